This design comes from an exercise in tuning for small area on the open sky130 flow, not from production work.
Where RTL was checked, it was by simulation tests only, not by an equivalence proof against the original.
The runs stand in the order in which they began. Some may have run side by side, so a run need not build on the results above it, and the first need not be the original design.
Not every run is shown, and edits may drop behaviour that the tests do not exercise.
The RTL of runs 2, 4 and 13 was laid out without a check of its function.
No driver is modelled on the clock port, so clock power and skew are understated where the tree is cut down; a real chip needs a root buffer or a tree.
No activity file was given, so power comes from the tool's default toggle rates.

==> design/flow/design.v <==
`timescale 1ns / 1ps
module dflopie #(
    parameter W = 1
) (
    input               clk_i, 
    input               rst_n_i,
    input               en_i,
    input       [W-1:0] data_in, 
    output      [W-1:0] data_out 
);
reg [W-1:0] data_out_reg;
always @(posedge clk_i or negedge rst_n_i) begin
    if(!rst_n_i) begin 
        data_out_reg <= 0;
    end
    else if(en_i) begin 
        data_out_reg <= data_in;
    end
end
assign data_out = data_out_reg;
endmodule
`timescale 1ns / 1ps
module fir_filter #(
    parameter  INPUT_SIGNAL = 8, 
    parameter  CO_EFF_WIDTH = 8,
    parameter  OUTPUT_SIGNAL = 16,
    parameter  TAPS          = 7
) (
    input clk_i,
    input rst_n_i,
    input en_i,
    input signed [INPUT_SIGNAL-1:0] noisy_sig_i,
    output reg signed [OUTPUT_SIGNAL-1:0] filtered_res_o
);
wire signed [CO_EFF_WIDTH-1:0] co_eff [0:TAPS-1];
wire signed [OUTPUT_SIGNAL-1:0] pdt [0:TAPS-1];
wire signed [OUTPUT_SIGNAL-1:0] delay [1:TAPS-1];
wire signed [OUTPUT_SIGNAL-1:0] sum [1:TAPS-1];
assign co_eff[0] = -1;
assign co_eff[1] = 23;
assign co_eff[2] = 33;
assign co_eff[3] = 38;
assign co_eff[4] = 33;
assign co_eff[5] = 23;
assign co_eff[6] = -1;
genvar jj;
generate
    for (jj=0 ; jj<TAPS; jj++) begin 
        assign pdt[jj] = co_eff[jj] * noisy_sig_i;
    end
endgenerate
genvar kk;
generate
    for (kk = 1; kk < TAPS ; kk++) begin 
        assign sum[kk] = delay[kk] + pdt[TAPS-(kk+1)];
    end
endgenerate
genvar ll;
generate
    for (ll = 1; ll < TAPS-1 ; ll++) begin 
        dflopie #(.W(OUTPUT_SIGNAL)) delay_ll 
        (
            .data_in(sum[ll]),
            .data_out(delay[ll+1]),
            .clk_i(clk_i),
            .rst_n_i(rst_n_i),
            .en_i(en_i)
        );
    end
endgenerate
dflopie #(.W(OUTPUT_SIGNAL)) delay_ll_d 
(
    .data_in(pdt[TAPS-1]),
    .data_out(delay[1]),
    .clk_i(clk_i),
    .rst_n_i(rst_n_i),
    .en_i(en_i)        
);
always @ (posedge clk_i or negedge rst_n_i) begin 
    if(!rst_n_i) 
        filtered_res_o <= 'b0;
    else
        filtered_res_o <= sum[6]; 
end
endmodule
==> design/flow/run.sh <==
#!/bin/bash
# synth_recipe.tcl (not shown) runs the flow's synth.tcl, then flattens the netlist and writes it again
# the make line also repeats each setting of config.mk as NAME=value (left out here)
make -C /OpenROAD-flow-scripts/flow DESIGN_CONFIG=/design/flow/config.mk WORK_HOME=/design/flow/orfs CLKGATE_MAP_FILE= SYNTH_SCRIPT=/design/flow/synth_recipe.tcl finish
==> design/flow/config.mk <==
export PLATFORM = sky130hd
export DESIGN_NAME = fir_filter
export DESIGN_NICKNAME = fir_filter
export VERILOG_FILES = /design/flow/design.v
export SDC_FILE = /design/flow/constraint.sdc
export NUM_CORES = 4
export LEC_CHECK = 0
export CAP_MARGIN = 20
export CORE_MARGIN = 2
export CORE_UTILIZATION = 40
export SLEW_MARGIN = 20
==> design/flow/constraint.sdc <==
create_clock -name core_clock -period 7.0 [get_ports {clk_i}]
set_input_delay 1.4000 -clock core_clock [delete_from_list [all_inputs] [get_ports {clk_i}]]
set_output_delay 1.4000 -clock core_clock [all_outputs]
set_load 0.01 [all_outputs]
==> flow_summary.toml, run 1 <==
[logic_synthesis]
synth_edf_count = 0
ys_ff_latch = 112
ys_async_sr_fraction_pct = 100
syn_avg_cell_area_um2 = 9.24
ys.warnings.count = 2
syn_inst = 1142
syn_area_mm2 = 0.0105
synthFlopType = "dfrtp_1"
yosysSeqAreaShare_pct = 26.6
syn-num-nets = 1328
synth.distinct_cells = 80

[global_route]
grt_pass1_vias = 8294
grt_max_degree = 59
grt_pass1_wl_um = 43300
grt-ovfl-total = 0
antenna_found_initial = 0
grtUsageTotal_pct = 19.4

[worst_hold_path]
hold_path_startpoint = "genblk3[2].delay_ll.data_out_reg[4]$_DFFE_PN0P_"
hold_path_end = "genblk3[2].delay_ll.data_out_reg[4]$_DFFE_PN0P_"
min_path_type = "reg2reg"
hold_depth = 1

[setup_path]
critPathLaunchType = "input port"
crit_type = "in2reg"
path_max_fanout = 6
crit_required_ns = 7.27
timing.rr.end = "genblk3[1].delay_ll.data_out_reg[10]$_DFFE_PN0P_"
reg2reg_from = "delay_ll_d.data_out_reg[0]$_DFFE_PN0P_"
cp.arrival_ns = 6.70
slowest_stage = "clkdlybuf4s50_1"
cp-end-kind = "flip-flop"
path_common_cell = "ha_1"
reg2reg_slack_ns = 4.33
reg2reg_depth = 8
max_stage_delay_ns = 0.63
worstPathCellList = "clkdlybuf4s50_1, inv_1, fa_1, inv_1, ha_1, fa_1, ha_1, a21oi_1, o21bai_1, a2111o_1, nand2_1, xnor2_1, ha_1, a211oi_1, o21ai_0, a21oi_1, o311ai_4, and4bb_1, a211o_1"

[clocking]
cts_tree = "yes"
cts.htree.levels = 3
clk_latency_ns = 0.38
clock_sinks = 112
ctsResizeCount = 0
hold_buffers = 0
numCtsBuffers = 9
cts_setup_buffers = 0
cts_root_buf = "clkbuf_16"
clkTransAtPathRegs_ns = 0.09
clock_path_buffers = 2

[routing]
wl_um = 26200
ant_nets = 0
drt_pre_antenna_iters = 5
wl_per_cell_um = 17.5
viasPerCell = 5.61
drt_iter0_drc = 502
vias = 8422
drc = 0

[die]
pin_count = 27
initial_utilization_pct = 40.6
dieArea_mm2 = 0.0277
die_h_um = 166
die-width_um = 166
row_count = 59
core-area_mm2 = 0.0260

[layout]
finalNetCount = 1347
final_common_cell = "ha_1"
area_delta_synth_final_pct = 9.22
fin_util_pct = 44.3
diodes = 0
largest_register_ffs = 80
instances_no_fill = 1501
layout_common_cells = "ha_1 (151), dfrtp_1 (112), inv_1 (98)"
drive_gt1_share_pct = 7.12

[run]
cap_violations = 0

[status]
status = "finished clean"

[sta]
fmax_mhz = 155
fin_crit_ns = 6.43
finalHoldViolations = 0
setup_viol = 0
finalWorstSetupSlack_ns = 0.568
tns_ns = 0
tightest_slew_ns = 0.831
fin_hold_ws_ns = 0.500
maxSlewHeadroom_pct = 44.5
finClkSkew_ns = 0.0190
post-route-period-util_pct = 91.9
rsz0062_at_grt = "no"
drv_slew = 0

[power]
vdd_drop_max_v = 0.000251
power.leakage_nw = 5.32
p_per_area_mw_per_mm2 = 468

[place]
port_buffers = 26
hpwl_um = 20400
dpl.cell_count = 1485
dp_slack_ns = 0.186
gp_congestion = 0.913
[through the flow]
step	area, um^2	power (W)
2_1_floorplan	10500	0.00393
3_3_place_gp	11200	0.00475
3_5_place_dp	11200	0.00480
4_1_cts	11500	0.00539
5_1_grt	11500	0.00592
6_report	11500	0.00539
[cell type report]
type,count,area [um^2]
inverters,100,375
well taps,335,419
clock buffers,9,225
fillers,2527,14500
multi-input cells,900,7250
flip-flops and latches,112,2800
repair buffers,38,345
clock inverters,7,98.8
[cell families after synthesis]
family / after synthesis / synth area share [%]
AOI/OAI and AO/OA: 367 / 24.2
xor gates and xnor gates: 73 / 6.19
adders and majority gates: 175 / 22.5
buffers and inverters: 130 / 4.66
DFF: 112 / 26.6
muxes: 42 / 4.46
and+or+nand+nor: 243 / 11.5
[worst max-delay path: cells and delay by family]
family	cells	cell delay [ns]
adders and majority gates	5	2.01
buffers and inverters	3	0.90
and+or+nand+nor	2	0.30
xor gates and xnor gates	1	0.15
AOI/OAI and AO/OA	8	1.93
[power breakdown]
| group | total, W | internal (W) | leakage (nW) | switching (W) |
|---|---|---|---|---|
| combinational | 0.00369 | 0.00164 | 3.84 | 0.00205 |
| clock | 0.000562 | 0.000261 | 0.154 | 0.000302 |
| sequential | 0.00114 | 0.000950 | 1.32 | 0.000193 |
| total | 0.00539 | 0.00285 | 5.32 | 0.00254 |
[synthesized netlist by cell type, drive strengths merged (3+ instances only)]
master / number / area [um^2]
inv: 99 / 372
o311ai: 11 / 121
nor4: 3 / 18.8
a31o: 5 / 43.8
a21boi: 5 / 37.5
and2: 5 / 31.3
o21a: 31 / 233
a21oi: 87 / 435
buf: 3 / 15.0
a211o: 8 / 70.1
dfrtp: 112 / 2800
o31a: 4 / 35.0
xor2: 19 / 166
nand4: 7 / 43.8
nand3b: 7 / 52.6
o31ai: 19 / 143
nor3b: 7 / 52.6
mux2: 40 / 450
xnor2: 53 / 464
nand3: 14 / 70.1
fa: 24 / 480
nor3: 23 / 115
a211oi: 17 / 143
ha: 151 / 1890
a21o: 38 / 285
o211ai: 14 / 110
a31oi: 10 / 62.6
or3: 6 / 42.5
nor2: 52 / 195
nand2b: 9 / 56.3
clkbuf: 27 / 101
nor2b: 14 / 87.6
nand2: 71 / 267
o21bai: 16 / 120
a311oi: 6 / 52.6
a2111o: 6 / 67.6
o2111ai: 4 / 35.0
o21ai: 56 / 280
and3: 18 / 113
a221o: 5 / 50.1
[metal layers]
metal	GRT usage [%]	share of wire, %	wire length [um]
met5	0	0	0
met4	5.88	2.6	669
met3	2.10	2.8	744
met2	31.1	44	11600
met1	27.6	50	13200
[worst max path at each step]
stage	endpoint	cells past startpoint	start	slack, ns
after global routing	genblk3[5].delay_ll.data_out_reg[15]$_DFFE_PN0P_	19	noisy_sig_i[5]	0.29
after floorplan	genblk3[5].delay_ll.data_out_reg[15]$_DFFE_PN0P_	18	noisy_sig_i[4]	1.26
after CTS	genblk3[5].delay_ll.data_out_reg[15]$_DFFE_PN0P_	19	noisy_sig_i[5]	0.59
after detailed placement	genblk3[5].delay_ll.data_out_reg[15]$_DFFE_PN0P_	19	noisy_sig_i[5]	0.19
after global placement	genblk3[5].delay_ll.data_out_reg[15]$_DFFE_PN0P_	19	noisy_sig_i[5]	0.31
final	genblk3[5].delay_ll.data_out_reg[15]$_DFFE_PN0P_	19	noisy_sig_i[5]	0.57
==> run 2, diff against run 1 <==
==> design/flow/design.v (replaced) <==
`timescale 1ns / 1ps
module dflopie #(
    parameter W = 1
) (
    input               clk_i, 
    input               rst_n_i,
    input               en_i,
    input       [W-1:0] data_in, 
    output      [W-1:0] data_out 
);
reg [W-1:0] data_out_reg;
always @(posedge clk_i or negedge rst_n_i) begin
    if(!rst_n_i) begin 
        data_out_reg <= 0;
    end
    else if(en_i) begin 
        data_out_reg <= data_in;
    end
end
assign data_out = data_out_reg;
endmodule
`timescale 1ns / 1ps
module fir_filter #(
    parameter  INPUT_SIGNAL = 8,
    parameter  CO_EFF_WIDTH = 8,
    parameter  OUTPUT_SIGNAL = 16,
    parameter  TAPS          = 7
) (
    input clk_i,
    input rst_n_i,
    input en_i,
    input signed [INPUT_SIGNAL-1:0] noisy_sig_i,
    output reg signed [OUTPUT_SIGNAL-1:0] filtered_res_o
);
reg [7:0] h1, h2, h3, h4, h5, h6;
always @(posedge clk_i or negedge rst_n_i) begin
    if (!rst_n_i) begin
        h1 <= 8'd0; h2 <= 8'd0; h3 <= 8'd0; h4 <= 8'd0; h5 <= 8'd0; h6 <= 8'd0;
    end else if (en_i) begin
        h1 <= noisy_sig_i; h2 <= h1; h3 <= h2; h4 <= h3; h5 <= h4; h6 <= h5;
    end
end
wire s1 = h1[0] ^ h5[0];
wire c2 = h1[0] & h5[0];
wire s3, c4;
fir_fa u_s3 (.a(h1[1]), .b(h5[1]), .ci(c2), .s(s3), .co(c4));
wire s5, c6;
fir_fa u_s5 (.a(h1[2]), .b(h5[2]), .ci(c4), .s(s5), .co(c6));
wire s7, c8;
fir_fa u_s7 (.a(h1[3]), .b(h5[3]), .ci(c6), .s(s7), .co(c8));
wire s9, c10;
fir_fa u_s9 (.a(h1[4]), .b(h5[4]), .ci(c8), .s(s9), .co(c10));
wire s11, c12;
fir_fa u_s11 (.a(h1[5]), .b(h5[5]), .ci(c10), .s(s11), .co(c12));
wire s13, c14;
fir_fa u_s13 (.a(h1[6]), .b(h5[6]), .ci(c12), .s(s13), .co(c14));
wire iv15 = ~c14;
wire s16, c17;
fir_fa u_s16 (.a(h1[7]), .b(h5[7]), .ci(iv15), .s(s16), .co(c17));
wire s18 = h2[0] ^ h4[0];
wire c19 = h2[0] & h4[0];
wire s20, c21;
fir_fa u_s20 (.a(h2[1]), .b(h4[1]), .ci(c19), .s(s20), .co(c21));
wire s22, c23;
fir_fa u_s22 (.a(h2[2]), .b(h4[2]), .ci(c21), .s(s22), .co(c23));
wire s24, c25;
fir_fa u_s24 (.a(h2[3]), .b(h4[3]), .ci(c23), .s(s24), .co(c25));
wire s26, c27;
fir_fa u_s26 (.a(h2[4]), .b(h4[4]), .ci(c25), .s(s26), .co(c27));
wire s28, c29;
fir_fa u_s28 (.a(h2[5]), .b(h4[5]), .ci(c27), .s(s28), .co(c29));
wire s30, c31;
fir_fa u_s30 (.a(h2[6]), .b(h4[6]), .ci(c29), .s(s30), .co(c31));
wire iv32 = ~c31;
wire s33, c34;
fir_fa u_s33 (.a(h2[7]), .b(h4[7]), .ci(iv32), .s(s33), .co(c34));
wire s35 = h6[0] ^ s1;
wire c36 = ~h6[0] | ~s1;
wire iv37 = ~s18;
wire s38, c39;
fir_fa u_s38 (.a(iv37), .b(s35), .ci(noisy_sig_i[0]), .s(s38), .co(c39));
wire iv40 = ~h6[1];
wire s41, c42;
fir_fa u_s41 (.a(h3[0]), .b(iv40), .ci(c36), .s(s41), .co(c42));
wire iv43 = ~s20;
wire s44, c45;
fir_fa u_s44 (.a(s3), .b(iv43), .ci(noisy_sig_i[1]), .s(s44), .co(c45));
wire iv46 = ~s41;
wire s47, c48;
fir_fa u_s47 (.a(iv46), .b(c39), .ci(s44), .s(s47), .co(c48));
wire iv49 = ~h6[2];
wire s50, c51;
fir_fa u_s50 (.a(h3[0]), .b(h3[1]), .ci(iv49), .s(s50), .co(c51));
wire iv52 = ~noisy_sig_i[2];
wire s53, c54;
fir_fa u_s53 (.a(s50), .b(iv52), .ci(c42), .s(s53), .co(c54));
wire iv55 = ~s22;
wire s56, c57;
fir_fa u_s56 (.a(s5), .b(iv55), .ci(c45), .s(s56), .co(c57));
wire iv58 = ~s53;
wire s59, c60;
fir_fa u_s59 (.a(iv58), .b(c48), .ci(s56), .s(s59), .co(c60));
wire s61 = s47 ^ s59;
wire c62 = s47 | s59;
wire iv63 = ~h6[3];
wire s64, c65;
fir_fa u_s64 (.a(h3[1]), .b(h3[2]), .ci(iv63), .s(s64), .co(c65));
wire s66, c67;
fir_fa u_s66 (.a(s1), .b(c51), .ci(s64), .s(s66), .co(c67));
wire iv68 = ~noisy_sig_i[3];
wire s69, c70;
fir_fa u_s69 (.a(iv68), .b(s66), .ci(c54), .s(s69), .co(c70));
wire iv71 = ~s24;
wire s72, c73;
fir_fa u_s72 (.a(s7), .b(iv71), .ci(c57), .s(s72), .co(c73));
wire iv74 = ~s69;
wire s75, c76;
fir_fa u_s75 (.a(iv74), .b(c60), .ci(s72), .s(s75), .co(c76));
wire s77 = c62 ^ s75;
wire c78 = c62 | s75;
wire iv79 = ~h6[4];
wire s80, c81;
fir_fa u_s80 (.a(h3[2]), .b(h3[3]), .ci(iv79), .s(s80), .co(c81));
wire s82, c83;
fir_fa u_s82 (.a(s1), .b(c65), .ci(s80), .s(s82), .co(c83));
wire iv84 = ~noisy_sig_i[4];
wire s85, c86;
fir_fa u_s85 (.a(s3), .b(iv84), .ci(c67), .s(s85), .co(c86));
wire s87, c88;
fir_fa u_s87 (.a(s82), .b(s85), .ci(c70), .s(s87), .co(c88));
wire iv89 = ~s26;
wire s90, c91;
fir_fa u_s90 (.a(s9), .b(iv89), .ci(c73), .s(s90), .co(c91));
wire iv92 = ~s87;
wire s93, c94;
fir_fa u_s93 (.a(iv92), .b(c76), .ci(s90), .s(s93), .co(c94));
wire s95 = c78 ^ s93;
wire c96 = c78 | s93;
wire s97, c98;
fir_fa u_s97 (.a(h3[0]), .b(h3[3]), .ci(h3[4]), .s(s97), .co(c98));
wire iv99 = ~h6[5];
wire s100, c101;
fir_fa u_s100 (.a(iv99), .b(s18), .ci(c81), .s(s100), .co(c101));
wire iv102 = ~noisy_sig_i[5];
wire s103, c104;
fir_fa u_s103 (.a(s97), .b(s3), .ci(iv102), .s(s103), .co(c104));
wire s105, c106;
fir_fa u_s105 (.a(c83), .b(s100), .ci(s5), .s(s105), .co(c106));
wire s107, c108;
fir_fa u_s107 (.a(c86), .b(s103), .ci(s105), .s(s107), .co(c108));
wire iv109 = ~s11;
wire s110, c111;
fir_fa u_s110 (.a(c88), .b(s107), .ci(iv109), .s(s110), .co(c111));
wire iv112 = ~c91;
wire s113, c114;
fir_fa u_s113 (.a(s28), .b(iv112), .ci(s110), .s(s113), .co(c114));
wire iv115 = ~s113;
wire s116, c117;
fir_fa u_s116 (.a(c94), .b(c96), .ci(iv115), .s(s116), .co(c117));
wire s118, c119;
fir_fa u_s118 (.a(h3[1]), .b(h3[4]), .ci(h3[5]), .s(s118), .co(c119));
wire iv120 = ~h6[6];
wire s121, c122;
fir_fa u_s121 (.a(iv120), .b(c98), .ci(s118), .s(s121), .co(c122));
wire iv123 = ~noisy_sig_i[6];
wire s124, c125;
fir_fa u_s124 (.a(s20), .b(c101), .ci(iv123), .s(s124), .co(c125));
wire s126, c127;
fir_fa u_s126 (.a(s121), .b(s5), .ci(c104), .s(s126), .co(c127));
wire s128, c129;
fir_fa u_s128 (.a(s124), .b(s7), .ci(c106), .s(s128), .co(c129));
wire s130, c131;
fir_fa u_s130 (.a(s126), .b(c108), .ci(s128), .s(s130), .co(c131));
wire iv132 = ~s13;
wire s133, c134;
fir_fa u_s133 (.a(s130), .b(iv132), .ci(s30), .s(s133), .co(c134));
wire s135, c136;
fir_fa u_s135 (.a(c111), .b(c114), .ci(s133), .s(s135), .co(c136));
wire s137 = s135 ^ c117;
wire c138 = s135 & ~c117;
wire s139, c140;
fir_fa u_s139 (.a(h3[2]), .b(h3[5]), .ci(h3[6]), .s(s139), .co(c140));
wire s141, c142;
fir_fa u_s141 (.a(h6[7]), .b(c119), .ci(s139), .s(s141), .co(c142));
wire s143, c144;
fir_fa u_s143 (.a(noisy_sig_i[7]), .b(c122), .ci(s141), .s(s143), .co(c144));
wire s145, c146;
fir_fa u_s145 (.a(s22), .b(c125), .ci(s7), .s(s145), .co(c146));
wire s147, c148;
fir_fa u_s147 (.a(s143), .b(c127), .ci(s9), .s(s147), .co(c148));
wire s149, c150;
fir_fa u_s149 (.a(c129), .b(s145), .ci(c131), .s(s149), .co(c150));
wire s151, c152;
fir_fa u_s151 (.a(s147), .b(s149), .ci(s16), .s(s151), .co(c152));
wire iv153 = ~s33;
wire s154, c155;
fir_fa u_s154 (.a(iv153), .b(c134), .ci(c136), .s(s154), .co(c155));
wire s156, c157;
fir_fa u_s156 (.a(s151), .b(c138), .ci(s154), .s(s156), .co(c157));
wire iv158 = ~h3[7];
wire s159, c160;
fir_fa u_s159 (.a(h3[3]), .b(h3[6]), .ci(iv158), .s(s159), .co(c160));
wire s161, c162;
fir_fa u_s161 (.a(c140), .b(s159), .ci(c142), .s(s161), .co(c162));
wire s163, c164;
fir_fa u_s163 (.a(c144), .b(s161), .ci(s24), .s(s163), .co(c164));
wire s165, c166;
fir_fa u_s165 (.a(s9), .b(c146), .ci(s163), .s(s165), .co(c166));
wire s167, c168;
fir_fa u_s167 (.a(s11), .b(c148), .ci(s165), .s(s167), .co(c168));
wire iv169 = ~c34;
wire s170, c171;
fir_fa u_s170 (.a(c150), .b(c17), .ci(iv169), .s(s170), .co(c171));
wire s172, c173;
fir_fa u_s172 (.a(s167), .b(c152), .ci(s170), .s(s172), .co(c173));
wire s174, c175;
fir_fa u_s174 (.a(c155), .b(s172), .ci(c157), .s(s174), .co(c175));
wire s176, c177;
fir_fa u_s176 (.a(h3[4]), .b(iv158), .ci(c160), .s(s176), .co(c177));
wire s178, c179;
fir_fa u_s178 (.a(s176), .b(c162), .ci(s26), .s(s178), .co(c179));
wire s180, c181;
fir_fa u_s180 (.a(c164), .b(s11), .ci(c166), .s(s180), .co(c181));
wire s182, c183;
fir_fa u_s182 (.a(s178), .b(s13), .ci(c168), .s(s182), .co(c183));
wire s184, c185;
fir_fa u_s184 (.a(s180), .b(c171), .ci(s182), .s(s184), .co(c185));
wire s186, c187;
fir_fa u_s186 (.a(c173), .b(s184), .ci(c175), .s(s186), .co(c187));
wire g188 = s186;
wire p189 = ~(s186);
wire s190, c191;
fir_fa u_s190 (.a(h3[5]), .b(c177), .ci(s28), .s(s190), .co(c191));
wire s192, c193;
fir_fa u_s192 (.a(c179), .b(s13), .ci(c181), .s(s192), .co(c193));
wire iv194 = ~s16;
wire s195, c196;
fir_fa u_s195 (.a(s190), .b(iv194), .ci(c183), .s(s195), .co(c196));
wire s197, c198;
fir_fa u_s197 (.a(s192), .b(c185), .ci(s195), .s(s197), .co(c198));
wire g199 = (c187 & s197);
wire p200 = (c187 ^ s197);
wire y201 = p200 ^ g188;
wire cc202 = g199 | (p200 & g188);
wire s203, c204;
fir_fa u_s203 (.a(h3[6]), .b(s30), .ci(c191), .s(s203), .co(c204));
wire iv205 = ~c193;
wire s206, c207;
fir_fa u_s206 (.a(c17), .b(s16), .ci(iv205), .s(s206), .co(c207));
wire iv208 = ~s206;
wire s209, c210;
fir_fa u_s209 (.a(s203), .b(c196), .ci(iv208), .s(s209), .co(c210));
wire g211 = (c198 & s209);
wire p212 = (c198 ^ s209);
wire y213 = p212 ^ cc202;
wire cc214 = g211 | (p212 & cc202);
wire iv215 = ~c204;
wire s216, c217;
fir_fa u_s216 (.a(h3[7]), .b(c17), .ci(iv215), .s(s216), .co(c217));
wire s218, c219;
fir_fa u_s218 (.a(s33), .b(c207), .ci(s216), .s(s218), .co(c219));
wire s220 = s218 ^ c210;
wire c221 = ~s218 | c210;
wire g222 = 1'b0;
wire p223 = s220;
wire y224 = p223 ^ cc214;
wire cc225 = g222 | (p223 & cc214);
wire s226, c227;
fir_fa u_s226 (.a(c34), .b(c217), .ci(c219), .s(s226), .co(c227));
wire s228 = c221 ^ s226;
wire c229 = c221 | ~s226;
wire g230 = 1'b0;
wire p231 = s228;
wire y232 = p231 ^ cc225;
wire cc233 = g230 | (p231 & cc225);
wire g234 = (~c227 & c229);
wire p235 = ~(c227 ^ c229);
wire y236 = p235 ^ cc233;
wire cc237 = g234 | (p235 & cc233);
wire y238 = cc237;
wire [15:0] y = {~y238, y236, y232, y224, y213, y201, p189, s174, s156, ~s137, ~s116, s95, s77, s61, s47, ~s38};
always @(posedge clk_i or negedge rst_n_i) begin
    if (!rst_n_i)
        filtered_res_o <= 16'sd0;
    else
        filtered_res_o <= y;
end
endmodule
module fir_fa (input a, input b, input ci, output s, output co);
assign s = a ^ b ^ ci;
assign co = (a & b) | (a & ci) | (b & ci);
endmodule
--- a/design/flow/config.mk
+++ b/design/flow/config.mk
@@ -5,7 +5,10 @@
 export SDC_FILE = /design/flow/constraint.sdc
 export NUM_CORES = 4
 export LEC_CHECK = 0
+export ABC_AREA = 1
 export CAP_MARGIN = 20
 export CORE_MARGIN = 2
 export CORE_UTILIZATION = 40
 export SLEW_MARGIN = 20
+export SYNTH_HIERARCHICAL = 1
+export SYNTH_MINIMUM_KEEP_SIZE = 0
==> run 2 against run 1 <==
Net effect:
- now fails the layout checks on negative setup slack
- highest routed layer unchanged
- final cell count decreased by 63%
- setup slack lost 0.69 ns
- flip-flop and latch count fell by 48
- via count is 70% lower
- utilization up 4.8 points
- fmax fell by 9.7%
- final area fell by 56%
- clock skew decreased by 0.0024 ns
- area after synthesis shrank 60%
- register-to-register slack worse by 4.4 ns
==> flow_summary.toml, run 2 <==
[sta]
drv_slew = 0
rsz0062_at_grt = "yes"
finalWorstSetupSlack_ns = -0.122
fin_hold_ws_ns = 0.481
fin_crit_ns = 7.12
maxSlewHeadroom_pct = 44.9
finalHoldViolations = 0
tns_ns = -0.122
fmax_mhz = 140
tightest_slew_ns = 0.826
setup_viol = 1
finClkSkew_ns = 0.0166
post-route-period-util_pct = 102

[setup_path]
path_max_fanout = 2
reg2reg_slack_ns = -0.08
cp.arrival_ns = 7.37
startpoint = "noisy_sig_i[5]"
timing.rr.end = "filtered_res_o[14]$_DFF_PN0_"
crit_required_ns = 7.25
critPathLaunchType = "input port"
crit_type = "in2reg"
reg2reg_from = "h5[0]$_DFFE_PN0P_"
reg2reg_depth = 23
cp-end-kind = "flip-flop"

[clocking]
clock_path_buffers = 2
numCtsBuffers = 9
cts_tree = "yes"
clock_sinks = 64
hold_buffers = 0
clkTransAtPathRegs_ns = 0.08
clk_latency_ns = 0.35
cts.htree.levels = 3
cts_root_buf = "clkbuf_8"

[logic_synthesis]
synth_area_leaders = "fa_1 (40%), dfrtp_1 (38%), nand2_1 (13%), inv_1 (4.6%), ha_1 (3.2%)"
ys_async_sr_fraction_pct = 100
syn_area_mm2 = 0.00424
syn-num-nets = 474
yosysSeqAreaShare_pct = 37.8
synth.largest_area_cell = "fa_1"
synthTopCellsByCount = "nand2_1 (144), fa_1 (85), dfrtp_1 (64), inv_1 (52), ha_1 (11)"
synth_top_area_share_pct = 40.1
ys.warnings.count = 7
yosysMostFrequentCell = "nand2_1"
syn_avg_cell_area_um2 = 11.6
synthFlopType = "dfrtp_1"
ys_ff_latch = 64
syn_inst = 367
synth_edf_count = 0
synth.distinct_cells = 8

[layout]
final_common_cell = "nand2_1"
fin_util_pct = 49.1
finalNetCount = 528
seq_area_mm2 = 0.00160
design_area_mm2 = 0.00507
fillers = 949
largest_register_ffs = 16
area_delta_synth_final_pct = 19.6
drive_gt1_share_pct = 18.3
multi_input_area_mm2 = 0.00247
diodes = 0
layout_common_cells = "nand2_1 (144), dfrtp_1 (64), fa_1 (60)"

[routing]
drt_iter0_drc = 105
vias = 2539
drc = 0
drt_pre_antenna_iters = 4
viasPerCell = 4.52
ant_nets = 0
wl_per_cell_um = 14.2
wl_um = 7970

[die]
row_count = 37
dieArea_mm2 = 0.0114
initial_utilization_pct = 41.1
core-area_mm2 = 0.0103
die_h_um = 107
pin_count = 27
die-width_um = 107

[place]
hpwl_um = 6020
placed_area_mm2 = 0.00483
gp_congestion = 0.809
port_buffers = 26

[global_route]
grtUsageTotal_pct = 16.0
grt_max_degree = 65
grt-ovfl-total = 0
antenna_found_initial = 0
grt_pass1_wl_um = 13700
grt_pass1_vias = 2800

[worst_hold_path]
hold_path_end = "h6[4]$_DFFE_PN0P_"
hold_path_startpoint = "h6[4]$_DFFE_PN0P_"
min_path_type = "reg2reg"
hold_depth = 2

[status]
status = "failed layout checks"
so_faults = "negative setup slack"

[run]
cap_violations = 0
## run 2: cell types whose count changed after synthesis, sizes merged, moves of 40 or more
cell	delta
nor2	-52
mux2	-40
o21ai	-56
dfrtp	-48
fa	+61
inv	-46
a21oi	-87
ha	-140
nand2	+73
xnor2	-53
## run 2: cells by family (layout without fill, tap and decap cells)
logic type	count (synthesis)	in the layout	share of synthesized area, %
AND/OR/NAND/NOR	144	144	12.7
adder cells (fa/ha/maj)	96	96	43.4
buffers and inverters	63	122	6.11
flip-flops	64	64	37.8
## run 2: worst max path at each step
| stage | to | slack, ns | depth (start not counted) |
|---|---|---|---|
| after floorplan | filtered_res_o[14]$_DFF_PN0_ | 0.01 | 23 |
| final | filtered_res_o[14]$_DFF_PN0_ | -0.12 | 20 |
| after detailed placement | filtered_res_o[14]$_DFF_PN0_ | -0.69 | 24 |
| after global routing | filtered_res_o[14]$_DFF_PN0_ | -0.25 | 23 |
| after CTS | filtered_res_o[14]$_DFF_PN0_ | -0.18 | 23 |
| after global placement | filtered_res_o[14]$_DFF_PN0_ | -0.59 | 24 |
## run 2: area by class of cell
cell class	instances	share of cell area, %
sequential	64	31.6
clock buffer	9	2.44
multi-input combinational	240	48.7
tap	136	3.36
timing repair buffer	53	9.06
inverter	53	3.92
clock inverter	7	0.938
## run 2: routing by layer
| metal | vias up | track usage, % | wire length [um] |
|---|---|---|---|
| li1 | 1169 | - | - |
| met1 | 1330 | 21.7 | 3570 |
| met2 | 38 | 25.4 | 4110 |
| met3 | 2 | 4.62 | 257 |
| met4 | 0 | 4.64 | 40 |
| met5 | - | 0 | 0 |
## run 2: what timing repair did
| item | CTS | global route |
|---|---|---|
| pin swaps | 6 | 2 |
| gates resized for setup | 13 | 14 |
| setup endpoints to repair | 2 | 2 |
| buffers inserted | 0 | 1 |
## run 2: Yosys stat by module, one instance, submodules excluded
module      times used  cell area (um^2)  cells  flip-flops and latches
fir_filter           1              2600    285                      64
fir_fa              82              20.0      1                       0
## run 2: worst max-delay path: stages
cell	delay, ns
clkdlybuf4s50_1	0.54
inv_1	0.07
fa_1	0.38
fa_1	0.48
fa_1	0.58
fa_1	0.44
fa_2	0.35
fa_1	0.46
fa_2	0.35
fa_2	0.34
fa_1	0.50
inv_2	0.05
fa_2	0.34
inv_2	0.06
fa_2	0.20
ha_4	0.14
ha_4	0.12
inv_2	0.03
fa_2	0.52
inv_2	0.03
## run 2: through the flow
stage / worst slack [ns] / cells
floorplan: 0.00984 / 367
global placement: -0.594 / 545
detailed placement: -0.686 / 545
CTS: -0.177 / 561
global route: -0.250 / 562
finish: -0.122 / 562
Power of run 2 is not shown: default switching activity piles up to over one toggle a cycle in this logic, so the estimate is an artifact.
==> run 3, diff against run 2 <==
--- a/design/flow/design.v
+++ b/design/flow/design.v
@@ -176,8 +176,8 @@
 fir_fa u_s133 (.a(s130), .b(iv132), .ci(s30), .s(s133), .co(c134));
 wire s135, c136;
 fir_fa u_s135 (.a(c111), .b(c114), .ci(s133), .s(s135), .co(c136));
-wire s137 = s135 ^ c117;
-wire c138 = s135 & ~c117;
+wire g137 = (~c117 & s135);
+wire p138 = ~(c117 ^ s135);
 wire s139, c140;
 fir_fa u_s139 (.a(h3[2]), .b(h3[5]), .ci(h3[6]), .s(s139), .co(c140));
 wire s141, c142;
@@ -195,90 +195,96 @@
 wire iv153 = ~s33;
 wire s154, c155;
 fir_fa u_s154 (.a(iv153), .b(c134), .ci(c136), .s(s154), .co(c155));
-wire s156, c157;
-fir_fa u_s156 (.a(s151), .b(c138), .ci(s154), .s(s156), .co(c157));
-wire iv158 = ~h3[7];
-wire s159, c160;
-fir_fa u_s159 (.a(h3[3]), .b(h3[6]), .ci(iv158), .s(s159), .co(c160));
+wire g156 = (s151 & s154);
+wire p157 = (s151 ^ s154);
+wire y158 = p157 ^ g137;
+wire cc159 = g156 | (p157 & g137);
+wire iv160 = ~h3[7];
 wire s161, c162;
-fir_fa u_s161 (.a(c140), .b(s159), .ci(c142), .s(s161), .co(c162));
+fir_fa u_s161 (.a(h3[3]), .b(h3[6]), .ci(iv160), .s(s161), .co(c162));
 wire s163, c164;
-fir_fa u_s163 (.a(c144), .b(s161), .ci(s24), .s(s163), .co(c164));
+fir_fa u_s163 (.a(c140), .b(s161), .ci(c142), .s(s163), .co(c164));
 wire s165, c166;
-fir_fa u_s165 (.a(s9), .b(c146), .ci(s163), .s(s165), .co(c166));
+fir_fa u_s165 (.a(c144), .b(s163), .ci(s24), .s(s165), .co(c166));
 wire s167, c168;
-fir_fa u_s167 (.a(s11), .b(c148), .ci(s165), .s(s167), .co(c168));
-wire iv169 = ~c34;
-wire s170, c171;
-fir_fa u_s170 (.a(c150), .b(c17), .ci(iv169), .s(s170), .co(c171));
+fir_fa u_s167 (.a(s9), .b(c146), .ci(s165), .s(s167), .co(c168));
+wire s169, c170;
+fir_fa u_s169 (.a(s11), .b(c148), .ci(s167), .s(s169), .co(c170));
+wire iv171 = ~c34;
 wire s172, c173;
-fir_fa u_s172 (.a(s167), .b(c152), .ci(s170), .s(s172), .co(c173));
+fir_fa u_s172 (.a(c150), .b(c17), .ci(iv171), .s(s172), .co(c173));
 wire s174, c175;
-fir_fa u_s174 (.a(c155), .b(s172), .ci(c157), .s(s174), .co(c175));
-wire s176, c177;
-fir_fa u_s176 (.a(h3[4]), .b(iv158), .ci(c160), .s(s176), .co(c177));
-wire s178, c179;
-fir_fa u_s178 (.a(s176), .b(c162), .ci(s26), .s(s178), .co(c179));
+fir_fa u_s174 (.a(s169), .b(c152), .ci(s172), .s(s174), .co(c175));
+wire g176 = (c155 & s174);
+wire p177 = (c155 ^ s174);
+wire y178 = p177 ^ cc159;
+wire cc179 = g176 | (p177 & cc159);
 wire s180, c181;
-fir_fa u_s180 (.a(c164), .b(s11), .ci(c166), .s(s180), .co(c181));
+fir_fa u_s180 (.a(h3[4]), .b(iv160), .ci(c162), .s(s180), .co(c181));
 wire s182, c183;
-fir_fa u_s182 (.a(s178), .b(s13), .ci(c168), .s(s182), .co(c183));
+fir_fa u_s182 (.a(s180), .b(c164), .ci(s26), .s(s182), .co(c183));
 wire s184, c185;
-fir_fa u_s184 (.a(s180), .b(c171), .ci(s182), .s(s184), .co(c185));
+fir_fa u_s184 (.a(c166), .b(s11), .ci(c168), .s(s184), .co(c185));
 wire s186, c187;
-fir_fa u_s186 (.a(c173), .b(s184), .ci(c175), .s(s186), .co(c187));
-wire g188 = s186;
-wire p189 = ~(s186);
-wire s190, c191;
-fir_fa u_s190 (.a(h3[5]), .b(c177), .ci(s28), .s(s190), .co(c191));
-wire s192, c193;
-fir_fa u_s192 (.a(c179), .b(s13), .ci(c181), .s(s192), .co(c193));
-wire iv194 = ~s16;
-wire s195, c196;
-fir_fa u_s195 (.a(s190), .b(iv194), .ci(c183), .s(s195), .co(c196));
-wire s197, c198;
-fir_fa u_s197 (.a(s192), .b(c185), .ci(s195), .s(s197), .co(c198));
-wire g199 = (c187 & s197);
-wire p200 = (c187 ^ s197);
-wire y201 = p200 ^ g188;
-wire cc202 = g199 | (p200 & g188);
+fir_fa u_s186 (.a(s182), .b(s13), .ci(c170), .s(s186), .co(c187));
+wire s188, c189;
+fir_fa u_s188 (.a(s184), .b(c173), .ci(s186), .s(s188), .co(c189));
+wire s190 = c175 ^ s188;
+wire c191 = c175 | s188;
+wire g192 = 1'b0;
+wire p193 = ~s190;
+wire y194 = p193 ^ cc179;
+wire cc195 = g192 | (p193 & cc179);
+wire s196, c197;
+fir_fa u_s196 (.a(h3[5]), .b(c181), .ci(s28), .s(s196), .co(c197));
+wire s198, c199;
+fir_fa u_s198 (.a(c183), .b(s13), .ci(c185), .s(s198), .co(c199));
+wire iv200 = ~s16;
+wire s201, c202;
+fir_fa u_s201 (.a(s196), .b(iv200), .ci(c187), .s(s201), .co(c202));
 wire s203, c204;
-fir_fa u_s203 (.a(h3[6]), .b(s30), .ci(c191), .s(s203), .co(c204));
-wire iv205 = ~c193;
-wire s206, c207;
-fir_fa u_s206 (.a(c17), .b(s16), .ci(iv205), .s(s206), .co(c207));
-wire iv208 = ~s206;
+fir_fa u_s203 (.a(s198), .b(c189), .ci(s201), .s(s203), .co(c204));
+wire g205 = (c191 & s203);
+wire p206 = (c191 ^ s203);
+wire y207 = p206 ^ cc195;
+wire cc208 = g205 | (p206 & cc195);
 wire s209, c210;
-fir_fa u_s209 (.a(s203), .b(c196), .ci(iv208), .s(s209), .co(c210));
-wire g211 = (c198 & s209);
-wire p212 = (c198 ^ s209);
-wire y213 = p212 ^ cc202;
-wire cc214 = g211 | (p212 & cc202);
-wire iv215 = ~c204;
-wire s216, c217;
-fir_fa u_s216 (.a(h3[7]), .b(c17), .ci(iv215), .s(s216), .co(c217));
-wire s218, c219;
-fir_fa u_s218 (.a(s33), .b(c207), .ci(s216), .s(s218), .co(c219));
-wire s220 = s218 ^ c210;
-wire c221 = ~s218 | c210;
-wire g222 = 1'b0;
-wire p223 = s220;
-wire y224 = p223 ^ cc214;
-wire cc225 = g222 | (p223 & cc214);
-wire s226, c227;
-fir_fa u_s226 (.a(c34), .b(c217), .ci(c219), .s(s226), .co(c227));
-wire s228 = c221 ^ s226;
-wire c229 = c221 | ~s226;
-wire g230 = 1'b0;
-wire p231 = s228;
-wire y232 = p231 ^ cc225;
-wire cc233 = g230 | (p231 & cc225);
-wire g234 = (~c227 & c229);
-wire p235 = ~(c227 ^ c229);
-wire y236 = p235 ^ cc233;
-wire cc237 = g234 | (p235 & cc233);
-wire y238 = cc237;
-wire [15:0] y = {~y238, y236, y232, y224, y213, y201, p189, s174, s156, ~s137, ~s116, s95, s77, s61, s47, ~s38};
+fir_fa u_s209 (.a(h3[6]), .b(s30), .ci(c197), .s(s209), .co(c210));
+wire iv211 = ~c199;
+wire s212, c213;
+fir_fa u_s212 (.a(c17), .b(s16), .ci(iv211), .s(s212), .co(c213));
+wire iv214 = ~s212;
+wire s215, c216;
+fir_fa u_s215 (.a(s209), .b(c202), .ci(iv214), .s(s215), .co(c216));
+wire g217 = (c204 & s215);
+wire p218 = (c204 ^ s215);
+wire y219 = p218 ^ cc208;
+wire cc220 = g217 | (p218 & cc208);
+wire iv221 = ~c210;
+wire s222, c223;
+fir_fa u_s222 (.a(h3[7]), .b(c17), .ci(iv221), .s(s222), .co(c223));
+wire s224, c225;
+fir_fa u_s224 (.a(s33), .b(c213), .ci(s222), .s(s224), .co(c225));
+wire s226 = s224 ^ c216;
+wire c227 = ~s224 | c216;
+wire g228 = 1'b0;
+wire p229 = s226;
+wire y230 = p229 ^ cc220;
+wire cc231 = g228 | (p229 & cc220);
+wire s232, c233;
+fir_fa u_s232 (.a(c34), .b(c223), .ci(c225), .s(s232), .co(c233));
+wire s234 = c227 ^ s232;
+wire c235 = c227 | ~s232;
+wire g236 = 1'b0;
+wire p237 = s234;
+wire y238 = p237 ^ cc231;
+wire cc239 = g236 | (p237 & cc231);
+wire g240 = (~c233 & c235);
+wire p241 = ~(c233 ^ c235);
+wire y242 = p241 ^ cc239;
+wire cc243 = g240 | (p241 & cc239);
+wire y244 = cc243;
+wire [15:0] y = {~y244, y242, y238, y230, y219, y207, y194, y178, y158, p138, ~s116, s95, s77, s61, s47, ~s38};
 always @(posedge clk_i or negedge rst_n_i) begin
     if (!rst_n_i)
         filtered_res_o <= 16'sd0;
==> run 3 against run 2 <==
Net effect:
- the run now finishes clean
- synthesized cell count is 2.2% higher
- fmax rose by 4.3%
- global-route usage decreased by 0.81 points
- flip-flop and latch count unchanged
- register-to-register slack improved by 0.32 ns
- final cell count shrank 2.0%
- final area shrank 2.7%
- area after synthesis increased by 0.74%
- routed wire length fell by 4.1%
- critical path depth rose by 2
- worst hold slack worse by 0.0092 ns
==> flow_summary.toml, run 3 <==
[status]
status = "finished clean"

[global_route]
grt_max_degree = 65
grt-ovfl-total = 0
antenna_found_initial = 0
grt_pass1_vias = 2630
grtUsageTotal_pct = 15.2
grt_pass1_wl_um = 13100

[layout]
final_common_cell = "nand2_1"
largest_register_ffs = 16
diodes = 0
instances_no_fill = 551
finalNetCount = 518
layout_common_cells = "nand2_1 (144), fa_1 (65), dfrtp_1 (64)"
drive_gt1_share_pct = 10.8
area_delta_synth_final_pct = 15.5

[die]
core-area_mm2 = 0.0104
dieArea_mm2 = 0.0115
initial_utilization_pct = 41.2
pin_count = 27
die_h_um = 107
row_count = 37
die-width_um = 107

[sta]
finalHoldViolations = 0
fmax_mhz = 146
post-route-period-util_pct = 97.6
maxSlewHeadroom_pct = 45.6
finClkSkew_ns = 0.00593
rsz0062_at_grt = "no"
finalWorstSetupSlack_ns = 0.171
drv_slew = 0
tightest_slew_ns = 0.816
fin_crit_ns = 6.83
setup_viol = 0

[clocking]
cts_tree = "yes"
clock_path_buffers = 2
cts.htree.levels = 3
clock_sinks = 64
hold_buffers = 0
clk_latency_ns = 0.35
numCtsBuffers = 9
cts_root_buf = "clkbuf_8"
clkTransAtPathRegs_ns = 0.07

[logic_synthesis]
synth_compound_area_share_pct = 0
yosys.area_share.simple_pct = 12.7
synth_top_area_share_pct = 39.4
synth.distinct_cells = 8
ys_ff_latch = 64
syn_inst = 375
synth.mux.area_fraction_pct = 0
ys_async_sr_fraction_pct = 100
synth.largest_area_cell = "fa_1"
syn-num-nets = 483
synthAdderAreaFrac_pct = 43.2
ys.warnings.count = 7
synth_top_family_by_area = "adder cells"
synthFlopType = "dfrtp_1"
syn_avg_cell_area_um2 = 11.4
synth_area_leaders = "fa_1 (39%), dfrtp_1 (37%), nand2_1 (13%), inv_1 (5.2%), ha_1 (3.8%)"
synthTopCellsByCount = "nand2_1 (144), fa_1 (84), dfrtp_1 (64), inv_1 (59), ha_1 (13)"
synth_xor_xnor_area_share_pct = 0
synth_edf_count = 0
yosysSeqAreaShare_pct = 37.5
syn_area_mm2 = 0.00427
yosysMostFrequentCell = "nand2_1"

[place]
dp_slack_ns = -0.385
port_buffers = 26
hpwl_um = 5880
dpl.cell_count = 534
gp_congestion = 0.802

[routing]
vias = 2493
drt_pre_antenna_iters = 4
drt_iter0_drc = 100
viasPerCell = 4.52
wl_per_cell_um = 13.9
wl_um = 7650
drc = 0
ant_nets = 0

[setup_path]
crit_required_ns = 7.24
cp-end-kind = "flip-flop"
path_max_fanout = 2
crit_type = "in2reg"
critPathLaunchType = "input port"
cp.arrival_ns = 7.07

[run]
cap_violations = 0

[worst_hold_path]
min_path_type = "reg2reg"
-- run 3: cell count changes after synthesis --
| cell | change |
|---|---|
| fa_1 | -1 |
| ha_1 | +2 |
| inv_1 | +7 |
-- run 3: cell type report --
class                           count  area (um^2)
Fill cell                         993         5440
Timing Repair Buffer               34          315
Multi-Input combinational cell    241         2430
Sequential cell                    64         1600
Clock inverter                      6         60.1
Tap cell                          136          170
Inverter                           60          225
Clock buffer                       10          128
-- run 3: Yosys stat by module, one instance, submodules excluded --
module / area, um^2 / times used / cells inside / flip-flops and latches
fir_filter: 2690 / 1 / 296 / 64
fir_fa: 20.0 / 79 / 1 / 0
-- run 3: timing repair --
action	CTS	global route
pin swaps	1	7
buffers inserted	0	1
setup endpoints to repair	1	2
resized for setup	4	16
-- run 3: logic make-up (layout without fill, tap and decap cells) --
| family | count (synthesis) | count (layout) |
|---|---|---|
| adder cells (fa/ha/maj) | 97 | 97 |
| buffers and inverters | 70 | 110 |
| flip-flops | 64 | 64 |
| AND/OR/NAND/NOR | 144 | 144 |
-- run 3: routing by layer --
metal | vias up | track usage [%] | wire length (um)
met5 | - | 0 | 0
met4 | 0 | 4.95 | 99
met3 | 8 | 3.39 | 232
met2 | 39 | 24.2 | 3870
met1 | 1297 | 21.0 | 3450
li1 | 1149 | - | -
-- run 3: worst paths after layout --
kind                       slack [ns]               from  cells past startpoint                            to
setup reg to reg                 0.24  h2[0]$_DFFE_PN0P_                     24  filtered_res_o[14]$_DFF_PN0_
hold / removal                   0.47  h6[3]$_DFFE_PN0P_                      2             h6[3]$_DFFE_PN0P_
min in group asynchronous        1.21            rst_n_i                      2   filtered_res_o[7]$_DFF_PN0_
max in group asynchronous        5.23            rst_n_i                      2  filtered_res_o[15]$_DFF_PN0_
setup / recovery                 0.17     noisy_sig_i[6]                     22  filtered_res_o[14]$_DFF_PN0_
hold reg to reg                  0.47  h6[3]$_DFFE_PN0P_                      2             h6[3]$_DFFE_PN0P_
-- run 3: worst max-delay path, stage by stage --
cell,delay [ns]
clkdlybuf4s50_1,0.47
inv_1,0.08
fa_1,0.48
fa_1,0.57
fa_1,0.44
fa_1,0.51
fa_2,0.35
fa_1,0.48
inv_1,0.05
fa_1,0.38
inv_1,0.08
fa_2,0.18
ha_1,0.13
inv_1,0.04
fa_1,0.35
inv_1,0.07
fa_1,0.16
ha_1,0.15
ha_1,0.13
inv_1,0.04
fa_1,0.47
inv_1,0.04
-- run 3: metrics by stage --
stage                     util [%]  area [um^2]  hold slack, ns  setup TNS [ns]
after global routing          47.6         4930           0.515               0
after global placement        45.2         4690           0.457          -0.520
final                         47.6         4930           0.472               0
after detailed placement      45.2         4690           0.461          -0.638
after floorplan                  -         4270           0.442               0
after CTS                     47.1         4890           0.480               0
Power of run 3 is left out for the same reason.
==> run 4, diff against run 3 <==
==> design/flow/design.v (replaced) <==
`timescale 1ns / 1ps
module dflopie #(
    parameter W = 1
) (
    input               clk_i, 
    input               rst_n_i,
    input               en_i,
    input       [W-1:0] data_in, 
    output      [W-1:0] data_out 
);
reg [W-1:0] data_out_reg;
always @(posedge clk_i or negedge rst_n_i) begin
    if(!rst_n_i) begin 
        data_out_reg <= 0;
    end
    else if(en_i) begin 
        data_out_reg <= data_in;
    end
end
assign data_out = data_out_reg;
endmodule
`timescale 1ns / 1ps
module fir_filter #(
    parameter  INPUT_SIGNAL = 8,
    parameter  CO_EFF_WIDTH = 8,
    parameter  OUTPUT_SIGNAL = 16,
    parameter  TAPS          = 7
) (
    input clk_i,
    input rst_n_i,
    input en_i,
    input signed [INPUT_SIGNAL-1:0] noisy_sig_i,
    output reg signed [OUTPUT_SIGNAL-1:0] filtered_res_o
);
reg [7:0] h1, h2, h3, h4, h5, h6;
wire en_n;
fir_inv u_en_n (.a(en_i), .y(en_n));
wire [7:0] h1_d, h2_d, h3_d, h4_d, h5_d, h6_d;
wire [7:0] h1_k, h2_k, h3_k, h4_k, h5_k, h6_k;
fir_nand u_k1[7:0] (.a(en_n), .b(h1), .y(h1_k));
fir_oai u_d1[7:0] (.g(h1_k), .p(en_n), .c(noisy_sig_i), .y(h1_d));
fir_nand u_k2[7:0] (.a(en_n), .b(h2), .y(h2_k));
fir_oai u_d2[7:0] (.g(h2_k), .p(en_n), .c(h1), .y(h2_d));
fir_nand u_k3[7:0] (.a(en_n), .b(h3), .y(h3_k));
fir_oai u_d3[7:0] (.g(h3_k), .p(en_n), .c(h2), .y(h3_d));
fir_nand u_k4[7:0] (.a(en_n), .b(h4), .y(h4_k));
fir_oai u_d4[7:0] (.g(h4_k), .p(en_n), .c(h3), .y(h4_d));
fir_nand u_k5[7:0] (.a(en_n), .b(h5), .y(h5_k));
fir_oai u_d5[7:0] (.g(h5_k), .p(en_n), .c(h4), .y(h5_d));
fir_nand u_k6[7:0] (.a(en_n), .b(h6), .y(h6_k));
fir_oai u_d6[7:0] (.g(h6_k), .p(en_n), .c(h5), .y(h6_d));
always @(posedge clk_i or negedge rst_n_i) begin
    if (!rst_n_i) begin
        h1 <= 8'hff; h2 <= 8'd0; h3 <= 8'hff; h4 <= 8'd0; h5 <= 8'hff; h6 <= 8'd0;
    end else begin
        h1 <= h1_d; h2 <= h2_d; h3 <= h3_d; h4 <= h4_d; h5 <= h5_d; h6 <= h6_d;
    end
end
wire x1;
fir_xor u_x1 (.a(h1[0]), .b(h5[0]), .y(x1));
wire g2;
fir_nor u_g2 (.a(h1[0]), .b(h5[0]), .y(g2));
wire iv3;
fir_inv u_iv3 (.a(g2), .y(iv3));
wire s4, c5;
fir_fa u_s4 (.a(h1[1]), .b(h5[1]), .c(iv3), .s(s4), .co(c5));
wire s6, c7;
fir_fa u_s6 (.a(h1[2]), .b(h5[2]), .c(c5), .s(s6), .co(c7));
wire s8, c9;
fir_fa u_s8 (.a(h1[3]), .b(h5[3]), .c(c7), .s(s8), .co(c9));
wire s10, c11;
fir_fa u_s10 (.a(h1[4]), .b(h5[4]), .c(c9), .s(s10), .co(c11));
wire s12, c13;
fir_fa u_s12 (.a(h1[5]), .b(h5[5]), .c(c11), .s(s12), .co(c13));
wire s14, c15;
fir_fa u_s14 (.a(h1[6]), .b(h5[6]), .c(c13), .s(s14), .co(c15));
wire iv16;
fir_inv u_iv16 (.a(c15), .y(iv16));
wire s17, c18;
fir_fa u_s17 (.a(h1[7]), .b(h5[7]), .c(iv16), .s(s17), .co(c18));
wire x19;
fir_xor u_x19 (.a(h2[0]), .b(h4[0]), .y(x19));
wire g20;
fir_nand u_g20 (.a(h2[0]), .b(h4[0]), .y(g20));
wire iv21;
fir_inv u_iv21 (.a(g20), .y(iv21));
wire s22, c23;
fir_fa u_s22 (.a(h2[1]), .b(h4[1]), .c(iv21), .s(s22), .co(c23));
wire s24, c25;
fir_fa u_s24 (.a(h2[2]), .b(h4[2]), .c(c23), .s(s24), .co(c25));
wire s26, c27;
fir_fa u_s26 (.a(h2[3]), .b(h4[3]), .c(c25), .s(s26), .co(c27));
wire s28, c29;
fir_fa u_s28 (.a(h2[4]), .b(h4[4]), .c(c27), .s(s28), .co(c29));
wire s30, c31;
fir_fa u_s30 (.a(h2[5]), .b(h4[5]), .c(c29), .s(s30), .co(c31));
wire s32, c33;
fir_fa u_s32 (.a(h2[6]), .b(h4[6]), .c(c31), .s(s32), .co(c33));
wire iv34;
fir_inv u_iv34 (.a(c33), .y(iv34));
wire s35, c36;
fir_fa u_s35 (.a(h2[7]), .b(h4[7]), .c(iv34), .s(s35), .co(c36));
wire x37;
fir_xor u_x37 (.a(h6[0]), .b(x1), .y(x37));
wire g38;
fir_nand u_g38 (.a(h6[0]), .b(x1), .y(g38));
wire iv39;
fir_inv u_iv39 (.a(x19), .y(iv39));
wire s40, c41;
fir_fa u_s40 (.a(iv39), .b(x37), .c(noisy_sig_i[0]), .s(s40), .co(c41));
wire iv42;
fir_inv u_iv42 (.a(s40), .y(iv42));
wire iv43;
fir_inv u_iv43 (.a(g38), .y(iv43));
wire s44, c45;
fir_fa u_s44 (.a(h3[0]), .b(h6[1]), .c(iv43), .s(s44), .co(c45));
wire iv46;
fir_inv u_iv46 (.a(noisy_sig_i[1]), .y(iv46));
wire s47, c48;
fir_fa u_s47 (.a(s4), .b(s22), .c(iv46), .s(s47), .co(c48));
wire iv49;
fir_inv u_iv49 (.a(s47), .y(iv49));
wire s50, c51;
fir_fa u_s50 (.a(s44), .b(c41), .c(iv49), .s(s50), .co(c51));
wire s52, c53;
fir_fa u_s52 (.a(h3[0]), .b(h3[1]), .c(h6[2]), .s(s52), .co(c53));
wire s54, c55;
fir_fa u_s54 (.a(s52), .b(c45), .c(noisy_sig_i[2]), .s(s54), .co(c55));
wire s56, c57;
fir_fa u_s56 (.a(s6), .b(s24), .c(c48), .s(s56), .co(c57));
wire s58, c59;
fir_fa u_s58 (.a(s54), .b(c51), .c(s50), .s(s58), .co(c59));
wire x60;
fir_xnor u_x60 (.a(s56), .b(s58), .y(x60));
wire g61;
wire iv62;
fir_inv u_iv62 (.a(s56), .y(iv62));
fir_nor u_g61 (.a(iv62), .b(s58), .y(g61));
wire s63, c64;
fir_fa u_s63 (.a(h3[1]), .b(h3[2]), .c(h6[3]), .s(s63), .co(c64));
wire iv65;
fir_inv u_iv65 (.a(x1), .y(iv65));
wire s66, c67;
fir_fa u_s66 (.a(iv65), .b(c53), .c(s63), .s(s66), .co(c67));
wire s68, c69;
fir_fa u_s68 (.a(noisy_sig_i[3]), .b(s66), .c(c55), .s(s68), .co(c69));
wire s70, c71;
fir_fa u_s70 (.a(s8), .b(s26), .c(c57), .s(s70), .co(c71));
wire iv72;
fir_inv u_iv72 (.a(s70), .y(iv72));
wire s73, c74;
fir_fa u_s73 (.a(s68), .b(iv72), .c(c59), .s(s73), .co(c74));
wire x75;
fir_xnor u_x75 (.a(g61), .b(s73), .y(x75));
wire g76;
wire iv77;
fir_inv u_iv77 (.a(g61), .y(iv77));
fir_nor u_g76 (.a(iv77), .b(s73), .y(g76));
wire s78, c79;
fir_fa u_s78 (.a(h3[2]), .b(h3[3]), .c(h6[4]), .s(s78), .co(c79));
wire s80, c81;
fir_fa u_s80 (.a(c64), .b(s78), .c(s4), .s(s80), .co(c81));
wire s82, c83;
fir_fa u_s82 (.a(iv65), .b(noisy_sig_i[4]), .c(c67), .s(s82), .co(c83));
wire s84, c85;
fir_fa u_s84 (.a(s80), .b(s82), .c(c69), .s(s84), .co(c85));
wire s86, c87;
fir_fa u_s86 (.a(s10), .b(s28), .c(c71), .s(s86), .co(c87));
wire iv88;
fir_inv u_iv88 (.a(s86), .y(iv88));
wire s89, c90;
fir_fa u_s89 (.a(s84), .b(iv88), .c(c74), .s(s89), .co(c90));
wire x91;
fir_xnor u_x91 (.a(g76), .b(s89), .y(x91));
wire g92;
wire iv93;
fir_inv u_iv93 (.a(g76), .y(iv93));
fir_nor u_g92 (.a(iv93), .b(s89), .y(g92));
wire s94, c95;
fir_fa u_s94 (.a(h3[0]), .b(h3[3]), .c(h3[4]), .s(s94), .co(c95));
wire s96, c97;
fir_fa u_s96 (.a(h6[5]), .b(c79), .c(s94), .s(s96), .co(c97));
wire s98, c99;
fir_fa u_s98 (.a(s4), .b(noisy_sig_i[5]), .c(s96), .s(s98), .co(c99));
wire s100, c101;
fir_fa u_s100 (.a(s6), .b(c81), .c(c83), .s(s100), .co(c101));
wire s102, c103;
fir_fa u_s102 (.a(s98), .b(s100), .c(c85), .s(s102), .co(c103));
wire s104, c105;
fir_fa u_s104 (.a(x19), .b(s12), .c(s30), .s(s104), .co(c105));
wire iv106;
fir_inv u_iv106 (.a(s102), .y(iv106));
wire s107, c108;
fir_fa u_s107 (.a(c87), .b(iv106), .c(s104), .s(s107), .co(c108));
wire iv109;
fir_inv u_iv109 (.a(c90), .y(iv109));
wire s110, c111;
fir_fa u_s110 (.a(iv109), .b(s107), .c(g92), .s(s110), .co(c111));
wire s112, c113;
fir_fa u_s112 (.a(h3[1]), .b(h3[4]), .c(h3[5]), .s(s112), .co(c113));
wire s114, c115;
fir_fa u_s114 (.a(h6[6]), .b(c95), .c(s112), .s(s114), .co(c115));
wire s116, c117;
fir_fa u_s116 (.a(noisy_sig_i[6]), .b(c97), .c(s114), .s(s116), .co(c117));
wire s118, c119;
fir_fa u_s118 (.a(s6), .b(c99), .c(s8), .s(s118), .co(c119));
wire iv120;
fir_inv u_iv120 (.a(s22), .y(iv120));
wire s121, c122;
fir_fa u_s121 (.a(iv120), .b(s116), .c(c101), .s(s121), .co(c122));
wire s123, c124;
fir_fa u_s123 (.a(s118), .b(s121), .c(c103), .s(s123), .co(c124));
wire s125, c126;
fir_fa u_s125 (.a(s14), .b(s32), .c(c105), .s(s125), .co(c126));
wire iv127;
fir_inv u_iv127 (.a(s123), .y(iv127));
wire s128, c129;
fir_fa u_s128 (.a(iv127), .b(c108), .c(s125), .s(s128), .co(c129));
wire x130;
fir_xor u_x130 (.a(s128), .b(c111), .y(x130));
wire g131;
fir_nand u_g131 (.a(s128), .b(c111), .y(g131));
wire s132, c133;
fir_fa u_s132 (.a(h3[2]), .b(h3[5]), .c(h3[6]), .s(s132), .co(c133));
wire iv134;
fir_inv u_iv134 (.a(h6[7]), .y(iv134));
wire s135, c136;
fir_fa u_s135 (.a(iv134), .b(c113), .c(s132), .s(s135), .co(c136));
wire iv137;
fir_inv u_iv137 (.a(noisy_sig_i[7]), .y(iv137));
wire s138, c139;
fir_fa u_s138 (.a(iv137), .b(c115), .c(s135), .s(s138), .co(c139));
wire s140, c141;
fir_fa u_s140 (.a(c117), .b(s8), .c(s138), .s(s140), .co(c141));
wire s142, c143;
fir_fa u_s142 (.a(s10), .b(c119), .c(c122), .s(s142), .co(c143));
wire s144, c145;
fir_fa u_s144 (.a(s140), .b(s142), .c(c124), .s(s144), .co(c145));
wire s146, c147;
fir_fa u_s146 (.a(s17), .b(s35), .c(s144), .s(s146), .co(c147));
wire s148, c149;
fir_fa u_s148 (.a(s24), .b(c126), .c(c129), .s(s148), .co(c149));
wire iv150;
fir_inv u_iv150 (.a(s148), .y(iv150));
wire s151, c152;
fir_fa u_s151 (.a(s146), .b(g131), .c(iv150), .s(s151), .co(c152));
wire iv153;
fir_inv u_iv153 (.a(s151), .y(iv153));
wire iv154;
fir_inv u_iv154 (.a(h3[7]), .y(iv154));
wire s155, c156;
fir_fa u_s155 (.a(h3[3]), .b(h3[6]), .c(iv154), .s(s155), .co(c156));
wire s157, c158;
fir_fa u_s157 (.a(c133), .b(s155), .c(c136), .s(s157), .co(c158));
wire iv159;
fir_inv u_iv159 (.a(s26), .y(iv159));
wire s160, c161;
fir_fa u_s160 (.a(c139), .b(s157), .c(iv159), .s(s160), .co(c161));
wire s162, c163;
fir_fa u_s162 (.a(s10), .b(c141), .c(s160), .s(s162), .co(c163));
wire s164, c165;
fir_fa u_s164 (.a(s12), .b(c143), .c(s162), .s(s164), .co(c165));
wire s166, c167;
fir_fa u_s166 (.a(c18), .b(c36), .c(s164), .s(s166), .co(c167));
wire s168, c169;
fir_fa u_s168 (.a(c145), .b(s166), .c(c147), .s(s168), .co(c169));
wire iv170;
fir_inv u_iv170 (.a(c149), .y(iv170));
wire s171, c172;
fir_fa u_s171 (.a(iv170), .b(s168), .c(c152), .s(s171), .co(c172));
wire iv173;
fir_inv u_iv173 (.a(s171), .y(iv173));
wire s174, c175;
fir_fa u_s174 (.a(h3[4]), .b(iv154), .c(c156), .s(s174), .co(c175));
wire s176, c177;
fir_fa u_s176 (.a(s174), .b(c158), .c(c161), .s(s176), .co(c177));
wire s178, c179;
fir_fa u_s178 (.a(s12), .b(c163), .c(s176), .s(s178), .co(c179));
wire s180, c181;
fir_fa u_s180 (.a(s14), .b(c165), .c(s178), .s(s180), .co(c181));
wire iv182;
fir_inv u_iv182 (.a(s28), .y(iv182));
wire s183, c184;
fir_fa u_s183 (.a(iv182), .b(c167), .c(s180), .s(s183), .co(c184));
wire s185, c186;
fir_fa u_s185 (.a(s183), .b(c169), .c(c172), .s(s185), .co(c186));
wire s187, c188;
fir_fa u_s187 (.a(h3[5]), .b(c175), .c(c177), .s(s187), .co(c188));
wire s189, c190;
fir_fa u_s189 (.a(s14), .b(c179), .c(s187), .s(s189), .co(c190));
wire iv191;
fir_inv u_iv191 (.a(c181), .y(iv191));
wire s192, c193;
fir_fa u_s192 (.a(s30), .b(s17), .c(iv191), .s(s192), .co(c193));
wire iv194;
fir_inv u_iv194 (.a(s192), .y(iv194));
wire s195, c196;
fir_fa u_s195 (.a(s189), .b(c184), .c(iv194), .s(s195), .co(c196));
wire g197;
fir_or u_g197 (.a(s195), .b(c186), .y(g197));
wire x198;
fir_xnor u_x198 (.a(s195), .b(c186), .y(x198));
wire x199;
fir_xor u_x199 (.a(x198), .b(s185), .y(x199));
wire cy200;
fir_oai u_cy200 (.g(g197), .p(x198), .c(s185), .y(cy200));
wire iv201;
fir_inv u_iv201 (.a(s32), .y(iv201));
wire s202, c203;
fir_fa u_s202 (.a(h3[6]), .b(iv201), .c(c188), .s(s202), .co(c203));
wire iv204;
fir_inv u_iv204 (.a(c190), .y(iv204));
wire s205, c206;
fir_fa u_s205 (.a(c18), .b(s17), .c(iv204), .s(s205), .co(c206));
wire iv207;
fir_inv u_iv207 (.a(s202), .y(iv207));
wire s208, c209;
fir_fa u_s208 (.a(iv207), .b(c193), .c(s205), .s(s208), .co(c209));
wire g210;
wire iv211;
fir_inv u_iv211 (.a(s208), .y(iv211));
fir_nor u_g210 (.a(iv211), .b(c196), .y(g210));
wire x212;
fir_xnor u_x212 (.a(s208), .b(c196), .y(x212));
wire x213;
fir_xor u_x213 (.a(x212), .b(cy200), .y(x213));
wire cy214;
fir_aoi u_cy214 (.g(g210), .p(x212), .c(cy200), .y(cy214));
wire iv215;
fir_inv u_iv215 (.a(s35), .y(iv215));
wire s216, c217;
fir_fa u_s216 (.a(h3[7]), .b(c18), .c(iv215), .s(s216), .co(c217));
wire iv218;
fir_inv u_iv218 (.a(c203), .y(iv218));
wire s219, c220;
fir_fa u_s219 (.a(iv218), .b(c206), .c(s216), .s(s219), .co(c220));
wire x221;
fir_xor u_x221 (.a(s219), .b(c209), .y(x221));
wire g222;
fir_nor u_g222 (.a(s219), .b(c209), .y(g222));
wire x223;
fir_xor u_x223 (.a(x221), .b(cy214), .y(x223));
wire g224;
fir_nor u_g224 (.a(x221), .b(cy214), .y(g224));
wire iv225;
fir_inv u_iv225 (.a(c36), .y(iv225));
wire s226, c227;
fir_fa u_s226 (.a(iv225), .b(c217), .c(c220), .s(s226), .co(c227));
wire x228;
fir_xor u_x228 (.a(g222), .b(s226), .y(x228));
wire g229;
wire iv230;
fir_inv u_iv230 (.a(g222), .y(iv230));
fir_nor u_g229 (.a(iv230), .b(s226), .y(g229));
wire x231;
fir_xor u_x231 (.a(x228), .b(g224), .y(x231));
wire g232;
fir_nand u_g232 (.a(x228), .b(g224), .y(g232));
wire g233;
wire iv234;
fir_inv u_iv234 (.a(g229), .y(iv234));
fir_nand u_g233 (.a(c227), .b(iv234), .y(g233));
wire x235;
fir_xor u_x235 (.a(c227), .b(g229), .y(x235));
wire x236;
fir_xor u_x236 (.a(x235), .b(g232), .y(x236));
wire cy237;
fir_oai u_cy237 (.g(g233), .p(x235), .c(g232), .y(cy237));
wire iv238;
fir_inv u_iv238 (.a(cy237), .y(iv238));
wire [15:0] y = {iv238, x236, x231, x223, x213, x199, s185, iv173, iv153, x130, s110, x91, x75, x60, s50, iv42};
always @(posedge clk_i or negedge rst_n_i) begin
    if (!rst_n_i)
        filtered_res_o <= 16'sd0;
    else
        filtered_res_o <= y;
end
endmodule
module fir_aoi (input g, input p, input c, output y);
assign y = ~(g | (p & c));
endmodule
module fir_fa (input a, input b, input c, output s, output co);
assign s = a ^ b ^ c;
assign co = (a & b) | (a & c) | (b & c);
endmodule
module fir_inv (input a, output y);
assign y = ~a;
endmodule
module fir_nand (input a, input b, output y);
assign y = ~(a & b);
endmodule
module fir_nor (input a, input b, output y);
assign y = ~(a | b);
endmodule
module fir_oai (input g, input p, input c, output y);
assign y = ~(g & (p | c));
endmodule
module fir_or (input a, input b, output y);
assign y = a | b;
endmodule
module fir_xnor (input a, input b, output y);
assign y = ~(a ^ b);
endmodule
module fir_xor (input a, input b, output y);
assign y = a ^ b;
endmodule
--- a/design/flow/config.mk
+++ b/design/flow/config.mk
@@ -5,7 +5,7 @@
 export SDC_FILE = /design/flow/constraint.sdc
 export NUM_CORES = 4
 export LEC_CHECK = 0
-export ABC_AREA = 1
+export ABC_AREA = 0
 export CAP_MARGIN = 20
 export CORE_MARGIN = 2
 export CORE_UTILIZATION = 40
==> run 4 against run 3 <==
Net effect:
- still clean
- register-to-register slack better by 0.12 ns
- die area is 4.5% lower
- final cell count fell by 9.1%
- via count fell by 9.6%
- non-clock buffer count grew 2
==> flow_summary.toml, run 4 <==
[logic_synthesis]
synthFlopType = "dfrtp_1"
synth_area_leaders = "fa_1 (40%), dfrtp_1 (25%), dfstp_2 (15%), o21ai_1 (6.1%), nand2_1 (4.9%)"
syn_avg_cell_area_um2 = 12.8
syn_area_mm2 = 0.00407
synth_top_area_share_pct = 40.3
synthTopCellsByCount = "fa_1 (82), nand2_1 (53), o21ai_1 (50), inv_1 (41), dfrtp_1 (40)"
yosysSeqAreaShare_pct = 40.1
ys_ff_latch = 64
syn_inst = 317
ys_async_sr_fraction_pct = 100
synth.largest_area_cell = "fa_1"
synth_edf_count = 0
yosysMostFrequentCell = "fa_1"
ys.warnings.count = 7
syn-num-nets = 410
synth.distinct_cells = 11

[layout]
area_delta_synth_final_pct = 17.6
layout_common_cells = "fa_1 (77), nand2_1 (53), o21ai_1 (49)"
design_area_mm2 = 0.00478
drive_gt1_share_pct = 16.0
final_common_cell = "fa_1"
fillers = 911
finalNetCount = 457
largest_register_ffs = 16
instances_no_fill = 501
seq_area_mm2 = 0.00163
diodes = 0
multi_input_area_mm2 = 0.00230

[die]
core-area_mm2 = 0.00982
pin_count = 27
row_count = 36
die_h_um = 105
dieArea_mm2 = 0.0110
initial_utilization_pct = 41.5
die-width_um = 105

[setup_path]
reg2reg_slack_ns = 0.36
cp-end-kind = "flip-flop"
reg2reg_depth = 21
crit_required_ns = 7.21
path_common_cell = "fa_1"
reg2reg_from = "h5[0]$_DFF_PN1_"
cp.arrival_ns = 6.92
worstPathCellList = "clkdlybuf4s50_1, fa_1, fa_1, fa_1, fa_1, fa_1, inv_1, fa_1, fa_1, inv_1, fa_1, fa_1, fa_1, xnor2_1, o21ai_2, a21oi_2, nor2_2, nand2_1, xor2_1"
max_stage_delay_ns = 0.48
path_max_fanout = 2
slowest_stage = "fa_1"
crit_type = "in2reg"
critPathLaunchType = "input port"
timing.rr.end = "filtered_res_o[14]$_DFF_PN0_"

[global_route]
grt_pass1_wl_um = 11700
grtUsageTotal_pct = 13.8
grt_pass1_vias = 2376
grt-ovfl-total = 0
grt_max_degree = 97
antenna_found_initial = 0

[clocking]
clock_path_buffers = 2
cts_root_buf = "clkbuf_8"
clkTransAtPathRegs_ns = 0.07
clk_latency_ns = 0.34
cts.htree.levels = 3
clock_sinks = 64
cts_tree = "yes"
numCtsBuffers = 9

[routing]
wl_per_cell_um = 13.2
viasPerCell = 4.50
ant_nets = 0
vias = 2254
drt_iter0_drc = 68
wl_um = 6610
drc = 0
drt_pre_antenna_iters = 4

[status]
status = "finished clean"

[sta]
finClkSkew_ns = 0.00987
post-route-period-util_pct = 95.9
finalHoldViolations = 0
fmax_mhz = 149
fin_hold_ws_ns = 0.470
setup_viol = 0
maxSlewHeadroom_pct = 42.1
drv_slew = 0
fin_crit_ns = 6.71
rsz0062_at_grt = "no"
tightest_slew_ns = 0.869
tns_ns = 0

[place]
dpl.cell_count = 483
port_buffers = 26
hpwl_um = 5280
gp_congestion = 0.832
placed_area_mm2 = 0.00454

[worst_hold_path]
hold_depth = 1
min_path_type = "reg2reg"
hold_path_end = "h5[1]$_DFF_PN1_"
hold_path_startpoint = "h4[1]$_DFF_PN0_"

[run]
cap_violations = 0
-- run 4: cell count changes after synthesis, sizes merged, moves of 10 or more --
cell,before,now
ha,13,0
inv,60,41
dfstp,0,24
nand2,144,53
o21ai,0,50
dfrtp,64,40
xor2,0,12
buf,10,0
-- run 4: cells by family (layout without fill, tap and decap cells) --
family,Yosys count,after routing,share of synthesized area (%)
adders and majority gates,82,82,40.3
DFF,64,64,40.1
and+or+nand+nor,62,62,5.78
AOI/OAI and AO/OA,51,51,6.36
buffers and inverters,41,92,3.78
xor gates and xnor gates,17,17,3.66
-- run 4: worst max path at each step --
| stage | from | end | slack, ns | cells after the start |
|---|---|---|---|---|
| 3_5_place_dp | noisy_sig_i[2] | filtered_res_o[15]$_DFF_PN0_ | -0.15 | 20 |
| 3_3_place_gp | noisy_sig_i[1] | filtered_res_o[15]$_DFF_PN0_ | -0.10 | 20 |
| 5_1_grt | h5[0]$_DFF_PN1_ | filtered_res_o[15]$_DFF_PN0_ | 0.002 | 22 |
| 2_1_floorplan | h5[0]$_DFF_PN1_ | filtered_res_o[14]$_DFF_PN0_ | 0.48 | 21 |
| 4_1_cts | h5[0]$_DFF_PN1_ | filtered_res_o[14]$_DFF_PN0_ | 0.13 | 21 |
| 6_report | noisy_sig_i[2] | filtered_res_o[14]$_DFF_PN0_ | 0.29 | 19 |
-- run 4: through the flow --
stage / utilization (%) / worst slack, ns
final: 48.7 / 0.288
after CTS: 48.3 / 0.132
after floorplan: - / 0.484
after global routing: 48.7 / 0.00216
after detailed placement: 46.3 / -0.148
after global placement: 46.3 / -0.102
-- run 4: layout make-up --
cell class	count	share of cell area, %
Clock buffer	12	3.24
Tap cell	133	3.48
Inverter	41	3.22
Clock inverter	3	0.889
Timing Repair Buffer	36	6.90
Sequential cell	64	34.1
Multi-Input combinational cell	212	48.1
-- run 4: worst max-delay path, delay by kind of cell --
family | cells | cell delay [ns]
XOR/XNOR | 2 | 0.34
buffers and inverters | 3 | 0.55
AND/OR/NAND/NOR | 2 | 0.23
AO/OA/AOI/OAI | 2 | 0.26
adder cells (fa/ha/maj) | 10 | 4.14
-- run 4: metal layers --
layer | up-vias | share of wire, % | track usage (%)
li1 | 1076 | - | -
met3 | 6 | 3.3 | 3.24
met4 | 0 | 1.2 | 4.86
met2 | 34 | 47 | 20.5
met1 | 1138 | 48 | 20.0
met5 | - | 0 | 0
-- run 4: per-module statistics from Yosys (local to each module, per instance), a selection --
module	area (um^2)	cells
fir_xor	8.76	1
fir_inv	3.75	1
fir_nand	3.75	1
fir_xnor	8.76	1
fir_nor	3.75	1
fir_oai	5.00	1
fir_filter	1630	64
-- run 4: timing repair --
item	4_1_cts	5_1_grt
setup endpoints to repair	0	2
hold buffers	0	0
gates resized for setup	0	8
setup buffers	0	3
Power of run 4 is left out for the same reason.
==> run 5, diff against run 4 <==
--- a/design/flow/design.v
+++ b/design/flow/design.v
@@ -216,10 +216,10 @@
 fir_inv u_iv127 (.a(s123), .y(iv127));
 wire s128, c129;
 fir_fa u_s128 (.a(iv127), .b(c108), .c(s125), .s(s128), .co(c129));
-wire x130;
-fir_xor u_x130 (.a(s128), .b(c111), .y(x130));
-wire g131;
-fir_nand u_g131 (.a(s128), .b(c111), .y(g131));
+wire g130;
+fir_nand u_g130 (.a(s128), .b(c111), .y(g130));
+wire x131;
+fir_xor u_x131 (.a(s128), .b(c111), .y(x131));
 wire s132, c133;
 fir_fa u_s132 (.a(h3[2]), .b(h3[5]), .c(h3[6]), .s(s132), .co(c133));
 wire iv134;
@@ -240,135 +240,153 @@
 fir_fa u_s146 (.a(s17), .b(s35), .c(s144), .s(s146), .co(c147));
 wire s148, c149;
 fir_fa u_s148 (.a(s24), .b(c126), .c(c129), .s(s148), .co(c149));
-wire iv150;
-fir_inv u_iv150 (.a(s148), .y(iv150));
-wire s151, c152;
-fir_fa u_s151 (.a(s146), .b(g131), .c(iv150), .s(s151), .co(c152));
-wire iv153;
-fir_inv u_iv153 (.a(s151), .y(iv153));
-wire iv154;
-fir_inv u_iv154 (.a(h3[7]), .y(iv154));
-wire s155, c156;
-fir_fa u_s155 (.a(h3[3]), .b(h3[6]), .c(iv154), .s(s155), .co(c156));
-wire s157, c158;
-fir_fa u_s157 (.a(c133), .b(s155), .c(c136), .s(s157), .co(c158));
-wire iv159;
-fir_inv u_iv159 (.a(s26), .y(iv159));
-wire s160, c161;
-fir_fa u_s160 (.a(c139), .b(s157), .c(iv159), .s(s160), .co(c161));
-wire s162, c163;
-fir_fa u_s162 (.a(s10), .b(c141), .c(s160), .s(s162), .co(c163));
-wire s164, c165;
-fir_fa u_s164 (.a(s12), .b(c143), .c(s162), .s(s164), .co(c165));
-wire s166, c167;
-fir_fa u_s166 (.a(c18), .b(c36), .c(s164), .s(s166), .co(c167));
-wire s168, c169;
-fir_fa u_s168 (.a(c145), .b(s166), .c(c147), .s(s168), .co(c169));
-wire iv170;
-fir_inv u_iv170 (.a(c149), .y(iv170));
-wire s171, c172;
-fir_fa u_s171 (.a(iv170), .b(s168), .c(c152), .s(s171), .co(c172));
-wire iv173;
-fir_inv u_iv173 (.a(s171), .y(iv173));
-wire s174, c175;
-fir_fa u_s174 (.a(h3[4]), .b(iv154), .c(c156), .s(s174), .co(c175));
+wire g150;
+wire iv151;
+fir_inv u_iv151 (.a(s146), .y(iv151));
+fir_nand u_g150 (.a(s148), .b(iv151), .y(g150));
+wire x152;
+fir_xor u_x152 (.a(s146), .b(s148), .y(x152));
+wire x153;
+fir_xor u_x153 (.a(x152), .b(g130), .y(x153));
+wire cy154;
+fir_oai u_cy154 (.g(g150), .p(x152), .c(g130), .y(cy154));
+wire iv155;
+fir_inv u_iv155 (.a(h3[7]), .y(iv155));
+wire s156, c157;
+fir_fa u_s156 (.a(h3[3]), .b(h3[6]), .c(iv155), .s(s156), .co(c157));
+wire s158, c159;
+fir_fa u_s158 (.a(c133), .b(s156), .c(c136), .s(s158), .co(c159));
+wire iv160;
+fir_inv u_iv160 (.a(s26), .y(iv160));
+wire s161, c162;
+fir_fa u_s161 (.a(c139), .b(s158), .c(iv160), .s(s161), .co(c162));
+wire s163, c164;
+fir_fa u_s163 (.a(s10), .b(c141), .c(s161), .s(s163), .co(c164));
+wire s165, c166;
+fir_fa u_s165 (.a(s12), .b(c143), .c(s163), .s(s165), .co(c166));
+wire s167, c168;
+fir_fa u_s167 (.a(c18), .b(c36), .c(s165), .s(s167), .co(c168));
+wire s169, c170;
+fir_fa u_s169 (.a(c145), .b(s167), .c(c147), .s(s169), .co(c170));
+wire g171;
+wire iv172;
+fir_inv u_iv172 (.a(c149), .y(iv172));
+fir_nor u_g171 (.a(iv172), .b(s169), .y(g171));
+wire x173;
+fir_xnor u_x173 (.a(c149), .b(s169), .y(x173));
+wire x174;
+fir_xor u_x174 (.a(x173), .b(cy154), .y(x174));
+wire cy175;
+fir_aoi u_cy175 (.g(g171), .p(x173), .c(cy154), .y(cy175));
 wire s176, c177;
-fir_fa u_s176 (.a(s174), .b(c158), .c(c161), .s(s176), .co(c177));
+fir_fa u_s176 (.a(h3[4]), .b(iv155), .c(c157), .s(s176), .co(c177));
 wire s178, c179;
-fir_fa u_s178 (.a(s12), .b(c163), .c(s176), .s(s178), .co(c179));
+fir_fa u_s178 (.a(s176), .b(c159), .c(c162), .s(s178), .co(c179));
 wire s180, c181;
-fir_fa u_s180 (.a(s14), .b(c165), .c(s178), .s(s180), .co(c181));
-wire iv182;
-fir_inv u_iv182 (.a(s28), .y(iv182));
-wire s183, c184;
-fir_fa u_s183 (.a(iv182), .b(c167), .c(s180), .s(s183), .co(c184));
+fir_fa u_s180 (.a(s12), .b(c164), .c(s178), .s(s180), .co(c181));
+wire s182, c183;
+fir_fa u_s182 (.a(s14), .b(c166), .c(s180), .s(s182), .co(c183));
+wire iv184;
+fir_inv u_iv184 (.a(s28), .y(iv184));
 wire s185, c186;
-fir_fa u_s185 (.a(s183), .b(c169), .c(c172), .s(s185), .co(c186));
-wire s187, c188;
-fir_fa u_s187 (.a(h3[5]), .b(c175), .c(c177), .s(s187), .co(c188));
-wire s189, c190;
-fir_fa u_s189 (.a(s14), .b(c179), .c(s187), .s(s189), .co(c190));
-wire iv191;
-fir_inv u_iv191 (.a(c181), .y(iv191));
-wire s192, c193;
-fir_fa u_s192 (.a(s30), .b(s17), .c(iv191), .s(s192), .co(c193));
-wire iv194;
-fir_inv u_iv194 (.a(s192), .y(iv194));
-wire s195, c196;
-fir_fa u_s195 (.a(s189), .b(c184), .c(iv194), .s(s195), .co(c196));
-wire g197;
-fir_or u_g197 (.a(s195), .b(c186), .y(g197));
-wire x198;
-fir_xnor u_x198 (.a(s195), .b(c186), .y(x198));
-wire x199;
-fir_xor u_x199 (.a(x198), .b(s185), .y(x199));
-wire cy200;
-fir_oai u_cy200 (.g(g197), .p(x198), .c(s185), .y(cy200));
-wire iv201;
-fir_inv u_iv201 (.a(s32), .y(iv201));
-wire s202, c203;
-fir_fa u_s202 (.a(h3[6]), .b(iv201), .c(c188), .s(s202), .co(c203));
-wire iv204;
-fir_inv u_iv204 (.a(c190), .y(iv204));
-wire s205, c206;
-fir_fa u_s205 (.a(c18), .b(s17), .c(iv204), .s(s205), .co(c206));
-wire iv207;
-fir_inv u_iv207 (.a(s202), .y(iv207));
-wire s208, c209;
-fir_fa u_s208 (.a(iv207), .b(c193), .c(s205), .s(s208), .co(c209));
-wire g210;
-wire iv211;
-fir_inv u_iv211 (.a(s208), .y(iv211));
-fir_nor u_g210 (.a(iv211), .b(c196), .y(g210));
-wire x212;
-fir_xnor u_x212 (.a(s208), .b(c196), .y(x212));
-wire x213;
-fir_xor u_x213 (.a(x212), .b(cy200), .y(x213));
-wire cy214;
-fir_aoi u_cy214 (.g(g210), .p(x212), .c(cy200), .y(cy214));
-wire iv215;
-fir_inv u_iv215 (.a(s35), .y(iv215));
-wire s216, c217;
-fir_fa u_s216 (.a(h3[7]), .b(c18), .c(iv215), .s(s216), .co(c217));
-wire iv218;
-fir_inv u_iv218 (.a(c203), .y(iv218));
-wire s219, c220;
-fir_fa u_s219 (.a(iv218), .b(c206), .c(s216), .s(s219), .co(c220));
-wire x221;
-fir_xor u_x221 (.a(s219), .b(c209), .y(x221));
-wire g222;
-fir_nor u_g222 (.a(s219), .b(c209), .y(g222));
-wire x223;
-fir_xor u_x223 (.a(x221), .b(cy214), .y(x223));
-wire g224;
-fir_nor u_g224 (.a(x221), .b(cy214), .y(g224));
-wire iv225;
-fir_inv u_iv225 (.a(c36), .y(iv225));
-wire s226, c227;
-fir_fa u_s226 (.a(iv225), .b(c217), .c(c220), .s(s226), .co(c227));
+fir_fa u_s185 (.a(iv184), .b(c168), .c(s182), .s(s185), .co(c186));
+wire x187;
+fir_xor u_x187 (.a(s185), .b(c170), .y(x187));
+wire g188;
+fir_nand u_g188 (.a(s185), .b(c170), .y(g188));
+wire x189;
+fir_xor u_x189 (.a(x187), .b(cy175), .y(x189));
+wire g190;
+fir_nor u_g190 (.a(x187), .b(cy175), .y(g190));
+wire s191, c192;
+fir_fa u_s191 (.a(h3[5]), .b(c177), .c(c179), .s(s191), .co(c192));
+wire s193, c194;
+fir_fa u_s193 (.a(s14), .b(c181), .c(s191), .s(s193), .co(c194));
+wire iv195;
+fir_inv u_iv195 (.a(c183), .y(iv195));
+wire s196, c197;
+fir_fa u_s196 (.a(s30), .b(s17), .c(iv195), .s(s196), .co(c197));
+wire iv198;
+fir_inv u_iv198 (.a(s196), .y(iv198));
+wire s199, c200;
+fir_fa u_s199 (.a(s193), .b(c186), .c(iv198), .s(s199), .co(c200));
+wire g201;
+wire iv202;
+fir_inv u_iv202 (.a(g188), .y(iv202));
+fir_nor u_g201 (.a(iv202), .b(s199), .y(g201));
+wire x203;
+fir_xnor u_x203 (.a(g188), .b(s199), .y(x203));
+wire x204;
+fir_xor u_x204 (.a(x203), .b(g190), .y(x204));
+wire cy205;
+fir_aoi u_cy205 (.g(g201), .p(x203), .c(g190), .y(cy205));
+wire iv206;
+fir_inv u_iv206 (.a(s32), .y(iv206));
+wire s207, c208;
+fir_fa u_s207 (.a(h3[6]), .b(iv206), .c(c192), .s(s207), .co(c208));
+wire iv209;
+fir_inv u_iv209 (.a(c194), .y(iv209));
+wire s210, c211;
+fir_fa u_s210 (.a(c18), .b(s17), .c(iv209), .s(s210), .co(c211));
+wire iv212;
+fir_inv u_iv212 (.a(s207), .y(iv212));
+wire s213, c214;
+fir_fa u_s213 (.a(iv212), .b(c197), .c(s210), .s(s213), .co(c214));
+wire g215;
+wire iv216;
+fir_inv u_iv216 (.a(c200), .y(iv216));
+fir_nand u_g215 (.a(s213), .b(iv216), .y(g215));
+wire x217;
+fir_xor u_x217 (.a(s213), .b(c200), .y(x217));
+wire x218;
+fir_xor u_x218 (.a(x217), .b(cy205), .y(x218));
+wire cy219;
+fir_oai u_cy219 (.g(g215), .p(x217), .c(cy205), .y(cy219));
+wire iv220;
+fir_inv u_iv220 (.a(s35), .y(iv220));
+wire s221, c222;
+fir_fa u_s221 (.a(h3[7]), .b(c18), .c(iv220), .s(s221), .co(c222));
+wire iv223;
+fir_inv u_iv223 (.a(c208), .y(iv223));
+wire s224, c225;
+fir_fa u_s224 (.a(iv223), .b(c211), .c(s221), .s(s224), .co(c225));
+wire x226;
+fir_xor u_x226 (.a(s224), .b(c214), .y(x226));
+wire g227;
+fir_nor u_g227 (.a(s224), .b(c214), .y(g227));
 wire x228;
-fir_xor u_x228 (.a(g222), .b(s226), .y(x228));
+fir_xnor u_x228 (.a(x226), .b(cy219), .y(x228));
 wire g229;
 wire iv230;
-fir_inv u_iv230 (.a(g222), .y(iv230));
-fir_nor u_g229 (.a(iv230), .b(s226), .y(g229));
-wire x231;
-fir_xor u_x231 (.a(x228), .b(g224), .y(x231));
-wire g232;
-fir_nand u_g232 (.a(x228), .b(g224), .y(g232));
-wire g233;
-wire iv234;
-fir_inv u_iv234 (.a(g229), .y(iv234));
-fir_nand u_g233 (.a(c227), .b(iv234), .y(g233));
-wire x235;
-fir_xor u_x235 (.a(c227), .b(g229), .y(x235));
-wire x236;
-fir_xor u_x236 (.a(x235), .b(g232), .y(x236));
-wire cy237;
-fir_oai u_cy237 (.g(g233), .p(x235), .c(g232), .y(cy237));
-wire iv238;
-fir_inv u_iv238 (.a(cy237), .y(iv238));
-wire [15:0] y = {iv238, x236, x231, x223, x213, x199, s185, iv173, iv153, x130, s110, x91, x75, x60, s50, iv42};
+fir_inv u_iv230 (.a(cy219), .y(iv230));
+fir_nor u_g229 (.a(iv230), .b(x226), .y(g229));
+wire iv231;
+fir_inv u_iv231 (.a(c36), .y(iv231));
+wire s232, c233;
+fir_fa u_s232 (.a(iv231), .b(c222), .c(c225), .s(s232), .co(c233));
+wire x234;
+fir_xor u_x234 (.a(g227), .b(s232), .y(x234));
+wire g235;
+wire iv236;
+fir_inv u_iv236 (.a(g227), .y(iv236));
+fir_nor u_g235 (.a(iv236), .b(s232), .y(g235));
+wire x237;
+fir_xor u_x237 (.a(x234), .b(g229), .y(x237));
+wire g238;
+fir_nand u_g238 (.a(x234), .b(g229), .y(g238));
+wire g239;
+wire iv240;
+fir_inv u_iv240 (.a(g235), .y(iv240));
+fir_nand u_g239 (.a(c233), .b(iv240), .y(g239));
+wire x241;
+fir_xor u_x241 (.a(c233), .b(g235), .y(x241));
+wire x242;
+fir_xor u_x242 (.a(x241), .b(g238), .y(x242));
+wire cy243;
+fir_oai u_cy243 (.g(g239), .p(x241), .c(g238), .y(cy243));
+wire iv244;
+fir_inv u_iv244 (.a(cy243), .y(iv244));
+wire [15:0] y = {iv244, x242, x237, x228, x218, x204, x189, x174, x153, x131, s110, x91, x75, x60, s50, iv42};
 always @(posedge clk_i or negedge rst_n_i) begin
     if (!rst_n_i)
         filtered_res_o <= 16'sd0;
@@ -395,9 +413,6 @@
 module fir_oai (input g, input p, input c, output y);
 assign y = ~(g & (p | c));
 endmodule
-module fir_or (input a, input b, output y);
-assign y = a | b;
-endmodule
 module fir_xnor (input a, input b, output y);
 assign y = ~(a ^ b);
 endmodule
==> run 5 against run 4 <==
Net effect:
- still clean
- die area is 0.44% higher
- worst hold slack got worse by 0.0014 ns
- sequential share of layout area up 0.26 points
- utilization is 0.63 points lower
- flip-flop and latch count unchanged
- non-clock buffer count decreased by 8
- setup slack improved by 0.40 ns
- via count fell by 0.80%
- final area fell by 0.84%
- final cell count up 0.40%
- fmax rose by 6.3%
==> flow_summary.toml, run 5 <==
[clocking]
clock_sinks = 64
clkTransAtPathRegs_ns = 0.07
hold_buffers = 0
cts.htree.levels = 3
cts_setup_buffers = 0
ctsResizeCount = 0
clock_path_buffers = 2
cts_root_buf = "clkbuf_8"
clk_latency_ns = 0.36
cts_tree = "yes"
numCtsBuffers = 9

[logic_synthesis]
ys_async_sr_fraction_pct = 100
synth.distinct_cells = 10
synth.mux.area_fraction_pct = 0
syn-num-nets = 416
synth.largest_area_cell = "fa_1"
syn_avg_cell_area_um2 = 12.5
syn_inst = 326
synth_xor_xnor_area_share_pct = 4.93
yosys.area_share.simple_pct = 6.06
synthFlopType = "dfrtp_1"
synth_top_family_by_area = "adder cells"
synth_area_leaders = "fa_1 (39%), dfrtp_1 (24%), dfstp_2 (15%), o21ai_1 (6.2%), nand2_1 (5.1%)"
synthAdderAreaFrac_pct = 38.7
synthTopCellsByCount = "fa_1 (79), nand2_1 (56), o21ai_1 (51), inv_1 (41), dfrtp_1 (40)"
ys.warnings.count = 7
synth_edf_count = 0
yosysSeqAreaShare_pct = 39.9
synth_compound_area_share_pct = 6.67
syn_area_mm2 = 0.00409
yosysMostFrequentCell = "fa_1"
ys_ff_latch = 64
synth_top_area_share_pct = 38.7

[layout]
layout_common_cells = "fa_1 (79), nand2_1 (56), o21ai_1 (51)"
diodes = 0
finalNetCount = 455
area_delta_synth_final_pct = 16.0
final_common_cell = "fa_1"
drive_gt1_share_pct = 12.4
fillers = 897
largest_register_ffs = 16

[setup_path]
cp-end-kind = "flip-flop"
worstPathCellList = "clkdlybuf4s50_1, fa_1, fa_1, fa_1, fa_1, fa_1, fa_1, fa_1, fa_1, xnor2_1, a21oi_2, nor2_1, a21oi_2, o21ai_1, inv_1, nor2_1, nand2_1, o21ai_1, inv_1"
reg2reg_depth = 22
path_max_fanout = 2
reg2reg_from = "h5[0]$_DFF_PN1_"
path_common_cell = "fa_1"
crit_type = "in2reg"
critPathLaunchType = "input port"
cp.arrival_ns = 6.57
reg2reg_slack_ns = 0.81
slowest_stage = "fa_1"
timing.rr.end = "filtered_res_o[15]$_DFF_PN0_"
crit_required_ns = 7.25
max_stage_delay_ns = 0.48

[die]
dieArea_mm2 = 0.0110
row_count = 36
initial_utilization_pct = 41.5
pin_count = 27
die_h_um = 105
core-area_mm2 = 0.00986
die-width_um = 105

[place]
hpwl_um = 5250
gp_congestion = 0.787
dp_slack_ns = 0.301
port_buffers = 26

[sta]
maxSlewHeadroom_pct = 42.5
tightest_slew_ns = 0.863
fin_crit_ns = 6.32
rsz0062_at_grt = "no"
drv_slew = 0
fin_hold_ws_ns = 0.468
post-route-period-util_pct = 90.2
finalWorstSetupSlack_ns = 0.683
tns_ns = 0
finClkSkew_ns = 0.00944
fmax_mhz = 158
setup_viol = 0
finalHoldViolations = 0

[global_route]
grtUsageTotal_pct = 14.3
grt_pass1_wl_um = 12000
grt_pass1_vias = 2453
grt_max_degree = 97
grt-ovfl-total = 0
antenna_found_initial = 0

[routing]
drt_iter0_drc = 83
ant_nets = 0
drc = 0
drt_pre_antenna_iters = 4
vias = 2236
wl_per_cell_um = 13.1
viasPerCell = 4.45
wl_um = 6570

[run]
cap_violations = 0

[worst_hold_path]
hold_depth = 1
hold_path_startpoint = "h4[3]$_DFF_PN0_"
min_path_type = "reg2reg"
hold_path_end = "h5[3]$_DFF_PN1_"

[status]
status = "finished clean"
[run 5: cell types whose count changed after synthesis]
| cell | delta |
|---|---|
| xor2_1 | +5 |
| or2_1 | -1 |
| nor2_1 | +2 |
| xnor2_1 | +1 |
| a21oi_2 | +1 |
| nand2_1 | +3 |
| fa_1 | -3 |
| o21ai_1 | +1 |
[run 5: stage by stage]
step                      instances  cell area, um^2  util, %
after floorplan                 326             4090        -
after detailed placement        487             4530     45.9
after CTS                       503             4740     48.1
after global routing            503             4740     48.1
final                           503             4740     48.1
after global placement          487             4530     45.9
[run 5: worst max path at each step]
stage	startpoint	to	slack, ns	depth (start not counted)
CTS	noisy_sig_i[2]	filtered_res_o[15]$_DFF_PN0_	0.68	19
global route	noisy_sig_i[2]	filtered_res_o[15]$_DFF_PN0_	0.37	19
finish	noisy_sig_i[2]	filtered_res_o[15]$_DFF_PN0_	0.68	19
floorplan	noisy_sig_i[2]	filtered_res_o[14]$_DFF_PN0_	1.03	17
global placement	noisy_sig_i[2]	filtered_res_o[15]$_DFF_PN0_	0.35	19
detailed placement	noisy_sig_i[2]	filtered_res_o[15]$_DFF_PN0_	0.30	19
[run 5: layout make-up]
cell class	count	area, um^2	share of cell area, %
clock inverters	7	95.1	2.00
clock buffers	9	124	2.61
repair buffers	28	270	5.70
multi-input cells	221	2300	48.5
inverters	41	154	3.24
well taps	133	166	3.51
flip-flops and latches	64	1630	34.4
[run 5: routing by layer]
| layer | track usage, % | vias to the layer above | wire length, um |
|---|---|---|---|
| met2 | 21.8 | 34 | 3080 |
| met3 | 2.99 | 7 | 250 |
| met1 | 19.8 | 1097 | 3140 |
| met5 | 0 | - | 0 |
| li1 | - | 1098 | - |
| met4 | 6.57 | 0 | 94 |
[run 5: modules after synthesis (local to each module, per instance)]
module / cells inside / area, um^2 / flip-flops and latches / copies in the design
fir_fa: 1 / 20.0 / 0 / 79
fir_inv: 1 / 3.75 / 0 / 41
fir_nand: 1 / 3.75 / 0 / 56
fir_xor: 1 / 8.76 / 0 / 17
fir_filter: 64 / 1630 / 64 / 1
fir_nor: 1 / 3.75 / 0 / 10
fir_oai: 1 / 5.00 / 0 / 51
fir_aoi: 1 / 8.76 / 0 / 2
fir_xnor: 1 / 8.76 / 0 / 6
[run 5: worst max-delay path: cells and delay by family]
kind	cells	cell delay [ns]
adder cells (fa/ha/maj)	8	3.32
XOR/XNOR	1	0.28
AO/OA/AOI/OAI	4	0.54
buffers and inverters	3	0.58
AND/OR/NAND/NOR	3	0.44
[run 5: cells by family after synthesis]
family	Yosys count
fa+ha+maj	79
simple gates	66
compound gates	53
xor+xnor	23
buf+inv	41
flops	64
Power of run 5 is left out for the same reason.
==> run 6, diff against run 5 <==
==> design/flow/flow/run.sh (new file) <==
#!/bin/bash
# Standard layout, with the port buffers made of the smallest buffer cell.
set -euo pipefail
export BUFFER_PORTS_ARGS="-buffer_cell sky130_fd_sc_hd__buf_1"
bash standard.sh > standard.log 2>&1
==> design/flow/standard.sh (new file) <==
#!/bin/bash
# synth_recipe.tcl (not shown) runs the flow's synth.tcl, then flattens the netlist and writes it again
# the make line also repeats each setting of config.mk as NAME=value (left out here)
make -C /OpenROAD-flow-scripts/flow DESIGN_CONFIG=/design/flow/config.mk WORK_HOME=/design/flow/orfs CLKGATE_MAP_FILE= SYNTH_SCRIPT=/design/flow/synth_recipe.tcl "${@:-finish}"
--- a/design/flow/config.mk
+++ b/design/flow/config.mk
@@ -8,7 +8,9 @@
 export ABC_AREA = 0
 export CAP_MARGIN = 20
 export CORE_MARGIN = 2
-export CORE_UTILIZATION = 40
+export CORE_UTILIZATION = 60
+export CTS_BUF_LIST = sky130_fd_sc_hd__clkbuf_4
+export CTS_CLUSTER_SIZE = 32
 export SLEW_MARGIN = 20
 export SYNTH_HIERARCHICAL = 1
 export SYNTH_MINIMUM_KEEP_SIZE = 0
removed: design/flow/run.sh
==> run 6 against run 5 <==
Net effect:
- critical path depth up 2
- fmax up 2.5%
- area after synthesis unchanged
- still clean
- global-route usage up 6.1 points
- critical endpoint is now filtered_res_o[14]$_DFF_PN0_
- final area down 6.4%
- worst hold slack better by 0.016 ns
- clock skew up 0.015 ns
- routed wire length down 2.8%
==> flow_summary.toml, run 6 <==
[sta]
setup_viol = 0
fin_crit_ns = 6.16
fmax_mhz = 162
post-route-period-util_pct = 88.0
tightest_slew_ns = 0.861
finClkSkew_ns = 0.0242
maxSlewHeadroom_pct = 42.6
rsz0062_at_grt = "no"
drv_slew = 0
tns_ns = 0
finalHoldViolations = 0

[layout]
largest_register_ffs = 16
layout_common_cells = "fa_1 (79), nand2_1 (56), o21ai_1 (51)"
design_area_mm2 = 0.00444
finalNetCount = 455
diodes = 0
fillers = 534
final_common_cell = "fa_1"
drive_gt1_share_pct = 12.2
fin_util_pct = 66.4
area_delta_synth_final_pct = 8.57

[setup_path]
cp-end-kind = "flip-flop"
worstPathCellList = "nor2_1, inv_1, fa_1, fa_1, fa_1, fa_1, fa_1, fa_1, fa_1, fa_1, fa_1, xor2_1, o21ai_1, a21oi_2, nor2_1, a21oi_2, o21ai_1, inv_1, nor2_1, nand2_1, xor2_1"
path_common_cell = "fa_1"
slowest_stage = "fa_1"
critPathLaunchType = "flip-flop"
cp.arrival_ns = 6.45
reg2reg_depth = 21
path_max_fanout = 4
crit_type = "reg2reg"
max_stage_delay_ns = 0.66
crit_required_ns = 7.29

[routing]
wl_um = 6380
ant_nets = 0
wl_per_cell_um = 14.2
drt_pre_antenna_iters = 4
drt_iter0_drc = 61
drc = 0
viasPerCell = 5.00
vias = 2248

[clocking]
clk_latency_ns = 0.41
clock_path_buffers = 2
cts_root_buf = "clkbuf_4"
clock_sinks = 64
cts_setup_buffers = 0
cts_tree = "yes"
clkTransAtPathRegs_ns = 0.10
cts.htree.levels = 3
hold_buffers = 0
numCtsBuffers = 9
ctsResizeCount = 0

[logic_synthesis]
synth.distinct_cells = 10
synth_top_area_share_pct = 38.7
ys_ff_latch = 64
yosysMostFrequentCell = "fa_1"
synthFlopType = "dfrtp_1"
synth_edf_count = 0
synth.largest_area_cell = "fa_1"
ys.warnings.count = 7
yosysSeqAreaShare_pct = 39.9
synthTopCellsByCount = "fa_1 (79), nand2_1 (56), o21ai_1 (51), inv_1 (41), dfrtp_1 (40)"
syn_inst = 326
syn-num-nets = 416
ys_async_sr_fraction_pct = 100
synth_area_leaders = "fa_1 (39%), dfrtp_1 (24%), dfstp_2 (15%), o21ai_1 (6.2%), nand2_1 (5.1%)"
syn_avg_cell_area_um2 = 12.5
syn_area_mm2 = 0.00409

[global_route]
grt_pass1_vias = 2297
grt_max_degree = 97
grt_pass1_wl_um = 11200
antenna_found_initial = 0
grt-ovfl-total = 0
grtUsageTotal_pct = 20.4

[worst_hold_path]
min_path_type = "reg2reg"
hold_depth = 1

[die]
core-area_mm2 = 0.00668
die_h_um = 86.6
dieArea_mm2 = 0.00749
initial_utilization_pct = 61.2
row_count = 30
pin_count = 27
die-width_um = 86.6

[place]
placed_area_mm2 = 0.00430
hpwl_um = 5140
port_buffers = 26
gp_congestion = 0.808

[status]
status = "finished clean"

[run]
cap_violations = 0
==> run 6: cell count changes in the layout (fill, tap and decap cells not counted), sizes merged <==
cell           change
clkdlybuf4s50     -25
buf               +24
clkbuf             +4
bufinv             -1
clkinv             -1
inv                -1
==> run 6: path summary, 6_finish.rpt <==
kind,startpoint,slack [ns],endpoint
min in group asynchronous,rst_n_i,1.14,h2[1]$_DFF_PN0_
hold reg to reg,h4[4]$_DFF_PN0_,0.48,h5[4]$_DFF_PN1_
hold / removal,h4[4]$_DFF_PN0_,0.48,h5[4]$_DFF_PN1_
setup reg to reg,h5[0]$_DFF_PN1_,0.84,filtered_res_o[14]$_DFF_PN0_
setup / recovery,h5[0]$_DFF_PN1_,0.84,filtered_res_o[14]$_DFF_PN0_
max in group asynchronous,rst_n_i,5.36,h2[7]$_DFF_PN0_
==> run 6: per-module statistics from Yosys, one instance, submodules excluded <==
| module | cells inside | flops+latches | cell area (um^2) |
|---|---|---|---|
| fir_filter | 64 | 64 | 1630 |
| fir_fa | 1 | 0 | 20.0 |
| fir_aoi | 1 | 0 | 8.76 |
| fir_xnor | 1 | 0 | 8.76 |
| fir_xor | 1 | 0 | 8.76 |
| fir_oai | 1 | 0 | 5.00 |
| fir_inv | 1 | 0 | 3.75 |
| fir_nand | 1 | 0 | 3.75 |
| fir_nor | 1 | 0 | 3.75 |
==> run 6: metrics by stage <==
step | setup WS [ns] | cells | hold WS (ns)
6_report | 0.838 | 450 | 0.485
5_1_grt | 0.433 | 450 | 0.500
2_1_floorplan | 1.03 | 326 | 0.446
4_1_cts | 0.773 | 450 | 0.473
3_5_place_dp | 0.667 | 434 | 0.465
3_3_place_gp | 0.740 | 434 | 0.456
==> run 6: metal layers <==
layer | vias to the layer above | track usage, % | part of all wire [%]
met2 | 38 | 29.6 | 45
met1 | 1109 | 30.1 | 50
met3 | 9 | 6.10 | 4.1
li1 | 1092 | - | -
met5 | - | 0 | 0
met4 | 0 | 6.82 | 1.5
==> run 6: cell type report <==
type	instances	area, um^2	share of cell area [%]
inverter	41	154	3.47
tap	80	100	2.25
clock buffer	12	90.1	2.03
multi-input combinational	221	2300	51.9
sequential	64	1630	36.8
clock inverter	4	46.3	1.04
timing repair buffer	28	114	2.56
==> run 6: cell families (layout without fill, tap and decap cells) <==
family | Yosys count | after routing | synth area share (%)
AOI/OAI and AO/OA | 53 | 53 | 6.67
xor gates and xnor gates | 23 | 23 | 4.93
adders and majority gates | 79 | 79 | 38.7
buffers and inverters | 41 | 85 | 3.76
DFF | 64 | 64 | 39.9
and+or+nand+nor | 66 | 66 | 6.06
==> run 6: critical path, delay by kind of cell, from the launching register on <==
family,cells,cell delay [ns]
compound gates,4,0.62
flops,1,0.40
buf+inv,2,0.12
fa+ha+maj,9,4.00
xor+xnor,2,0.37
simple gates,4,0.54
Power of run 6 is left out for the same reason.
==> run 7, diff against run 6 <==
==> design/flow/run.sh (new file) <==
#!/bin/bash
# synth_recipe.tcl (not shown) runs the flow's synth.tcl, then flattens the netlist and writes it again
# the make line also repeats each setting of config.mk as NAME=value (left out here)
make -C /OpenROAD-flow-scripts/flow DESIGN_CONFIG=/design/flow/config.mk WORK_HOME=/design/flow/orfs CLKGATE_MAP_FILE= SYNTH_SCRIPT=/design/flow/synth_recipe.tcl finish
removed: design/flow/flow/run.sh
removed: design/flow/standard.sh
==> run 7 against run 6 <==
Net effect:
- sequential share of layout area is 1.6 points lower
- final area grew 4.5%
- still clean
- critical path type is now in2reg
- setup slack got worse by 0.11 ns
- flip-flop and latch count unchanged
- register-to-register slack worse by 0.04 ns
- routed wire length is 1.4% higher
- critical endpoint is now filtered_res_o[15]$_DFF_PN0_
- die area is the same
==> flow_summary.toml, run 7 <==
[status]
status = "finished clean"

[place]
dpl.cell_count = 434
hpwl_um = 5130
gp_congestion = 0.839
placed_area_mm2 = 0.00446
port_buffers = 26

[setup_path]
crit_family = "adder cells"
path_common_cell = "fa_1"
reg2reg_slack_ns = 0.80
cp.arrival_ns = 6.58
cp-end-kind = "flip-flop"
crit_required_ns = 7.31
critPathLaunchType = "input port"
path_max_fanout = 2
timing.rr.end = "filtered_res_o[15]$_DFF_PN0_"
slowest_stage = "clkdlybuf4s50_1"
max_stage_delay_ns = 0.47
path_depth = 19
cp_num_buf_inv = 3
reg2reg_depth = 22
worstPathCellList = "clkdlybuf4s50_1, fa_1, fa_1, fa_1, fa_1, fa_1, fa_1, fa_1, fa_1, xnor2_1, a21oi_2, nor2_1, a21oi_2, o21ai_1, inv_1, nor2_1, nand2_1, o21ai_1, inv_1"
reg2reg_from = "h5[0]$_DFF_PN1_"
crit_type = "in2reg"

[layout]
finalNetCount = 455
design_area_mm2 = 0.00464
drive_gt1_share_pct = 11.6
diodes = 0
final_common_cell = "fa_1"
area_delta_synth_final_pct = 13.4
layout_common_cells = "fa_1 (79), nand2_1 (56), o21ai_1 (51)"
largest_register_ffs = 16
instances_no_fill = 450

[logic_synthesis]
syn_area_mm2 = 0.00409
synth.distinct_cells = 10
synth_top_area_share_pct = 38.7
yosysMostFrequentCell = "fa_1"
ys.warnings.count = 7
synth.mux.area_fraction_pct = 0
ys_async_sr_fraction_pct = 100
yosysSeqAreaShare_pct = 39.9
synth_edf_count = 0
yosys.area_share.simple_pct = 6.06
syn_avg_cell_area_um2 = 12.5
syn_inst = 326
syn-num-nets = 416
synth_area_leaders = "fa_1 (39%), dfrtp_1 (24%), dfstp_2 (15%), o21ai_1 (6.2%), nand2_1 (5.1%)"
synthAdderAreaFrac_pct = 38.7
synth.largest_area_cell = "fa_1"
synth_compound_area_share_pct = 6.67
ys_ff_latch = 64
synth_xor_xnor_area_share_pct = 4.93
synthTopCellsByCount = "fa_1 (79), nand2_1 (56), o21ai_1 (51), inv_1 (41), dfrtp_1 (40)"
synth_top_family_by_area = "adder cells"
synthFlopType = "dfrtp_1"

[sta]
fin_crit_ns = 6.27
finClkSkew_ns = 0.0157
tightest_slew_ns = 0.843
rsz0062_at_grt = "no"
setup_viol = 0
finalHoldViolations = 0
tns_ns = 0
maxSlewHeadroom_pct = 43.8
post-route-period-util_pct = 89.6
drv_slew = 0
fmax_mhz = 159

[run]
cap_violations = 0

[clocking]
ctsResizeCount = 0
clkTransAtPathRegs_ns = 0.10
cts.htree.levels = 3
cts_setup_buffers = 0
cts_root_buf = "clkbuf_4"
clock_path_buffers = 2
clock_sinks = 64
hold_buffers = 0
numCtsBuffers = 9
cts_tree = "yes"
clk_latency_ns = 0.42

[global_route]
grt_pass1_wl_um = 11300
grt_pass1_vias = 2379
grtUsageTotal_pct = 20.7
antenna_found_initial = 0
grt-ovfl-total = 0
grt_max_degree = 97

[routing]
drt_iter0_drc = 76
wl_per_cell_um = 14.4
ant_nets = 0
vias = 2268
viasPerCell = 5.04
drt_pre_antenna_iters = 4
drc = 0
wl_um = 6480

[worst_hold_path]
hold_path_end = "h3[6]$_DFF_PN1_"
min_path_type = "reg2reg"
hold_depth = 1
hold_path_startpoint = "h2[6]$_DFF_PN0_"

[die]
dieArea_mm2 = 0.00749
die_h_um = 86.6
initial_utilization_pct = 61.2
pin_count = 27
die-width_um = 86.6
row_count = 30
core-area_mm2 = 0.00668
-- run 7: cell counts after synthesis --
No cell type changed its count.
-- run 7: cell type report --
type	count	area (um^2)
multi-input cells	221	2300
fillers	529	2040
flip-flops and latches	64	1630
repair buffers	28	270
inverters	41	154
clock inverters	7	110
well taps	80	100
clock buffers	9	67.6
-- run 7: Yosys stat by module, one instance, submodules excluded --
| module | times used | flip-flops and latches | area [um^2] |
|---|---|---|---|
| fir_filter | 1 | 64 | 1630 |
| fir_fa | 79 | 0 | 20.0 |
| fir_aoi | 2 | 0 | 8.76 |
| fir_xnor | 6 | 0 | 8.76 |
| fir_xor | 17 | 0 | 8.76 |
| fir_oai | 51 | 0 | 5.00 |
| fir_inv | 41 | 0 | 3.75 |
| fir_nand | 56 | 0 | 3.75 |
| fir_nor | 10 | 0 | 3.75 |
-- run 7: per-layer routing --
| metal | track usage (%) | routed length (um) | up-vias |
|---|---|---|---|
| met4 | 9.23 | 150 | 0 |
| met3 | 5.33 | 205 | 13 |
| met1 | 29.0 | 3140 | 1117 |
| li1 | - | - | 1095 |
| met2 | 31.3 | 2980 | 43 |
| met5 | 0 | 0 | - |
-- run 7: worst max path at each step --
| stage | startpoint | to |
|---|---|---|
| after CTS | h5[0]$_DFF_PN1_ | filtered_res_o[15]$_DFF_PN0_ |
| final | noisy_sig_i[2] | filtered_res_o[15]$_DFF_PN0_ |
| after detailed placement | noisy_sig_i[2] | filtered_res_o[15]$_DFF_PN0_ |
| after global routing | h5[0]$_DFF_PN1_ | filtered_res_o[15]$_DFF_PN0_ |
| after global placement | noisy_sig_i[2] | filtered_res_o[15]$_DFF_PN0_ |
| after floorplan | noisy_sig_i[2] | filtered_res_o[14]$_DFF_PN0_ |
-- run 7: worst reg2reg max path, cell delays in order, from the launching register on --
cell,delay [ns]
dfstp_2,0.40
nor2_1,0.10
inv_1,0.06
fa_1,0.39
fa_1,0.40
fa_1,0.40
fa_1,0.39
fa_1,0.66
fa_1,0.49
fa_1,0.40
fa_1,0.43
fa_1,0.47
xor2_1,0.19
o21ai_1,0.22
a21oi_2,0.10
nor2_1,0.20
a21oi_2,0.09
o21ai_1,0.20
inv_1,0.07
nor2_1,0.16
nand2_1,0.10
o21ai_1,0.13
inv_1,0.05
-- run 7: logic make-up after synthesis --
kind of cell / count (synthesis)
fa+ha+maj: 79
flops: 64
compound gates: 53
simple gates: 66
xor+xnor: 23
buf+inv: 41
-- run 7: stage by stage --
| step | utilization, % | hold WS, ns | worst slack (ns) |
|---|---|---|---|
| floorplan | - | 0.446 | 1.03 |
| global placement | 66.7 | 0.456 | 0.376 |
| detailed placement | 66.7 | 0.466 | 0.315 |
| CTS | 69.4 | 0.486 | 0.751 |
| global route | 69.4 | 0.506 | 0.419 |
| finish | 69.4 | 0.477 | 0.730 |
Power of run 7 is left out for the same reason.
==> run 8, diff against run 7 <==
==> design/flow/design.v (replaced) <==
`timescale 1ns / 1ps
module dflopie #(
    parameter W = 1
) (
    input               clk_i, 
    input               rst_n_i,
    input               en_i,
    input       [W-1:0] data_in, 
    output      [W-1:0] data_out 
);
reg [W-1:0] data_out_reg;
always @(posedge clk_i or negedge rst_n_i) begin
    if(!rst_n_i) begin 
        data_out_reg <= 0;
    end
    else if(en_i) begin 
        data_out_reg <= data_in;
    end
end
assign data_out = data_out_reg;
endmodule
`timescale 1ns / 1ps
module fir_filter #(
    parameter  INPUT_SIGNAL = 8,
    parameter  CO_EFF_WIDTH = 8,
    parameter  OUTPUT_SIGNAL = 16,
    parameter  TAPS          = 7
) (
    input clk_i,
    input rst_n_i,
    input en_i,
    input signed [INPUT_SIGNAL-1:0] noisy_sig_i,
    output reg signed [OUTPUT_SIGNAL-1:0] filtered_res_o
);
reg [7:0] h1, h2, h3, h4, h5, h6;
wire en_n;
fir_inv u_en_n (.a(en_i), .y(en_n));
wire [7:0] h1_d, h2_d, h3_d, h4_d, h5_d, h6_d;
wire [7:0] h1_k, h2_k, h3_k, h4_k, h5_k, h6_k;
fir_nand u_k1[7:0] (.a(en_n), .b(h1), .y(h1_k));
fir_oai u_d1[7:0] (.g(h1_k), .p(en_n), .c(noisy_sig_i), .y(h1_d));
fir_nand u_k2[7:0] (.a(en_n), .b(h2), .y(h2_k));
fir_oai u_d2[7:0] (.g(h2_k), .p(en_n), .c(h1), .y(h2_d));
fir_nand u_k3[7:0] (.a(en_n), .b(h3), .y(h3_k));
fir_oai u_d3[7:0] (.g(h3_k), .p(en_n), .c(h2), .y(h3_d));
fir_nand u_k4[7:0] (.a(en_n), .b(h4), .y(h4_k));
fir_oai u_d4[7:0] (.g(h4_k), .p(en_n), .c(h3), .y(h4_d));
fir_nand u_k5[7:0] (.a(en_n), .b(h5), .y(h5_k));
fir_oai u_d5[7:0] (.g(h5_k), .p(en_n), .c(h4), .y(h5_d));
fir_nand u_k6[7:0] (.a(en_n), .b(h6), .y(h6_k));
fir_oai u_d6[7:0] (.g(h6_k), .p(en_n), .c(h5), .y(h6_d));
always @(posedge clk_i or negedge rst_n_i) begin
    if (!rst_n_i) begin
        h1 <= 8'hff; h2 <= 8'd0; h3 <= 8'hff; h4 <= 8'd0; h5 <= 8'hff; h6 <= 8'd0;
    end else begin
        h1 <= h1_d; h2 <= h2_d; h3 <= h3_d; h4 <= h4_d; h5 <= h5_d; h6 <= h6_d;
    end
end
wire x1;
fir_xor u_x1 (.a(h1[0]), .b(h5[0]), .y(x1));
wire g2;
fir_nor u_g2 (.a(h1[0]), .b(h5[0]), .y(g2));
wire iv3;
fir_inv u_iv3 (.a(g2), .y(iv3));
wire s4, c5;
fir_fa u_s4 (.a(h1[1]), .b(h5[1]), .c(iv3), .s(s4), .co(c5));
wire s6, c7;
fir_fa u_s6 (.a(h1[2]), .b(h5[2]), .c(c5), .s(s6), .co(c7));
wire s8, c9;
fir_fa u_s8 (.a(h1[3]), .b(h5[3]), .c(c7), .s(s8), .co(c9));
wire s10, c11;
fir_fa u_s10 (.a(h1[4]), .b(h5[4]), .c(c9), .s(s10), .co(c11));
wire s12, c13;
fir_fa u_s12 (.a(h1[5]), .b(h5[5]), .c(c11), .s(s12), .co(c13));
wire s14, c15;
fir_fa u_s14 (.a(h1[6]), .b(h5[6]), .c(c13), .s(s14), .co(c15));
wire iv16;
fir_inv u_iv16 (.a(c15), .y(iv16));
wire s17, c18;
fir_fa u_s17 (.a(h1[7]), .b(h5[7]), .c(iv16), .s(s17), .co(c18));
wire x19;
fir_xor u_x19 (.a(h2[0]), .b(h4[0]), .y(x19));
wire g20;
fir_nand u_g20 (.a(h2[0]), .b(h4[0]), .y(g20));
wire iv21;
fir_inv u_iv21 (.a(g20), .y(iv21));
wire s22, c23;
fir_fa u_s22 (.a(h2[1]), .b(h4[1]), .c(iv21), .s(s22), .co(c23));
wire s24, c25;
fir_fa u_s24 (.a(h2[2]), .b(h4[2]), .c(c23), .s(s24), .co(c25));
wire s26, c27;
fir_fa u_s26 (.a(h2[3]), .b(h4[3]), .c(c25), .s(s26), .co(c27));
wire s28, c29;
fir_fa u_s28 (.a(h2[4]), .b(h4[4]), .c(c27), .s(s28), .co(c29));
wire s30, c31;
fir_fa u_s30 (.a(h2[5]), .b(h4[5]), .c(c29), .s(s30), .co(c31));
wire s32, c33;
fir_fa u_s32 (.a(h2[6]), .b(h4[6]), .c(c31), .s(s32), .co(c33));
wire iv34;
fir_inv u_iv34 (.a(c33), .y(iv34));
wire s35, c36;
fir_fa u_s35 (.a(h2[7]), .b(h4[7]), .c(iv34), .s(s35), .co(c36));
wire x37;
fir_xor u_x37 (.a(h6[0]), .b(x1), .y(x37));
wire g38;
fir_nand u_g38 (.a(h6[0]), .b(x1), .y(g38));
wire iv39;
fir_inv u_iv39 (.a(x19), .y(iv39));
wire s40, c41;
fir_fa u_s40 (.a(iv39), .b(x37), .c(noisy_sig_i[0]), .s(s40), .co(c41));
wire iv42;
fir_inv u_iv42 (.a(s40), .y(iv42));
wire s43, c44;
fir_fa u_s43 (.a(h3[0]), .b(g38), .c(s22), .s(s43), .co(c44));
wire s45, c46;
fir_fa u_s45 (.a(h6[1]), .b(noisy_sig_i[1]), .c(c41), .s(s45), .co(c46));
wire iv47;
fir_inv u_iv47 (.a(s45), .y(iv47));
wire s48, c49;
fir_fa u_s48 (.a(s4), .b(s43), .c(iv47), .s(s48), .co(c49));
wire x50;
fir_xor u_x50 (.a(h3[1]), .b(h6[2]), .y(x50));
wire g51;
wire iv52;
fir_inv u_iv52 (.a(h6[2]), .y(iv52));
fir_nor u_g51 (.a(iv52), .b(h3[1]), .y(g51));
wire s53, c54;
fir_fa u_s53 (.a(x50), .b(s6), .c(c44), .s(s53), .co(c54));
wire iv55;
fir_inv u_iv55 (.a(s24), .y(iv55));
wire s56, c57;
fir_fa u_s56 (.a(noisy_sig_i[2]), .b(iv55), .c(c46), .s(s56), .co(c57));
wire iv58;
fir_inv u_iv58 (.a(s56), .y(iv58));
wire s59, c60;
fir_fa u_s59 (.a(s53), .b(iv58), .c(c49), .s(s59), .co(c60));
wire iv61;
fir_inv u_iv61 (.a(h3[2]), .y(iv61));
wire s62, c63;
fir_fa u_s62 (.a(h3[0]), .b(iv61), .c(h6[3]), .s(s62), .co(c63));
wire s64, c65;
fir_fa u_s64 (.a(g51), .b(s62), .c(noisy_sig_i[3]), .s(s64), .co(c65));
wire s66, c67;
fir_fa u_s66 (.a(x1), .b(s8), .c(c54), .s(s66), .co(c67));
wire iv68;
fir_inv u_iv68 (.a(s66), .y(iv68));
wire s69, c70;
fir_fa u_s69 (.a(s64), .b(iv68), .c(c57), .s(s69), .co(c70));
wire iv71;
fir_inv u_iv71 (.a(s69), .y(iv71));
wire s72, c73;
fir_fa u_s72 (.a(s26), .b(iv71), .c(c60), .s(s72), .co(c73));
wire s74, c75;
fir_fa u_s74 (.a(h3[1]), .b(h6[4]), .c(c63), .s(s74), .co(c75));
wire iv76;
fir_inv u_iv76 (.a(s4), .y(iv76));
wire s77, c78;
fir_fa u_s77 (.a(h3[3]), .b(x1), .c(iv76), .s(s77), .co(c78));
wire s79, c80;
fir_fa u_s79 (.a(noisy_sig_i[4]), .b(s74), .c(c65), .s(s79), .co(c80));
wire s81, c82;
fir_fa u_s81 (.a(s10), .b(s28), .c(c67), .s(s81), .co(c82));
wire iv83;
fir_inv u_iv83 (.a(s79), .y(iv83));
wire s84, c85;
fir_fa u_s84 (.a(s77), .b(iv83), .c(s81), .s(s84), .co(c85));
wire iv86;
fir_inv u_iv86 (.a(c70), .y(iv86));
wire s87, c88;
fir_fa u_s87 (.a(iv86), .b(s84), .c(c73), .s(s87), .co(c88));
wire s89, c90;
fir_fa u_s89 (.a(h3[0]), .b(h3[2]), .c(h6[5]), .s(s89), .co(c90));
wire s91, c92;
fir_fa u_s91 (.a(iv39), .b(s4), .c(noisy_sig_i[5]), .s(s91), .co(c92));
wire s93, c94;
fir_fa u_s93 (.a(s89), .b(c75), .c(s6), .s(s93), .co(c94));
wire s95, c96;
fir_fa u_s95 (.a(s91), .b(s93), .c(c80), .s(s95), .co(c96));
wire s97, c98;
fir_fa u_s97 (.a(s12), .b(s30), .c(c82), .s(s97), .co(c98));
wire iv99;
fir_inv u_iv99 (.a(s95), .y(iv99));
wire s100, c101;
fir_fa u_s100 (.a(h3[4]), .b(c78), .c(iv99), .s(s100), .co(c101));
wire s102, c103;
fir_fa u_s102 (.a(s100), .b(c85), .c(s97), .s(s102), .co(c103));
wire x104;
fir_xor u_x104 (.a(s102), .b(c88), .y(x104));
wire g105;
fir_nand u_g105 (.a(s102), .b(c88), .y(g105));
wire s106, c107;
fir_fa u_s106 (.a(h3[1]), .b(h3[3]), .c(h6[6]), .s(s106), .co(c107));
wire iv108;
fir_inv u_iv108 (.a(h3[5]), .y(iv108));
wire s109, c110;
fir_fa u_s109 (.a(iv108), .b(c90), .c(s106), .s(s109), .co(c110));
wire s111, c112;
fir_fa u_s111 (.a(noisy_sig_i[6]), .b(s6), .c(c92), .s(s111), .co(c112));
wire s113, c114;
fir_fa u_s113 (.a(s109), .b(s8), .c(c94), .s(s113), .co(c114));
wire s115, c116;
fir_fa u_s115 (.a(s111), .b(s113), .c(c96), .s(s115), .co(c116));
wire s117, c118;
fir_fa u_s117 (.a(s22), .b(c101), .c(c98), .s(s117), .co(c118));
wire iv119;
fir_inv u_iv119 (.a(s115), .y(iv119));
wire s120, c121;
fir_fa u_s120 (.a(iv119), .b(s14), .c(s32), .s(s120), .co(c121));
wire s122, c123;
fir_fa u_s122 (.a(c103), .b(s117), .c(s120), .s(s122), .co(c123));
wire g124;
wire iv125;
fir_inv u_iv125 (.a(s122), .y(iv125));
fir_nor u_g124 (.a(iv125), .b(g105), .y(g124));
wire x126;
fir_xnor u_x126 (.a(g105), .b(s122), .y(x126));
wire s127, c128;
fir_fa u_s127 (.a(iv61), .b(h3[6]), .c(h6[7]), .s(s127), .co(c128));
wire s129, c130;
fir_fa u_s129 (.a(h3[4]), .b(c107), .c(c110), .s(s129), .co(c130));
wire s131, c132;
fir_fa u_s131 (.a(s127), .b(noisy_sig_i[7]), .c(s24), .s(s131), .co(c132));
wire s133, c134;
fir_fa u_s133 (.a(s129), .b(s8), .c(c112), .s(s133), .co(c134));
wire iv135;
fir_inv u_iv135 (.a(s131), .y(iv135));
wire s136, c137;
fir_fa u_s136 (.a(iv135), .b(s10), .c(c114), .s(s136), .co(c137));
wire s138, c139;
fir_fa u_s138 (.a(s133), .b(s136), .c(c116), .s(s138), .co(c139));
wire s140, c141;
fir_fa u_s140 (.a(s138), .b(s17), .c(s35), .s(s140), .co(c141));
wire s142, c143;
fir_fa u_s142 (.a(c118), .b(c121), .c(c123), .s(s142), .co(c143));
wire g144;
wire iv145;
fir_inv u_iv145 (.a(s142), .y(iv145));
fir_nor u_g144 (.a(iv145), .b(s140), .y(g144));
wire x146;
fir_xnor u_x146 (.a(s140), .b(s142), .y(x146));
wire x147;
fir_xor u_x147 (.a(x146), .b(g124), .y(x147));
wire cy148;
fir_aoi u_cy148 (.g(g144), .p(x146), .c(g124), .y(cy148));
wire s149, c150;
fir_fa u_s149 (.a(h3[3]), .b(h3[5]), .c(h3[7]), .s(s149), .co(c150));
wire s151, c152;
fir_fa u_s151 (.a(c128), .b(s26), .c(c132), .s(s151), .co(c152));
wire s153, c154;
fir_fa u_s153 (.a(s149), .b(c130), .c(s10), .s(s153), .co(c154));
wire iv155;
fir_inv u_iv155 (.a(s151), .y(iv155));
wire s156, c157;
fir_fa u_s156 (.a(iv155), .b(c134), .c(s12), .s(s156), .co(c157));
wire s158, c159;
fir_fa u_s158 (.a(c137), .b(s153), .c(s156), .s(s158), .co(c159));
wire s160, c161;
fir_fa u_s160 (.a(c139), .b(c18), .c(c36), .s(s160), .co(c161));
wire s162, c163;
fir_fa u_s162 (.a(s158), .b(c141), .c(s160), .s(s162), .co(c163));
wire g164;
wire iv165;
fir_inv u_iv165 (.a(s162), .y(iv165));
fir_nand u_g164 (.a(c143), .b(iv165), .y(g164));
wire x166;
fir_xor u_x166 (.a(c143), .b(s162), .y(x166));
wire x167;
fir_xor u_x167 (.a(x166), .b(cy148), .y(x167));
wire cy168;
fir_oai u_cy168 (.g(g164), .p(x166), .c(cy148), .y(cy168));
wire s169, c170;
fir_fa u_s169 (.a(h3[4]), .b(h3[6]), .c(c150), .s(s169), .co(c170));
wire iv171;
fir_inv u_iv171 (.a(s169), .y(iv171));
wire s172, c173;
fir_fa u_s172 (.a(iv171), .b(s28), .c(c152), .s(s172), .co(c173));
wire iv174;
fir_inv u_iv174 (.a(s172), .y(iv174));
wire s175, c176;
fir_fa u_s175 (.a(s12), .b(c154), .c(iv174), .s(s175), .co(c176));
wire s177, c178;
fir_fa u_s177 (.a(s14), .b(c157), .c(s175), .s(s177), .co(c178));
wire s179, c180;
fir_fa u_s179 (.a(c159), .b(c161), .c(s177), .s(s179), .co(c180));
wire g181;
fir_nor u_g181 (.a(c163), .b(s179), .y(g181));
wire x182;
fir_xor u_x182 (.a(c163), .b(s179), .y(x182));
wire x183;
fir_xor u_x183 (.a(x182), .b(cy168), .y(x183));
wire cy184;
fir_aoi u_cy184 (.g(g181), .p(x182), .c(cy168), .y(cy184));
wire iv185;
fir_inv u_iv185 (.a(h3[7]), .y(iv185));
wire s186, c187;
fir_fa u_s186 (.a(h3[5]), .b(iv185), .c(c170), .s(s186), .co(c187));
wire iv188;
fir_inv u_iv188 (.a(s186), .y(iv188));
wire s189, c190;
fir_fa u_s189 (.a(iv188), .b(s30), .c(c173), .s(s189), .co(c190));
wire iv191;
fir_inv u_iv191 (.a(s189), .y(iv191));
wire s192, c193;
fir_fa u_s192 (.a(s14), .b(iv191), .c(c176), .s(s192), .co(c193));
wire iv194;
fir_inv u_iv194 (.a(s17), .y(iv194));
wire s195, c196;
fir_fa u_s195 (.a(iv194), .b(c178), .c(s192), .s(s195), .co(c196));
wire g197;
fir_or u_g197 (.a(c180), .b(s195), .y(g197));
wire x198;
fir_xnor u_x198 (.a(c180), .b(s195), .y(x198));
wire x199;
fir_xor u_x199 (.a(x198), .b(cy184), .y(x199));
wire cy200;
fir_oai u_cy200 (.g(g197), .p(x198), .c(cy184), .y(cy200));
wire iv201;
fir_inv u_iv201 (.a(h3[6]), .y(iv201));
wire s202, c203;
fir_fa u_s202 (.a(iv201), .b(s32), .c(c190), .s(s202), .co(c203));
wire s204, c205;
fir_fa u_s204 (.a(c18), .b(s17), .c(s202), .s(s204), .co(c205));
wire s206, c207;
fir_fa u_s206 (.a(c187), .b(c193), .c(c196), .s(s206), .co(c207));
wire g208;
wire iv209;
fir_inv u_iv209 (.a(s204), .y(iv209));
fir_nor u_g208 (.a(iv209), .b(s206), .y(g208));
wire x210;
fir_xnor u_x210 (.a(s204), .b(s206), .y(x210));
wire x211;
fir_xor u_x211 (.a(x210), .b(cy200), .y(x211));
wire cy212;
fir_aoi u_cy212 (.g(g208), .p(x210), .c(cy200), .y(cy212));
wire s213, c214;
fir_fa u_s213 (.a(h3[7]), .b(c18), .c(c203), .s(s213), .co(c214));
wire iv215;
fir_inv u_iv215 (.a(s35), .y(iv215));
wire s216, c217;
fir_fa u_s216 (.a(iv215), .b(c205), .c(s213), .s(s216), .co(c217));
wire x218;
fir_xor u_x218 (.a(s216), .b(c207), .y(x218));
wire g219;
wire iv220;
fir_inv u_iv220 (.a(c207), .y(iv220));
fir_nor u_g219 (.a(iv220), .b(s216), .y(g219));
wire x221;
fir_xnor u_x221 (.a(x218), .b(cy212), .y(x221));
wire g222;
wire iv223;
fir_inv u_iv223 (.a(x218), .y(iv223));
fir_nor u_g222 (.a(iv223), .b(cy212), .y(g222));
wire iv224;
fir_inv u_iv224 (.a(c36), .y(iv224));
wire s225, c226;
fir_fa u_s225 (.a(iv224), .b(c214), .c(c217), .s(s225), .co(c226));
wire x227;
fir_xor u_x227 (.a(g219), .b(s225), .y(x227));
wire g228;
wire iv229;
fir_inv u_iv229 (.a(g219), .y(iv229));
fir_nor u_g228 (.a(iv229), .b(s225), .y(g228));
wire x230;
fir_xor u_x230 (.a(x227), .b(g222), .y(x230));
wire g231;
fir_nand u_g231 (.a(x227), .b(g222), .y(g231));
wire g232;
wire iv233;
fir_inv u_iv233 (.a(g228), .y(iv233));
fir_nand u_g232 (.a(c226), .b(iv233), .y(g232));
wire x234;
fir_xor u_x234 (.a(c226), .b(g228), .y(x234));
wire x235;
fir_xor u_x235 (.a(x234), .b(g231), .y(x235));
wire cy236;
fir_oai u_cy236 (.g(g232), .p(x234), .c(g231), .y(cy236));
wire iv237;
fir_inv u_iv237 (.a(cy236), .y(iv237));
wire [15:0] y = {iv237, x235, x230, x221, x211, x199, x183, x167, x147, x126, x104, s87, s72, s59, s48, iv42};
always @(posedge clk_i or negedge rst_n_i) begin
    if (!rst_n_i)
        filtered_res_o <= 16'sd0;
    else
        filtered_res_o <= y;
end
endmodule
module fir_aoi (input g, input p, input c, output y);
assign y = ~(g | (p & c));
endmodule
module fir_fa (input a, input b, input c, output s, output co);
assign s = a ^ b ^ c;
assign co = (a & b) | (a & c) | (b & c);
endmodule
module fir_inv (input a, output y);
assign y = ~a;
endmodule
module fir_nand (input a, input b, output y);
assign y = ~(a & b);
endmodule
module fir_nor (input a, input b, output y);
assign y = ~(a | b);
endmodule
module fir_oai (input g, input p, input c, output y);
assign y = ~(g & (p | c));
endmodule
module fir_or (input a, input b, output y);
assign y = a | b;
endmodule
module fir_xnor (input a, input b, output y);
assign y = ~(a ^ b);
endmodule
module fir_xor (input a, input b, output y);
assign y = a ^ b;
endmodule
==> design/flow/flow/run.sh (new file) <==
#!/bin/bash
# The standard layout (standard.sh, all ORFS steps), with two changes:
# the port buffers are the smallest buffer cell, and the clock tree uses
# larger sink clusters without dummy loads.
set -euo pipefail
export BUFFER_PORTS_ARGS="-buffer_cell sky130_fd_sc_hd__buf_1"
export CTS_ARGS="-sink_clustering_enable -repair_clock_nets -sink_clustering_size 16 -buf_list {sky130_fd_sc_hd__clkbuf_2 sky130_fd_sc_hd__clkbuf_4} -dont_use_dummy_load"
bash standard.sh > standard.log 2>&1
==> design/flow/standard.sh (new file) <==
#!/bin/bash
# synth_recipe.tcl (not shown) runs the flow's synth.tcl, then flattens the netlist and writes it again
# the make line also repeats each setting of config.mk as NAME=value (left out here)
make -C /OpenROAD-flow-scripts/flow DESIGN_CONFIG=/design/flow/config.mk WORK_HOME=/design/flow/orfs CLKGATE_MAP_FILE= SYNTH_SCRIPT=/design/flow/synth_recipe.tcl "${@:-finish}"
--- a/design/flow/config.mk
+++ b/design/flow/config.mk
@@ -8,9 +8,7 @@
 export ABC_AREA = 0
 export CAP_MARGIN = 20
 export CORE_MARGIN = 2
-export CORE_UTILIZATION = 60
-export CTS_BUF_LIST = sky130_fd_sc_hd__clkbuf_4
-export CTS_CLUSTER_SIZE = 32
+export CORE_UTILIZATION = 70
 export SLEW_MARGIN = 20
 export SYNTH_HIERARCHICAL = 1
 export SYNTH_MINIMUM_KEEP_SIZE = 0
removed: design/flow/run.sh
==> run 8 against run 7 <==
Net effect:
- first-iteration DRC count increased by 21%
- critical endpoint is now filtered_res_o[14]$_DFF_PN0_
- utilization increased by 8.6 points
- critical path depth increased by 1
- final area decreased by 6.9%
- clock-buffer cell count unchanged
- non-clock buffer count increased by 1
==> flow_summary.toml, run 8 <==
[status]
status = "finished clean"

[routing]
drt_pre_antenna_iters = 4
met1_length_um = 3040
dr_wl_met2_um = 3030
vias = 2288
drt_iter0_drc = 92
topRoutingLayerUsed = "met4"
viasPerCell = 5.31
ant_nets = 0
drc = 0
wl_um = 6420
wl_per_cell_um = 14.9
wl_met3_um = 224

[die]
die_h_um = 80.0
row_count = 27
core-area_mm2 = 0.00554
initial_utilization_pct = 72.9
die-width_um = 80.0
pin_count = 27
dieArea_mm2 = 0.00640

[layout]
final_common_cell = "fa_1"
seq_area_mm2 = 0.00163
fillers = 349
drive_gt1_share_pct = 11.4
area_delta_synth_final_pct = 6.91
largest_register_ffs = 16
finalNetCount = 449
diodes = 0
multi_input_area_mm2 = 0.00226
design_area_mm2 = 0.00432
layout_common_cells = "fa_1 (77), nand2_1 (54), o21ai_1 (51)"

[logic_synthesis]
syn-num-nets = 409
ys_async_sr_fraction_pct = 100
synth.largest_area_cell = "fa_1"
synth.distinct_cells = 11
ys.warnings.count = 7
synth_edf_count = 0
synth_top_area_share_pct = 38.2
syn_avg_cell_area_um2 = 12.6
syn_area_mm2 = 0.00404
syn_inst = 321
yosysMostFrequentCell = "fa_1"
synthTopCellsByCount = "fa_1 (77), nand2_1 (54), o21ai_1 (51), dfrtp_1 (40), inv_1 (40)"
synth_area_leaders = "fa_1 (38%), dfrtp_1 (25%), dfstp_2 (16%), o21ai_1 (6.3%), nand2_1 (5.0%)"
ys_ff_latch = 64
yosysSeqAreaShare_pct = 40.4
synthFlopType = "dfrtp_1"

[clocking]
numCtsBuffers = 9
clock_sinks = 64
clkTransAtPathRegs_ns = 0.12
cts_tree = "yes"
clock_path_buffers = 2
cts_setup_buffers = 0
ctsResizeCount = 0
clk_latency_ns = 0.41
hold_buffers = 0
cts_root_buf = "clkbuf_4"
cts.htree.levels = 3

[global_route]
grt_pass1_wl_um = 11400
grt_max_degree = 97
antenna_found_initial = 0
grtUsageTotal_pct = 24.8
grt-ovfl-total = 0
grt_pass1_vias = 2383

[place]
port_buffers = 26
hpwl_um = 5280
placed_area_mm2 = 0.00425
dp_slack_ns = 0.679
gp_congestion = 0.875

[sta]
finClkSkew_ns = 0.0458
setup_viol = 0
fmax_mhz = 159
drv_slew = 0
maxSlewHeadroom_pct = 43.4
tns_ns = 0
post-route-period-util_pct = 89.7
finalHoldViolations = 0
tightest_slew_ns = 0.849
fin_crit_ns = 6.28
finalWorstSetupSlack_ns = 0.719
rsz0062_at_grt = "no"

[worst_hold_path]
min_path_type = "reg2reg"

[setup_path]
slowest_stage = "fa_1"
critPathLaunchType = "flip-flop"
cp-end-kind = "flip-flop"
max_stage_delay_ns = 0.58
path_max_fanout = 4
worstPathCellList = "nor2_1, inv_1, fa_1, fa_1, fa_1, fa_1, fa_1, fa_1, fa_1, fa_1, fa_1, xnor2_1, a21oi_2, o21ai_1, a21oi_2, o21ai_1, a21oi_2, nor2_1, nand2_1, xor2_1"
path_common_cell = "fa_1"
crit_type = "reg2reg"
crit_required_ns = 7.26
cp.arrival_ns = 6.54

[run]
cap_violations = 0
==> run 8: layout make-up <==
type | instances | area share [%]
Sequential cell | 64 | 37.8
Inverter | 40 | 3.48
Timing Repair Buffer | 29 | 2.81
Multi-Input combinational cell | 217 | 52.3
Clock buffer | 9 | 1.56
Tap cell | 72 | 2.09
==> run 8: worst paths after layout <==
path / startpoint / endpoint / slack, ns / depth (start not counted)
max: h1[0]$_DFF_PN1_ / filtered_res_o[14]$_DFF_PN0_ / 0.72 / 20
max reg2reg: h1[0]$_DFF_PN1_ / filtered_res_o[14]$_DFF_PN0_ / 0.72 / 20
max in group asynchronous: rst_n_i / filtered_res_o[4]$_DFF_PN0_ / 5.33 / 2
min reg2reg: h2[1]$_DFF_PN0_ / h3[1]$_DFF_PN1_ / 0.48 / 1
min in group asynchronous: rst_n_i / h4[1]$_DFF_PN0_ / 1.15 / 2
min: h2[1]$_DFF_PN0_ / h3[1]$_DFF_PN1_ / 0.48 / 1
==> run 8: stage by stage <==
| stage | std cells | utilization [%] | hold slack [ns] |
|---|---|---|---|
| final | 431 | 78.0 | 0.479 |
| after global routing | 431 | 78.0 | 0.508 |
| after CTS | 431 | 78.0 | 0.482 |
| after detailed placement | 422 | 76.7 | 0.465 |
| after global placement | 422 | 76.7 | 0.458 |
| after floorplan | 321 | - | 0.446 |
==> run 8: cells by family after synthesis <==
kind of cell / count (synthesis) / synth area share, %
adders and majority gates: 77 / 38.2
DFF: 64 / 40.4
and+or+nand+nor: 64 / 6.01
xor gates and xnor gates: 22 / 4.77
AOI/OAI and AO/OA: 54 / 6.97
buffers and inverters: 40 / 3.72
==> run 8: per-module statistics from Yosys (local to each module, per instance) <==
module,copies in the design,flip-flops and latches
fir_xnor,5,0
fir_oai,51,0
fir_or,1,0
fir_xor,17,0
fir_fa,77,0
fir_inv,40,0
fir_nor,9,0
fir_nand,54,0
fir_aoi,3,0
fir_filter,1,64
==> run 8: metal layers <==
layer,vias up,track usage (%)
met1,1148,37.0
met3,11,4.64
met4,0,11.2
li1,1084,-
met2,45,36.3
met5,-,0
==> run 8: critical path: cells and delay by family (launching register included) <==
family                     cells  cell delay [ns]
AOI/OAI and AO/OA              5             0.79
xor gates and xnor gates       2             0.44
adders and majority gates      9             4.07
buffers and inverters          1             0.06
DFF                            1             0.40
and+or+nand+nor                3             0.37
Power of run 8 is left out for the same reason.
==> run 9, diff against run 8 <==
==> design/flow/flow/run.sh (replaced) <==
#!/bin/bash
# The standard layout (standard.sh, all ORFS steps), with two changes:
# the port buffers are the smallest buffer cell, and the clock tree uses
# larger sink clusters without dummy loads.
set -euo pipefail
export BUFFER_PORTS_ARGS="-buffer_cell sky130_fd_sc_hd__buf_1"
export CTS_ARGS="-sink_clustering_enable -repair_clock_nets -sink_clustering_size 32 -sink_clustering_max_diameter 100 -buf_list sky130_fd_sc_hd__clkbuf_4 -dont_use_dummy_load"
bash standard.sh > standard.log 2>&1
==> run 9 against run 8 <==
Net effect:
- critical path type unchanged
- still clean on timing, DRC and antenna
- routed wire length unchanged
- non-clock buffer count did not move
- clock skew is the same
- register-to-register slack about the same
- final area is the same
- clock-buffer cell count is the same
- via count is the same
- global-route usage unchanged
==> flow_summary.toml, run 9 <==
[status]
status = "finished clean"

[sta]
rsz0062_at_grt = "no"
setup_viol = 0
post-route-period-util_pct = 89.7
tightest_slew_ns = 0.849
fmax_mhz = 159
drv_slew = 0
finClkSkew_ns = 0.0458
maxSlewHeadroom_pct = 43.4
finalHoldViolations = 0
tns_ns = 0
fin_crit_ns = 6.28

[logic_synthesis]
ys.warnings.count = 7
synth_top_area_share_pct = 38.2
syn_inst = 321
synthFlopType = "dfrtp_1"
syn_area_mm2 = 0.00404
synth_edf_count = 0
yosysSeqAreaShare_pct = 40.4
synth_area_leaders = "fa_1 (38%), dfrtp_1 (25%), dfstp_2 (16%), o21ai_1 (6.3%), nand2_1 (5.0%)"
synth.distinct_cells = 11
syn_avg_cell_area_um2 = 12.6
synthTopCellsByCount = "fa_1 (77), nand2_1 (54), o21ai_1 (51), dfrtp_1 (40), inv_1 (40)"
ys_async_sr_fraction_pct = 100
yosysMostFrequentCell = "fa_1"
syn-num-nets = 409
synth.largest_area_cell = "fa_1"
ys_ff_latch = 64

[routing]
drc = 0
drt_iter0_drc = 92
drt_pre_antenna_iters = 4
wl_per_cell_um = 14.9
viasPerCell = 5.31
wl_um = 6420
ant_nets = 0
vias = 2288

[global_route]
grt-ovfl-total = 0
grt_max_degree = 97
grtUsageTotal_pct = 24.8
grt_pass1_vias = 2383
grt_pass1_wl_um = 11400
antenna_found_initial = 0

[setup_path]
slowest_stage = "fa_1"
startpoint = "h1[0]$_DFF_PN1_"
max_stage_delay_ns = 0.58
path_common_cell = "fa_1"
path_max_fanout = 4
crit_required_ns = 7.26
worstPathCellList = "nor2_1, inv_1, fa_1, fa_1, fa_1, fa_1, fa_1, fa_1, fa_1, fa_1, fa_1, xnor2_1, a21oi_2, o21ai_1, a21oi_2, o21ai_1, a21oi_2, nor2_1, nand2_1, xor2_1"
reg2reg_from = "h1[0]$_DFF_PN1_"
cp.arrival_ns = 6.54
crit_type = "reg2reg"
cp-end-kind = "flip-flop"
reg2reg_depth = 20
critPathLaunchType = "flip-flop"

[clocking]
ctsResizeCount = 0
clock_path_buffers = 2
cts_setup_buffers = 0
cts.htree.levels = 3
hold_buffers = 0
clk_latency_ns = 0.41
cts_root_buf = "clkbuf_4"
numCtsBuffers = 9
cts_tree = "yes"
clock_sinks = 64
clkTransAtPathRegs_ns = 0.12

[die]
die_h_um = 80.0
row_count = 27
pin_count = 27
core-area_mm2 = 0.00554
die-width_um = 80.0
dieArea_mm2 = 0.00640
initial_utilization_pct = 72.9

[run]
cap_violations = 0

[worst_hold_path]
min_path_type = "reg2reg"
hold_depth = 1
hold_path_startpoint = "h2[1]$_DFF_PN0_"

[layout]
diodes = 0
area_delta_synth_final_pct = 6.91
drive_gt1_share_pct = 11.4
fin_util_pct = 78.0
largest_register_ffs = 16
layout_common_cells = "fa_1 (77), nand2_1 (54), o21ai_1 (51)"
final_common_cell = "fa_1"
finalNetCount = 449

[place]
port_buffers = 26
gp_congestion = 0.875
hpwl_um = 5280
run 9: cell counts after synthesis:
No cell type changed its count.
run 9: modules after synthesis (local to each module, per instance), a selection:
module	times used	cells inside	cell area, um^2	flip-flops and latches
fir_xor	17	1	8.76	0
fir_oai	51	1	5.00	0
fir_fa	77	1	20.0	0
fir_filter	1	64	1630	64
fir_nand	54	1	3.75	0
fir_inv	40	1	3.75	0
fir_xnor	5	1	8.76	0
fir_or	1	1	6.26	0
run 9: path summary, 6_finish.rpt:
check	endpoint	slack, ns
min in group asynchronous	h4[1]$_DFF_PN0_	1.15
setup / recovery	filtered_res_o[14]$_DFF_PN0_	0.72
setup reg to reg	filtered_res_o[14]$_DFF_PN0_	0.72
hold reg to reg	h3[1]$_DFF_PN1_	0.48
hold / removal	h3[1]$_DFF_PN1_	0.48
max in group asynchronous	filtered_res_o[4]$_DFF_PN0_	5.33
run 9: cells by family after synthesis:
logic type	Yosys count	synth area share [%]
and+or+nand+nor	64	6.01
adders and majority gates	77	38.2
xor gates and xnor gates	22	4.77
DFF	64	40.4
buffers and inverters	40	3.72
AOI/OAI and AO/OA	54	6.97
run 9: stage by stage:
step           instance area (um^2)  hold WS (ns)  std cells  worst slack, ns
2_1_floorplan                  4040         0.446        321             1.00
3_3_place_gp                   4250         0.458        422            0.771
3_5_place_dp                   4250         0.465        422            0.679
4_1_cts                        4320         0.482        431            0.687
5_1_grt                        4320         0.508        431            0.370
6_report                       4320         0.479        431            0.719
run 9: layout make-up:
type	instances	area, um^2
clock buffers	9	67.6
fillers	349	1220
inverters	40	150
multi-input cells	217	2260
flip-flops and latches	64	1630
well taps	72	90.1
repair buffers	29	121
run 9: critical path, delay by kind of cell (launching register included):
family          cells  cell delay [ns]
compound gates      5             0.79
xor+xnor            2             0.44
buf+inv             1             0.06
flops               1             0.40
fa+ha+maj           9             4.07
simple gates        3             0.37
run 9: metal layers:
layer | share of wire [%] | GRT usage, % | vias up | wire (um)
met5 | 0 | 0 | - | 0
met4 | 1.9 | 11.2 | 0 | 122
met3 | 3.5 | 4.64 | 11 | 224
met2 | 47 | 36.3 | 45 | 3030
met1 | 47 | 37.0 | 1148 | 3040
li1 | - | - | 1084 | -
Power of run 9 is left out for the same reason.
==> run 10, diff against run 9 <==
==> design/flow/design.v (replaced) <==
`timescale 1ns / 1ps
module dflopie #(
    parameter W = 1
) (
    input               clk_i, 
    input               rst_n_i,
    input               en_i,
    input       [W-1:0] data_in, 
    output      [W-1:0] data_out 
);
reg [W-1:0] data_out_reg;
always @(posedge clk_i or negedge rst_n_i) begin
    if(!rst_n_i) begin 
        data_out_reg <= 0;
    end
    else if(en_i) begin 
        data_out_reg <= data_in;
    end
end
assign data_out = data_out_reg;
endmodule
`timescale 1ns / 1ps
module fir_filter #(
    parameter  INPUT_SIGNAL = 8,
    parameter  CO_EFF_WIDTH = 8,
    parameter  OUTPUT_SIGNAL = 16,
    parameter  TAPS          = 7
) (
    input clk_i,
    input rst_n_i,
    input en_i,
    input signed [INPUT_SIGNAL-1:0] noisy_sig_i,
    output reg signed [OUTPUT_SIGNAL-1:0] filtered_res_o
);
reg [7:0] h1, h2, h3, h4, h5, h6;
wire en_n;
fir_inv u_en_n (.a(en_i), .y(en_n));
wire [7:0] h1_d, h2_d, h3_d, h4_d, h5_d, h6_d;
wire [7:0] h1_k, h2_k, h3_k, h4_k, h5_k, h6_k;
fir_nand u_k1[7:0] (.a(en_n), .b(h1), .y(h1_k));
fir_oai u_d1[7:0] (.g(h1_k), .p(en_n), .c(noisy_sig_i), .y(h1_d));
fir_nand u_k2[7:0] (.a(en_n), .b(h2), .y(h2_k));
fir_oai u_d2[7:0] (.g(h2_k), .p(en_n), .c(h1), .y(h2_d));
fir_nand u_k3[7:0] (.a(en_n), .b(h3), .y(h3_k));
fir_oai u_d3[7:0] (.g(h3_k), .p(en_n), .c(h2), .y(h3_d));
fir_nand u_k4[7:0] (.a(en_n), .b(h4), .y(h4_k));
fir_oai u_d4[7:0] (.g(h4_k), .p(en_n), .c(h3), .y(h4_d));
fir_nand u_k5[7:0] (.a(en_n), .b(h5), .y(h5_k));
fir_oai u_d5[7:0] (.g(h5_k), .p(en_n), .c(h4), .y(h5_d));
fir_nand u_k6[7:0] (.a(en_n), .b(h6), .y(h6_k));
fir_oai u_d6[7:0] (.g(h6_k), .p(en_n), .c(h5), .y(h6_d));
always @(posedge clk_i or negedge rst_n_i) begin
    if (!rst_n_i) begin
        h1 <= 8'hff; h2 <= 8'd0; h3 <= 8'hff; h4 <= 8'd0; h5 <= 8'hff; h6 <= 8'd0;
    end else begin
        h1 <= h1_d; h2 <= h2_d; h3 <= h3_d; h4 <= h4_d; h5 <= h5_d; h6 <= h6_d;
    end
end
wire x1;
fir_xor u_x1 (.a(h1[0]), .b(h5[0]), .y(x1));
wire g2;
fir_or u_g2 (.a(h1[0]), .b(h5[0]), .y(g2));
wire s3, c4;
fir_fa u_s3 (.a(h1[1]), .b(h5[1]), .c(g2), .s(s3), .co(c4));
wire s5, c6;
fir_fa u_s5 (.a(h1[2]), .b(h5[2]), .c(c4), .s(s5), .co(c6));
wire s7, c8;
fir_fa u_s7 (.a(h1[3]), .b(h5[3]), .c(c6), .s(s7), .co(c8));
wire s9, c10;
fir_fa u_s9 (.a(h1[4]), .b(h5[4]), .c(c8), .s(s9), .co(c10));
wire s11, c12;
fir_fa u_s11 (.a(h1[5]), .b(h5[5]), .c(c10), .s(s11), .co(c12));
wire s13, c14;
fir_fa u_s13 (.a(h1[6]), .b(h5[6]), .c(c12), .s(s13), .co(c14));
wire iv15;
fir_inv u_iv15 (.a(c14), .y(iv15));
wire s16, c17;
fir_fa u_s16 (.a(h1[7]), .b(h5[7]), .c(iv15), .s(s16), .co(c17));
wire x18;
fir_xor u_x18 (.a(h2[0]), .b(h4[0]), .y(x18));
wire g19;
fir_and u_g19 (.a(h2[0]), .b(h4[0]), .y(g19));
wire s20, c21;
fir_fa u_s20 (.a(h2[1]), .b(h4[1]), .c(g19), .s(s20), .co(c21));
wire s22, c23;
fir_fa u_s22 (.a(h2[2]), .b(h4[2]), .c(c21), .s(s22), .co(c23));
wire s24, c25;
fir_fa u_s24 (.a(h2[3]), .b(h4[3]), .c(c23), .s(s24), .co(c25));
wire s26, c27;
fir_fa u_s26 (.a(h2[4]), .b(h4[4]), .c(c25), .s(s26), .co(c27));
wire s28, c29;
fir_fa u_s28 (.a(h2[5]), .b(h4[5]), .c(c27), .s(s28), .co(c29));
wire s30, c31;
fir_fa u_s30 (.a(h2[6]), .b(h4[6]), .c(c29), .s(s30), .co(c31));
wire iv32;
fir_inv u_iv32 (.a(c31), .y(iv32));
wire s33, c34;
fir_fa u_s33 (.a(h2[7]), .b(h4[7]), .c(iv32), .s(s33), .co(c34));
wire x35;
fir_xor u_x35 (.a(h6[0]), .b(x1), .y(x35));
wire g36;
fir_nand u_g36 (.a(h6[0]), .b(x1), .y(g36));
wire iv37;
fir_inv u_iv37 (.a(x18), .y(iv37));
wire s38, c39;
fir_fa u_s38 (.a(iv37), .b(x35), .c(noisy_sig_i[0]), .s(s38), .co(c39));
wire iv40;
fir_inv u_iv40 (.a(s38), .y(iv40));
wire s41, c42;
fir_fa u_s41 (.a(h3[0]), .b(g36), .c(s3), .s(s41), .co(c42));
wire s43, c44;
fir_fa u_s43 (.a(h6[1]), .b(noisy_sig_i[1]), .c(c39), .s(s43), .co(c44));
wire iv45;
fir_inv u_iv45 (.a(s43), .y(iv45));
wire s46, c47;
fir_fa u_s46 (.a(s20), .b(s41), .c(iv45), .s(s46), .co(c47));
wire x48;
fir_xor u_x48 (.a(h3[1]), .b(h6[2]), .y(x48));
wire g49;
fir_nandb u_g49 (.a(h6[2]), .b(h3[1]), .y(g49));
wire s50, c51;
fir_fa u_s50 (.a(x48), .b(s5), .c(s22), .s(s50), .co(c51));
wire iv52;
fir_inv u_iv52 (.a(noisy_sig_i[2]), .y(iv52));
wire s53, c54;
fir_fa u_s53 (.a(iv52), .b(c42), .c(s50), .s(s53), .co(c54));
wire iv55;
fir_inv u_iv55 (.a(c44), .y(iv55));
wire s56, c57;
fir_fa u_s56 (.a(iv55), .b(s53), .c(c47), .s(s56), .co(c57));
wire s58, c59;
fir_fa u_s58 (.a(h3[2]), .b(g49), .c(x1), .s(s58), .co(c59));
wire s60, c61;
fir_fa u_s60 (.a(h3[0]), .b(h6[3]), .c(noisy_sig_i[3]), .s(s60), .co(c61));
wire s62, c63;
fir_fa u_s62 (.a(s58), .b(s7), .c(s24), .s(s62), .co(c63));
wire s64, c65;
fir_fa u_s64 (.a(c51), .b(c54), .c(s62), .s(s64), .co(c65));
wire iv66;
fir_inv u_iv66 (.a(s60), .y(iv66));
wire s67, c68;
fir_fa u_s67 (.a(iv66), .b(s64), .c(c57), .s(s67), .co(c68));
wire iv69;
fir_inv u_iv69 (.a(h3[3]), .y(iv69));
wire s70, c71;
fir_fa u_s70 (.a(h3[1]), .b(iv69), .c(h6[4]), .s(s70), .co(c71));
wire s72, c73;
fir_fa u_s72 (.a(s70), .b(s3), .c(noisy_sig_i[4]), .s(s72), .co(c73));
wire iv74;
fir_inv u_iv74 (.a(c61), .y(iv74));
wire s75, c76;
fir_fa u_s75 (.a(x1), .b(c59), .c(iv74), .s(s75), .co(c76));
wire s77, c78;
fir_fa u_s77 (.a(s75), .b(s9), .c(s26), .s(s77), .co(c78));
wire s79, c80;
fir_fa u_s79 (.a(c63), .b(c65), .c(s77), .s(s79), .co(c80));
wire iv81;
fir_inv u_iv81 (.a(s72), .y(iv81));
wire s82, c83;
fir_fa u_s82 (.a(iv81), .b(s79), .c(c68), .s(s82), .co(c83));
wire s84, c85;
fir_fa u_s84 (.a(h3[0]), .b(h3[2]), .c(h6[5]), .s(s84), .co(c85));
wire s86, c87;
fir_fa u_s86 (.a(iv37), .b(c71), .c(s84), .s(s86), .co(c87));
wire s88, c89;
fir_fa u_s88 (.a(s3), .b(noisy_sig_i[5]), .c(s86), .s(s88), .co(c89));
wire s90, c91;
fir_fa u_s90 (.a(s5), .b(c73), .c(s88), .s(s90), .co(c91));
wire s92, c93;
fir_fa u_s92 (.a(h3[4]), .b(c76), .c(s11), .s(s92), .co(c93));
wire iv94;
fir_inv u_iv94 (.a(s90), .y(iv94));
wire s95, c96;
fir_fa u_s95 (.a(iv94), .b(s28), .c(c78), .s(s95), .co(c96));
wire s97, c98;
fir_fa u_s97 (.a(c80), .b(s92), .c(s95), .s(s97), .co(c98));
wire x99;
fir_xor u_x99 (.a(s97), .b(c83), .y(x99));
wire g100;
fir_nand u_g100 (.a(s97), .b(c83), .y(g100));
wire s101, c102;
fir_fa u_s101 (.a(h3[1]), .b(h3[3]), .c(h6[6]), .s(s101), .co(c102));
wire s103, c104;
fir_fa u_s103 (.a(c85), .b(s101), .c(noisy_sig_i[6]), .s(s103), .co(c104));
wire s105, c106;
fir_fa u_s105 (.a(c87), .b(s5), .c(s103), .s(s105), .co(c106));
wire s107, c108;
fir_fa u_s107 (.a(c89), .b(s7), .c(s105), .s(s107), .co(c108));
wire iv109;
fir_inv u_iv109 (.a(c91), .y(iv109));
wire s110, c111;
fir_fa u_s110 (.a(h3[5]), .b(s20), .c(iv109), .s(s110), .co(c111));
wire s112, c113;
fir_fa u_s112 (.a(s110), .b(s13), .c(s30), .s(s112), .co(c113));
wire iv114;
fir_inv u_iv114 (.a(s107), .y(iv114));
wire s115, c116;
fir_fa u_s115 (.a(iv114), .b(c93), .c(c96), .s(s115), .co(c116));
wire s117, c118;
fir_fa u_s117 (.a(c98), .b(s112), .c(s115), .s(s117), .co(c118));
wire g119;
fir_nandb u_g119 (.a(s117), .b(g100), .y(g119));
wire x120;
fir_xnor u_x120 (.a(g100), .b(s117), .y(x120));
wire s121, c122;
fir_fa u_s121 (.a(h3[2]), .b(h3[4]), .c(c102), .s(s121), .co(c122));
wire s123, c124;
fir_fa u_s123 (.a(h3[6]), .b(h6[7]), .c(noisy_sig_i[7]), .s(s123), .co(c124));
wire s125, c126;
fir_fa u_s125 (.a(s121), .b(c104), .c(s7), .s(s125), .co(c126));
wire s127, c128;
fir_fa u_s127 (.a(c106), .b(s9), .c(s125), .s(s127), .co(c128));
wire s129, c130;
fir_fa u_s129 (.a(s22), .b(s123), .c(c111), .s(s129), .co(c130));
wire s131, c132;
fir_fa u_s131 (.a(s129), .b(c113), .c(c116), .s(s131), .co(c132));
wire s133, c134;
fir_fa u_s133 (.a(c108), .b(s127), .c(s16), .s(s133), .co(c134));
wire iv135;
fir_inv u_iv135 (.a(s33), .y(iv135));
wire s136, c137;
fir_fa u_s136 (.a(iv135), .b(c118), .c(s131), .s(s136), .co(c137));
wire g138;
fir_nandb u_g138 (.a(s136), .b(s133), .y(g138));
wire x139;
fir_xor u_x139 (.a(s133), .b(s136), .y(x139));
wire x140;
fir_xor u_x140 (.a(x139), .b(g119), .y(x140));
wire cy141;
fir_oai u_cy141 (.g(g138), .p(x139), .c(g119), .y(cy141));
wire s142, c143;
fir_fa u_s142 (.a(h3[3]), .b(h3[5]), .c(h3[7]), .s(s142), .co(c143));
wire iv144;
fir_inv u_iv144 (.a(c124), .y(iv144));
wire s145, c146;
fir_fa u_s145 (.a(s142), .b(c122), .c(iv144), .s(s145), .co(c146));
wire s147, c148;
fir_fa u_s147 (.a(s145), .b(s9), .c(c126), .s(s147), .co(c148));
wire s149, c150;
fir_fa u_s149 (.a(s11), .b(c128), .c(s147), .s(s149), .co(c150));
wire s151, c152;
fir_fa u_s151 (.a(s149), .b(c17), .c(c34), .s(s151), .co(c152));
wire s153, c154;
fir_fa u_s153 (.a(s24), .b(c130), .c(c132), .s(s153), .co(c154));
wire iv155;
fir_inv u_iv155 (.a(s153), .y(iv155));
wire s156, c157;
fir_fa u_s156 (.a(c134), .b(s151), .c(iv155), .s(s156), .co(c157));
wire g158;
wire iv159;
fir_inv u_iv159 (.a(c137), .y(iv159));
fir_nor u_g158 (.a(iv159), .b(s156), .y(g158));
wire x160;
fir_xnor u_x160 (.a(c137), .b(s156), .y(x160));
wire x161;
fir_xor u_x161 (.a(x160), .b(cy141), .y(x161));
wire cy162;
fir_aoi u_cy162 (.g(g158), .p(x160), .c(cy141), .y(cy162));
wire s163, c164;
fir_fa u_s163 (.a(h3[4]), .b(h3[6]), .c(c143), .s(s163), .co(c164));
wire s165, c166;
fir_fa u_s165 (.a(s163), .b(c146), .c(s11), .s(s165), .co(c166));
wire s167, c168;
fir_fa u_s167 (.a(c148), .b(s13), .c(c150), .s(s167), .co(c168));
wire s169, c170;
fir_fa u_s169 (.a(s165), .b(s167), .c(c152), .s(s169), .co(c170));
wire iv171;
fir_inv u_iv171 (.a(s169), .y(iv171));
wire s172, c173;
fir_fa u_s172 (.a(s26), .b(c154), .c(iv171), .s(s172), .co(c173));
wire g174;
fir_nandb u_g174 (.a(s172), .b(c157), .y(g174));
wire x175;
fir_xor u_x175 (.a(c157), .b(s172), .y(x175));
wire x176;
fir_xor u_x176 (.a(x175), .b(cy162), .y(x176));
wire cy177;
fir_oai u_cy177 (.g(g174), .p(x175), .c(cy162), .y(cy177));
wire iv178;
fir_inv u_iv178 (.a(h3[7]), .y(iv178));
wire s179, c180;
fir_fa u_s179 (.a(h3[5]), .b(iv178), .c(c164), .s(s179), .co(c180));
wire s181, c182;
fir_fa u_s181 (.a(s179), .b(s13), .c(c166), .s(s181), .co(c182));
wire iv183;
fir_inv u_iv183 (.a(c168), .y(iv183));
wire s184, c185;
fir_fa u_s184 (.a(s28), .b(s16), .c(iv183), .s(s184), .co(c185));
wire iv186;
fir_inv u_iv186 (.a(s184), .y(iv186));
wire s187, c188;
fir_fa u_s187 (.a(s181), .b(c170), .c(iv186), .s(s187), .co(c188));
wire g189;
wire iv190;
fir_inv u_iv190 (.a(c173), .y(iv190));
fir_nor u_g189 (.a(iv190), .b(s187), .y(g189));
wire x191;
fir_xnor u_x191 (.a(c173), .b(s187), .y(x191));
wire x192;
fir_xor u_x192 (.a(x191), .b(cy177), .y(x192));
wire cy193;
fir_aoi u_cy193 (.g(g189), .p(x191), .c(cy177), .y(cy193));
wire s194, c195;
fir_fa u_s194 (.a(h3[6]), .b(c180), .c(c182), .s(s194), .co(c195));
wire s196, c197;
fir_fa u_s196 (.a(s30), .b(c17), .c(s16), .s(s196), .co(c197));
wire iv198;
fir_inv u_iv198 (.a(s194), .y(iv198));
wire s199, c200;
fir_fa u_s199 (.a(iv198), .b(c185), .c(s196), .s(s199), .co(c200));
wire g201;
fir_nandb u_g201 (.a(s199), .b(c188), .y(g201));
wire x202;
fir_xor u_x202 (.a(s199), .b(c188), .y(x202));
wire x203;
fir_xor u_x203 (.a(x202), .b(cy193), .y(x203));
wire cy204;
fir_oai u_cy204 (.g(g201), .p(x202), .c(cy193), .y(cy204));
wire s205, c206;
fir_fa u_s205 (.a(h3[7]), .b(c17), .c(iv135), .s(s205), .co(c206));
wire s207, c208;
fir_fa u_s207 (.a(c197), .b(s205), .c(c200), .s(s207), .co(c208));
wire x209;
fir_xor u_x209 (.a(c195), .b(s207), .y(x209));
wire g210;
fir_nandb u_g210 (.a(c195), .b(s207), .y(g210));
wire x211;
fir_xor u_x211 (.a(x209), .b(cy204), .y(x211));
wire g212;
fir_nand u_g212 (.a(x209), .b(cy204), .y(g212));
wire s213, c214;
fir_fa u_s213 (.a(c206), .b(c208), .c(g210), .s(s213), .co(c214));
wire x215;
fir_xor u_x215 (.a(c34), .b(s213), .y(x215));
wire g216;
fir_nandb u_g216 (.a(c34), .b(s213), .y(g216));
wire x217;
fir_xnor u_x217 (.a(x215), .b(g212), .y(x217));
wire g218;
fir_nandb u_g218 (.a(x215), .b(g212), .y(g218));
wire g219;
fir_nand u_g219 (.a(c214), .b(g216), .y(g219));
wire x220;
fir_xnor u_x220 (.a(c214), .b(g216), .y(x220));
wire x221;
fir_xor u_x221 (.a(x220), .b(g218), .y(x221));
wire cy222;
fir_oai u_cy222 (.g(g219), .p(x220), .c(g218), .y(cy222));
wire iv223;
fir_inv u_iv223 (.a(cy222), .y(iv223));
wire [15:0] y = {iv223, x221, x217, x211, x203, x192, x176, x161, x140, x120, x99, s82, s67, s56, s46, iv40};
always @(posedge clk_i or negedge rst_n_i) begin
    if (!rst_n_i)
        filtered_res_o <= 16'sd0;
    else
        filtered_res_o <= y;
end
endmodule
module fir_and (input a, input b, output y);
assign y = a & b;
endmodule
module fir_aoi (input g, input p, input c, output y);
assign y = ~(g | (p & c));
endmodule
module fir_fa (input a, input b, input c, output s, output co);
assign s = a ^ b ^ c;
assign co = (a & b) | (a & c) | (b & c);
endmodule
module fir_inv (input a, output y);
assign y = ~a;
endmodule
module fir_nand (input a, input b, output y);
assign y = ~(a & b);
endmodule
module fir_nandb (input a, input b, output y);
assign y = ~a | b;
endmodule
module fir_nor (input a, input b, output y);
assign y = ~(a | b);
endmodule
module fir_oai (input g, input p, input c, output y);
assign y = ~(g & (p | c));
endmodule
module fir_or (input a, input b, output y);
assign y = a | b;
endmodule
module fir_xnor (input a, input b, output y);
assign y = ~(a ^ b);
endmodule
module fir_xor (input a, input b, output y);
assign y = a ^ b;
endmodule
==> design/flow/flow/run.sh (replaced) <==
#!/bin/bash
# The standard layout (standard.sh, all ORFS steps), with two changes:
# the port buffers are the smallest buffer cell, and the clock tree is built
# from small clock buffers without dummy loads.
set -euo pipefail
export BUFFER_PORTS_ARGS="-buffer_cell sky130_fd_sc_hd__buf_1"
export CTS_ARGS="-sink_clustering_enable -repair_clock_nets -buf_list sky130_fd_sc_hd__clkbuf_4 -dont_use_dummy_load"
bash standard.sh > standard.log 2>&1
==> run 10 against run 9 <==
Net effect:
- still clean
- utilization is 0.14 points lower
- critical path depth is 1 higher
- clock skew is 0.0041 ns lower
- setup slack worse by 0.31 ns
- first-iteration DRC count is 27% higher
- die area is 0.80% lower
- area after synthesis is 0.84% lower
- final cell count is 3.5% lower
- register-to-register slack worse by 0.31 ns
- via count is 2.6% lower
- global-route usage is 0.25 points higher
- fmax is 4.7% lower
- critical endpoint is now filtered_res_o[15]$_DFF_PN0_
- largest cell class unchanged
- highest routed layer unchanged
==> flow_summary.toml, run 10 <==
[logic_synthesis]
synth_area_leaders = "fa_1 (38%), dfrtp_1 (25%), dfstp_2 (16%), o21ai_1 (6.5%), nand2_1 (4.9%)"
yosysSeqAreaShare_pct = 40.7
syn-num-nets = 395
synth_edf_count = 0
syn_avg_cell_area_um2 = 13.0
syn_area_mm2 = 0.00401
synth_top_area_share_pct = 38.5
synthTopCellsByCount = "fa_1 (77), nand2_1 (52), o21ai_1 (52), dfrtp_1 (40), inv_1 (26)"
synthFlopType = "dfrtp_1"
syn_inst = 307
yosysMostFrequentCell = "fa_1"
ys_async_sr_fraction_pct = 100
ys.warnings.count = 7
synth.distinct_cells = 13
ys_ff_latch = 64
synth.largest_area_cell = "fa_1"

[sta]
fmax_mhz = 152
finalHoldViolations = 0
setup_viol = 0
maxSlewHeadroom_pct = 43.3
tns_ns = 0
rsz0062_at_grt = "no"
post-route-period-util_pct = 94.2
tightest_slew_ns = 0.850
fin_crit_ns = 6.59
drv_slew = 0
fin_hold_ws_ns = 0.450
finClkSkew_ns = 0.0416

[global_route]
grt-ovfl-total = 0
grt_pass1_wl_um = 11300
grtUsageTotal_pct = 25.0
grt_pass1_vias = 2342
grt_max_degree = 97
antenna_found_initial = 0

[place]
port_buffers = 26
placed_area_mm2 = 0.00421
dpl.cell_count = 407
gp_congestion = 0.814
hpwl_um = 5290

[routing]
wl_per_cell_um = 15.7
vias = 2228
viasPerCell = 5.36
drc = 0
drt_pre_antenna_iters = 5
ant_nets = 0
drt_iter0_drc = 117
wl_um = 6540

[layout]
largest_register_ffs = 16
area_delta_synth_final_pct = 6.96
finalNetCount = 434
fillers = 365
instances_no_fill = 416
layout_common_cells = "fa_1 (77), o21ai_1 (52), nand2_1 (52)"
final_common_cell = "fa_1"
drive_gt1_share_pct = 11.6
diodes = 0
design_area_mm2 = 0.00429

[setup_path]
reg2reg_from = "h5[0]$_DFF_PN1_"
crit_required_ns = 7.27
reg2reg_slack_ns = 0.41
cp_num_buf_inv = 2
max_stage_delay_ns = 0.56
startpoint = "h5[0]$_DFF_PN1_"
crit_family = "adder cells"
cp-endpoint = "filtered_res_o[15]$_DFF_PN0_"
path_common_cell = "fa_1"
cp-end-kind = "flip-flop"
path_max_fanout = 4
cp.arrival_ns = 6.86
worstPathCellList = "or2_1, fa_1, fa_1, fa_1, fa_1, fa_1, fa_1, fa_1, fa_1, fa_1, inv_1, fa_1, xnor2_2, a21oi_2, o21ai_1, a21oi_2, o21ai_1, nand2_1, nand2b_1, o21ai_1, inv_1"
critPathLaunchType = "flip-flop"
path_depth = 21
reg2reg_depth = 21
timing.rr.end = "filtered_res_o[15]$_DFF_PN0_"
slowest_stage = "fa_1"
crit_type = "reg2reg"

[die]
die_h_um = 79.7
pin_count = 27
row_count = 27
initial_utilization_pct = 72.8
die-width_um = 79.7
core-area_mm2 = 0.00551
dieArea_mm2 = 0.00634

[run]
cap_violations = 0

[clocking]
cts_tree = "yes"
numCtsBuffers = 9
cts_setup_buffers = 0
cts.htree.levels = 3
clk_latency_ns = 0.41
clock_sinks = 64
clkTransAtPathRegs_ns = 0.11
clock_path_buffers = 2
cts_root_buf = "clkbuf_4"

[worst_hold_path]
hold_path_startpoint = "h4[5]$_DFF_PN0_"
min_path_type = "reg2reg"

[status]
status = "finished clean"
[run 10: cell count changes after synthesis, sizes merged]
cell	before	now
o21ai	51	52
nand2	54	52
and2	0	1
a21oi	3	2
nand2b	0	8
nor2	9	2
inv	40	26
[run 10: cells by family (layout without fill, tap and decap cells)]
kind of cell / count (synthesis) / count (layout) / synth area share, %
compound gates: 54 / 54 / 6.93
xor+xnor: 22 / 22 / 4.81
fa+ha+maj: 77 / 77 / 38.5
buf+inv: 26 / 63 / 2.44
flops: 64 / 64 / 40.7
simple gates: 64 / 64 / 6.62
[run 10: worst min-delay path by stage]
stage | end | cells after the start
after global placement | h5[5]$_DFF_PN1_ | 1
final | h5[5]$_DFF_PN1_ | 1
after floorplan | h5[0]$_DFF_PN1_ | 1
after detailed placement | h5[3]$_DFF_PN1_ | 1
after global routing | h5[5]$_DFF_PN1_ | 1
after CTS | h5[5]$_DFF_PN1_ | 1
[run 10: area by class of cell]
cell class | instances | area (um^2) | area share, %
sequential | 64 | 1630 | 38.1
multi-input combinational | 217 | 2280 | 53.3
clock buffer | 9 | 67.6 | 1.58
inverter | 26 | 97.6 | 2.28
timing repair buffer | 28 | 114 | 2.66
tap | 72 | 90.1 | 2.10
[run 10: per-module statistics from Yosys, one instance, submodules excluded]
| module | times used | cells inside |
|---|---|---|
| fir_filter | 1 | 64 |
| fir_or | 1 | 1 |
| fir_and | 1 | 1 |
| fir_xor | 17 | 1 |
| fir_aoi | 2 | 1 |
| fir_nand | 52 | 1 |
| fir_xnor | 5 | 1 |
| fir_nor | 2 | 1 |
| fir_nandb | 8 | 1 |
| fir_fa | 77 | 1 |
| fir_inv | 26 | 1 |
| fir_oai | 52 | 1 |
[run 10: repair_timing]
item | 4_1_cts | 5_1_grt
hold buffers | 0 | 0
resized for setup | 0 | 1
endpoints found under the setup margin | 0 | 1
[run 10: per-layer routing]
metal | track usage, % | share of wire, %
met1 | 37.1 | 46
met3 | 5.09 | 5.3
met5 | 0 | 0
met2 | 36.2 | 47
met4 | 12.1 | 1.3
[run 10: per-stage QoR]
stage | utilization (%) | setup WS, ns
5_1_grt | 77.8 | 0.0225
2_1_floorplan | - | 0.744
3_5_place_dp | 76.5 | 0.390
3_3_place_gp | 76.5 | 0.525
6_report | 77.8 | 0.407
4_1_cts | 77.7 | 0.353
Power of run 10 is left out for the same reason.
==> run 11, diff against run 10 <==
--- a/design/flow/config.mk
+++ b/design/flow/config.mk
@@ -8,7 +8,7 @@
 export ABC_AREA = 0
 export CAP_MARGIN = 20
 export CORE_MARGIN = 2
-export CORE_UTILIZATION = 70
+export CORE_UTILIZATION = 80
 export SLEW_MARGIN = 20
 export SYNTH_HIERARCHICAL = 1
 export SYNTH_MINIMUM_KEEP_SIZE = 0
==> run 11 against run 10 <==
Net effect:
- routed wire length rose by 12%
- clock skew shrank 0.00085 ns
- still clean on timing, DRC and antenna
- worst hold slack improved by 0.026 ns
==> flow_summary.toml, run 11 <==
[clocking]
clock_sinks = 64
clock_path_buffers = 2
clkTransAtPathRegs_ns = 0.11
cts_tree = "yes"
cts.htree.levels = 3
clk_latency_ns = 0.41
numCtsBuffers = 9
cts_root_buf = "clkbuf_4"
hold_buffers = 0

[status]
status = "finished clean"

[logic_synthesis]
syn-num-nets = 395
syn_area_mm2 = 0.00401
ys_async_sr_fraction_pct = 100
syn_inst = 307
synth.distinct_cells = 13
syn_avg_cell_area_um2 = 13.0
yosysSeqAreaShare_pct = 40.7
yosysMostFrequentCell = "fa_1"
synth.largest_area_cell = "fa_1"
synth_edf_count = 0
ys.warnings.count = 7
synth_area_leaders = "fa_1 (38%), dfrtp_1 (25%), dfstp_2 (16%), o21ai_1 (6.5%), nand2_1 (4.9%)"
synthTopCellsByCount = "fa_1 (77), nand2_1 (52), o21ai_1 (52), dfrtp_1 (40), inv_1 (26)"
ys_ff_latch = 64
synthFlopType = "dfrtp_1"
synth_top_area_share_pct = 38.5

[setup_path]
reg2reg_slack_ns = 0.24
reg2reg_from = "h5[0]$_DFF_PN1_"
path_common_cell = "fa_1"
cp.arrival_ns = 7.04
cp_num_buf_inv = 2
cp-end-kind = "flip-flop"
worstPathCellList = "or2_1, fa_1, fa_1, fa_1, fa_1, fa_1, fa_1, fa_1, fa_1, fa_1, inv_1, fa_1, xnor2_2, a21oi_2, o21ai_1, a21oi_2, o21ai_1, nand2_1, nand2b_1, o21ai_1, inv_1"
crit_family = "adder cells"
crit_type = "reg2reg"
crit_required_ns = 7.28
timing.rr.end = "filtered_res_o[15]$_DFF_PN0_"
path_max_fanout = 4
max_stage_delay_ns = 0.57
reg2reg_depth = 21
critPathLaunchType = "flip-flop"
slowest_stage = "fa_1"

[layout]
final_common_cell = "fa_1"
area_delta_synth_final_pct = 6.81
drive_gt1_share_pct = 11.6
diodes = 0
largest_register_ffs = 16
fillers = 213
finalNetCount = 434
layout_common_cells = "fa_1 (77), o21ai_1 (52), nand2_1 (52)"

[place]
gp_congestion = 0.828
dp_slack_ns = 0.239
port_buffers = 26
hpwl_um = 5740

[global_route]
grt_pass1_wl_um = 12300
antenna_found_initial = 0
grt_pass1_vias = 2563
grtUsageTotal_pct = 32.0
grt-ovfl-total = 0
grt_max_degree = 97

[sta]
fmax_mhz = 148
finClkSkew_ns = 0.0408
fin_crit_ns = 6.76
tightest_slew_ns = 0.861
rsz0062_at_grt = "no"
post-route-period-util_pct = 96.6
drv_slew = 0
finalWorstSetupSlack_ns = 0.235
tns_ns = 0
finalHoldViolations = 0
maxSlewHeadroom_pct = 42.6
setup_viol = 0

[routing]
vias = 2343
topRoutingLayerUsed = "met4"
met1_length_um = 3020
drt_pre_antenna_iters = 4
viasPerCell = 5.70
wl_per_cell_um = 17.8
drt_iter0_drc = 90
drc = 0
wl_met3_um = 438
wl_um = 7320
ant_nets = 0
dr_wl_met2_um = 3620

[worst_hold_path]
hold_path_end = "h5[3]$_DFF_PN1_"
hold_depth = 1
hold_path_startpoint = "h4[3]$_DFF_PN0_"
min_path_type = "reg2reg"

[die]
core-area_mm2 = 0.00479
die-width_um = 74.8
row_count = 25
initial_utilization_pct = 83.7
pin_count = 27
die_h_um = 74.8
dieArea_mm2 = 0.00559

[run]
cap_violations = 0
==> run 11: cell counts after synthesis <==
No cell type changed its count.
==> run 11: worst max-delay path by stage <==
stage | startpoint | endpoint | slack [ns] | cells after the start
after CTS | h5[0]$_DFF_PN1_ | filtered_res_o[15]$_DFF_PN0_ | 0.19 | 21
after detailed placement | h5[0]$_DFF_PN1_ | filtered_res_o[15]$_DFF_PN0_ | 0.24 | 21
after floorplan | h5[0]$_DFF_PN1_ | filtered_res_o[14]$_DFF_PN0_ | 0.74 | 20
after global placement | noisy_sig_i[3] | filtered_res_o[15]$_DFF_PN0_ | 0.54 | 20
final | h5[0]$_DFF_PN1_ | filtered_res_o[15]$_DFF_PN0_ | 0.24 | 21
after global routing | h5[0]$_DFF_PN1_ | filtered_res_o[15]$_DFF_PN0_ | 0.01 | 21
==> run 11: modules after synthesis, one instance, submodules excluded <==
module	flip-flops and latches	cells	cell area, um^2	times used
fir_xor	0	1	8.76	17
fir_oai	0	1	5.00	52
fir_aoi	0	1	8.76	2
fir_nand	0	1	3.75	52
fir_nor	0	1	3.75	2
fir_inv	0	1	3.75	26
fir_and	0	1	6.26	1
fir_filter	64	64	1630	1
fir_xnor	0	1	8.76	5
fir_or	0	1	6.26	1
fir_nandb	0	1	6.26	8
fir_fa	0	1	20.0	77
==> run 11: per-layer routing <==
layer	vias to the layer above	GRT usage [%]
li1	1044	-
met1	1190	42.8
met2	82	49.2
met3	27	8.70
met4	0	17.3
met5	-	0
==> run 11: cells by family after synthesis <==
| group | share of synthesized area (%) |
|---|---|
| buffers and inverters | 2.44 |
| flip-flops | 40.7 |
| XOR/XNOR | 4.81 |
| AND/OR/NAND/NOR | 6.62 |
| adder cells (fa/ha/maj) | 38.5 |
| AO/OA/AOI/OAI | 6.93 |
==> run 11: per-stage QoR <==
step,util (%),area [um^2],std cells,hold slack [ns]
2_1_floorplan,-,4010,307,0.445
6_report,89.4,4280,411,0.476
4_1_cts,89.3,4270,411,0.486
3_5_place_dp,87.8,4200,402,0.469
5_1_grt,89.4,4280,411,0.503
3_3_place_gp,87.8,4200,402,0.455
==> run 11: cell type report <==
| type | instances | area, um^2 | area share, % |
|---|---|---|---|
| Clock buffer | 9 | 67.6 | 1.58 |
| Inverter | 26 | 97.6 | 2.28 |
| Timing Repair Buffer | 28 | 114 | 2.66 |
| Sequential cell | 64 | 1630 | 38.1 |
| Multi-Input combinational cell | 217 | 2280 | 53.4 |
| Tap cell | 67 | 83.8 | 1.96 |
==> run 11: timing repair <==
action                                  CTS  global route
resized for setup                         0             1
setup buffers                             0             0
endpoints found under the setup margin    0             2
Power of run 11 is left out for the same reason.
==> run 12, diff against run 11 <==
--- a/design/flow/config.mk
+++ b/design/flow/config.mk
@@ -8,7 +8,9 @@
 export ABC_AREA = 0
 export CAP_MARGIN = 20
 export CORE_MARGIN = 2
-export CORE_UTILIZATION = 80
+export CORE_UTILIZATION = 70
+export GPL_ROUTABILITY_DRIVEN = 0
+export GPL_TIMING_DRIVEN = 0
 export SLEW_MARGIN = 20
 export SYNTH_HIERARCHICAL = 1
 export SYNTH_MINIMUM_KEEP_SIZE = 0
==> run 12 against run 11 <==
Net effect:
- critical path type unchanged
- still clean
- utilization decreased by 11 points
- flip-flop and latch count unchanged
- fmax increased by 3.3%
- synthesized cell count unchanged
- register-to-register slack improved by 0.22 ns
- final cell count increased by 1.2%
- first-iteration DRC count decreased by 13%
- worst hold slack got worse by 0.0022 ns
- setup slack improved by 0.22 ns
- sequential share of layout area decreased by 0.30 points
==> flow_summary.toml, run 12 <==
[die]
pin_count = 27
dieArea_mm2 = 0.00634
die_h_um = 79.7
initial_utilization_pct = 72.8
core-area_mm2 = 0.00551
die-width_um = 79.7
row_count = 27

[worst_hold_path]
min_path_type = "reg2reg"
hold_path_startpoint = "h4[4]$_DFF_PN0_"
hold_depth = 1
hold_path_end = "h5[4]$_DFF_PN1_"

[sta]
tns_ns = 0
finalHoldViolations = 0
rsz0062_at_grt = "no"
post-route-period-util_pct = 93.5
tightest_slew_ns = 0.692
fin_crit_ns = 6.55
maxSlewHeadroom_pct = 53.9
setup_viol = 0
fmax_mhz = 153
drv_slew = 0
finClkSkew_ns = 0.0385

[setup_path]
crit_type = "reg2reg"
reg2reg_depth = 21
path_max_fanout = 4
crit_required_ns = 7.28
reg2reg_slack_ns = 0.45
reg2reg_from = "h5[0]$_DFF_PN1_"
cp.arrival_ns = 6.83
critPathLaunchType = "flip-flop"
startpoint = "h5[0]$_DFF_PN1_"
timing.rr.end = "filtered_res_o[15]$_DFF_PN0_"
cp-end-kind = "flip-flop"

[routing]
drc = 0
ant_nets = 0
drt_pre_antenna_iters = 4
viasPerCell = 5.32
topRoutingLayerUsed = "met4"
met1_length_um = 2960
wl_per_cell_um = 15.2
wl_um = 6330
dr_wl_met2_um = 2930
vias = 2213
drt_iter0_drc = 78
wl_met3_um = 318

[logic_synthesis]
synth.distinct_cells = 13
synth.largest_area_cell = "fa_1"
ys.warnings.count = 7
synth_edf_count = 0
ys_async_sr_fraction_pct = 100
syn_inst = 307
syn_avg_cell_area_um2 = 13.0
ys_ff_latch = 64
syn_area_mm2 = 0.00401
synth_area_leaders = "fa_1 (38%), dfrtp_1 (25%), dfstp_2 (16%), o21ai_1 (6.5%), nand2_1 (4.9%)"
synthTopCellsByCount = "fa_1 (77), nand2_1 (52), o21ai_1 (52), dfrtp_1 (40), inv_1 (26)"
yosysMostFrequentCell = "fa_1"
syn-num-nets = 395
yosysSeqAreaShare_pct = 40.7
synthFlopType = "dfrtp_1"
synth_top_area_share_pct = 38.5

[layout]
multi_input_area_mm2 = 0.00228
fillers = 357
finalNetCount = 434
layout_common_cells = "fa_1 (77), o21ai_1 (52), nand2_1 (52)"
diodes = 0
largest_register_ffs = 16
area_delta_synth_final_pct = 7.65
final_common_cell = "fa_1"
design_area_mm2 = 0.00431
seq_area_mm2 = 0.00163
drive_gt1_share_pct = 11.6

[global_route]
grtUsageTotal_pct = 24.9
antenna_found_initial = 0
grt-ovfl-total = 0
grt_max_degree = 61
grt_pass1_vias = 2360
grt_pass1_wl_um = 11300

[clocking]
cts_tree = "yes"
cts.htree.levels = 3
clk_latency_ns = 0.41
numCtsBuffers = 9
clkTransAtPathRegs_ns = 0.09
cts_setup_buffers = 0
clock_path_buffers = 2
cts_root_buf = "clkbuf_4"
clock_sinks = 64

[place]
hpwl_um = 5340
placed_area_mm2 = 0.00424
port_buffers = 26

[run]
cap_violations = 0

[status]
status = "finished clean"
[run 12: worst max-delay path, cell delays in order (launching register included)]
cell and delay (ns):
dfstp_2 0.40, or2_1 0.25, fa_1 0.40, fa_1 0.39
fa_1 0.39, fa_1 0.41, fa_1 0.40, fa_1 0.56
fa_1 0.47, fa_1 0.42, fa_1 0.48, inv_1 0.05
fa_1 0.49, xnor2_2 0.22, a21oi_2 0.09, o21ai_1 0.23
a21oi_2 0.10, o21ai_1 0.20, nand2_1 0.10, nand2b_1 0.18
o21ai_1 0.14, inv_1 0.05
[run 12: kinds of logic after synthesis]
family | synth area share [%]
buf+inv | 2.44
flops | 40.7
simple gates | 6.62
fa+ha+maj | 38.5
xor+xnor | 4.81
compound gates | 6.93
[run 12: routing by layer]
| metal | global-route usage (%) | up-vias |
|---|---|---|
| li1 | - | 1057 |
| met1 | 35.7 | 1097 |
| met2 | 37.1 | 49 |
| met3 | 5.77 | 10 |
| met4 | 11.6 | 0 |
| met5 | 0 | - |
[run 12: layout make-up]
| cell class | count | area share [%] |
|---|---|---|
| sequential | 64 | 37.8 |
| clock buffer | 9 | 1.57 |
| inverter | 26 | 2.32 |
| tap | 72 | 2.09 |
| multi-input combinational | 217 | 53.0 |
| timing repair buffer | 28 | 3.22 |
[run 12: how the worst max path moves through the flow]
stage,endpoint,cells after the start
floorplan,filtered_res_o[14]$_DFF_PN0_,20
global placement,filtered_res_o[15]$_DFF_PN0_,21
detailed placement,filtered_res_o[15]$_DFF_PN0_,21
CTS,filtered_res_o[15]$_DFF_PN0_,21
global route,filtered_res_o[15]$_DFF_PN0_,21
finish,filtered_res_o[15]$_DFF_PN0_,21
[run 12: per-module statistics from Yosys (local to each module, per instance), excerpt]
| module | cell area, um^2 | copies in the design |
|---|---|---|
| fir_and | 6.26 | 1 |
| fir_inv | 3.75 | 26 |
| fir_nand | 3.75 | 52 |
| fir_nandb | 6.26 | 8 |
| fir_nor | 3.75 | 2 |
| fir_oai | 5.00 | 52 |
| fir_xnor | 8.76 | 5 |
| fir_xor | 8.76 | 17 |
[run 12: through the flow]
step	hold slack, ns	utilization, %	cells	worst slack [ns]
finish	0.474	78.3	416	0.452
detailed placement	0.466	77.0	407	0.375
floorplan	0.445	-	307	0.744
global route	0.488	78.3	416	0.0632
CTS	0.474	78.2	416	0.353
global placement	0.458	76.2	405	0.452
[run 12: what timing repair did]
item | 4_1_cts | 5_1_grt
hold buffers | 0 | 0
endpoints found under the setup margin | 0 | 1
gates resized for setup | 0 | 1
Power of run 12 is left out for the same reason.
==> run 13, diff against run 12 <==
--- a/design/flow/design.v
+++ b/design/flow/design.v
@@ -174,10 +174,10 @@
 fir_fa u_s95 (.a(iv94), .b(s28), .c(c78), .s(s95), .co(c96));
 wire s97, c98;
 fir_fa u_s97 (.a(c80), .b(s92), .c(s95), .s(s97), .co(c98));
-wire x99;
-fir_xor u_x99 (.a(s97), .b(c83), .y(x99));
-wire g100;
-fir_nand u_g100 (.a(s97), .b(c83), .y(g100));
+wire g99;
+fir_nand u_g99 (.a(s97), .b(c83), .y(g99));
+wire x100;
+fir_xor u_x100 (.a(s97), .b(c83), .y(x100));
 wire s101, c102;
 fir_fa u_s101 (.a(h3[1]), .b(h3[3]), .c(h6[6]), .s(s101), .co(c102));
 wire s103, c104;
@@ -198,10 +198,10 @@
 fir_fa u_s115 (.a(iv114), .b(c93), .c(c96), .s(s115), .co(c116));
 wire s117, c118;
 fir_fa u_s117 (.a(c98), .b(s112), .c(s115), .s(s117), .co(c118));
-wire g119;
-fir_nandb u_g119 (.a(s117), .b(g100), .y(g119));
-wire x120;
-fir_xnor u_x120 (.a(g100), .b(s117), .y(x120));
+wire x119;
+fir_xnor u_x119 (.a(s117), .b(g99), .y(x119));
+wire g120;
+fir_nandb u_g120 (.a(s117), .b(g99), .y(g120));
 wire s121, c122;
 fir_fa u_s121 (.a(h3[2]), .b(h3[4]), .c(c102), .s(s121), .co(c122));
 wire s123, c124;
@@ -220,14 +220,12 @@
 fir_inv u_iv135 (.a(s33), .y(iv135));
 wire s136, c137;
 fir_fa u_s136 (.a(iv135), .b(c118), .c(s131), .s(s136), .co(c137));
-wire g138;
-fir_nandb u_g138 (.a(s136), .b(s133), .y(g138));
-wire x139;
-fir_xor u_x139 (.a(s133), .b(s136), .y(x139));
-wire x140;
-fir_xor u_x140 (.a(x139), .b(g119), .y(x140));
-wire cy141;
-fir_oai u_cy141 (.g(g138), .p(x139), .c(g119), .y(cy141));
+wire iv138;
+fir_inv u_iv138 (.a(s136), .y(iv138));
+wire s139, c140;
+fir_fa u_s139 (.a(s133), .b(iv138), .c(g120), .s(s139), .co(c140));
+wire iv141;
+fir_inv u_iv141 (.a(s139), .y(iv141));
 wire s142, c143;
 fir_fa u_s142 (.a(h3[3]), .b(h3[5]), .c(h3[7]), .s(s142), .co(c143));
 wire iv144;
@@ -246,109 +244,105 @@
 fir_inv u_iv155 (.a(s153), .y(iv155));
 wire s156, c157;
 fir_fa u_s156 (.a(c134), .b(s151), .c(iv155), .s(s156), .co(c157));
-wire g158;
-wire iv159;
-fir_inv u_iv159 (.a(c137), .y(iv159));
-fir_nor u_g158 (.a(iv159), .b(s156), .y(g158));
-wire x160;
-fir_xnor u_x160 (.a(c137), .b(s156), .y(x160));
-wire x161;
-fir_xor u_x161 (.a(x160), .b(cy141), .y(x161));
-wire cy162;
-fir_aoi u_cy162 (.g(g158), .p(x160), .c(cy141), .y(cy162));
-wire s163, c164;
-fir_fa u_s163 (.a(h3[4]), .b(h3[6]), .c(c143), .s(s163), .co(c164));
-wire s165, c166;
-fir_fa u_s165 (.a(s163), .b(c146), .c(s11), .s(s165), .co(c166));
-wire s167, c168;
-fir_fa u_s167 (.a(c148), .b(s13), .c(c150), .s(s167), .co(c168));
-wire s169, c170;
-fir_fa u_s169 (.a(s165), .b(s167), .c(c152), .s(s169), .co(c170));
-wire iv171;
-fir_inv u_iv171 (.a(s169), .y(iv171));
-wire s172, c173;
-fir_fa u_s172 (.a(s26), .b(c154), .c(iv171), .s(s172), .co(c173));
-wire g174;
-fir_nandb u_g174 (.a(s172), .b(c157), .y(g174));
+wire iv158;
+fir_inv u_iv158 (.a(c137), .y(iv158));
+wire s159, c160;
+fir_fa u_s159 (.a(iv158), .b(s156), .c(c140), .s(s159), .co(c160));
+wire iv161;
+fir_inv u_iv161 (.a(s159), .y(iv161));
+wire s162, c163;
+fir_fa u_s162 (.a(h3[4]), .b(h3[6]), .c(c143), .s(s162), .co(c163));
+wire s164, c165;
+fir_fa u_s164 (.a(s162), .b(c146), .c(s11), .s(s164), .co(c165));
+wire s166, c167;
+fir_fa u_s166 (.a(c148), .b(s13), .c(c150), .s(s166), .co(c167));
+wire s168, c169;
+fir_fa u_s168 (.a(s164), .b(s166), .c(c152), .s(s168), .co(c169));
+wire iv170;
+fir_inv u_iv170 (.a(s168), .y(iv170));
+wire s171, c172;
+fir_fa u_s171 (.a(s26), .b(c154), .c(iv170), .s(s171), .co(c172));
+wire g173;
+fir_nandb u_g173 (.a(s171), .b(c157), .y(g173));
+wire x174;
+fir_xor u_x174 (.a(c157), .b(s171), .y(x174));
 wire x175;
-fir_xor u_x175 (.a(c157), .b(s172), .y(x175));
-wire x176;
-fir_xor u_x176 (.a(x175), .b(cy162), .y(x176));
-wire cy177;
-fir_oai u_cy177 (.g(g174), .p(x175), .c(cy162), .y(cy177));
-wire iv178;
-fir_inv u_iv178 (.a(h3[7]), .y(iv178));
-wire s179, c180;
-fir_fa u_s179 (.a(h3[5]), .b(iv178), .c(c164), .s(s179), .co(c180));
-wire s181, c182;
-fir_fa u_s181 (.a(s179), .b(s13), .c(c166), .s(s181), .co(c182));
-wire iv183;
-fir_inv u_iv183 (.a(c168), .y(iv183));
-wire s184, c185;
-fir_fa u_s184 (.a(s28), .b(s16), .c(iv183), .s(s184), .co(c185));
-wire iv186;
-fir_inv u_iv186 (.a(s184), .y(iv186));
-wire s187, c188;
-fir_fa u_s187 (.a(s181), .b(c170), .c(iv186), .s(s187), .co(c188));
-wire g189;
-wire iv190;
-fir_inv u_iv190 (.a(c173), .y(iv190));
-fir_nor u_g189 (.a(iv190), .b(s187), .y(g189));
+fir_xor u_x175 (.a(x174), .b(c160), .y(x175));
+wire cy176;
+fir_oai u_cy176 (.g(g173), .p(x174), .c(c160), .y(cy176));
+wire iv177;
+fir_inv u_iv177 (.a(h3[7]), .y(iv177));
+wire s178, c179;
+fir_fa u_s178 (.a(h3[5]), .b(iv177), .c(c163), .s(s178), .co(c179));
+wire s180, c181;
+fir_fa u_s180 (.a(s178), .b(s13), .c(c165), .s(s180), .co(c181));
+wire iv182;
+fir_inv u_iv182 (.a(c167), .y(iv182));
+wire s183, c184;
+fir_fa u_s183 (.a(s28), .b(s16), .c(iv182), .s(s183), .co(c184));
+wire iv185;
+fir_inv u_iv185 (.a(s183), .y(iv185));
+wire s186, c187;
+fir_fa u_s186 (.a(s180), .b(c169), .c(iv185), .s(s186), .co(c187));
+wire g188;
+wire iv189;
+fir_inv u_iv189 (.a(c172), .y(iv189));
+fir_nor u_g188 (.a(iv189), .b(s186), .y(g188));
+wire x190;
+fir_xnor u_x190 (.a(c172), .b(s186), .y(x190));
 wire x191;
-fir_xnor u_x191 (.a(c173), .b(s187), .y(x191));
-wire x192;
-fir_xor u_x192 (.a(x191), .b(cy177), .y(x192));
-wire cy193;
-fir_aoi u_cy193 (.g(g189), .p(x191), .c(cy177), .y(cy193));
-wire s194, c195;
-fir_fa u_s194 (.a(h3[6]), .b(c180), .c(c182), .s(s194), .co(c195));
-wire s196, c197;
-fir_fa u_s196 (.a(s30), .b(c17), .c(s16), .s(s196), .co(c197));
-wire iv198;
-fir_inv u_iv198 (.a(s194), .y(iv198));
-wire s199, c200;
-fir_fa u_s199 (.a(iv198), .b(c185), .c(s196), .s(s199), .co(c200));
-wire g201;
-fir_nandb u_g201 (.a(s199), .b(c188), .y(g201));
+fir_xor u_x191 (.a(x190), .b(cy176), .y(x191));
+wire cy192;
+fir_aoi u_cy192 (.g(g188), .p(x190), .c(cy176), .y(cy192));
+wire s193, c194;
+fir_fa u_s193 (.a(h3[6]), .b(c179), .c(c181), .s(s193), .co(c194));
+wire s195, c196;
+fir_fa u_s195 (.a(s30), .b(c17), .c(s16), .s(s195), .co(c196));
+wire iv197;
+fir_inv u_iv197 (.a(s193), .y(iv197));
+wire s198, c199;
+fir_fa u_s198 (.a(iv197), .b(c184), .c(s195), .s(s198), .co(c199));
+wire g200;
+fir_nandb u_g200 (.a(s198), .b(c187), .y(g200));
+wire x201;
+fir_xor u_x201 (.a(s198), .b(c187), .y(x201));
 wire x202;
-fir_xor u_x202 (.a(s199), .b(c188), .y(x202));
-wire x203;
-fir_xor u_x203 (.a(x202), .b(cy193), .y(x203));
-wire cy204;
-fir_oai u_cy204 (.g(g201), .p(x202), .c(cy193), .y(cy204));
-wire s205, c206;
-fir_fa u_s205 (.a(h3[7]), .b(c17), .c(iv135), .s(s205), .co(c206));
-wire s207, c208;
-fir_fa u_s207 (.a(c197), .b(s205), .c(c200), .s(s207), .co(c208));
-wire x209;
-fir_xor u_x209 (.a(c195), .b(s207), .y(x209));
-wire g210;
-fir_nandb u_g210 (.a(c195), .b(s207), .y(g210));
-wire x211;
-fir_xor u_x211 (.a(x209), .b(cy204), .y(x211));
-wire g212;
-fir_nand u_g212 (.a(x209), .b(cy204), .y(g212));
-wire s213, c214;
-fir_fa u_s213 (.a(c206), .b(c208), .c(g210), .s(s213), .co(c214));
-wire x215;
-fir_xor u_x215 (.a(c34), .b(s213), .y(x215));
-wire g216;
-fir_nandb u_g216 (.a(c34), .b(s213), .y(g216));
-wire x217;
-fir_xnor u_x217 (.a(x215), .b(g212), .y(x217));
+fir_xor u_x202 (.a(x201), .b(cy192), .y(x202));
+wire cy203;
+fir_oai u_cy203 (.g(g200), .p(x201), .c(cy192), .y(cy203));
+wire s204, c205;
+fir_fa u_s204 (.a(h3[7]), .b(c17), .c(iv135), .s(s204), .co(c205));
+wire s206, c207;
+fir_fa u_s206 (.a(c196), .b(s204), .c(c199), .s(s206), .co(c207));
+wire x208;
+fir_xor u_x208 (.a(c194), .b(s206), .y(x208));
+wire g209;
+fir_nandb u_g209 (.a(c194), .b(s206), .y(g209));
+wire x210;
+fir_xor u_x210 (.a(x208), .b(cy203), .y(x210));
+wire g211;
+fir_nand u_g211 (.a(x208), .b(cy203), .y(g211));
+wire s212, c213;
+fir_fa u_s212 (.a(c205), .b(c207), .c(g209), .s(s212), .co(c213));
+wire x214;
+fir_xor u_x214 (.a(c34), .b(s212), .y(x214));
+wire g215;
+fir_nandb u_g215 (.a(c34), .b(s212), .y(g215));
+wire x216;
+fir_xnor u_x216 (.a(x214), .b(g211), .y(x216));
+wire g217;
+fir_nandb u_g217 (.a(x214), .b(g211), .y(g217));
 wire g218;
-fir_nandb u_g218 (.a(x215), .b(g212), .y(g218));
-wire g219;
-fir_nand u_g219 (.a(c214), .b(g216), .y(g219));
+fir_nand u_g218 (.a(c213), .b(g215), .y(g218));
+wire x219;
+fir_xnor u_x219 (.a(c213), .b(g215), .y(x219));
 wire x220;
-fir_xnor u_x220 (.a(c214), .b(g216), .y(x220));
-wire x221;
-fir_xor u_x221 (.a(x220), .b(g218), .y(x221));
-wire cy222;
-fir_oai u_cy222 (.g(g219), .p(x220), .c(g218), .y(cy222));
-wire iv223;
-fir_inv u_iv223 (.a(cy222), .y(iv223));
-wire [15:0] y = {iv223, x221, x217, x211, x203, x192, x176, x161, x140, x120, x99, s82, s67, s56, s46, iv40};
+fir_xor u_x220 (.a(x219), .b(g217), .y(x220));
+wire cy221;
+fir_oai u_cy221 (.g(g218), .p(x219), .c(g217), .y(cy221));
+wire iv222;
+fir_inv u_iv222 (.a(cy221), .y(iv222));
+wire [15:0] y = {iv222, x220, x216, x210, x202, x191, x175, iv161, iv141, x119, x100, s82, s67, s56, s46, iv40};
 always @(posedge clk_i or negedge rst_n_i) begin
     if (!rst_n_i)
         filtered_res_o <= 16'sd0;
--- a/design/flow/config.mk
+++ b/design/flow/config.mk
@@ -9,8 +9,6 @@
 export CAP_MARGIN = 20
 export CORE_MARGIN = 2
 export CORE_UTILIZATION = 70
-export GPL_ROUTABILITY_DRIVEN = 0
-export GPL_TIMING_DRIVEN = 0
 export SLEW_MARGIN = 20
 export SYNTH_HIERARCHICAL = 1
 export SYNTH_MINIMUM_KEEP_SIZE = 0
==> run 13 against run 12 <==
Net effect:
- highest routed layer unchanged
- final area is 0.23% lower
- non-clock buffer count is 2 higher
- register-to-register slack worse by 0.17 ns
- largest cell class unchanged
- sequential share of layout area is 0.088 points higher
- via count is 0.41% higher
==> flow_summary.toml, run 13 <==
[routing]
viasPerCell = 5.35
drc = 0
ant_nets = 0
drt_iter0_drc = 74
drt_pre_antenna_iters = 4
wl_um = 6760
vias = 2222
wl_per_cell_um = 16.3

[die]
dieArea_mm2 = 0.00633
die_h_um = 79.6
initial_utilization_pct = 72.6
pin_count = 27
core-area_mm2 = 0.00551
row_count = 27
die-width_um = 79.6

[logic_synthesis]
synth_area_leaders = "fa_1 (40%), dfrtp_1 (25%), dfstp_2 (16%), o21ai_1 (6.4%), nand2_1 (4.9%)"
synthTopCellsByCount = "fa_1 (79), nand2_1 (52), o21ai_1 (51), dfrtp_1 (40), inv_1 (29)"
yosysSeqAreaShare_pct = 40.8
syn_inst = 304
syn_avg_cell_area_um2 = 13.2
synthFlopType = "dfrtp_1"
synth.largest_area_cell = "fa_1"
synth_edf_count = 0
synth_top_area_share_pct = 39.5
synth.distinct_cells = 13
syn-num-nets = 394
ys_async_sr_fraction_pct = 100
ys_ff_latch = 64
yosysMostFrequentCell = "fa_1"
ys.warnings.count = 7
syn_area_mm2 = 0.00400

[layout]
layout_common_cells = "fa_1 (75), nand2_1 (52), o21ai_1 (49)"
drive_gt1_share_pct = 13.4
diodes = 0
fillers = 352
finalNetCount = 435
design_area_mm2 = 0.00430
final_common_cell = "fa_1"
area_delta_synth_final_pct = 7.60
largest_register_ffs = 16

[global_route]
grt_pass1_vias = 2430
antenna_found_initial = 0
grt_max_degree = 97
grtUsageTotal_pct = 25.9
grt-ovfl-total = 0
grt_pass1_wl_um = 11800

[worst_hold_path]
hold_path_startpoint = "h2[5]$_DFF_PN0_"
min_path_type = "reg2reg"

[sta]
drv_slew = 0
fin_crit_ns = 6.72
tightest_slew_ns = 0.839
fmax_mhz = 149
maxSlewHeadroom_pct = 44.1
tns_ns = 0
finClkSkew_ns = 0.0285
finalHoldViolations = 0
rsz0062_at_grt = "no"
post-route-period-util_pct = 95.9
setup_viol = 0
fin_hold_ws_ns = 0.464

[setup_path]
timing.rr.end = "filtered_res_o[15]$_DFF_PN0_"
worstPathCellList = "or2_1, fa_1, fa_2, fa_1, fa_1, fa_1, fa_2, fa_1, fa_1, fa_1, inv_1, fa_1, fa_1, o21ai_2, a21oi_2, o21ai_2, nand2_1, nand2b_1, o21ai_1, inv_1"
cp_num_buf_inv = 2
path_depth = 20
crit_type = "reg2reg"
cp-end-kind = "flip-flop"
cp-endpoint = "filtered_res_o[15]$_DFF_PN0_"
crit_required_ns = 7.30
cp.arrival_ns = 7.01
path_max_fanout = 4
crit_family = "adder cells"
path_common_cell = "fa_1"
max_stage_delay_ns = 0.58
critPathLaunchType = "flip-flop"
startpoint = "h5[0]$_DFF_PN1_"
slowest_stage = "fa_2"
reg2reg_from = "h5[0]$_DFF_PN1_"
reg2reg_slack_ns = 0.28
reg2reg_depth = 20

[clocking]
clock_path_buffers = 2
cts_tree = "yes"
cts_root_buf = "clkbuf_4"
clock_sinks = 64
cts.htree.levels = 3
clk_latency_ns = 0.41
hold_buffers = 0
numCtsBuffers = 9
clkTransAtPathRegs_ns = 0.10

[place]
placed_area_mm2 = 0.00420
hpwl_um = 5450
gp_congestion = 0.889
port_buffers = 26

[status]
status = "finished clean"

[run]
cap_violations = 0
## run 13: changes by cell type after synthesis, sizes merged
cell    change
a21oi       -1
fa          +2
inv         +3
nand2b      -1
nor2        -1
o21ai       -1
xnor2       -1
xor2        -3
## run 13: worst min path at each step
stage,endpoint,slack [ns],cells after the start
final,h3[5]$_DFF_PN1_,0.46,1
after global routing,h5[4]$_DFF_PN1_,0.49,1
after CTS,h3[5]$_DFF_PN1_,0.47,1
after detailed placement,h5[6]$_DFF_PN1_,0.47,1
after global placement,h5[6]$_DFF_PN1_,0.46,1
after floorplan,h5[0]$_DFF_PN1_,0.45,1
## run 13: kinds of logic after synthesis
family | share of synthesized area, %
AND/OR/NAND/NOR | 6.38
AO/OA/AOI/OAI | 6.60
flip-flops | 40.8
adder cells (fa/ha/maj) | 39.5
XOR/XNOR | 3.94
buffers and inverters | 2.72
## run 13: per-stage QoR
step | worst slack (ns) | instances | util, %
global placement | 0.287 | 404 | 76.3
finish | 0.285 | 415 | 78.1
global route | 0.0497 | 415 | 78.1
detailed placement | 0.0538 | 404 | 76.3
floorplan | 0.451 | 304 | -
CTS | 0.0563 | 413 | 77.6
## run 13: cell type report
class                      instances  area [um^2]  share of cell area [%]
clock buffer                       9         67.6                    1.57
sequential                        64         1630                    37.9
tap                               72         90.1                    2.09
timing repair buffer              30          129                    3.00
inverter                          29          109                    2.53
multi-input combinational        211         2280                    52.9
## run 13: what timing repair did
action | in CTS | in global routing
setup buffers | 0 | 2
pin swaps | 0 | 2
gates resized for setup | 1 | 5
setup endpoints to repair | 1 | 2
## run 13: per-module statistics from Yosys (local to each module, per instance)
module / times used / area [um^2] / cells / flops+latches
fir_inv: 29 / 3.75 / 1 / 0
fir_and: 1 / 6.26 / 1 / 0
fir_oai: 51 / 5.00 / 1 / 0
fir_nand: 52 / 3.75 / 1 / 0
fir_xor: 14 / 8.76 / 1 / 0
fir_aoi: 1 / 8.76 / 1 / 0
fir_filter: 1 / 1630 / 64 / 64
fir_nandb: 7 / 6.26 / 1 / 0
fir_fa: 79 / 20.0 / 1 / 0
fir_nor: 1 / 3.75 / 1 / 0
fir_xnor: 4 / 8.76 / 1 / 0
fir_or: 1 / 6.26 / 1 / 0
## run 13: routing by layer
layer | track usage, % | vias up | part of all wire, %
li1 | - | 1041 | -
met1 | 36.9 | 1124 | 46
met2 | 39.9 | 45 | 48
met3 | 5.77 | 12 | 4.3
met4 | 10.3 | 0 | 1.2
met5 | 0 | - | 0
Power of run 13 is left out for the same reason.
==> run 14, diff against run 13 <==
==> design/flow/design.v (replaced) <==
`timescale 1ns / 1ps
module dflopie #(
    parameter W = 1
) (
    input               clk_i, 
    input               rst_n_i,
    input               en_i,
    input       [W-1:0] data_in, 
    output      [W-1:0] data_out 
);
reg [W-1:0] data_out_reg;
always @(posedge clk_i or negedge rst_n_i) begin
    if(!rst_n_i) begin 
        data_out_reg <= 0;
    end
    else if(en_i) begin 
        data_out_reg <= data_in;
    end
end
assign data_out = data_out_reg;
endmodule
`timescale 1ns / 1ps
module fir_filter #(
    parameter  INPUT_SIGNAL = 8,
    parameter  CO_EFF_WIDTH = 8,
    parameter  OUTPUT_SIGNAL = 16,
    parameter  TAPS          = 7
) (
    input clk_i,
    input rst_n_i,
    input en_i,
    input signed [INPUT_SIGNAL-1:0] noisy_sig_i,
    output reg signed [OUTPUT_SIGNAL-1:0] filtered_res_o
);
reg [7:0] h1, h2, h3, h4, h5, h6;
wire en_n;
fir_inv u_en_n (.a(en_i), .y(en_n));
wire [7:0] h1_d, h2_d, h3_d, h4_d, h5_d, h6_d;
wire [7:0] h1_k, h2_k, h3_k, h4_k, h5_k, h6_k;
fir_nand u_k1[7:0] (.a(en_n), .b(h1), .y(h1_k));
fir_oai u_d1[7:0] (.g(h1_k), .p(en_n), .c(noisy_sig_i), .y(h1_d));
fir_nand u_k2[7:0] (.a(en_n), .b(h2), .y(h2_k));
fir_oai u_d2[7:0] (.g(h2_k), .p(en_n), .c(h1), .y(h2_d));
fir_nand u_k3[7:0] (.a(en_n), .b(h3), .y(h3_k));
fir_oai u_d3[7:0] (.g(h3_k), .p(en_n), .c(h2), .y(h3_d));
fir_nand u_k4[7:0] (.a(en_n), .b(h4), .y(h4_k));
fir_oai u_d4[7:0] (.g(h4_k), .p(en_n), .c(h3), .y(h4_d));
fir_nand u_k5[7:0] (.a(en_n), .b(h5), .y(h5_k));
fir_oai u_d5[7:0] (.g(h5_k), .p(en_n), .c(h4), .y(h5_d));
fir_nand u_k6[7:0] (.a(en_n), .b(h6), .y(h6_k));
fir_oai u_d6[7:0] (.g(h6_k), .p(en_n), .c(h5), .y(h6_d));
always @(posedge clk_i or negedge rst_n_i) begin
    if (!rst_n_i) begin
        h1 <= 8'hff; h2 <= 8'd0; h3 <= 8'hff; h4 <= 8'd0; h5 <= 8'hff; h6 <= 8'd0;
    end else begin
        h1 <= h1_d; h2 <= h2_d; h3 <= h3_d; h4 <= h4_d; h5 <= h5_d; h6 <= h6_d;
    end
end
wire x1;
fir_xor u_x1 (.a(h1[0]), .b(h5[0]), .y(x1));
wire g2;
fir_or u_g2 (.a(h1[0]), .b(h5[0]), .y(g2));
wire s3, c4;
fir_fa u_s3 (.a(h1[1]), .b(h5[1]), .c(g2), .s(s3), .co(c4));
wire s5, c6;
fir_fa u_s5 (.a(h1[2]), .b(h5[2]), .c(c4), .s(s5), .co(c6));
wire s7, c8;
fir_fa u_s7 (.a(h1[3]), .b(h5[3]), .c(c6), .s(s7), .co(c8));
wire s9, c10;
fir_fa u_s9 (.a(h1[4]), .b(h5[4]), .c(c8), .s(s9), .co(c10));
wire s11, c12;
fir_fa u_s11 (.a(h1[5]), .b(h5[5]), .c(c10), .s(s11), .co(c12));
wire s13, c14;
fir_fa u_s13 (.a(h1[6]), .b(h5[6]), .c(c12), .s(s13), .co(c14));
wire iv15;
fir_inv u_iv15 (.a(c14), .y(iv15));
wire s16, c17;
fir_fa u_s16 (.a(h1[7]), .b(h5[7]), .c(iv15), .s(s16), .co(c17));
wire x18;
fir_xor u_x18 (.a(h2[0]), .b(h4[0]), .y(x18));
wire g19;
fir_and u_g19 (.a(h2[0]), .b(h4[0]), .y(g19));
wire s20, c21;
fir_fa u_s20 (.a(h2[1]), .b(h4[1]), .c(g19), .s(s20), .co(c21));
wire s22, c23;
fir_fa u_s22 (.a(h2[2]), .b(h4[2]), .c(c21), .s(s22), .co(c23));
wire s24, c25;
fir_fa u_s24 (.a(h2[3]), .b(h4[3]), .c(c23), .s(s24), .co(c25));
wire s26, c27;
fir_fa u_s26 (.a(h2[4]), .b(h4[4]), .c(c25), .s(s26), .co(c27));
wire s28, c29;
fir_fa u_s28 (.a(h2[5]), .b(h4[5]), .c(c27), .s(s28), .co(c29));
wire s30, c31;
fir_fa u_s30 (.a(h2[6]), .b(h4[6]), .c(c29), .s(s30), .co(c31));
wire iv32;
fir_inv u_iv32 (.a(c31), .y(iv32));
wire s33, c34;
fir_fa u_s33 (.a(h2[7]), .b(h4[7]), .c(iv32), .s(s33), .co(c34));
wire x35;
fir_xor u_x35 (.a(h6[0]), .b(x1), .y(x35));
wire g36;
fir_nand u_g36 (.a(h6[0]), .b(x1), .y(g36));
wire iv37;
fir_inv u_iv37 (.a(x18), .y(iv37));
wire s38, c39;
fir_fa u_s38 (.a(iv37), .b(x35), .c(noisy_sig_i[0]), .s(s38), .co(c39));
wire iv40;
fir_inv u_iv40 (.a(s38), .y(iv40));
wire s41, c42;
fir_fa u_s41 (.a(g36), .b(s3), .c(s20), .s(s41), .co(c42));
wire s43, c44;
fir_fa u_s43 (.a(h6[1]), .b(noisy_sig_i[1]), .c(c39), .s(s43), .co(c44));
wire iv45;
fir_inv u_iv45 (.a(s43), .y(iv45));
wire s46, c47;
fir_fa u_s46 (.a(h3[0]), .b(s41), .c(iv45), .s(s46), .co(c47));
wire x48;
fir_xor u_x48 (.a(h3[1]), .b(h6[2]), .y(x48));
wire g49;
fir_nandb u_g49 (.a(h6[2]), .b(h3[1]), .y(g49));
wire s50, c51;
fir_fa u_s50 (.a(x48), .b(s5), .c(c42), .s(s50), .co(c51));
wire iv52;
fir_inv u_iv52 (.a(noisy_sig_i[2]), .y(iv52));
wire s53, c54;
fir_fa u_s53 (.a(iv52), .b(s22), .c(s50), .s(s53), .co(c54));
wire iv55;
fir_inv u_iv55 (.a(c44), .y(iv55));
wire s56, c57;
fir_fa u_s56 (.a(iv55), .b(s53), .c(c47), .s(s56), .co(c57));
wire s58, c59;
fir_fa u_s58 (.a(h3[2]), .b(g49), .c(x1), .s(s58), .co(c59));
wire s60, c61;
fir_fa u_s60 (.a(h3[0]), .b(h6[3]), .c(noisy_sig_i[3]), .s(s60), .co(c61));
wire s62, c63;
fir_fa u_s62 (.a(s58), .b(s7), .c(s24), .s(s62), .co(c63));
wire s64, c65;
fir_fa u_s64 (.a(c51), .b(c54), .c(s62), .s(s64), .co(c65));
wire iv66;
fir_inv u_iv66 (.a(s60), .y(iv66));
wire s67, c68;
fir_fa u_s67 (.a(iv66), .b(s64), .c(c57), .s(s67), .co(c68));
wire s69, c70;
fir_fa u_s69 (.a(h3[1]), .b(h6[4]), .c(s3), .s(s69), .co(c70));
wire s71, c72;
fir_fa u_s71 (.a(noisy_sig_i[4]), .b(s69), .c(c61), .s(s71), .co(c72));
wire s73, c74;
fir_fa u_s73 (.a(h3[3]), .b(x1), .c(s9), .s(s73), .co(c74));
wire iv75;
fir_inv u_iv75 (.a(s71), .y(iv75));
wire s76, c77;
fir_fa u_s76 (.a(c59), .b(iv75), .c(s26), .s(s76), .co(c77));
wire s78, c79;
fir_fa u_s78 (.a(c65), .b(s73), .c(s76), .s(s78), .co(c79));
wire s80, c81;
fir_fa u_s80 (.a(c63), .b(s78), .c(c68), .s(s80), .co(c81));
wire s82, c83;
fir_fa u_s82 (.a(h3[0]), .b(h3[2]), .c(h6[5]), .s(s82), .co(c83));
wire s84, c85;
fir_fa u_s84 (.a(iv37), .b(s82), .c(noisy_sig_i[5]), .s(s84), .co(c85));
wire s86, c87;
fir_fa u_s86 (.a(s3), .b(s5), .c(c70), .s(s86), .co(c87));
wire s88, c89;
fir_fa u_s88 (.a(s84), .b(s86), .c(c72), .s(s88), .co(c89));
wire s90, c91;
fir_fa u_s90 (.a(h3[4]), .b(s11), .c(c74), .s(s90), .co(c91));
wire iv92;
fir_inv u_iv92 (.a(s88), .y(iv92));
wire s93, c94;
fir_fa u_s93 (.a(iv92), .b(s28), .c(c77), .s(s93), .co(c94));
wire s95, c96;
fir_fa u_s95 (.a(c79), .b(s90), .c(s93), .s(s95), .co(c96));
wire x97;
fir_xor u_x97 (.a(s95), .b(c81), .y(x97));
wire g98;
fir_nand u_g98 (.a(s95), .b(c81), .y(g98));
wire s99, c100;
fir_fa u_s99 (.a(h3[1]), .b(h3[3]), .c(h6[6]), .s(s99), .co(c100));
wire iv101;
fir_inv u_iv101 (.a(h3[5]), .y(iv101));
wire s102, c103;
fir_fa u_s102 (.a(iv101), .b(c83), .c(s99), .s(s102), .co(c103));
wire s104, c105;
fir_fa u_s104 (.a(s102), .b(s5), .c(c85), .s(s104), .co(c105));
wire s106, c107;
fir_fa u_s106 (.a(noisy_sig_i[6]), .b(s7), .c(c87), .s(s106), .co(c107));
wire s108, c109;
fir_fa u_s108 (.a(s104), .b(s106), .c(c89), .s(s108), .co(c109));
wire s110, c111;
fir_fa u_s110 (.a(s20), .b(s13), .c(s30), .s(s110), .co(c111));
wire iv112;
fir_inv u_iv112 (.a(s108), .y(iv112));
wire s113, c114;
fir_fa u_s113 (.a(iv112), .b(c91), .c(c94), .s(s113), .co(c114));
wire s115, c116;
fir_fa u_s115 (.a(c96), .b(s110), .c(s113), .s(s115), .co(c116));
wire g117;
fir_nandb u_g117 (.a(s115), .b(g98), .y(g117));
wire x118;
fir_xnor u_x118 (.a(g98), .b(s115), .y(x118));
wire s119, c120;
fir_fa u_s119 (.a(h3[2]), .b(h3[4]), .c(c100), .s(s119), .co(c120));
wire s121, c122;
fir_fa u_s121 (.a(h3[6]), .b(h6[7]), .c(s22), .s(s121), .co(c122));
wire s123, c124;
fir_fa u_s123 (.a(c103), .b(s119), .c(s7), .s(s123), .co(c124));
wire s125, c126;
fir_fa u_s125 (.a(c105), .b(s9), .c(c107), .s(s125), .co(c126));
wire s127, c128;
fir_fa u_s127 (.a(s123), .b(s125), .c(c109), .s(s127), .co(c128));
wire s129, c130;
fir_fa u_s129 (.a(noisy_sig_i[7]), .b(s121), .c(c111), .s(s129), .co(c130));
wire s131, c132;
fir_fa u_s131 (.a(s127), .b(s16), .c(s33), .s(s131), .co(c132));
wire s133, c134;
fir_fa u_s133 (.a(c114), .b(c116), .c(s129), .s(s133), .co(c134));
wire g135;
fir_nandb u_g135 (.a(s133), .b(s131), .y(g135));
wire x136;
fir_xor u_x136 (.a(s131), .b(s133), .y(x136));
wire x137;
fir_xor u_x137 (.a(x136), .b(g117), .y(x137));
wire cy138;
fir_oai u_cy138 (.g(g135), .p(x136), .c(g117), .y(cy138));
wire s139, c140;
fir_fa u_s139 (.a(h3[3]), .b(h3[7]), .c(c120), .s(s139), .co(c140));
wire s141, c142;
fir_fa u_s141 (.a(iv101), .b(s24), .c(c122), .s(s141), .co(c142));
wire s143, c144;
fir_fa u_s143 (.a(s139), .b(s9), .c(s11), .s(s143), .co(c144));
wire s145, c146;
fir_fa u_s145 (.a(c124), .b(c126), .c(s143), .s(s145), .co(c146));
wire s147, c148;
fir_fa u_s147 (.a(c128), .b(c17), .c(c34), .s(s147), .co(c148));
wire s149, c150;
fir_fa u_s149 (.a(s145), .b(c132), .c(s147), .s(s149), .co(c150));
wire s151, c152;
fir_fa u_s151 (.a(s141), .b(c130), .c(c134), .s(s151), .co(c152));
wire g153;
wire iv154;
fir_inv u_iv154 (.a(s151), .y(iv154));
fir_nor u_g153 (.a(iv154), .b(s149), .y(g153));
wire x155;
fir_xnor u_x155 (.a(s149), .b(s151), .y(x155));
wire x156;
fir_xor u_x156 (.a(x155), .b(cy138), .y(x156));
wire cy157;
fir_aoi u_cy157 (.g(g153), .p(x155), .c(cy138), .y(cy157));
wire s158, c159;
fir_fa u_s158 (.a(h3[6]), .b(c140), .c(s11), .s(s158), .co(c159));
wire iv160;
fir_inv u_iv160 (.a(h3[4]), .y(iv160));
wire s161, c162;
fir_fa u_s161 (.a(iv160), .b(s26), .c(c142), .s(s161), .co(c162));
wire iv163;
fir_inv u_iv163 (.a(s161), .y(iv163));
wire s164, c165;
fir_fa u_s164 (.a(iv163), .b(s13), .c(c144), .s(s164), .co(c165));
wire s166, c167;
fir_fa u_s166 (.a(s158), .b(c146), .c(c148), .s(s166), .co(c167));
wire s168, c169;
fir_fa u_s168 (.a(s164), .b(c150), .c(s166), .s(s168), .co(c169));
wire g170;
fir_nandb u_g170 (.a(c152), .b(s168), .y(g170));
wire x171;
fir_xor u_x171 (.a(c152), .b(s168), .y(x171));
wire x172;
fir_xor u_x172 (.a(x171), .b(cy157), .y(x172));
wire cy173;
fir_oai u_cy173 (.g(g170), .p(x171), .c(cy157), .y(cy173));
wire s174, c175;
fir_fa u_s174 (.a(iv101), .b(h3[7]), .c(c162), .s(s174), .co(c175));
wire s176, c177;
fir_fa u_s176 (.a(s13), .b(c159), .c(c165), .s(s176), .co(c177));
wire s178, c179;
fir_fa u_s178 (.a(s28), .b(s174), .c(s16), .s(s178), .co(c179));
wire iv180;
fir_inv u_iv180 (.a(s178), .y(iv180));
wire s181, c182;
fir_fa u_s181 (.a(s176), .b(iv180), .c(c167), .s(s181), .co(c182));
wire g183;
fir_nor u_g183 (.a(c169), .b(s181), .y(g183));
wire x184;
fir_xor u_x184 (.a(c169), .b(s181), .y(x184));
wire x185;
fir_xor u_x185 (.a(x184), .b(cy173), .y(x185));
wire cy186;
fir_aoi u_cy186 (.g(g183), .p(x184), .c(cy173), .y(cy186));
wire s187, c188;
fir_fa u_s187 (.a(s30), .b(c17), .c(s16), .s(s187), .co(c188));
wire s189, c190;
fir_fa u_s189 (.a(c175), .b(c179), .c(s187), .s(s189), .co(c190));
wire s191, c192;
fir_fa u_s191 (.a(h3[6]), .b(c177), .c(c182), .s(s191), .co(c192));
wire g193;
fir_nandb u_g193 (.a(s189), .b(s191), .y(g193));
wire x194;
fir_xor u_x194 (.a(s189), .b(s191), .y(x194));
wire x195;
fir_xor u_x195 (.a(x194), .b(cy186), .y(x195));
wire cy196;
fir_oai u_cy196 (.g(g193), .p(x194), .c(cy186), .y(cy196));
wire s197, c198;
fir_fa u_s197 (.a(h3[7]), .b(c17), .c(c188), .s(s197), .co(c198));
wire iv199;
fir_inv u_iv199 (.a(s33), .y(iv199));
wire s200, c201;
fir_fa u_s200 (.a(iv199), .b(c190), .c(s197), .s(s200), .co(c201));
wire x202;
fir_xor u_x202 (.a(c192), .b(s200), .y(x202));
wire g203;
fir_nandb u_g203 (.a(c192), .b(s200), .y(g203));
wire x204;
fir_xor u_x204 (.a(x202), .b(cy196), .y(x204));
wire g205;
fir_nand u_g205 (.a(x202), .b(cy196), .y(g205));
wire s206, c207;
fir_fa u_s206 (.a(c198), .b(c201), .c(g203), .s(s206), .co(c207));
wire x208;
fir_xor u_x208 (.a(c34), .b(s206), .y(x208));
wire g209;
fir_nandb u_g209 (.a(c34), .b(s206), .y(g209));
wire x210;
fir_xnor u_x210 (.a(x208), .b(g205), .y(x210));
wire g211;
fir_nandb u_g211 (.a(x208), .b(g205), .y(g211));
wire g212;
fir_nand u_g212 (.a(c207), .b(g209), .y(g212));
wire x213;
fir_xnor u_x213 (.a(c207), .b(g209), .y(x213));
wire x214;
fir_xor u_x214 (.a(x213), .b(g211), .y(x214));
wire cy215;
fir_oai u_cy215 (.g(g212), .p(x213), .c(g211), .y(cy215));
wire iv216;
fir_inv u_iv216 (.a(cy215), .y(iv216));
wire [15:0] y = {iv216, x214, x210, x204, x195, x185, x172, x156, x137, x118, x97, s80, s67, s56, s46, iv40};
always @(posedge clk_i or negedge rst_n_i) begin
    if (!rst_n_i)
        filtered_res_o <= 16'sd0;
    else
        filtered_res_o <= y;
end
endmodule
module fir_and (input a, input b, output y);
assign y = a & b;
endmodule
module fir_aoi (input g, input p, input c, output y);
assign y = ~(g | (p & c));
endmodule
module fir_fa (input a, input b, input c, output s, output co);
assign s = a ^ b ^ c;
assign co = (a & b) | (a & c) | (b & c);
endmodule
module fir_inv (input a, output y);
assign y = ~a;
endmodule
module fir_nand (input a, input b, output y);
assign y = ~(a & b);
endmodule
module fir_nandb (input a, input b, output y);
assign y = ~a | b;
endmodule
module fir_nor (input a, input b, output y);
assign y = ~(a | b);
endmodule
module fir_oai (input g, input p, input c, output y);
assign y = ~(g & (p | c));
endmodule
module fir_or (input a, input b, output y);
assign y = a | b;
endmodule
module fir_xnor (input a, input b, output y);
assign y = ~(a ^ b);
endmodule
module fir_xor (input a, input b, output y);
assign y = a ^ b;
endmodule
==> run 14 against run 13 <==
Net effect:
- still clean on timing, DRC and antenna
- register-to-register slack gained 0.06 ns
- worst hold slack gained 0.015 ns
- final cell count shrank 1.2%
- routed wire length shrank 0.12%
- clock skew shrank 0.0031 ns
- synthesized cell count shrank 1.3%
- flip-flop and latch count is the same
- critical endpoint is now filtered_res_o[14]$_DFF_PN0_
==> flow_summary.toml, run 14 <==
[clocking]
clock_path_buffers = 2
cts.htree.levels = 3
cts_root_buf = "clkbuf_4"
cts_setup_buffers = 0
cts_tree = "yes"
clk_latency_ns = 0.41
clkTransAtPathRegs_ns = 0.10
clock_sinks = 64
numCtsBuffers = 9

[worst_hold_path]
min_path_type = "reg2reg"

[sta]
tightest_slew_ns = 0.841
maxSlewHeadroom_pct = 43.9
fin_crit_ns = 6.66
tns_ns = 0
rsz0062_at_grt = "no"
finalHoldViolations = 0
fmax_mhz = 150
fin_hold_ws_ns = 0.479
drv_slew = 0
setup_viol = 0
finClkSkew_ns = 0.0254
post-route-period-util_pct = 95.1

[die]
die-width_um = 79.4
pin_count = 27
dieArea_mm2 = 0.00631
initial_utilization_pct = 72.3
row_count = 27
core-area_mm2 = 0.00551
die_h_um = 79.4

[setup_path]
path_max_fanout = 4
crit_type = "reg2reg"
critPathLaunchType = "flip-flop"
crit_required_ns = 7.27
cp-end-kind = "flip-flop"
cp.arrival_ns = 6.92

[logic_synthesis]
yosysMostFrequentCell = "fa_1"
synth_compound_area_share_pct = 6.98
synth_top_family_by_area = "adder cells"
yosys.area_share.simple_pct = 6.66
synth.largest_area_cell = "fa_1"
ys.warnings.count = 7
ys_async_sr_fraction_pct = 100
synth.distinct_cells = 13
synth_xor_xnor_area_share_pct = 4.84
yosysSeqAreaShare_pct = 41.0
synthTopCellsByCount = "fa_1 (77), nand2_1 (52), o21ai_1 (52), dfrtp_1 (40), dfstp_2 (24)"
synth.mux.area_fraction_pct = 0
syn_avg_cell_area_um2 = 13.3
synth_area_leaders = "fa_1 (39%), dfrtp_1 (25%), dfstp_2 (16%), o21ai_1 (6.5%), nand2_1 (4.9%)"
ys_ff_latch = 64
synth_edf_count = 0
syn_inst = 300
syn_area_mm2 = 0.00398
synthAdderAreaFrac_pct = 38.7
syn-num-nets = 388
synth_top_area_share_pct = 38.7
synthFlopType = "dfrtp_1"

[layout]
diodes = 0
fin_util_pct = 77.6
area_delta_synth_final_pct = 7.42
layout_common_cells = "fa_1 (75), nand2_1 (52), o21ai_1 (51)"
instances_no_fill = 410
final_common_cell = "fa_1"
drive_gt1_share_pct = 13.0
finalNetCount = 428
largest_register_ffs = 16

[routing]
wl_per_cell_um = 16.5
drt_pre_antenna_iters = 4
drt_iter0_drc = 79
ant_nets = 0
vias = 2217
drc = 0
viasPerCell = 5.41
wl_um = 6760

[place]
gp_congestion = 0.854
hpwl_um = 5450
dpl.cell_count = 401
port_buffers = 26

[global_route]
grtUsageTotal_pct = 26.4
grt_max_degree = 97
grt_pass1_vias = 2444
grt-ovfl-total = 0
antenna_found_initial = 0
grt_pass1_wl_um = 11800

[status]
status = "finished clean"

[run]
cap_violations = 0
## run 14: changes by cell type after synthesis
cell / previous run / this run
fa_1: 79 / 77
o21ai_1: 51 / 52
nor2_1: 1 / 2
nand2b_1: 7 / 8
xor2_1: 14 / 18
inv_1: 29 / 19
a21oi_2: 1 / 2
## run 14: final cells by class
cell class | instances | area, um^2
Timing Repair Buffer | 29 | 121
Sequential cell | 64 | 1630
Fill cell | 355 | 1230
Inverter | 19 | 71.3
Multi-Input combinational cell | 217 | 2290
Tap cell | 72 | 90.1
Clock buffer | 9 | 67.6
## run 14: logic make-up after synthesis
group | Yosys count
xor+xnor | 22
fa+ha+maj | 77
compound gates | 54
simple gates | 64
buf+inv | 19
flops | 64
## run 14: critical path, stage by stage (launching register included)
cell and delay, ns:
dfstp_2 0.57, or2_1 0.14, fa_2 0.50, fa_1 0.42, fa_1 0.45, fa_1 0.40
fa_1 0.43, fa_1 0.47, fa_1 0.46, fa_1 0.47, fa_1 0.42, fa_1 0.50
xnor2_2 0.23, a21oi_2 0.11, o21ai_2 0.19, a21oi_2 0.09, o21ai_1 0.20, nand2_1 0.10
nand2b_1 0.17, xor2_1 0.17
## run 14: final timing paths
check	start	to	slack (ns)	cells after the start
min in group asynchronous	rst_n_i	filtered_res_o[0]$_DFF_PN0_	1.14	2
worst max-delay path	h5[0]$_DFF_PN1_	filtered_res_o[14]$_DFF_PN0_	0.34	19
worst max register to register	h5[0]$_DFF_PN1_	filtered_res_o[14]$_DFF_PN0_	0.34	19
max in group asynchronous	rst_n_i	h4[5]$_DFF_PN0_	5.34	2
worst min register to register	h2[0]$_DFF_PN0_	h3[0]$_DFF_PN1_	0.48	1
worst min-delay path	h2[0]$_DFF_PN0_	h3[0]$_DFF_PN1_	0.48	1
## run 14: repair_timing
item,4_1_cts,5_1_grt
endpoints found under the setup margin,0,2
hold endpoints to repair,0,0
gates resized for setup,0,4
hold buffers,0,0
## run 14: metrics by stage
stage               instance area (um^2)  worst slack, ns
floorplan                           3980            0.531
detailed placement                  4190            0.201
global placement                    4190            0.380
finish                              4280            0.342
global route                        4280          0.00865
CTS                                 4260            0.171
## run 14: per-module statistics from Yosys, one instance, submodules excluded
module	cells inside	area, um^2	flops+latches	copies in the design
fir_and	1	6.26	0	1
fir_aoi	1	8.76	0	2
fir_fa	1	20.0	0	77
fir_filter	64	1630	64	1
fir_inv	1	3.75	0	19
fir_nand	1	3.75	0	52
fir_nandb	1	6.26	0	8
fir_nor	1	3.75	0	2
fir_oai	1	5.00	0	52
fir_or	1	6.26	0	1
fir_xnor	1	8.76	0	4
fir_xor	1	8.76	0	18
## run 14: layer usage
layer / share of wire, % / global-route usage (%) / vias up
met2: 48 / 39.3 / 63
met4: 2.6 / 12.4 / 0
li1: - / - / 1039
met5: 0 / 0 / -
met3: 4.3 / 4.75 / 14
met1: 45 / 38.9 / 1101
Power of run 14 is left out for the same reason.
==> run 15, diff against run 14 <==
--- a/design/flow/config.mk
+++ b/design/flow/config.mk
@@ -6,9 +6,9 @@
 export NUM_CORES = 4
 export LEC_CHECK = 0
 export ABC_AREA = 0
-export CAP_MARGIN = 20
+export CAP_MARGIN = 5
 export CORE_MARGIN = 2
 export CORE_UTILIZATION = 70
-export SLEW_MARGIN = 20
+export SLEW_MARGIN = 5
 export SYNTH_HIERARCHICAL = 1
 export SYNTH_MINIMUM_KEEP_SIZE = 0
==> run 15 against run 14 <==
Net effect:
- critical path type unchanged
- worst hold slack unchanged
- still clean on timing, DRC and antenna
- die area unchanged
- register-to-register slack about the same
- synthesized cell count unchanged
- routed wire length unchanged
- first-iteration DRC count unchanged
==> flow_summary.toml, run 15 <==
[layout]
drive_gt1_share_pct = 13.0
multi_input_area_mm2 = 0.00229
diodes = 0
finalNetCount = 428
largest_register_ffs = 16
layout_common_cells = "fa_1 (75), nand2_1 (52), o21ai_1 (51)"
final_common_cell = "fa_1"
fillers = 355
area_delta_synth_final_pct = 7.42
seq_area_mm2 = 0.00163

[global_route]
antenna_found_initial = 0
grt_max_degree = 97
grt-ovfl-total = 0
grt_pass1_vias = 2444
grtUsageTotal_pct = 26.4
grt_pass1_wl_um = 11800

[logic_synthesis]
synthFlopType = "dfrtp_1"
synth_edf_count = 0
syn_inst = 300
synth.distinct_cells = 13
synthTopCellsByCount = "fa_1 (77), nand2_1 (52), o21ai_1 (52), dfrtp_1 (40), dfstp_2 (24)"
synth.largest_area_cell = "fa_1"
ys_ff_latch = 64
ys.warnings.count = 7
synth_top_area_share_pct = 38.7
syn_area_mm2 = 0.00398
synth_area_leaders = "fa_1 (39%), dfrtp_1 (25%), dfstp_2 (16%), o21ai_1 (6.5%), nand2_1 (4.9%)"
syn-num-nets = 388
ys_async_sr_fraction_pct = 100
yosysSeqAreaShare_pct = 41.0
syn_avg_cell_area_um2 = 13.3
yosysMostFrequentCell = "fa_1"

[setup_path]
reg2reg_depth = 19
cp-endpoint = "filtered_res_o[14]$_DFF_PN0_"
startpoint = "h5[0]$_DFF_PN1_"
reg2reg_from = "h5[0]$_DFF_PN1_"
reg2reg_slack_ns = 0.34
timing.rr.end = "filtered_res_o[14]$_DFF_PN0_"
cp-end-kind = "flip-flop"
crit_required_ns = 7.27
cp.arrival_ns = 6.92
path_max_fanout = 4
critPathLaunchType = "flip-flop"
crit_type = "reg2reg"

[routing]
drc = 0
wl_per_cell_um = 16.5
wl_um = 6760
drt_pre_antenna_iters = 4
ant_nets = 0
drt_iter0_drc = 79
vias = 2217
viasPerCell = 5.41

[status]
status = "finished clean"

[die]
die-width_um = 79.4
core-area_mm2 = 0.00551
initial_utilization_pct = 72.3
pin_count = 27
dieArea_mm2 = 0.00631
row_count = 27
die_h_um = 79.4

[clocking]
clock_sinks = 64
cts_root_buf = "clkbuf_4"
clkTransAtPathRegs_ns = 0.10
cts.htree.levels = 3
numCtsBuffers = 9
clk_latency_ns = 0.41
cts_setup_buffers = 0
cts_tree = "yes"
clock_path_buffers = 2

[sta]
finClkSkew_ns = 0.0254
fmax_mhz = 150
rsz0062_at_grt = "no"
post-route-period-util_pct = 95.1
fin_crit_ns = 6.66
maxSlewHeadroom_pct = 43.9
setup_viol = 0
tns_ns = 0
drv_slew = 0
finalHoldViolations = 0
tightest_slew_ns = 0.841

[place]
hpwl_um = 5450
port_buffers = 26
gp_congestion = 0.854

[run]
cap_violations = 0

[worst_hold_path]
min_path_type = "reg2reg"
run 15: cell counts in the layout (fill, tap and decap cells not counted):
No cell type changed its count.
run 15: routing by layer:
layer	track usage, %	up-vias	part of all wire (%)
li1	-	1039	-
met3	4.75	14	4.3
met5	0	-	0
met4	12.4	0	2.6
met1	38.9	1101	45
met2	39.3	63	48
run 15: metrics by stage:
| stage | setup WS, ns | cells | hold WS, ns | area [um^2] | utilization [%] |
|---|---|---|---|---|---|
| final | 0.342 | 410 | 0.479 | 4280 | 77.6 |
| after CTS | 0.171 | 410 | 0.483 | 4260 | 77.3 |
| after floorplan | 0.531 | 300 | 0.445 | 3980 | - |
| after detailed placement | 0.201 | 401 | 0.469 | 4190 | 76.1 |
| after global placement | 0.380 | 401 | 0.456 | 4190 | 76.1 |
| after global routing | 0.00865 | 410 | 0.504 | 4280 | 77.6 |
run 15: logic make-up (layout without fill, tap and decap cells):
kind of cell,Yosys count,after routing,share of synthesized area (%)
flip-flops,64,64,41.0
buffers and inverters,19,57,1.79
AND/OR/NAND/NOR,64,64,6.66
XOR/XNOR,22,22,4.84
AO/OA/AOI/OAI,54,54,6.98
adder cells (fa/ha/maj),77,77,38.7
run 15: worst min-delay path by stage:
stage	to	slack, ns	cells after the start	startpoint
2_1_floorplan	h5[0]$_DFF_PN1_	0.45	1	h4[0]$_DFF_PN0_
3_3_place_gp	h3[0]$_DFF_PN1_	0.46	1	h2[0]$_DFF_PN0_
3_5_place_dp	h3[0]$_DFF_PN1_	0.47	1	h2[0]$_DFF_PN0_
4_1_cts	h3[0]$_DFF_PN1_	0.48	1	h2[0]$_DFF_PN0_
5_1_grt	h5[4]$_DFF_PN1_	0.50	1	h4[4]$_DFF_PN0_
6_report	h3[0]$_DFF_PN1_	0.48	1	h2[0]$_DFF_PN0_
run 15: modules after synthesis (local to each module, per instance), excerpt:
module | cell area (um^2) | cells | flip-flops and latches
fir_xor | 8.76 | 1 | 0
fir_and | 6.26 | 1 | 0
fir_or | 6.26 | 1 | 0
fir_fa | 20.0 | 1 | 0
fir_nandb | 6.26 | 1 | 0
fir_nand | 3.75 | 1 | 0
run 15: area by class of cell:
| type | instances | share of cell area [%] |
|---|---|---|
| inverter | 19 | 1.67 |
| clock buffer | 9 | 1.58 |
| tap | 72 | 2.11 |
| multi-input combinational | 217 | 53.6 |
| sequential | 64 | 38.2 |
| timing repair buffer | 29 | 2.84 |
run 15: worst max-delay path, cell delays in order (launching register included):
cell,delay [ns]
dfstp_2,0.57
or2_1,0.14
fa_2,0.50
fa_1,0.42
fa_1,0.45
fa_1,0.40
fa_1,0.43
fa_1,0.47
fa_1,0.46
fa_1,0.47
fa_1,0.42
fa_1,0.50
xnor2_2,0.23
a21oi_2,0.11
o21ai_2,0.19
a21oi_2,0.09
o21ai_1,0.20
nand2_1,0.10
nand2b_1,0.17
xor2_1,0.17
run 15: repair_timing:
action	CTS	global route
gates resized for setup	0	4
hold buffers	0	0
setup endpoints to repair	0	2
Power of run 15 is left out for the same reason.
==> run 16, diff against run 15 <==
==> design/flow/flow/run.sh (replaced) <==
#!/bin/bash
# The standard layout (standard.sh, all ORFS steps), with these changes:
# - the port buffers are the smallest buffer cell;
# - the clock tree: CTS builds its tree of clkbuf_4 without dummy loads, then
#   flow/regroup.tcl (run by ORFS after CTS) merges its eight leaf clusters
#   into four, each driven by one clkbuf_8 straight from the clock port
#   (the same buffer depth for every register).
set -euo pipefail
export BUFFER_PORTS_ARGS="-buffer_cell sky130_fd_sc_hd__buf_1"
export CTS_ARGS="-sink_clustering_enable -repair_clock_nets -buf_list sky130_fd_sc_hd__clkbuf_4 -dont_use_dummy_load"
export POST_CTS_TCL="$PWD/flow/regroup.tcl"
export CLKPORT=clk_i NLEAF=4 LEAFBUF=sky130_fd_sc_hd__clkbuf_8
bash standard.sh > standard.log 2>&1
==> design/flow/flow/regroup.tcl (new file) <==
# Post-CTS hook (ORFS POST_CTS_TCL).
# Rebuild the clock tree made by CTS: the clock port drives NLEAF leaf buffers
# directly (no root buffer); each leaf drives the sinks of two or more of the
# original leaves, merged by distance.
proc inst_xy {inst} { set b [$inst getBBox]; return [list [expr {([$b xMin]+[$b xMax])/2}] [expr {([$b yMin]+[$b yMax])/2}]] }
proc out_net {inst} { foreach it [$inst getITerms] { if {[[$it getMTerm] getIoType] == "OUTPUT"} { return [$it getNet] } }; return "NULL" }
proc in_iterm {inst} { foreach it [$inst getITerms] { if {[[$it getMTerm] getIoType] == "INPUT" && ![$it isClocked]} { set n [[$it getMTerm] getName]; if {$n == "A"} { return $it } } }; return "NULL" }
set block [ord::get_db_block]
set db [ord::get_db]
set clk_net [[$block findBTerm $::env(CLKPORT)] getNet]
set root ""
foreach it [$clk_net getITerms] { set root [$it getInst] }
set rnet [out_net $root]
set leaves {}
foreach it [$rnet getITerms] { if {[$it getInst] != $root} { lappend leaves [$it getInst] } }
# groups: start with one group per leaf, merge the closest pair until NLEAF remain
set groups {}
foreach l $leaves { lappend groups [list $l] }
proc gxy {g} { set sx 0; set sy 0; foreach l $g { lassign [inst_xy $l] x y; set sx [expr {$sx+$x}]; set sy [expr {$sy+$y}] }; return [list [expr {$sx/[llength $g]}] [expr {$sy/[llength $g]}]] }
while {[llength $groups] > $::env(NLEAF)} {
  set best -1; set bi 0; set bj 0
  for {set i 0} {$i < [llength $groups]} {incr i} {
    for {set j [expr {$i+1}]} {$j < [llength $groups]} {incr j} {
      lassign [gxy [lindex $groups $i]] x1 y1; lassign [gxy [lindex $groups $j]] x2 y2
      set d [expr {abs($x1-$x2)+abs($y1-$y2) + 0.0}]
      # prefer balanced groups
      set d [expr {$d * ([llength [lindex $groups $i]] + [llength [lindex $groups $j]])}]
      if {$best < 0 || $d < $best} { set best $d; set bi $i; set bj $j }
    }
  }
  set ng [concat [lindex $groups $bi] [lindex $groups $bj]]
  set groups [lreplace $groups $bj $bj]
  set groups [lreplace $groups $bi $bi $ng]
}
set master [$db findMaster $::env(LEAFBUF)]
foreach g $groups {
  set keep [lindex $g 0]
  set knet [out_net $keep]
  foreach other [lrange $g 1 end] {
    set onet [out_net $other]
    foreach it [$onet getITerms] { if {[$it getInst] != $other} { $it disconnect; $it connect $knet } }
    odb::dbInst_destroy $other
    odb::dbNet_destroy $onet
  }
  $keep swapMaster $master
  set ki [in_iterm $keep]
  $ki disconnect
  $ki connect $clk_net
  # move to the centroid of its sinks
  set sx 0; set sy 0; set n 0
  foreach it [$knet getITerms] { if {[$it getInst] != $keep} { lassign [inst_xy [$it getInst]] x y; set sx [expr {$sx+$x}]; set sy [expr {$sy+$y}]; incr n } }
  $keep setLocation [expr {int($sx/$n)}] [expr {int($sy/$n)}]
  puts "regroup: leaf [$keep getName] sinks $n"
}
odb::dbInst_destroy $root
odb::dbNet_destroy $rnet
detailed_placement
check_placement -verbose
--- a/design/flow/config.mk
+++ b/design/flow/config.mk
@@ -6,9 +6,9 @@
 export NUM_CORES = 4
 export LEC_CHECK = 0
 export ABC_AREA = 0
-export CAP_MARGIN = 5
+export CAP_MARGIN = 20
 export CORE_MARGIN = 2
 export CORE_UTILIZATION = 70
-export SLEW_MARGIN = 5
+export SLEW_MARGIN = 20
 export SYNTH_HIERARCHICAL = 1
 export SYNTH_MINIMUM_KEEP_SIZE = 0
==> run 16 against run 15 <==
Net effect:
- critical path type unchanged
- clock-buffer cell count shrank 5
- largest cell class unchanged
- synthesized cell count is the same
- final area shrank 0.29%
- flip-flop and latch count is the same
- highest routed layer unchanged
- via count shrank 3.0%
- fmax about the same
==> flow_summary.toml, run 16 <==
[status]
status = "finished clean"

[logic_synthesis]
ys_async_sr_fraction_pct = 100
synth.largest_area_cell = "fa_1"
syn_avg_cell_area_um2 = 13.3
synth.distinct_cells = 13
ys_ff_latch = 64
yosysMostFrequentCell = "fa_1"
synthFlopType = "dfrtp_1"
syn_inst = 300
synth_edf_count = 0
syn-num-nets = 388
ys.warnings.count = 7
synthTopCellsByCount = "fa_1 (77), nand2_1 (52), o21ai_1 (52), dfrtp_1 (40), dfstp_2 (24)"
yosysSeqAreaShare_pct = 41.0
synth_area_leaders = "fa_1 (39%), dfrtp_1 (25%), dfstp_2 (16%), o21ai_1 (6.5%), nand2_1 (4.9%)"
synth_top_area_share_pct = 38.7
syn_area_mm2 = 0.00398

[routing]
ant_nets = 0
vias = 2150
drt_iter0_drc = 83
wl_um = 6620
drc = 0
viasPerCell = 5.31
wl_per_cell_um = 16.3
drt_pre_antenna_iters = 4

[layout]
design_area_mm2 = 0.00426
final_common_cell = "fa_1"
largest_register_ffs = 16
drive_gt1_share_pct = 11.7
layout_common_cells = "fa_1 (75), nand2_1 (52), o21ai_1 (51)"
fillers = 358
finalNetCount = 423
diodes = 0
area_delta_synth_final_pct = 7.10

[setup_path]
max_stage_delay_ns = 0.57
cp-end-kind = "flip-flop"
worstPathCellList = "or2_1, fa_2, fa_1, fa_1, fa_1, fa_1, fa_1, fa_1, fa_1, fa_1, fa_1, xnor2_2, a21oi_2, o21ai_2, a21oi_2, o21ai_1, nand2_1, nand2b_1, xor2_1"
path_common_cell = "fa_1"
reg2reg_slack_ns = 0.34
slowest_stage = "dfstp_2"
critPathLaunchType = "flip-flop"
path_max_fanout = 4
crit_type = "reg2reg"
cp.arrival_ns = 6.67
crit_required_ns = 7.02

[clocking]
clkTransAtPathRegs_ns = 0.10
clock_sinks = 64
clk_latency_ns = 0.16

[place]
dp_slack_ns = 0.201
port_buffers = 26
placed_area_mm2 = 0.00419
hpwl_um = 5450
gp_congestion = 0.854

[sta]
fin_crit_ns = 6.66
tns_ns = 0
tightest_slew_ns = 0.834
fmax_mhz = 150
rsz0062_at_grt = "no"
fin_hold_ws_ns = 0.481
finalHoldViolations = 0
finalWorstSetupSlack_ns = 0.344
setup_viol = 0
maxSlewHeadroom_pct = 44.4
finClkSkew_ns = 0.0236
drv_slew = 0
post-route-period-util_pct = 95.1

[global_route]
grt_pass1_vias = 2395
grt_max_degree = 97
antenna_found_initial = 0
grt-ovfl-total = 0
grtUsageTotal_pct = 25.4
grt_pass1_wl_um = 11600

[die]
row_count = 27
initial_utilization_pct = 72.3
die-width_um = 79.4
die_h_um = 79.4
core-area_mm2 = 0.00551
dieArea_mm2 = 0.00631
pin_count = 27

[run]
cap_violations = 0

[worst_hold_path]
min_path_type = "reg2reg"
run 16: cell counts after synthesis:
No cell type changed its count.
run 16: cell families (layout without fill, tap and decap cells):
kind of cell,count (synthesis),count (layout),share of synthesized area (%)
DFF,64,64,41.0
adders and majority gates,77,77,38.7
xor gates and xnor gates,22,22,4.84
AOI/OAI and AO/OA,54,54,6.98
and+or+nand+nor,64,64,6.66
buffers and inverters,19,52,1.79
run 16: worst paths after layout:
check                                     start                           end  cells after the start
min in group asynchronous               rst_n_i               h4[0]$_DFF_PN0_                      2
worst min register to register  h2[0]$_DFF_PN0_               h3[0]$_DFF_PN1_                      1
max in group asynchronous               rst_n_i  filtered_res_o[15]$_DFF_PN0_                      2
worst max register to register  h5[0]$_DFF_PN1_  filtered_res_o[14]$_DFF_PN0_                     19
worst min-delay path            h2[0]$_DFF_PN0_               h3[0]$_DFF_PN1_                      1
worst max-delay path            h5[0]$_DFF_PN1_  filtered_res_o[14]$_DFF_PN0_                     19
run 16: per-stage QoR:
step | util [%] | instances
detailed placement | 76.1 | 401
global route | 77.4 | 405
global placement | 76.1 | 401
finish | 77.4 | 405
floorplan | - | 300
run 16: area by class of cell:
class	count	area (um^2)	area share [%]
multi-input cells	217	2290	53.8
flip-flops and latches	64	1630	38.3
repair buffers	29	121	2.85
well taps	72	90.1	2.11
inverters	19	71.3	1.67
clock buffers	4	55.1	1.29
run 16: routing by layer:
layer  track usage, %  vias up  part of all wire [%]
li1                 -     1024                     -
met1             39.1     1080                    46
met2             39.6       39                    49
met3             3.05        7                   3.6
met4             7.41        0                   1.6
met5                0        -                     0
run 16: critical path: cells and delay by family (launching register included):
family                     cells  cell delay [ns]
AOI/OAI and AO/OA              4             0.59
xor gates and xnor gates       2             0.40
adders and majority gates     10             4.52
DFF                            1             0.57
and+or+nand+nor                3             0.41
run 16: Yosys stat by module (local to each module, per instance), excerpt:
module,cells inside,flip-flops and latches,area (um^2),copies in the design
fir_nor,1,0,3.75,2
fir_or,1,0,6.26,1
fir_filter,64,64,1630,1
fir_xor,1,0,8.76,18
fir_xnor,1,0,8.76,4
fir_nandb,1,0,6.26,8
fir_aoi,1,0,8.76,2
fir_oai,1,0,5.00,52
fir_and,1,0,6.26,1
fir_fa,1,0,20.0,77
fir_nand,1,0,3.75,52
Power of run 16 is left out for the same reason.
==> run 17, diff against run 16 <==
--- a/design/flow/config.mk
+++ b/design/flow/config.mk
@@ -9,6 +9,7 @@
 export CAP_MARGIN = 20
 export CORE_MARGIN = 2
 export CORE_UTILIZATION = 70
+export SETUP_SLACK_MARGIN = -0.3
 export SLEW_MARGIN = 20
 export SYNTH_HIERARCHICAL = 1
 export SYNTH_MINIMUM_KEEP_SIZE = 0
==> run 17 against run 16 <==
Net effect:
- area after synthesis unchanged
- critical path depth did not move
- utilization decreased by 0.30 points
- largest cell class unchanged
- clock-buffer cell count unchanged
- routed wire length decreased by 1.0%
- global-route usage unchanged
- via count up 0.23%
- worst hold slack about the same
- register-to-register slack lost 0.15 ns
- non-clock buffer count unchanged
- clock skew barely moved
==> flow_summary.toml, run 17 <==
[place]
hpwl_um = 5450
port_buffers = 26
dpl.cell_count = 401
gp_congestion = 0.854

[setup_path]
crit_family = "adder cells"
crit_required_ns = 7.02
max_stage_delay_ns = 0.66
worstPathCellList = "or2_1, fa_1, fa_1, fa_1, fa_1, fa_1, fa_1, fa_1, fa_1, fa_1, fa_1, xnor2_1, a21oi_2, o21ai_1, a21oi_2, o21ai_1, nand2_1, nand2b_1, xor2_1"
path_common_cell = "fa_1"
path_max_fanout = 4
cp_num_buf_inv = 0
slowest_stage = "fa_1"
critPathLaunchType = "flip-flop"
reg2reg_slack_ns = 0.20
cp-end-kind = "flip-flop"
cp.arrival_ns = 6.82
crit_type = "reg2reg"

[clocking]
clkTransAtPathRegs_ns = 0.10
clock_sinks = 64
clk_latency_ns = 0.16

[logic_synthesis]
synthAdderAreaFrac_pct = 38.7
syn_area_mm2 = 0.00398
syn_inst = 300
yosysSeqAreaShare_pct = 41.0
yosys.area_share.simple_pct = 6.66
syn_avg_cell_area_um2 = 13.3
syn-num-nets = 388
synthTopCellsByCount = "fa_1 (77), nand2_1 (52), o21ai_1 (52), dfrtp_1 (40), dfstp_2 (24)"
yosysMostFrequentCell = "fa_1"
synth_edf_count = 0
synth_top_family_by_area = "adder cells"
synth.largest_area_cell = "fa_1"
synth_top_area_share_pct = 38.7
synth_xor_xnor_area_share_pct = 4.84
synth.mux.area_fraction_pct = 0
synth_compound_area_share_pct = 6.98
ys_ff_latch = 64
ys_async_sr_fraction_pct = 100
ys.warnings.count = 7
synth.distinct_cells = 13
synthFlopType = "dfrtp_1"
synth_area_leaders = "fa_1 (39%), dfrtp_1 (25%), dfstp_2 (16%), o21ai_1 (6.5%), nand2_1 (4.9%)"

[layout]
area_delta_synth_final_pct = 6.70
finalNetCount = 423
largest_register_ffs = 16
instances_no_fill = 405
drive_gt1_share_pct = 10.5
fin_util_pct = 77.1
seq_area_mm2 = 0.00163
final_common_cell = "fa_1"
layout_common_cells = "fa_1 (77), o21ai_1 (52), nand2_1 (52)"
multi_input_area_mm2 = 0.00228
diodes = 0
fillers = 357

[routing]
drt_pre_antenna_iters = 4
vias = 2155
drc = 0
drt_iter0_drc = 77
viasPerCell = 5.32
wl_um = 6550
wl_per_cell_um = 16.2
ant_nets = 0

[global_route]
grtUsageTotal_pct = 25.4
grt_max_degree = 97
antenna_found_initial = 0
grt-ovfl-total = 0
grt_pass1_vias = 2395
grt_pass1_wl_um = 11600

[die]
dieArea_mm2 = 0.00631
die_h_um = 79.4
row_count = 27
initial_utilization_pct = 72.3
core-area_mm2 = 0.00551
pin_count = 27
die-width_um = 79.4

[sta]
tightest_slew_ns = 0.834
fin_crit_ns = 6.80
setup_viol = 0
fmax_mhz = 147
maxSlewHeadroom_pct = 44.4
post-route-period-util_pct = 97.2
finClkSkew_ns = 0.0236
finalHoldViolations = 0
fin_hold_ws_ns = 0.481
drv_slew = 0

[worst_hold_path]
min_path_type = "reg2reg"

[status]
status = "finished clean"

[run]
cap_violations = 0
[run 17: cell counts after synthesis]
Identical to the previous run, type by type.
[run 17: worst paths after layout]
check                                               end            start  cells after the start
min in group asynchronous               h4[0]$_DFF_PN0_          rst_n_i                      2
min reg2reg                             h3[0]$_DFF_PN1_  h2[0]$_DFF_PN0_                      1
max reg2reg                filtered_res_o[14]$_DFF_PN0_  h5[0]$_DFF_PN1_                     19
max in group asynchronous  filtered_res_o[15]$_DFF_PN0_          rst_n_i                      2
max                        filtered_res_o[14]$_DFF_PN0_  h5[0]$_DFF_PN1_                     19
min                                     h3[0]$_DFF_PN1_  h2[0]$_DFF_PN0_                      1
[run 17: per-layer routing]
layer  vias to the layer above  wire [um]  track usage [%]
met1                      1078       3030             39.1
met4                         0        104             7.41
met5                         -          0                0
li1                       1021          -                -
met3                         7        258             3.05
met2                        49       3160             39.6
[run 17: worst reg2reg max path, delay by kind of cell, from the launching register on]
family	cells	cell delay, ns
adder cells (fa/ha/maj)	10	4.61
flip-flops	1	0.40
AND/OR/NAND/NOR	3	0.51
XOR/XNOR	2	0.46
AO/OA/AOI/OAI	4	0.66
[run 17: kinds of logic after synthesis]
logic type               count (synthesis)
AO/OA/AOI/OAI                           54
buffers and inverters                   19
adder cells (fa/ha/maj)                 77
flip-flops                              64
XOR/XNOR                                22
AND/OR/NAND/NOR                         64
[run 17: Yosys stat by module, one instance, submodules excluded, excerpt]
module | area [um^2] | cells | times used
fir_fa | 20.0 | 1 | 77
fir_or | 6.26 | 1 | 1
fir_nor | 3.75 | 1 | 2
fir_xnor | 8.76 | 1 | 4
fir_aoi | 8.76 | 1 | 2
fir_filter | 1630 | 64 | 1
[run 17: area by class of cell]
type	count	area share [%]
sequential	64	38.4
inverter	19	1.68
clock buffer	4	1.30
timing repair buffer	29	2.86
multi-input combinational	217	53.6
tap	72	2.12
[run 17: metrics by stage]
stage | TNS (ns) | worst slack (ns) | area [um^2]
global placement | 0 | 0.380 | 4190
finish | 0 | 0.197 | 4250
global route | -0.300 | -0.162 | 4250
detailed placement | 0 | 0.201 | 4190
floorplan | 0 | 0.531 | 3980
Power of run 17 is left out for the same reason.

[re-timing with driven ports]
The flow's constraints put no driver on any port. The routed layouts listed below were extracted and timed again, unchanged, in two steps.
Step 1, drivers: a clkbuf_16 drives clk_i and a buf_2 each remaining input, both assumed.
Step 2 also shifts input and output timing later by t, the mid clock arrival at the registers, as if the neighbouring blocks saw the same clock.
Three values: ideal, step 1, step 2; two values: the first two.
run | t (ns) | slack for setup (ns) | worst setup path at the end | latest minus earliest clock arrival (ns)
run 1 | 0.416 | 0.568 / 0.592 / 0.176 | input to register | 0.019 / 0.019
run 2 | 0.376 | -0.122 / -0.118 / -0.494 | input to register | 0.018 / 0.018
run 3 | 0.372 | 0.171 / 0.177 / -0.195 | input to register | 0.006 / 0.006
run 4 | 0.363 | 0.288 / 0.295 / -0.069 | input to register | 0.010 / 0.009
run 5 | 0.381 | 0.683 / 0.685 / 0.304 | input to register | 0.010 / 0.009
run 6 | 0.431 | 0.838 / 0.838 / 0.685 | input to register | 0.025 / 0.024
run 7 | 0.438 | 0.730 / 0.738 / 0.300 | input to register | 0.016 / 0.016
run 8 | 0.416 | 0.719 / 0.719 / 0.671 | input to register | 0.046 / 0.045
run 9 | 0.416 | 0.719 / 0.719 / 0.671 | input to register | 0.046 / 0.045
run 10 | 0.413 | 0.407 / 0.407 / 0.407 | register to register | 0.041 / 0.041
run 11 | 0.413 | 0.235 / 0.235 / 0.235 | register to register | 0.041 / 0.041
run 12 | 0.422 | 0.452 / 0.452 / 0.452 | register to register | 0.038 / 0.039
run 13 | 0.421 | 0.285 / 0.285 / 0.285 | register to register | 0.028 / 0.029
run 14 | 0.429 | 0.342 / 0.342 / 0.342 | register to register | 0.026 / 0.026
run 15 | 0.429 | 0.342 / 0.342 / 0.342 | register to register | 0.026 / 0.026
run 16 | 0.211 | 0.344 / 0.344 / 0.344 | register to register | 0.023 / 0.023
run 17 | 0.210 | 0.197 / 0.197 / 0.197 | register to register | 0.023 / 0.024
With both steps, setup timing fails in run 3 and run 4, where it was met with ideal ports. The setup slack of run 7, which loses most, moves by +0.008 ns with the drivers and by -0.430 ns with both steps.
